Source: an optimization exercise on an open RTL-to-GDS flow (aim: small area, a short achievable clock period and few clock cycles per item). Production flows keep margins and buffers that such runs may drop.
The RTL was checked by simulation tests, not by an equivalence proof against the original design.
Runs are listed by start time; runs that overlapped did not see each other's results, and the first one shown may already differ from the original design.
The series may have gaps, and a smaller design here may also do less where the tests do not look.

## design/flow/run.sh

```bash
#!/bin/bash
# synth_recipe.tcl (not shown) runs the flow's synth.tcl, then flattens the netlist and writes it again
# the make line also repeats each setting of config.mk as NAME=value (left out here)
make -C /OpenROAD-flow-scripts/flow DESIGN_CONFIG=/design/flow/config.mk WORK_HOME=/design/flow/orfs CLKGATE_MAP_FILE= SYNTH_SCRIPT=/design/flow/synth_recipe.tcl finish
```

## design/flow/config.mk

```make
export PLATFORM = sky130hd
export DESIGN_NAME = lwc
export DESIGN_NICKNAME = lwc
export VERILOG_FILES = /design/flow/design.v
export SDC_FILE = /design/flow/constraint.sdc
export NUM_CORES = 4
export LEC_CHECK = 0
export CAP_MARGIN = 20
export CORE_MARGIN = 2
export CORE_UTILIZATION = 40
export PLACE_DENSITY = 0.6
export SLEW_MARGIN = 20
```

## design/flow/constraint.sdc

```tcl
create_clock -name core_clock -period 6.0 [get_ports {clk}]
set_input_delay 1.2000 -clock core_clock [delete_from_list [all_inputs] [get_ports {clk}]]
set_output_delay 1.2000 -clock core_clock [all_outputs]
set_load 0.01 [all_outputs]
```

## design/flow/design.v

```verilog
module FIFOL1(CLK,
              RST,
              D_IN,
              ENQ,
              FULL_N,
              D_OUT,
              DEQ,
              EMPTY_N,
              CLR);
   parameter             width = 1;
   input                 CLK;
   input                 RST;
   input [width - 1 : 0] D_IN;
   input                 ENQ;
   input                 DEQ;
   input                 CLR ;
   output                FULL_N;
   output                 EMPTY_N;
   output [width - 1 : 0] D_OUT;
   reg                    empty_reg ;
   reg [width - 1 : 0]    D_OUT;
   assign FULL_N = !empty_reg || DEQ;
   assign EMPTY_N = empty_reg ;
   always@(posedge CLK )
     begin
        if (RST == 1'b1)
           begin
             empty_reg <=  1'b0;
           end
        else
           begin
              if (CLR)
                begin
                   empty_reg <=  1'b0;
                end
              else if (ENQ)
                begin
                   empty_reg <=  1'b1;
                end
              else if (DEQ)
                begin
                   empty_reg <=  1'b0;
                end  
           end  
     end  
   always@(posedge CLK )
     begin
          begin
              if (ENQ)
                D_OUT     <=  D_IN;
           end  
     end  
   always@(posedge CLK)
     begin: error_checks
        reg deqerror, enqerror ;
        deqerror =  0;
        enqerror = 0;
        if ( ! empty_reg && DEQ )
          begin
             deqerror = 1 ;
             $display( "Warning: FIFOL1: %m -- Dequeuing from empty fifo" ) ;
          end
        if ( ! FULL_N && ENQ && ! DEQ)
          begin
             enqerror =  1 ;
             $display( "Warning: FIFOL1: %m -- Enqueuing to a full fifo" ) ;
          end
     end
endmodule
module lwc(clk,
	   rst,
	   pdi_data,
	   pdi_valid,
	   pdi_ready,
	   sdi_data,
	   sdi_valid,
	   sdi_ready,
	   do_data,
	   do_last,
	   do_valid,
	   do_ready);
  input  clk;
  input  rst;
  input  [31 : 0] pdi_data;
  input  pdi_valid;
  output pdi_ready;
  input  [31 : 0] sdi_data;
  input  sdi_valid;
  output sdi_ready;
  output [31 : 0] do_data;
  output do_last;
  output do_valid;
  input  do_ready;
  wire [31 : 0] do_data;
  wire do_last, do_valid, pdi_ready, sdi_ready;
  wire [32 : 0] lwc_headersFifo_rv_port1__read,
		lwc_headersFifo_rv_port1__write_1,
		lwc_headersFifo_rv_port2__read,
		lwc_tagFifo_rv_port1__read,
		lwc_tagFifo_rv_port1__write_1,
		lwc_tagFifo_rv_port2__read;
  wire lwc_doSender_fifof_dequeueing_whas,
       lwc_doSender_fifof_enqueueing_whas,
       lwc_doSender_fifof_x_wire_whas,
       lwc_headersFifo_rv_EN_port1__write,
       lwc_pdiReceiver_deq_pw_whas,
       lwc_sdiReceiver_deq_pw_whas;
  reg [319 : 0] ascon_asconState;
  wire [319 : 0] ascon_asconState_D_IN;
  wire ascon_asconState_EN;
  reg [2 : 0] ascon_bdiValidBytes;
  wire [2 : 0] ascon_bdiValidBytes_D_IN;
  wire ascon_bdiValidBytes_EN;
  reg ascon_emitTag;
  wire ascon_emitTag_D_IN, ascon_emitTag_EN;
  reg ascon_finalADStep;
  wire ascon_finalADStep_D_IN, ascon_finalADStep_EN;
  reg ascon_inEmptyType;
  wire ascon_inEmptyType_D_IN, ascon_inEmptyType_EN;
  reg ascon_inLastBlockPadded;
  wire ascon_inLastBlockPadded_D_IN, ascon_inLastBlockPadded_EN;
  reg ascon_inLastOfType;
  wire ascon_inLastOfType_D_IN, ascon_inLastOfType_EN;
  reg [1 : 0] ascon_inPadarg;
  wire [1 : 0] ascon_inPadarg_D_IN;
  wire ascon_inPadarg_EN;
  reg ascon_inPaddedBlockZero;
  wire ascon_inPaddedBlockZero_D_IN, ascon_inPaddedBlockZero_EN;
  reg [3 : 0] ascon_inRecvType;
  wire [3 : 0] ascon_inRecvType_D_IN;
  wire ascon_inRecvType_EN;
  reg [1 : 0] ascon_inState;
  reg [1 : 0] ascon_inState_D_IN;
  wire ascon_inState_EN;
  reg ascon_initStep;
  wire ascon_initStep_D_IN, ascon_initStep_EN;
  reg [127 : 0] ascon_keyR;
  wire [127 : 0] ascon_keyR_D_IN;
  wire ascon_keyR_EN;
  reg ascon_outLastOfType;
  wire ascon_outLastOfType_D_IN, ascon_outLastOfType_EN;
  reg [1 : 0] ascon_outPadarg;
  wire [1 : 0] ascon_outPadarg_D_IN;
  wire ascon_outPadarg_EN;
  reg [2 : 0] ascon_piso_countReg;
  reg [2 : 0] ascon_piso_countReg_D_IN;
  wire ascon_piso_countReg_EN;
  reg [127 : 0] ascon_piso_vec;
  reg [127 : 0] ascon_piso_vec_D_IN;
  wire ascon_piso_vec_EN;
  reg [3 : 0] ascon_roundCounter;
  wire [3 : 0] ascon_roundCounter_D_IN;
  wire ascon_roundCounter_EN;
  reg [2 : 0] ascon_sipo_count_reg;
  wire [2 : 0] ascon_sipo_count_reg_D_IN;
  wire ascon_sipo_count_reg_EN;
  reg [127 : 0] ascon_sipo_vec;
  reg [127 : 0] ascon_sipo_vec_D_IN;
  wire ascon_sipo_vec_EN;
  reg [1 : 0] ascon_xState;
  reg [1 : 0] ascon_xState_D_IN;
  wire ascon_xState_EN;
  reg [1 : 0] lwc_doSender_fifof_cntr_r;
  wire [1 : 0] lwc_doSender_fifof_cntr_r_D_IN;
  wire lwc_doSender_fifof_cntr_r_EN;
  reg [32 : 0] lwc_doSender_fifof_q_0;
  reg [32 : 0] lwc_doSender_fifof_q_0_D_IN;
  wire lwc_doSender_fifof_q_0_EN;
  reg [32 : 0] lwc_doSender_fifof_q_1;
  reg [32 : 0] lwc_doSender_fifof_q_1_D_IN;
  wire lwc_doSender_fifof_q_1_EN;
  reg [1 : 0] lwc_finalRemainBytes;
  wire [1 : 0] lwc_finalRemainBytes_D_IN;
  wire lwc_finalRemainBytes_EN;
  reg [32 : 0] lwc_headersFifo_rv;
  wire [32 : 0] lwc_headersFifo_rv_D_IN;
  wire lwc_headersFifo_rv_EN;
  reg lwc_inSegEoT;
  wire lwc_inSegEoT_D_IN, lwc_inSegEoT_EN;
  reg lwc_inSegLast;
  wire lwc_inSegLast_D_IN, lwc_inSegLast_EN;
  reg [3 : 0] lwc_inSegType;
  wire [3 : 0] lwc_inSegType_D_IN;
  wire lwc_inSegType_EN;
  reg [3 : 0] lwc_inState;
  reg [3 : 0] lwc_inState_D_IN;
  wire lwc_inState_EN;
  reg [13 : 0] lwc_inWordCounter;
  reg [13 : 0] lwc_inWordCounter_D_IN;
  wire lwc_inWordCounter_EN;
  reg [13 : 0] lwc_outCounter;
  reg [13 : 0] lwc_outCounter_D_IN;
  wire lwc_outCounter_EN;
  reg [1 : 0] lwc_outRemainder;
  wire [1 : 0] lwc_outRemainder_D_IN;
  wire lwc_outRemainder_EN;
  reg lwc_outSegLast;
  wire lwc_outSegLast_D_IN, lwc_outSegLast_EN;
  reg [3 : 0] lwc_outSegType;
  wire [3 : 0] lwc_outSegType_D_IN;
  wire lwc_outSegType_EN;
  reg [1 : 0] lwc_outState;
  reg [1 : 0] lwc_outState_D_IN;
  wire lwc_outState_EN;
  reg lwc_statFailure;
  wire lwc_statFailure_D_IN, lwc_statFailure_EN;
  reg [32 : 0] lwc_tagFifo_rv;
  wire [32 : 0] lwc_tagFifo_rv_D_IN;
  wire lwc_tagFifo_rv_EN;
  wire [31 : 0] lwc_pdiReceiver_fifof_D_IN, lwc_pdiReceiver_fifof_D_OUT;
  wire lwc_pdiReceiver_fifof_CLR,
       lwc_pdiReceiver_fifof_DEQ,
       lwc_pdiReceiver_fifof_EMPTY_N,
       lwc_pdiReceiver_fifof_ENQ,
       lwc_pdiReceiver_fifof_FULL_N;
  wire [31 : 0] lwc_sdiReceiver_fifof_D_IN, lwc_sdiReceiver_fifof_D_OUT;
  wire lwc_sdiReceiver_fifof_CLR,
       lwc_sdiReceiver_fifof_DEQ,
       lwc_sdiReceiver_fifof_EMPTY_N,
       lwc_sdiReceiver_fifof_ENQ,
       lwc_sdiReceiver_fifof_FULL_N;
  wire WILL_FIRE_RL_ascon_rl_absorb_squeeze,
       WILL_FIRE_RL_ascon_rl_fill_zero,
       WILL_FIRE_RL_ascon_rl_output_tag,
       WILL_FIRE_RL_lwc_doSender_fifof_both,
       WILL_FIRE_RL_lwc_doSender_fifof_decCtr,
       WILL_FIRE_RL_lwc_doSender_fifof_incCtr,
       WILL_FIRE_RL_lwc_rl_enq_tag,
       WILL_FIRE_RL_lwc_rl_feed_core_pdi,
       WILL_FIRE_RL_lwc_rl_feed_core_sdi,
       WILL_FIRE_RL_lwc_rl_get_pdi_hdr,
       WILL_FIRE_RL_lwc_rl_get_sdi_hdr,
       WILL_FIRE_RL_lwc_rl_get_sdi_inst,
       WILL_FIRE_RL_lwc_rl_get_tag_data,
       WILL_FIRE_RL_lwc_rl_get_tag_hdr,
       WILL_FIRE_RL_lwc_rl_out_header,
       WILL_FIRE_RL_lwc_rl_out_status,
       WILL_FIRE_RL_lwc_rl_pdi_instruction,
       WILL_FIRE_RL_lwc_rl_sendout_data,
       WILL_FIRE_RL_lwc_rl_verify_tag;
  reg [127 : 0] MUX_ascon_piso_vec_write_1__VAL_2;
  reg [32 : 0] MUX_lwc_doSender_fifof_q_0_write_1__VAL_1,
	       MUX_lwc_headersFifo_rv_port1__write_1__VAL_1;
  reg [3 : 0] MUX_ascon_roundCounter_write_1__VAL_1;
  reg [1 : 0] MUX_ascon_inState_write_1__VAL_3;
  wire [319 : 0] MUX_ascon_asconState_write_1__VAL_1,
		 MUX_ascon_asconState_write_1__VAL_2;
  wire [127 : 0] MUX_ascon_piso_vec_write_1__VAL_1,
		 MUX_ascon_sipo_vec_write_1__VAL_1,
		 MUX_ascon_sipo_vec_write_1__VAL_2,
		 MUX_ascon_sipo_vec_write_1__VAL_3;
  wire [32 : 0] MUX_lwc_doSender_fifof_q_0_write_1__VAL_2,
		MUX_lwc_doSender_fifof_q_1_write_1__VAL_2,
		MUX_lwc_doSender_fifof_q_1_write_1__VAL_3,
		MUX_lwc_doSender_fifof_x_wire_wset_1__VAL_1,
		MUX_lwc_doSender_fifof_x_wire_wset_1__VAL_2,
		MUX_lwc_doSender_fifof_x_wire_wset_1__VAL_3;
  wire [13 : 0] MUX_lwc_inWordCounter_write_1__VAL_1,
		MUX_lwc_outCounter_write_1__VAL_1,
		MUX_lwc_outCounter_write_1__VAL_2;
  wire [3 : 0] MUX_lwc_inState_write_1__VAL_2,
	       MUX_lwc_inState_write_1__VAL_3,
	       MUX_lwc_inState_write_1__VAL_5;
  wire [2 : 0] MUX_ascon_piso_countReg_write_1__VAL_2,
	       MUX_ascon_sipo_count_reg_write_1__VAL_1;
  wire [1 : 0] MUX_ascon_inState_write_1__VAL_2,
	       MUX_ascon_inState_write_1__VAL_4,
	       MUX_ascon_inState_write_1__VAL_5,
	       MUX_ascon_xState_write_1__VAL_1,
	       MUX_lwc_doSender_fifof_cntr_r_write_1__VAL_2,
	       MUX_lwc_outState_write_1__VAL_2,
	       MUX_lwc_outState_write_1__VAL_3;
  wire MUX_ascon_emitTag_write_1__SEL_1,
       MUX_ascon_emitTag_write_1__VAL_1,
       MUX_ascon_finalADStep_write_1__SEL_1,
       MUX_ascon_inLastBlockPadded_write_1__SEL_1,
       MUX_ascon_inLastBlockPadded_write_1__VAL_2,
       MUX_ascon_inPaddedBlockZero_write_1__VAL_1,
       MUX_ascon_inState_write_1__PSEL_2,
       MUX_ascon_inState_write_1__SEL_1,
       MUX_ascon_inState_write_1__SEL_2,
       MUX_ascon_initStep_write_1__SEL_1,
       MUX_ascon_outLastOfType_write_1__SEL_1,
       MUX_ascon_piso_countReg_write_1__SEL_2,
       MUX_ascon_roundCounter_write_1__SEL_1,
       MUX_ascon_sipo_count_reg_write_1__SEL_1,
       MUX_ascon_xState_write_1__SEL_1,
       MUX_lwc_doSender_fifof_q_0_write_1__SEL_1,
       MUX_lwc_doSender_fifof_q_0_write_1__SEL_2,
       MUX_lwc_doSender_fifof_q_1_write_1__SEL_1,
       MUX_lwc_doSender_fifof_q_1_write_1__SEL_2,
       MUX_lwc_headersFifo_rv_port1__write_1__SEL_1,
       MUX_lwc_inState_write_1__SEL_1,
       MUX_lwc_inState_write_1__SEL_2,
       MUX_lwc_inState_write_1__SEL_3,
       MUX_lwc_inState_write_1__SEL_4,
       MUX_lwc_inWordCounter_write_1__SEL_1,
       MUX_lwc_inWordCounter_write_1__SEL_3,
       MUX_lwc_outCounter_write_1__SEL_1,
       MUX_lwc_outCounter_write_1__SEL_2,
       MUX_lwc_outState_write_1__SEL_1,
       MUX_lwc_outState_write_1__SEL_2,
       MUX_lwc_outState_write_1__SEL_3,
       MUX_lwc_statFailure_write_1__SEL_1;
  reg [191 : 0] IF_ascon_inRecvType_2_EQ_12_4_THEN_ascon_ascon_ETC___d194;
  reg [63 : 0] CASE_ascon_inRecvType_4_x1_avValue_fst_x2895_5_ETC__q2,
	       CASE_ascon_inRecvType_4_x1_avValue_fst_x3896_5_ETC__q3,
	       IF_IF_ascon_inRecvType_2_EQ_13_3_OR_ascon_inRe_ETC___d126,
	       IF_IF_ascon_inRecvType_2_EQ_13_3_OR_ascon_inRe_ETC___d166,
	       IF_ascon_inRecvType_2_EQ_13_3_THEN_ascon_keyR__ETC___d132,
	       x1_avValue_fst_x0__h2901,
	       x1_avValue_fst_x1__h2902,
	       x__h3347,
	       x__h3901;
  reg [31 : 0] IF_ascon_inPadarg_4_EQ_0_3_THEN_ascon_sipo_vec_ETC___d103,
	       IF_ascon_inPadarg_4_EQ_0_3_THEN_ascon_sipo_vec_ETC___d119,
	       IF_ascon_inPadarg_4_EQ_0_3_THEN_ascon_sipo_vec_ETC___d146,
	       IF_ascon_inPadarg_4_EQ_0_3_THEN_ascon_sipo_vec_ETC___d161,
	       IF_ascon_outPadarg_50_EQ_0_51_THEN_ascon_piso__ETC___d562,
	       IF_lwc_finalRemainBytes_29_EQ_0_37_THEN_lwc_pd_ETC___d479,
	       IF_lwc_finalRemainBytes_29_EQ_0_37_THEN_lwc_sd_ETC___d451;
  reg [7 : 0] CASE_x561_0_0x4B_1_0x5A_2_0x69_3_0x78_4_0x87_5_ETC__q1;
  reg [2 : 0] IF_ascon_inRecvType_2_EQ_13_3_OR_ascon_inRecvT_ETC___d81;
  reg CASE_lwc_pdiReceiver_fifofD_OUT_BITS_31_TO_28_ETC__q5;
  wire [191 : 0] IF_ascon_inRecvType_2_EQ_5_6_OR_ascon_inRecvTy_ETC___d191;
  wire [127 : 0] IF_ascon_finalADStep_04_THEN_ascon_asconState__ETC___d292,
		 IF_ascon_inEmptyType_1_THEN_ascon_asconState_5_ETC___d67,
		 IF_ascon_initStep_05_THEN_ascon_asconState_5_B_ETC___d293,
		 IF_ascon_roundCounter_00_EQ_1_01_AND_NOT_ascon_ETC___d295,
		 IF_ascon_roundCounter_00_EQ_1_01_THEN_IF_ascon_ETC___d294;
  wire [63 : 0] newState___1_x2__h2873,
		newState___1_x3__h2874,
		newState___2_x0__h3403,
		newState___2_x0__h3614,
		newState_x0__h1855,
		newState_x1__h1856,
		newState_x4__h1601,
		state_x0__h9031,
		state_x1__h9042,
		state_x2__h9028,
		state_x2__h9086,
		state_x3__h5417,
		state_x3__h8972,
		state_x4__h5339,
		state_x4__h5413,
		t0__h5389,
		x1_avValue_fst_x2__h2885,
		x1_avValue_fst_x2__h2890,
		x1_avValue_fst_x2__h2895,
		x1_avValue_fst_x3__h2886,
		x1_avValue_fst_x3__h2891,
		x1_avValue_fst_x3__h2896,
		x1_avValue_x0__h1868,
		x1_avValue_x1__h1869,
		x1_avValue_x4__h1872,
		x__h5477,
		x__h5733,
		x__h5735,
		x__h5965,
		x__h6081,
		x__h6190,
		x__h6204,
		x__h8758,
		x__h8948,
		x__h9005,
		x__h9225,
		x__h9311,
		x__h9323,
		x__h9338,
		x__h9341,
		x__h9427,
		x__h9439,
		x__h9457,
		x__h9543,
		x__h9555,
		x__h9572,
		y__h5734,
		y__h5964,
		y__h6080,
		y__h6203,
		y__h6205,
		y__h9006,
		y__h9078,
		y__h9100,
		y__h9226,
		y__h9324,
		y__h9337,
		y__h9342,
		y__h9440,
		y__h9458,
		y__h9556,
		y__h9573;
  wire [31 : 0] b__h15315,
		b__h15322,
		b__h15325,
		b__h16271,
		b__h16278,
		b__h16281,
		b__h18425,
		b__h18432,
		b__h18435,
		lwc_headersFifo_rv_BITS_31_TO_0__q4,
		x__h18399;
  wire [13 : 0] x__h18558;
  wire [7 : 0] spliced_bits__h9104;
  wire [3 : 0] IF_ascon_inEmptyType_1_THEN_12_ELSE_IF_ascon_i_ETC___d37,
	       IF_lwc_inSegType_82_EQ_5_85_AND_lwc_inSegEoT_3_ETC___d489,
	       x__h5561;
  wire [2 : 0] IF_ascon_inEmptyType_1_THEN_0_ELSE_IF_ascon_in_ETC___d79,
	       IF_ascon_inLastBlockPadded_3_THEN_IF_ascon_inP_ETC___d77;
  wire [1 : 0] IF_ascon_inEmptyType_1_THEN_0_ELSE_IF_ascon_in_ETC___d26,
	       lwc_doSender_fifof_cntr_r_41_MINUS_1___d350;
  wire NOT_IF_lwc_tagFifo_rv_port0__read__27_BIT_32_2_ETC___d541,
       NOT_ascon_roundCounter_00_EQ_1_01_98_OR_NOT_as_ETC___d299,
       NOT_lwc_outCounter_36_BITS_13_TO_1_42_EQ_0_43__ETC___d576,
       _dand2ascon_inState_EN_write,
       _dfoo1,
       _dfoo3,
       ascon_inRecvType_2_EQ_1_8_AND_NOT_ascon_inEmpt_ETC___d44,
       ascon_inRecvType_2_EQ_1_8_AND_ascon_inEmptyTyp_ETC___d49,
       ascon_inRecvType_2_EQ_4_7_AND_NOT_ascon_inEmpt_ETC___d43,
       ascon_inRecvType_2_EQ_5_6_AND_NOT_ascon_inEmpt_ETC___d42,
       ascon_roundCounter_00_EQ_1_01_AND_ascon_emitTa_ETC___d304,
       lwc_inWordCounter_27_BITS_13_TO_1_30_EQ_0_31_A_ETC___d440;
  assign pdi_ready =
	     lwc_pdiReceiver_fifof_FULL_N || lwc_pdiReceiver_deq_pw_whas ;
  assign sdi_ready =
	     lwc_sdiReceiver_fifof_FULL_N || lwc_sdiReceiver_deq_pw_whas ;
  assign do_data = lwc_doSender_fifof_q_0[31:0] ;
  assign do_last = lwc_doSender_fifof_q_0[32] ;
  assign do_valid = lwc_doSender_fifof_cntr_r != 2'd0 ;
  FIFOL1 #(.width(32'd32)) lwc_pdiReceiver_fifof(.RST(rst),
						 .CLK(clk),
						 .D_IN(lwc_pdiReceiver_fifof_D_IN),
						 .ENQ(lwc_pdiReceiver_fifof_ENQ),
						 .DEQ(lwc_pdiReceiver_fifof_DEQ),
						 .CLR(lwc_pdiReceiver_fifof_CLR),
						 .D_OUT(lwc_pdiReceiver_fifof_D_OUT),
						 .FULL_N(lwc_pdiReceiver_fifof_FULL_N),
						 .EMPTY_N(lwc_pdiReceiver_fifof_EMPTY_N));
  FIFOL1 #(.width(32'd32)) lwc_sdiReceiver_fifof(.RST(rst),
						 .CLK(clk),
						 .D_IN(lwc_sdiReceiver_fifof_D_IN),
						 .ENQ(lwc_sdiReceiver_fifof_ENQ),
						 .DEQ(lwc_sdiReceiver_fifof_DEQ),
						 .CLR(lwc_sdiReceiver_fifof_CLR),
						 .D_OUT(lwc_sdiReceiver_fifof_D_OUT),
						 .FULL_N(lwc_sdiReceiver_fifof_FULL_N),
						 .EMPTY_N(lwc_sdiReceiver_fifof_EMPTY_N));
  assign WILL_FIRE_RL_ascon_rl_absorb_squeeze =
	     ascon_sipo_count_reg == 3'd4 && ascon_piso_countReg == 3'd0 &&
	     ascon_inState == 2'd3 &&
	     ascon_xState == 2'd0 ;
  assign WILL_FIRE_RL_ascon_rl_output_tag =
	     ascon_piso_countReg == 3'd0 && ascon_xState == 2'd2 ;
  assign WILL_FIRE_RL_ascon_rl_fill_zero =
	     ascon_sipo_count_reg != 3'd4 && ascon_inState == 2'd2 ;
  assign WILL_FIRE_RL_lwc_rl_pdi_instruction =
	     lwc_inState == 4'd0 && lwc_pdiReceiver_fifof_EMPTY_N ;
  assign WILL_FIRE_RL_lwc_rl_get_sdi_inst =
	     lwc_inState == 4'd1 && lwc_sdiReceiver_fifof_EMPTY_N ;
  assign WILL_FIRE_RL_lwc_rl_get_sdi_hdr =
	     ascon_inState == 2'd0 && lwc_inState == 4'd3 &&
	     lwc_sdiReceiver_fifof_EMPTY_N ;
  assign WILL_FIRE_RL_lwc_rl_feed_core_sdi =
	     ascon_sipo_count_reg != 3'd4 && ascon_inState == 2'd1 &&
	     lwc_inState == 4'd8 &&
	     lwc_sdiReceiver_fifof_EMPTY_N ;
  assign WILL_FIRE_RL_lwc_rl_feed_core_pdi =
	     ascon_sipo_count_reg != 3'd4 && ascon_inState == 2'd1 &&
	     lwc_inState == 4'd4 &&
	     lwc_pdiReceiver_fifof_EMPTY_N ;
  assign WILL_FIRE_RL_lwc_rl_get_tag_hdr =
	     lwc_inState == 4'd5 && lwc_pdiReceiver_fifof_EMPTY_N ;
  assign WILL_FIRE_RL_lwc_rl_out_header =
	     lwc_doSender_fifof_cntr_r != 2'd2 && lwc_outState == 2'd0 &&
	     lwc_headersFifo_rv[32] ;
  assign WILL_FIRE_RL_lwc_rl_get_pdi_hdr =
	     ascon_inState == 2'd0 && lwc_inState == 4'd2 &&
	     lwc_pdiReceiver_fifof_EMPTY_N &&
	     CASE_lwc_pdiReceiver_fifofD_OUT_BITS_31_TO_28_ETC__q5 ;
  assign WILL_FIRE_RL_lwc_rl_enq_tag =
	     lwc_inState == 4'd7 && !lwc_headersFifo_rv_port1__read[32] ;
  assign WILL_FIRE_RL_lwc_rl_verify_tag =
	     ascon_piso_countReg != 3'd0 && lwc_outState == 2'd2 &&
	     lwc_tagFifo_rv[32] ;
  assign WILL_FIRE_RL_lwc_rl_get_tag_data =
	     lwc_inState == 4'd6 && !lwc_tagFifo_rv_port1__read[32] &&
	     lwc_pdiReceiver_fifof_EMPTY_N ;
  assign WILL_FIRE_RL_lwc_rl_sendout_data =
	     lwc_doSender_fifof_cntr_r != 2'd2 &&
	     ascon_piso_countReg != 3'd0 &&
	     lwc_outState == 2'd1 ;
  assign WILL_FIRE_RL_lwc_rl_out_status =
	     lwc_doSender_fifof_cntr_r != 2'd2 && lwc_outState == 2'd3 ;
  assign WILL_FIRE_RL_lwc_doSender_fifof_incCtr =
	     lwc_doSender_fifof_enqueueing_whas &&
	     !lwc_doSender_fifof_dequeueing_whas &&
	     lwc_doSender_fifof_x_wire_whas ;
  assign WILL_FIRE_RL_lwc_doSender_fifof_decCtr =
	     !lwc_doSender_fifof_enqueueing_whas &&
	     lwc_doSender_fifof_dequeueing_whas ;
  assign WILL_FIRE_RL_lwc_doSender_fifof_both =
	     lwc_doSender_fifof_enqueueing_whas &&
	     lwc_doSender_fifof_dequeueing_whas &&
	     lwc_doSender_fifof_x_wire_whas ;
  assign MUX_ascon_emitTag_write_1__SEL_1 =
	     WILL_FIRE_RL_ascon_rl_absorb_squeeze &&
	     (ascon_inRecvType == 4'd5 || ascon_inRecvType == 4'd4) ;
  assign MUX_ascon_finalADStep_write_1__SEL_1 =
	     WILL_FIRE_RL_ascon_rl_absorb_squeeze &&
	     ascon_inRecvType_2_EQ_1_8_AND_ascon_inEmptyTyp_ETC___d49 ;
  assign MUX_ascon_inLastBlockPadded_write_1__SEL_1 =
	     WILL_FIRE_RL_ascon_rl_fill_zero &&
	     (ascon_sipo_count_reg == 3'd0 ||
	      !ascon_inLastBlockPadded && ascon_inLastOfType) ;
  assign MUX_ascon_inState_write_1__SEL_1 =
	     WILL_FIRE_RL_ascon_rl_fill_zero && ascon_sipo_count_reg[1] &&
	     ascon_sipo_count_reg[0] ;
  assign MUX_ascon_inState_write_1__PSEL_2 =
	     WILL_FIRE_RL_lwc_rl_feed_core_pdi ||
	     WILL_FIRE_RL_lwc_rl_feed_core_sdi ;
  assign MUX_ascon_inState_write_1__SEL_2 =
	     MUX_ascon_inState_write_1__PSEL_2 &&
	     (ascon_sipo_count_reg[1] && ascon_sipo_count_reg[0] ||
	      lwc_inWordCounter_27_BITS_13_TO_1_30_EQ_0_31_A_ETC___d440) ;
  assign MUX_ascon_initStep_write_1__SEL_1 =
	     WILL_FIRE_RL_ascon_rl_absorb_squeeze &&
	     ascon_inRecvType == 4'd13 ;
  assign MUX_ascon_outLastOfType_write_1__SEL_1 =
	     WILL_FIRE_RL_ascon_rl_absorb_squeeze &&
	     (ascon_inRecvType_2_EQ_5_6_AND_NOT_ascon_inEmpt_ETC___d42 ||
	      ascon_inRecvType_2_EQ_4_7_AND_NOT_ascon_inEmpt_ETC___d43) ;
  assign MUX_ascon_piso_countReg_write_1__SEL_2 =
	     WILL_FIRE_RL_lwc_rl_sendout_data ||
	     WILL_FIRE_RL_lwc_rl_verify_tag ;
  assign MUX_ascon_roundCounter_write_1__SEL_1 =
	     WILL_FIRE_RL_ascon_rl_absorb_squeeze &&
	     (ascon_inRecvType == 4'd13 || ascon_inRecvType == 4'd5 ||
	      ascon_inRecvType == 4'd4 ||
	      ascon_inRecvType == 4'd1 && !ascon_inEmptyType) ;
  assign MUX_ascon_sipo_count_reg_write_1__SEL_1 =
	     WILL_FIRE_RL_lwc_rl_feed_core_pdi ||
	     WILL_FIRE_RL_lwc_rl_feed_core_sdi ||
	     WILL_FIRE_RL_ascon_rl_fill_zero ;
  assign MUX_ascon_xState_write_1__SEL_1 =
	     ascon_xState == 2'd1 && ascon_roundCounter == 4'd1 ;
  assign MUX_lwc_doSender_fifof_q_0_write_1__SEL_1 =
	     WILL_FIRE_RL_lwc_doSender_fifof_incCtr &&
	     lwc_doSender_fifof_cntr_r == 2'd0 ;
  assign MUX_lwc_doSender_fifof_q_0_write_1__SEL_2 =
	     WILL_FIRE_RL_lwc_doSender_fifof_both && _dfoo3 ;
  assign MUX_lwc_doSender_fifof_q_1_write_1__SEL_1 =
	     WILL_FIRE_RL_lwc_doSender_fifof_incCtr &&
	     lwc_doSender_fifof_cntr_r == 2'd1 ;
  assign MUX_lwc_doSender_fifof_q_1_write_1__SEL_2 =
	     WILL_FIRE_RL_lwc_doSender_fifof_both && _dfoo1 ;
  assign MUX_lwc_headersFifo_rv_port1__write_1__SEL_1 =
	     WILL_FIRE_RL_lwc_rl_get_pdi_hdr &&
	     (lwc_pdiReceiver_fifof_D_OUT[31:28] == 4'd5 ||
	      lwc_pdiReceiver_fifof_D_OUT[31:28] == 4'd4 ||
	      lwc_pdiReceiver_fifof_D_OUT[31:28] == 4'd7 &&
	      lwc_pdiReceiver_fifof_D_OUT[24]) ;
  assign MUX_lwc_inState_write_1__SEL_1 =
	     WILL_FIRE_RL_lwc_rl_get_tag_data &&
	     lwc_inWordCounter[13:1] == 13'd0 ;
  assign MUX_lwc_inState_write_1__SEL_2 =
	     WILL_FIRE_RL_lwc_rl_get_pdi_hdr &&
	     (lwc_pdiReceiver_fifof_D_OUT[15:0] != 16'd0 ||
	      lwc_pdiReceiver_fifof_D_OUT[24] ||
	      lwc_pdiReceiver_fifof_D_OUT[31:28] == 4'd5 &&
	      lwc_pdiReceiver_fifof_D_OUT[25]) ;
  assign MUX_lwc_inState_write_1__SEL_3 =
	     WILL_FIRE_RL_lwc_rl_feed_core_pdi &&
	     (lwc_inWordCounter[13:1] == 13'd0 && !lwc_inWordCounter[0] ||
	      lwc_finalRemainBytes == 2'd0 &&
	      lwc_inWordCounter[13:1] == 13'd0) ;
  assign MUX_lwc_inState_write_1__SEL_4 =
	     WILL_FIRE_RL_lwc_rl_feed_core_sdi &&
	     (lwc_inWordCounter[13:1] == 13'd0 && !lwc_inWordCounter[0] ||
	      lwc_finalRemainBytes == 2'd0 &&
	      lwc_inWordCounter[13:1] == 13'd0) ;
  assign MUX_lwc_inWordCounter_write_1__SEL_1 =
	     WILL_FIRE_RL_lwc_rl_get_tag_data ||
	     WILL_FIRE_RL_lwc_rl_feed_core_pdi ||
	     WILL_FIRE_RL_lwc_rl_feed_core_sdi ;
  assign MUX_lwc_inWordCounter_write_1__SEL_3 =
	     WILL_FIRE_RL_lwc_rl_get_tag_hdr ||
	     WILL_FIRE_RL_lwc_rl_get_pdi_hdr ;
  assign MUX_lwc_outCounter_write_1__SEL_1 =
	     WILL_FIRE_RL_lwc_rl_out_header &&
	     (lwc_headersFifo_rv_BITS_31_TO_0__q4[15:0] != 16'd0 ||
	      lwc_headersFifo_rv_BITS_31_TO_0__q4[31:28] == 4'd4) ;
  assign MUX_lwc_outCounter_write_1__SEL_2 =
	     WILL_FIRE_RL_lwc_rl_sendout_data &&
	     NOT_lwc_outCounter_36_BITS_13_TO_1_42_EQ_0_43__ETC___d576 ;
  assign MUX_lwc_outState_write_1__SEL_1 =
	     WILL_FIRE_RL_lwc_rl_verify_tag && lwc_outCounter[13:1] == 13'd0 ;
  assign MUX_lwc_outState_write_1__SEL_2 =
	     WILL_FIRE_RL_lwc_rl_sendout_data &&
	     (lwc_outCounter[13:1] == 13'd0 && !lwc_outCounter[0] ||
	      lwc_outRemainder == 2'd0 && lwc_outCounter[13:1] == 13'd0) ;
  assign MUX_lwc_outState_write_1__SEL_3 =
	     WILL_FIRE_RL_lwc_rl_out_header &&
	     (lwc_headersFifo_rv_BITS_31_TO_0__q4[15:0] != 16'd0 ||
	      lwc_headersFifo_rv_BITS_31_TO_0__q4[24] ||
	      lwc_headersFifo_rv_BITS_31_TO_0__q4[31:28] == 4'd4) ;
  assign MUX_lwc_statFailure_write_1__SEL_1 =
	     WILL_FIRE_RL_lwc_rl_verify_tag &&
	     NOT_IF_lwc_tagFifo_rv_port0__read__27_BIT_32_2_ETC___d541 ;
  assign MUX_ascon_asconState_write_1__VAL_1 =
	     { x__h3347,
	       x__h3901,
	       IF_ascon_inRecvType_2_EQ_12_4_THEN_ascon_ascon_ETC___d194 } ;
  assign MUX_ascon_asconState_write_1__VAL_2 =
	     { x__h8948,
	       x__h9311,
	       x__h9427,
	       IF_ascon_roundCounter_00_EQ_1_01_AND_NOT_ascon_ETC___d295 } ;
  assign MUX_ascon_emitTag_write_1__VAL_1 =
	     ascon_inEmptyType ||
	     ascon_inLastOfType && ascon_inLastBlockPadded ;
  assign MUX_ascon_inLastBlockPadded_write_1__VAL_2 =
	     lwc_finalRemainBytes != 2'd0 &&
	     lwc_inWordCounter[13:1] == 13'd0 &&
	     !lwc_inWordCounter[0] &&
	     lwc_inSegEoT ;
  assign MUX_ascon_inPaddedBlockZero_write_1__VAL_1 =
	     !ascon_inEmptyType && ascon_sipo_count_reg == 3'd0 ;
  assign MUX_ascon_inState_write_1__VAL_2 =
	     (ascon_sipo_count_reg[1] && ascon_sipo_count_reg[0]) ?
	       2'd3 :
	       2'd2 ;
  always @*
	 begin
	   case (ascon_inRecvType)
	     4'd1, 4'd4, 4'd5:
		 MUX_ascon_inState_write_1__VAL_3 =
		     IF_ascon_inEmptyType_1_THEN_0_ELSE_IF_ascon_in_ETC___d26;
	     4'd12, 4'd13: MUX_ascon_inState_write_1__VAL_3 = 2'd0;
	     default: MUX_ascon_inState_write_1__VAL_3 = 2'd0;
	   endcase
	 end
  assign MUX_ascon_inState_write_1__VAL_4 =
	     (lwc_sdiReceiver_fifof_D_OUT[15:0] == 16'd0) ? 2'd2 : 2'd1 ;
  assign MUX_ascon_inState_write_1__VAL_5 =
	     (lwc_pdiReceiver_fifof_D_OUT[15:0] == 16'd0) ? 2'd2 : 2'd1 ;
  assign MUX_ascon_piso_countReg_write_1__VAL_2 = ascon_piso_countReg - 3'd1 ;
  assign MUX_ascon_piso_vec_write_1__VAL_1 =
	     { ascon_piso_vec[95:0], ascon_piso_vec[127:96] } ;
  always @*
	 begin
	   case (ascon_inRecvType)
	     4'd1:
		 MUX_ascon_piso_vec_write_1__VAL_2 =
		     IF_ascon_inEmptyType_1_THEN_ascon_asconState_5_ETC___d67;
	     4'd4, 4'd5:
		 MUX_ascon_piso_vec_write_1__VAL_2 =
		     { newState_x0__h1855, newState_x1__h1856 };
	     4'd12:
		 MUX_ascon_piso_vec_write_1__VAL_2 =
		     ascon_asconState[319:192];
	     4'd13:
		 MUX_ascon_piso_vec_write_1__VAL_2 =
		     { 64'h80800C0800000000, ascon_keyR[127:64] };
	     default: MUX_ascon_piso_vec_write_1__VAL_2 =
			  ascon_asconState[319:192];
	   endcase
	 end
  always @*
	 begin
	   case (ascon_inRecvType)
	     4'd1: MUX_ascon_roundCounter_write_1__VAL_1 = 4'd8;
	     4'd13: MUX_ascon_roundCounter_write_1__VAL_1 = 4'd12;
	     default: MUX_ascon_roundCounter_write_1__VAL_1 =
			  IF_ascon_inEmptyType_1_THEN_12_ELSE_IF_ascon_i_ETC___d37;
	   endcase
	 end
  assign MUX_ascon_sipo_count_reg_write_1__VAL_1 =
	     ascon_sipo_count_reg + 3'd1 ;
  assign MUX_ascon_sipo_vec_write_1__VAL_1 =
	     (ascon_sipo_count_reg == 3'd0 ||
	      !ascon_inLastBlockPadded && ascon_inLastOfType) ?
	       { ascon_sipo_vec[95:0], 32'h80000000 } :
	       { ascon_sipo_vec[95:0], 32'd0 } ;
  assign MUX_ascon_sipo_vec_write_1__VAL_2 =
	     { ascon_sipo_vec[95:0],
	       lwc_inWordCounter_27_BITS_13_TO_1_30_EQ_0_31_A_ETC___d440 ?
		 IF_lwc_finalRemainBytes_29_EQ_0_37_THEN_lwc_sd_ETC___d451 :
		 lwc_sdiReceiver_fifof_D_OUT } ;
  assign MUX_ascon_sipo_vec_write_1__VAL_3 =
	     { ascon_sipo_vec[95:0],
	       lwc_inWordCounter_27_BITS_13_TO_1_30_EQ_0_31_A_ETC___d440 ?
		 IF_lwc_finalRemainBytes_29_EQ_0_37_THEN_lwc_pd_ETC___d479 :
		 lwc_pdiReceiver_fifof_D_OUT } ;
  assign MUX_ascon_xState_write_1__VAL_1 =
	     (!ascon_emitTag || ascon_finalADStep || ascon_initStep) ?
	       2'd0 :
	       2'd2 ;
  assign MUX_lwc_doSender_fifof_cntr_r_write_1__VAL_2 =
	     lwc_doSender_fifof_cntr_r + 2'd1 ;
  always @*
	 begin
	   (* parallel_case *) case (1'b1)
	     WILL_FIRE_RL_lwc_rl_out_header:
		 MUX_lwc_doSender_fifof_q_0_write_1__VAL_1 =
		     MUX_lwc_doSender_fifof_x_wire_wset_1__VAL_1;
	     WILL_FIRE_RL_lwc_rl_sendout_data:
		 MUX_lwc_doSender_fifof_q_0_write_1__VAL_1 =
		     MUX_lwc_doSender_fifof_x_wire_wset_1__VAL_2;
	     WILL_FIRE_RL_lwc_rl_out_status:
		 MUX_lwc_doSender_fifof_q_0_write_1__VAL_1 =
		     MUX_lwc_doSender_fifof_x_wire_wset_1__VAL_3;
	     default: MUX_lwc_doSender_fifof_q_0_write_1__VAL_1 =
			  33'bxxxxxxxxxxxxxxxxxxxxxxxxxxxxxxxxx   ;
	   endcase
	 end
  assign MUX_lwc_doSender_fifof_q_0_write_1__VAL_2 =
	     (lwc_doSender_fifof_cntr_r == 2'd1) ?
	       MUX_lwc_doSender_fifof_q_0_write_1__VAL_1 :
	       lwc_doSender_fifof_q_1 ;
  assign MUX_lwc_doSender_fifof_q_1_write_1__VAL_2 =
	     (lwc_doSender_fifof_cntr_r == 2'd2) ?
	       MUX_lwc_doSender_fifof_q_0_write_1__VAL_1 :
	       { 1'd0,
		 32'bxxxxxxxxxxxxxxxxxxxxxxxxxxxxxxxx    } ;
  assign MUX_lwc_doSender_fifof_q_1_write_1__VAL_3 =
	     { 1'd0,
	       32'bxxxxxxxxxxxxxxxxxxxxxxxxxxxxxxxx    } ;
  assign MUX_lwc_doSender_fifof_x_wire_wset_1__VAL_1 =
	     { 1'd0, lwc_headersFifo_rv[31:0] } ;
  assign MUX_lwc_doSender_fifof_x_wire_wset_1__VAL_2 = { 1'd0, x__h18399 } ;
  assign MUX_lwc_doSender_fifof_x_wire_wset_1__VAL_3 =
	     { 4'd15, lwc_statFailure, 28'b0 } ;
  always @*
	 begin
	   case (lwc_pdiReceiver_fifof_D_OUT[31:28])
	     4'd4:
		 MUX_lwc_headersFifo_rv_port1__write_1__VAL_1 =
		     { 7'd84,
		       lwc_pdiReceiver_fifof_D_OUT[25],
		       9'd0,
		       lwc_pdiReceiver_fifof_D_OUT[15:0] };
	     4'd5:
		 MUX_lwc_headersFifo_rv_port1__write_1__VAL_1 =
		     { 7'd80,
		       lwc_pdiReceiver_fifof_D_OUT[25],
		       9'd256,
		       lwc_pdiReceiver_fifof_D_OUT[15:0] };
	     default: MUX_lwc_headersFifo_rv_port1__write_1__VAL_1 =
			  33'h193000020;
	   endcase
	 end
  assign MUX_lwc_inState_write_1__VAL_2 =
	     (lwc_pdiReceiver_fifof_D_OUT[15:0] == 16'd0) ?
	       ((lwc_pdiReceiver_fifof_D_OUT[31:28] == 4'd5 &&
		 lwc_pdiReceiver_fifof_D_OUT[25]) ?
		  4'd5 :
		  ((lwc_pdiReceiver_fifof_D_OUT[31:28] == 4'd4) ?
		     4'd7 :
		     4'd0)) :
	       4'd4 ;
  assign MUX_lwc_inState_write_1__VAL_3 =
	     (lwc_inSegType == 4'd4 && lwc_inSegEoT) ?
	       4'd7 :
	       IF_lwc_inSegType_82_EQ_5_85_AND_lwc_inSegEoT_3_ETC___d489 ;
  assign MUX_lwc_inState_write_1__VAL_5 =
	     lwc_pdiReceiver_fifof_D_OUT[30] ? 4'd1 : 4'd2 ;
  assign MUX_lwc_inWordCounter_write_1__VAL_1 = lwc_inWordCounter - 14'd1 ;
  assign MUX_lwc_outCounter_write_1__VAL_1 =
	     (lwc_headersFifo_rv_BITS_31_TO_0__q4[15:0] == 16'd0) ?
	       14'd4 :
	       lwc_headersFifo_rv_BITS_31_TO_0__q4[15:2] ;
  assign MUX_lwc_outCounter_write_1__VAL_2 =
	     (lwc_outCounter[13:1] == 13'd0 && !lwc_outCounter[0] ||
	      lwc_outRemainder == 2'd0 && lwc_outCounter[13:1] == 13'd0) ?
	       14'd4 :
	       x__h18558 ;
  assign MUX_lwc_outState_write_1__VAL_2 =
	     lwc_outSegLast ?
	       ((lwc_outSegType == 4'd4) ? 2'd2 : 2'd3) :
	       2'd0 ;
  assign MUX_lwc_outState_write_1__VAL_3 =
	     (lwc_headersFifo_rv_BITS_31_TO_0__q4[15:0] == 16'd0) ?
	       ((lwc_headersFifo_rv_BITS_31_TO_0__q4[31:28] == 4'd4) ?
		  2'd2 :
		  2'd3) :
	       2'd1 ;
  assign lwc_doSender_fifof_x_wire_whas =
	     WILL_FIRE_RL_lwc_rl_out_header ||
	     WILL_FIRE_RL_lwc_rl_sendout_data ||
	     WILL_FIRE_RL_lwc_rl_out_status ;
  assign lwc_pdiReceiver_deq_pw_whas =
	     WILL_FIRE_RL_lwc_rl_get_tag_data ||
	     WILL_FIRE_RL_lwc_rl_get_tag_hdr ||
	     WILL_FIRE_RL_lwc_rl_feed_core_pdi ||
	     WILL_FIRE_RL_lwc_rl_get_pdi_hdr ||
	     WILL_FIRE_RL_lwc_rl_pdi_instruction ;
  assign lwc_sdiReceiver_deq_pw_whas =
	     WILL_FIRE_RL_lwc_rl_feed_core_sdi ||
	     WILL_FIRE_RL_lwc_rl_get_sdi_hdr ||
	     WILL_FIRE_RL_lwc_rl_get_sdi_inst ;
  assign lwc_doSender_fifof_enqueueing_whas =
	     WILL_FIRE_RL_lwc_rl_out_status ||
	     WILL_FIRE_RL_lwc_rl_sendout_data ||
	     WILL_FIRE_RL_lwc_rl_out_header ;
  assign lwc_doSender_fifof_dequeueing_whas =
	     lwc_doSender_fifof_cntr_r != 2'd0 && do_ready ;
  assign lwc_headersFifo_rv_port1__read =
	     WILL_FIRE_RL_lwc_rl_out_header ?
	       MUX_lwc_doSender_fifof_q_1_write_1__VAL_3 :
	       lwc_headersFifo_rv ;
  assign lwc_headersFifo_rv_EN_port1__write =
	     WILL_FIRE_RL_lwc_rl_get_pdi_hdr &&
	     (lwc_pdiReceiver_fifof_D_OUT[31:28] == 4'd5 ||
	      lwc_pdiReceiver_fifof_D_OUT[31:28] == 4'd4 ||
	      lwc_pdiReceiver_fifof_D_OUT[31:28] == 4'd7 &&
	      lwc_pdiReceiver_fifof_D_OUT[24]) ||
	     WILL_FIRE_RL_lwc_rl_enq_tag ;
  assign lwc_headersFifo_rv_port1__write_1 =
	     MUX_lwc_headersFifo_rv_port1__write_1__SEL_1 ?
	       MUX_lwc_headersFifo_rv_port1__write_1__VAL_1 :
	       33'h183000010 ;
  assign lwc_headersFifo_rv_port2__read =
	     lwc_headersFifo_rv_EN_port1__write ?
	       lwc_headersFifo_rv_port1__write_1 :
	       lwc_headersFifo_rv_port1__read ;
  assign lwc_tagFifo_rv_port1__read =
	     WILL_FIRE_RL_lwc_rl_verify_tag ?
	       MUX_lwc_doSender_fifof_q_1_write_1__VAL_3 :
	       lwc_tagFifo_rv ;
  assign lwc_tagFifo_rv_port1__write_1 =
	     { 1'd1, lwc_pdiReceiver_fifof_D_OUT } ;
  assign lwc_tagFifo_rv_port2__read =
	     WILL_FIRE_RL_lwc_rl_get_tag_data ?
	       lwc_tagFifo_rv_port1__write_1 :
	       lwc_tagFifo_rv_port1__read ;
  assign ascon_asconState_D_IN =
	     WILL_FIRE_RL_ascon_rl_absorb_squeeze ?
	       MUX_ascon_asconState_write_1__VAL_1 :
	       MUX_ascon_asconState_write_1__VAL_2 ;
  assign ascon_asconState_EN =
	     WILL_FIRE_RL_ascon_rl_absorb_squeeze || ascon_xState == 2'd1 ;
  assign ascon_bdiValidBytes_D_IN = MUX_ascon_sipo_count_reg_write_1__VAL_1 ;
  assign ascon_bdiValidBytes_EN = MUX_ascon_inState_write_1__PSEL_2 ;
  assign ascon_emitTag_D_IN =
	     MUX_ascon_emitTag_write_1__SEL_1 &&
	     MUX_ascon_emitTag_write_1__VAL_1 ;
  assign ascon_emitTag_EN =
	     WILL_FIRE_RL_ascon_rl_absorb_squeeze &&
	     (ascon_inRecvType == 4'd5 || ascon_inRecvType == 4'd4) ||
	     ascon_xState == 2'd1 &&
	     ascon_roundCounter_00_EQ_1_01_AND_ascon_emitTa_ETC___d304 ;
  assign ascon_finalADStep_D_IN =
	     MUX_ascon_finalADStep_write_1__SEL_1 && !ascon_inEmptyType ;
  assign ascon_finalADStep_EN =
	     WILL_FIRE_RL_ascon_rl_absorb_squeeze &&
	     ascon_inRecvType_2_EQ_1_8_AND_ascon_inEmptyTyp_ETC___d49 ||
	     ascon_xState == 2'd1 && ascon_roundCounter == 4'd1 &&
	     !ascon_initStep &&
	     ascon_finalADStep ;
  assign ascon_inEmptyType_D_IN =
	     WILL_FIRE_RL_lwc_rl_get_sdi_hdr ?
	       lwc_sdiReceiver_fifof_D_OUT[15:0] == 16'd0 :
	       lwc_pdiReceiver_fifof_D_OUT[15:0] == 16'd0 ;
  assign ascon_inEmptyType_EN =
	     WILL_FIRE_RL_lwc_rl_get_sdi_hdr ||
	     WILL_FIRE_RL_lwc_rl_get_pdi_hdr ;
  assign ascon_inLastBlockPadded_D_IN =
	     MUX_ascon_inLastBlockPadded_write_1__SEL_1 ||
	     MUX_ascon_inLastBlockPadded_write_1__VAL_2 ;
  assign ascon_inLastBlockPadded_EN =
	     MUX_ascon_inLastBlockPadded_write_1__SEL_1 ||
	     WILL_FIRE_RL_lwc_rl_feed_core_pdi ||
	     WILL_FIRE_RL_lwc_rl_feed_core_sdi ;
  assign ascon_inLastOfType_D_IN =
	     lwc_inWordCounter[13:1] == 13'd0 &&
	     (!lwc_inWordCounter[0] || lwc_finalRemainBytes == 2'd0) &&
	     lwc_inSegEoT ;
  assign ascon_inLastOfType_EN = MUX_ascon_inState_write_1__PSEL_2 ;
  assign ascon_inPadarg_D_IN = lwc_finalRemainBytes ;
  assign ascon_inPadarg_EN = MUX_ascon_inState_write_1__PSEL_2 ;
  assign ascon_inPaddedBlockZero_D_IN =
	     MUX_ascon_inLastBlockPadded_write_1__SEL_1 &&
	     MUX_ascon_inPaddedBlockZero_write_1__VAL_1 ;
  assign ascon_inPaddedBlockZero_EN =
	     MUX_ascon_inLastBlockPadded_write_1__SEL_1 ||
	     WILL_FIRE_RL_ascon_rl_absorb_squeeze &&
	     (ascon_inRecvType_2_EQ_5_6_AND_NOT_ascon_inEmpt_ETC___d42 ||
	      ascon_inRecvType_2_EQ_4_7_AND_NOT_ascon_inEmpt_ETC___d43 ||
	      ascon_inRecvType_2_EQ_1_8_AND_NOT_ascon_inEmpt_ETC___d44) ;
  assign ascon_inRecvType_D_IN =
	     WILL_FIRE_RL_lwc_rl_get_pdi_hdr ?
	       lwc_pdiReceiver_fifof_D_OUT[31:28] :
	       lwc_sdiReceiver_fifof_D_OUT[31:28] ;
  assign ascon_inRecvType_EN =
	     WILL_FIRE_RL_lwc_rl_get_pdi_hdr ||
	     WILL_FIRE_RL_lwc_rl_get_sdi_hdr ;
  always @*
	 begin
	   (* parallel_case *) case (1'b1)
	     MUX_ascon_inState_write_1__SEL_1: ascon_inState_D_IN = 2'd3;
	     MUX_ascon_inState_write_1__SEL_2:
		 ascon_inState_D_IN = MUX_ascon_inState_write_1__VAL_2;
	     WILL_FIRE_RL_ascon_rl_absorb_squeeze:
		 ascon_inState_D_IN = MUX_ascon_inState_write_1__VAL_3;
	     WILL_FIRE_RL_lwc_rl_get_sdi_hdr:
		 ascon_inState_D_IN = MUX_ascon_inState_write_1__VAL_4;
	     WILL_FIRE_RL_lwc_rl_get_pdi_hdr:
		 ascon_inState_D_IN = MUX_ascon_inState_write_1__VAL_5;
	     default: ascon_inState_D_IN = 2'bxx   ;
	   endcase
	 end
  assign ascon_inState_EN =
	     WILL_FIRE_RL_ascon_rl_fill_zero && ascon_sipo_count_reg[1] &&
	     ascon_sipo_count_reg[0] ||
	     _dand2ascon_inState_EN_write ||
	     WILL_FIRE_RL_ascon_rl_absorb_squeeze ||
	     WILL_FIRE_RL_lwc_rl_get_sdi_hdr ||
	     WILL_FIRE_RL_lwc_rl_get_pdi_hdr ;
  assign ascon_initStep_D_IN = MUX_ascon_initStep_write_1__SEL_1 ;
  assign ascon_initStep_EN =
	     WILL_FIRE_RL_ascon_rl_absorb_squeeze &&
	     ascon_inRecvType == 4'd13 ||
	     ascon_xState == 2'd1 && ascon_roundCounter == 4'd1 &&
	     ascon_initStep ;
  assign ascon_keyR_D_IN = ascon_sipo_vec ;
  assign ascon_keyR_EN =
	     WILL_FIRE_RL_ascon_rl_absorb_squeeze &&
	     ascon_inRecvType == 4'd12 ;
  assign ascon_outLastOfType_D_IN =
	     !MUX_ascon_outLastOfType_write_1__SEL_1 || ascon_inLastOfType ;
  assign ascon_outLastOfType_EN =
	     WILL_FIRE_RL_ascon_rl_absorb_squeeze &&
	     (ascon_inRecvType_2_EQ_5_6_AND_NOT_ascon_inEmpt_ETC___d42 ||
	      ascon_inRecvType_2_EQ_4_7_AND_NOT_ascon_inEmpt_ETC___d43) ||
	     WILL_FIRE_RL_ascon_rl_output_tag ;
  assign ascon_outPadarg_D_IN =
	     MUX_ascon_outLastOfType_write_1__SEL_1 ? ascon_inPadarg : 2'd0 ;
  assign ascon_outPadarg_EN =
	     WILL_FIRE_RL_ascon_rl_absorb_squeeze &&
	     (ascon_inRecvType_2_EQ_5_6_AND_NOT_ascon_inEmpt_ETC___d42 ||
	      ascon_inRecvType_2_EQ_4_7_AND_NOT_ascon_inEmpt_ETC___d43) ||
	     WILL_FIRE_RL_ascon_rl_output_tag ;
  always @*
	 begin
	   (* parallel_case *) case (1'b1)
	     WILL_FIRE_RL_ascon_rl_absorb_squeeze:
		 ascon_piso_countReg_D_IN =
		     IF_ascon_inRecvType_2_EQ_13_3_OR_ascon_inRecvT_ETC___d81;
	     MUX_ascon_piso_countReg_write_1__SEL_2:
		 ascon_piso_countReg_D_IN =
		     MUX_ascon_piso_countReg_write_1__VAL_2;
	     WILL_FIRE_RL_ascon_rl_output_tag:
		 ascon_piso_countReg_D_IN = 3'd4;
	     default: ascon_piso_countReg_D_IN =
			  3'bxxx   ;
	   endcase
	 end
  assign ascon_piso_countReg_EN =
	     WILL_FIRE_RL_ascon_rl_absorb_squeeze ||
	     WILL_FIRE_RL_lwc_rl_sendout_data ||
	     WILL_FIRE_RL_lwc_rl_verify_tag ||
	     WILL_FIRE_RL_ascon_rl_output_tag ;
  always @*
	 begin
	   (* parallel_case *) case (1'b1)
	     MUX_ascon_piso_countReg_write_1__SEL_2:
		 ascon_piso_vec_D_IN = MUX_ascon_piso_vec_write_1__VAL_1;
	     WILL_FIRE_RL_ascon_rl_absorb_squeeze:
		 ascon_piso_vec_D_IN = MUX_ascon_piso_vec_write_1__VAL_2;
	     WILL_FIRE_RL_ascon_rl_output_tag:
		 ascon_piso_vec_D_IN = ascon_asconState[127:0];
	     default: ascon_piso_vec_D_IN =
			  128'bxxxxxxxxxxxxxxxxxxxxxxxxxxxxxxxxxxxxxxxxxxxxxxxxxxxxxxxxxxxxxxxxxxxxxxxxxxxxxxxxxxxxxxxxxxxxxxxxxxxxxxxxxxxxxxxxxxxxxxxxxxxxxxxx   ;
	   endcase
	 end
  assign ascon_piso_vec_EN =
	     WILL_FIRE_RL_lwc_rl_sendout_data ||
	     WILL_FIRE_RL_lwc_rl_verify_tag ||
	     WILL_FIRE_RL_ascon_rl_absorb_squeeze ||
	     WILL_FIRE_RL_ascon_rl_output_tag ;
  assign ascon_roundCounter_D_IN =
	     MUX_ascon_roundCounter_write_1__SEL_1 ?
	       MUX_ascon_roundCounter_write_1__VAL_1 :
	       x__h5561 ;
  assign ascon_roundCounter_EN =
	     WILL_FIRE_RL_ascon_rl_absorb_squeeze &&
	     (ascon_inRecvType == 4'd13 || ascon_inRecvType == 4'd5 ||
	      ascon_inRecvType == 4'd4 ||
	      ascon_inRecvType == 4'd1 && !ascon_inEmptyType) ||
	     ascon_xState == 2'd1 &&
	     NOT_ascon_roundCounter_00_EQ_1_01_98_OR_NOT_as_ETC___d299 ;
  assign ascon_sipo_count_reg_D_IN =
	     MUX_ascon_sipo_count_reg_write_1__SEL_1 ?
	       MUX_ascon_sipo_count_reg_write_1__VAL_1 :
	       3'd0 ;
  assign ascon_sipo_count_reg_EN =
	     WILL_FIRE_RL_lwc_rl_feed_core_pdi ||
	     WILL_FIRE_RL_lwc_rl_feed_core_sdi ||
	     WILL_FIRE_RL_ascon_rl_fill_zero ||
	     WILL_FIRE_RL_ascon_rl_absorb_squeeze ;
  always @*
	 begin
	   (* parallel_case *) case (1'b1)
	     WILL_FIRE_RL_ascon_rl_fill_zero:
		 ascon_sipo_vec_D_IN = MUX_ascon_sipo_vec_write_1__VAL_1;
	     WILL_FIRE_RL_lwc_rl_feed_core_sdi:
		 ascon_sipo_vec_D_IN = MUX_ascon_sipo_vec_write_1__VAL_2;
	     WILL_FIRE_RL_lwc_rl_feed_core_pdi:
		 ascon_sipo_vec_D_IN = MUX_ascon_sipo_vec_write_1__VAL_3;
	     default: ascon_sipo_vec_D_IN =
			  128'bxxxxxxxxxxxxxxxxxxxxxxxxxxxxxxxxxxxxxxxxxxxxxxxxxxxxxxxxxxxxxxxxxxxxxxxxxxxxxxxxxxxxxxxxxxxxxxxxxxxxxxxxxxxxxxxxxxxxxxxxxxxxxxxx   ;
	   endcase
	 end
  assign ascon_sipo_vec_EN =
	     WILL_FIRE_RL_ascon_rl_fill_zero ||
	     WILL_FIRE_RL_lwc_rl_feed_core_sdi ||
	     WILL_FIRE_RL_lwc_rl_feed_core_pdi ;
  always @*
	 begin
	   (* parallel_case *) case (1'b1)
	     MUX_ascon_xState_write_1__SEL_1:
		 ascon_xState_D_IN = MUX_ascon_xState_write_1__VAL_1;
	     MUX_ascon_roundCounter_write_1__SEL_1: ascon_xState_D_IN = 2'd1;
	     WILL_FIRE_RL_ascon_rl_output_tag: ascon_xState_D_IN = 2'd0;
	     default: ascon_xState_D_IN = 2'bxx   ;
	   endcase
	 end
  assign ascon_xState_EN =
	     ascon_xState == 2'd1 && ascon_roundCounter == 4'd1 ||
	     WILL_FIRE_RL_ascon_rl_absorb_squeeze &&
	     (ascon_inRecvType == 4'd13 || ascon_inRecvType == 4'd5 ||
	      ascon_inRecvType == 4'd4 ||
	      ascon_inRecvType == 4'd1 && !ascon_inEmptyType) ||
	     WILL_FIRE_RL_ascon_rl_output_tag ;
  assign lwc_doSender_fifof_cntr_r_D_IN =
	     WILL_FIRE_RL_lwc_doSender_fifof_decCtr ?
	       lwc_doSender_fifof_cntr_r_41_MINUS_1___d350 :
	       MUX_lwc_doSender_fifof_cntr_r_write_1__VAL_2 ;
  assign lwc_doSender_fifof_cntr_r_EN =
	     WILL_FIRE_RL_lwc_doSender_fifof_decCtr ||
	     WILL_FIRE_RL_lwc_doSender_fifof_incCtr ;
  always @*
	 begin
	   (* parallel_case *) case (1'b1)
	     MUX_lwc_doSender_fifof_q_0_write_1__SEL_1:
		 lwc_doSender_fifof_q_0_D_IN =
		     MUX_lwc_doSender_fifof_q_0_write_1__VAL_1;
	     MUX_lwc_doSender_fifof_q_0_write_1__SEL_2:
		 lwc_doSender_fifof_q_0_D_IN =
		     MUX_lwc_doSender_fifof_q_0_write_1__VAL_2;
	     WILL_FIRE_RL_lwc_doSender_fifof_decCtr:
		 lwc_doSender_fifof_q_0_D_IN = lwc_doSender_fifof_q_1;
	     default: lwc_doSender_fifof_q_0_D_IN =
			  33'bxxxxxxxxxxxxxxxxxxxxxxxxxxxxxxxxx   ;
	   endcase
	 end
  assign lwc_doSender_fifof_q_0_EN =
	     WILL_FIRE_RL_lwc_doSender_fifof_incCtr &&
	     lwc_doSender_fifof_cntr_r == 2'd0 ||
	     WILL_FIRE_RL_lwc_doSender_fifof_both && _dfoo3 ||
	     WILL_FIRE_RL_lwc_doSender_fifof_decCtr ;
  always @*
	 begin
	   (* parallel_case *) case (1'b1)
	     MUX_lwc_doSender_fifof_q_1_write_1__SEL_1:
		 lwc_doSender_fifof_q_1_D_IN =
		     MUX_lwc_doSender_fifof_q_0_write_1__VAL_1;
	     MUX_lwc_doSender_fifof_q_1_write_1__SEL_2:
		 lwc_doSender_fifof_q_1_D_IN =
		     MUX_lwc_doSender_fifof_q_1_write_1__VAL_2;
	     WILL_FIRE_RL_lwc_doSender_fifof_decCtr:
		 lwc_doSender_fifof_q_1_D_IN =
		     MUX_lwc_doSender_fifof_q_1_write_1__VAL_3;
	     default: lwc_doSender_fifof_q_1_D_IN =
			  33'bxxxxxxxxxxxxxxxxxxxxxxxxxxxxxxxxx   ;
	   endcase
	 end
  assign lwc_doSender_fifof_q_1_EN =
	     WILL_FIRE_RL_lwc_doSender_fifof_incCtr &&
	     lwc_doSender_fifof_cntr_r == 2'd1 ||
	     WILL_FIRE_RL_lwc_doSender_fifof_both && _dfoo1 ||
	     WILL_FIRE_RL_lwc_doSender_fifof_decCtr ;
  assign lwc_finalRemainBytes_D_IN =
	     WILL_FIRE_RL_lwc_rl_get_sdi_hdr ?
	       lwc_sdiReceiver_fifof_D_OUT[1:0] :
	       lwc_pdiReceiver_fifof_D_OUT[1:0] ;
  assign lwc_finalRemainBytes_EN =
	     WILL_FIRE_RL_lwc_rl_get_sdi_hdr ||
	     WILL_FIRE_RL_lwc_rl_get_pdi_hdr ;
  assign lwc_headersFifo_rv_D_IN = lwc_headersFifo_rv_port2__read ;
  assign lwc_headersFifo_rv_EN = 1'b1 ;
  assign lwc_inSegEoT_D_IN =
	     !WILL_FIRE_RL_lwc_rl_get_pdi_hdr ||
	     lwc_pdiReceiver_fifof_D_OUT[25] ;
  assign lwc_inSegEoT_EN =
	     WILL_FIRE_RL_lwc_rl_get_pdi_hdr ||
	     WILL_FIRE_RL_lwc_rl_get_sdi_hdr ;
  assign lwc_inSegLast_D_IN =
	     !WILL_FIRE_RL_lwc_rl_get_pdi_hdr ||
	     lwc_pdiReceiver_fifof_D_OUT[24] ;
  assign lwc_inSegLast_EN =
	     WILL_FIRE_RL_lwc_rl_get_pdi_hdr ||
	     WILL_FIRE_RL_lwc_rl_get_sdi_hdr ;
  assign lwc_inSegType_D_IN = lwc_pdiReceiver_fifof_D_OUT[31:28] ;
  assign lwc_inSegType_EN = WILL_FIRE_RL_lwc_rl_get_pdi_hdr ;
  always @*
	 begin
	   (* parallel_case *) case (1'b1)
	     MUX_lwc_inState_write_1__SEL_2:
		 lwc_inState_D_IN = MUX_lwc_inState_write_1__VAL_2;
	     MUX_lwc_inState_write_1__SEL_3:
		 lwc_inState_D_IN = MUX_lwc_inState_write_1__VAL_3;
	     WILL_FIRE_RL_lwc_rl_pdi_instruction:
		 lwc_inState_D_IN = MUX_lwc_inState_write_1__VAL_5;
	     MUX_lwc_inState_write_1__SEL_1 ||
	     MUX_lwc_inState_write_1__SEL_4 ||
	     WILL_FIRE_RL_lwc_rl_enq_tag:
		 lwc_inState_D_IN = 4'd0;
	     WILL_FIRE_RL_lwc_rl_get_sdi_inst: lwc_inState_D_IN = 4'd3;
	     WILL_FIRE_RL_lwc_rl_get_tag_hdr: lwc_inState_D_IN = 4'd6;
	     WILL_FIRE_RL_lwc_rl_get_sdi_hdr: lwc_inState_D_IN = 4'd8;
	     default: lwc_inState_D_IN = 4'bxxxx   ;
	   endcase
	 end
  assign lwc_inState_EN =
	     WILL_FIRE_RL_lwc_rl_get_tag_data &&
	     lwc_inWordCounter[13:1] == 13'd0 ||
	     WILL_FIRE_RL_lwc_rl_get_pdi_hdr &&
	     (lwc_pdiReceiver_fifof_D_OUT[15:0] != 16'd0 ||
	      lwc_pdiReceiver_fifof_D_OUT[24] ||
	      lwc_pdiReceiver_fifof_D_OUT[31:28] == 4'd5 &&
	      lwc_pdiReceiver_fifof_D_OUT[25]) ||
	     WILL_FIRE_RL_lwc_rl_feed_core_pdi &&
	     (lwc_inWordCounter[13:1] == 13'd0 && !lwc_inWordCounter[0] ||
	      lwc_finalRemainBytes == 2'd0 &&
	      lwc_inWordCounter[13:1] == 13'd0) ||
	     WILL_FIRE_RL_lwc_rl_feed_core_sdi &&
	     (lwc_inWordCounter[13:1] == 13'd0 && !lwc_inWordCounter[0] ||
	      lwc_finalRemainBytes == 2'd0 &&
	      lwc_inWordCounter[13:1] == 13'd0) ||
	     WILL_FIRE_RL_lwc_rl_pdi_instruction ||
	     WILL_FIRE_RL_lwc_rl_enq_tag ||
	     WILL_FIRE_RL_lwc_rl_get_sdi_inst ||
	     WILL_FIRE_RL_lwc_rl_get_tag_hdr ||
	     WILL_FIRE_RL_lwc_rl_get_sdi_hdr ;
  always @*
	 begin
	   (* parallel_case *) case (1'b1)
	     MUX_lwc_inWordCounter_write_1__SEL_1:
		 lwc_inWordCounter_D_IN =
		     MUX_lwc_inWordCounter_write_1__VAL_1;
	     WILL_FIRE_RL_lwc_rl_get_sdi_hdr:
		 lwc_inWordCounter_D_IN = lwc_sdiReceiver_fifof_D_OUT[15:2];
	     MUX_lwc_inWordCounter_write_1__SEL_3:
		 lwc_inWordCounter_D_IN = lwc_pdiReceiver_fifof_D_OUT[15:2];
	     default: lwc_inWordCounter_D_IN =
			  14'bxxxxxxxxxxxxxx   ;
	   endcase
	 end
  assign lwc_inWordCounter_EN =
	     WILL_FIRE_RL_lwc_rl_get_tag_data ||
	     WILL_FIRE_RL_lwc_rl_feed_core_pdi ||
	     WILL_FIRE_RL_lwc_rl_feed_core_sdi ||
	     WILL_FIRE_RL_lwc_rl_get_sdi_hdr ||
	     WILL_FIRE_RL_lwc_rl_get_tag_hdr ||
	     WILL_FIRE_RL_lwc_rl_get_pdi_hdr ;
  always @*
	 begin
	   (* parallel_case *) case (1'b1)
	     MUX_lwc_outCounter_write_1__SEL_1:
		 lwc_outCounter_D_IN = MUX_lwc_outCounter_write_1__VAL_1;
	     MUX_lwc_outCounter_write_1__SEL_2:
		 lwc_outCounter_D_IN = MUX_lwc_outCounter_write_1__VAL_2;
	     WILL_FIRE_RL_lwc_rl_verify_tag: lwc_outCounter_D_IN = x__h18558;
	     default: lwc_outCounter_D_IN =
			  14'bxxxxxxxxxxxxxx   ;
	   endcase
	 end
  assign lwc_outCounter_EN =
	     WILL_FIRE_RL_lwc_rl_out_header &&
	     (lwc_headersFifo_rv_BITS_31_TO_0__q4[15:0] != 16'd0 ||
	      lwc_headersFifo_rv_BITS_31_TO_0__q4[31:28] == 4'd4) ||
	     WILL_FIRE_RL_lwc_rl_sendout_data &&
	     NOT_lwc_outCounter_36_BITS_13_TO_1_42_EQ_0_43__ETC___d576 ||
	     WILL_FIRE_RL_lwc_rl_verify_tag ;
  assign lwc_outRemainder_D_IN = lwc_headersFifo_rv_BITS_31_TO_0__q4[1:0] ;
  assign lwc_outRemainder_EN = WILL_FIRE_RL_lwc_rl_out_header ;
  assign lwc_outSegLast_D_IN = lwc_headersFifo_rv_BITS_31_TO_0__q4[24] ;
  assign lwc_outSegLast_EN = WILL_FIRE_RL_lwc_rl_out_header ;
  assign lwc_outSegType_D_IN = lwc_headersFifo_rv_BITS_31_TO_0__q4[31:28] ;
  assign lwc_outSegType_EN = WILL_FIRE_RL_lwc_rl_out_header ;
  always @*
	 begin
	   (* parallel_case *) case (1'b1)
	     MUX_lwc_outState_write_1__SEL_1: lwc_outState_D_IN = 2'd3;
	     MUX_lwc_outState_write_1__SEL_2:
		 lwc_outState_D_IN = MUX_lwc_outState_write_1__VAL_2;
	     MUX_lwc_outState_write_1__SEL_3:
		 lwc_outState_D_IN = MUX_lwc_outState_write_1__VAL_3;
	     WILL_FIRE_RL_lwc_rl_out_status: lwc_outState_D_IN = 2'd0;
	     default: lwc_outState_D_IN = 2'bxx   ;
	   endcase
	 end
  assign lwc_outState_EN =
	     WILL_FIRE_RL_lwc_rl_verify_tag &&
	     lwc_outCounter[13:1] == 13'd0 ||
	     WILL_FIRE_RL_lwc_rl_sendout_data &&
	     (lwc_outCounter[13:1] == 13'd0 && !lwc_outCounter[0] ||
	      lwc_outRemainder == 2'd0 && lwc_outCounter[13:1] == 13'd0) ||
	     WILL_FIRE_RL_lwc_rl_out_header &&
	     (lwc_headersFifo_rv_BITS_31_TO_0__q4[15:0] != 16'd0 ||
	      lwc_headersFifo_rv_BITS_31_TO_0__q4[24] ||
	      lwc_headersFifo_rv_BITS_31_TO_0__q4[31:28] == 4'd4) ||
	     WILL_FIRE_RL_lwc_rl_out_status ;
  assign lwc_statFailure_D_IN = MUX_lwc_statFailure_write_1__SEL_1 ;
  assign lwc_statFailure_EN =
	     WILL_FIRE_RL_lwc_rl_verify_tag &&
	     NOT_IF_lwc_tagFifo_rv_port0__read__27_BIT_32_2_ETC___d541 ||
	     WILL_FIRE_RL_lwc_rl_out_status ;
  assign lwc_tagFifo_rv_D_IN = lwc_tagFifo_rv_port2__read ;
  assign lwc_tagFifo_rv_EN = 1'b1 ;
  assign lwc_pdiReceiver_fifof_D_IN = pdi_data ;
  assign lwc_pdiReceiver_fifof_ENQ =
	     lwc_pdiReceiver_fifof_FULL_N && pdi_valid ;
  assign lwc_pdiReceiver_fifof_DEQ = lwc_pdiReceiver_deq_pw_whas ;
  assign lwc_pdiReceiver_fifof_CLR = 1'b0 ;
  assign lwc_sdiReceiver_fifof_D_IN = sdi_data ;
  assign lwc_sdiReceiver_fifof_ENQ =
	     lwc_sdiReceiver_fifof_FULL_N && sdi_valid ;
  assign lwc_sdiReceiver_fifof_DEQ = lwc_sdiReceiver_deq_pw_whas ;
  assign lwc_sdiReceiver_fifof_CLR = 1'b0 ;
  assign IF_ascon_finalADStep_04_THEN_ascon_asconState__ETC___d292 =
	     ascon_finalADStep ?
	       { state_x3__h8972, x__h8758 } :
	       { x__h9543, x__h6190 } ;
  assign IF_ascon_inEmptyType_1_THEN_0_ELSE_IF_ascon_in_ETC___d26 =
	     ascon_inEmptyType ?
	       2'd0 :
	       (ascon_inLastOfType ?
		  (ascon_inLastBlockPadded ? 2'd0 : 2'd2) :
		  2'd1) ;
  assign IF_ascon_inEmptyType_1_THEN_0_ELSE_IF_ascon_in_ETC___d79 =
	     ascon_inEmptyType ?
	       3'd0 :
	       (ascon_inLastOfType ?
		  IF_ascon_inLastBlockPadded_3_THEN_IF_ascon_inP_ETC___d77 :
		  3'd4) ;
  assign IF_ascon_inEmptyType_1_THEN_12_ELSE_IF_ascon_i_ETC___d37 =
	     ascon_inEmptyType ?
	       4'd12 :
	       (ascon_inLastOfType ?
		  (ascon_inLastBlockPadded ? 4'd12 : 4'd8) :
		  4'd8) ;
  assign IF_ascon_inEmptyType_1_THEN_ascon_asconState_5_ETC___d67 =
	     ascon_inEmptyType ?
	       ascon_asconState[319:192] :
	       { newState_x0__h1855, newState_x1__h1856 } ;
  assign IF_ascon_inLastBlockPadded_3_THEN_IF_ascon_inP_ETC___d77 =
	     ascon_inLastBlockPadded ?
	       (ascon_inPaddedBlockZero ? 3'd0 : ascon_bdiValidBytes) :
	       3'd4 ;
  assign IF_ascon_inRecvType_2_EQ_5_6_OR_ascon_inRecvTy_ETC___d191 =
	     { CASE_ascon_inRecvType_4_x1_avValue_fst_x2895_5_ETC__q2,
	       CASE_ascon_inRecvType_4_x1_avValue_fst_x3896_5_ETC__q3,
	       ascon_asconState[63:0] } ;
  assign IF_ascon_initStep_05_THEN_ascon_asconState_5_B_ETC___d293 =
	     ascon_initStep ?
	       { x__h9543, x__h6190 } :
	       IF_ascon_finalADStep_04_THEN_ascon_asconState__ETC___d292 ;
  assign IF_ascon_roundCounter_00_EQ_1_01_AND_NOT_ascon_ETC___d295 =
	     (ascon_roundCounter == 4'd1 && !ascon_emitTag &&
	      !ascon_initStep &&
	      !ascon_finalADStep) ?
	       { state_x3__h8972, state_x4__h5339 } :
	       IF_ascon_roundCounter_00_EQ_1_01_THEN_IF_ascon_ETC___d294 ;
  assign IF_ascon_roundCounter_00_EQ_1_01_THEN_IF_ascon_ETC___d294 =
	     (ascon_roundCounter == 4'd1) ?
	       IF_ascon_initStep_05_THEN_ascon_asconState_5_B_ETC___d293 :
	       { state_x3__h8972, state_x4__h5339 } ;
  assign IF_lwc_inSegType_82_EQ_5_85_AND_lwc_inSegEoT_3_ETC___d489 =
	     (lwc_inSegType == 4'd5 && lwc_inSegEoT) ?
	       4'd5 :
	       (lwc_inSegLast ? 4'd0 : 4'd2) ;
  assign NOT_IF_lwc_tagFifo_rv_port0__read__27_BIT_32_2_ETC___d541 =
	     lwc_tagFifo_rv[31:0] != ascon_piso_vec[127:96] ;
  assign NOT_ascon_roundCounter_00_EQ_1_01_98_OR_NOT_as_ETC___d299 =
	     ascon_roundCounter != 4'd1 ||
	     !ascon_emitTag && !ascon_initStep && !ascon_finalADStep ;
  assign NOT_lwc_outCounter_36_BITS_13_TO_1_42_EQ_0_43__ETC___d576 =
	     lwc_outCounter[13:1] != 13'd0 ||
	     lwc_outRemainder != 2'd0 && lwc_outCounter[0] ||
	     lwc_outSegType == 4'd4 && lwc_outSegLast ;
  assign _dand2ascon_inState_EN_write =
	     (WILL_FIRE_RL_lwc_rl_feed_core_pdi ||
	      WILL_FIRE_RL_lwc_rl_feed_core_sdi) &&
	     (ascon_sipo_count_reg[1] && ascon_sipo_count_reg[0] ||
	      lwc_inWordCounter_27_BITS_13_TO_1_30_EQ_0_31_A_ETC___d440) ;
  assign _dfoo1 =
	     lwc_doSender_fifof_cntr_r != 2'd2 ||
	     lwc_doSender_fifof_cntr_r_41_MINUS_1___d350 == 2'd1 ;
  assign _dfoo3 =
	     lwc_doSender_fifof_cntr_r != 2'd1 ||
	     lwc_doSender_fifof_cntr_r_41_MINUS_1___d350 == 2'd0 ;
  assign ascon_inRecvType_2_EQ_1_8_AND_NOT_ascon_inEmpt_ETC___d44 =
	     ascon_inRecvType == 4'd1 && !ascon_inEmptyType &&
	     ascon_inLastBlockPadded &&
	     ascon_inLastOfType ;
  assign ascon_inRecvType_2_EQ_1_8_AND_ascon_inEmptyTyp_ETC___d49 =
	     ascon_inRecvType == 4'd1 &&
	     (ascon_inEmptyType ||
	      ascon_inLastBlockPadded && ascon_inLastOfType) ;
  assign ascon_inRecvType_2_EQ_4_7_AND_NOT_ascon_inEmpt_ETC___d43 =
	     ascon_inRecvType == 4'd4 && !ascon_inEmptyType &&
	     ascon_inLastBlockPadded &&
	     ascon_inLastOfType ;
  assign ascon_inRecvType_2_EQ_5_6_AND_NOT_ascon_inEmpt_ETC___d42 =
	     ascon_inRecvType == 4'd5 && !ascon_inEmptyType &&
	     ascon_inLastBlockPadded &&
	     ascon_inLastOfType ;
  assign ascon_roundCounter_00_EQ_1_01_AND_ascon_emitTa_ETC___d304 =
	     ascon_roundCounter == 4'd1 && ascon_emitTag && !ascon_initStep &&
	     !ascon_finalADStep ;
  assign b__h15315 = { lwc_sdiReceiver_fifof_D_OUT[31:24], 24'd8388608 } ;
  assign b__h15322 = { lwc_sdiReceiver_fifof_D_OUT[31:16], 16'd32768 } ;
  assign b__h15325 = { lwc_sdiReceiver_fifof_D_OUT[31:8], 8'd128 } ;
  assign b__h16271 = { lwc_pdiReceiver_fifof_D_OUT[31:24], 24'd8388608 } ;
  assign b__h16278 = { lwc_pdiReceiver_fifof_D_OUT[31:16], 16'd32768 } ;
  assign b__h16281 = { lwc_pdiReceiver_fifof_D_OUT[31:8], 8'd128 } ;
  assign b__h18425 = { ascon_piso_vec[127:120], 24'd0 } ;
  assign b__h18432 = { ascon_piso_vec[127:112], 16'd0 } ;
  assign b__h18435 = { ascon_piso_vec[127:104], 8'd0 } ;
  assign lwc_doSender_fifof_cntr_r_41_MINUS_1___d350 =
	     lwc_doSender_fifof_cntr_r - 2'd1 ;
  assign lwc_headersFifo_rv_BITS_31_TO_0__q4 = lwc_headersFifo_rv[31:0] ;
  assign lwc_inWordCounter_27_BITS_13_TO_1_30_EQ_0_31_A_ETC___d440 =
	     lwc_inWordCounter[13:1] == 13'd0 && lwc_inSegEoT &&
	     !lwc_inWordCounter[0] ||
	     lwc_finalRemainBytes == 2'd0 &&
	     lwc_inWordCounter[13:1] == 13'd0 &&
	     lwc_inSegEoT ;
  assign newState___1_x2__h2873 =
	     ascon_asconState[191:128] ^ ascon_keyR[127:64] ;
  assign newState___1_x3__h2874 =
	     ascon_asconState[127:64] ^ ascon_keyR[63:0] ;
  assign newState___2_x0__h3403 =
	     { IF_ascon_inPadarg_4_EQ_0_3_THEN_ascon_sipo_vec_ETC___d103,
	       x1_avValue_fst_x0__h2901[31:0] } ;
  assign newState___2_x0__h3614 =
	     { ascon_sipo_vec[127:96],
	       IF_ascon_inPadarg_4_EQ_0_3_THEN_ascon_sipo_vec_ETC___d119 } ;
  assign newState_x0__h1855 =
	     ascon_asconState[319:256] ^ ascon_sipo_vec[127:64] ;
  assign newState_x1__h1856 =
	     ascon_asconState[255:192] ^ ascon_sipo_vec[63:0] ;
  assign newState_x4__h1601 =
	     { ascon_asconState[63:1], ~ascon_asconState[0] } ;
  assign spliced_bits__h9104 =
	     ascon_asconState[135:128] ^
	     CASE_x561_0_0x4B_1_0x5A_2_0x69_3_0x78_4_0x87_5_ETC__q1 ;
  assign state_x0__h9031 = t0__h5389 ^ y__h9078 ;
  assign state_x1__h9042 = ascon_asconState[255:192] ^ y__h9337 ;
  assign state_x2__h9028 = y__h9100 ^ y__h5964 ;
  assign state_x2__h9086 =
	     { ascon_asconState[191:136], spliced_bits__h9104 } ;
  assign state_x3__h5417 = ascon_asconState[127:64] ^ y__h6080 ;
  assign state_x3__h8972 = x__h9555 ^ y__h9556 ;
  assign state_x4__h5339 = state_x4__h5413 ^ y__h6203 ;
  assign state_x4__h5413 = x__h5733 ^ y__h5734 ;
  assign t0__h5389 = ascon_asconState[319:256] ^ ascon_asconState[63:0] ;
  assign x1_avValue_fst_x2__h2885 =
	     ascon_inLastBlockPadded ?
	       newState___1_x2__h2873 :
	       ascon_asconState[191:128] ;
  assign x1_avValue_fst_x2__h2890 =
	     ascon_inLastOfType ?
	       x1_avValue_fst_x2__h2885 :
	       ascon_asconState[191:128] ;
  assign x1_avValue_fst_x2__h2895 =
	     ascon_inEmptyType ?
	       newState___1_x2__h2873 :
	       x1_avValue_fst_x2__h2890 ;
  assign x1_avValue_fst_x3__h2886 =
	     ascon_inLastBlockPadded ?
	       newState___1_x3__h2874 :
	       ascon_asconState[127:64] ;
  assign x1_avValue_fst_x3__h2891 =
	     ascon_inLastOfType ?
	       x1_avValue_fst_x3__h2886 :
	       ascon_asconState[127:64] ;
  assign x1_avValue_fst_x3__h2896 =
	     ascon_inEmptyType ?
	       newState___1_x3__h2874 :
	       x1_avValue_fst_x3__h2891 ;
  assign x1_avValue_x0__h1868 =
	     ascon_inEmptyType ?
	       ascon_asconState[319:256] :
	       newState_x0__h1855 ;
  assign x1_avValue_x1__h1869 =
	     ascon_inEmptyType ?
	       ascon_asconState[255:192] :
	       newState_x1__h1856 ;
  assign x1_avValue_x4__h1872 =
	     ascon_inEmptyType ? newState_x4__h1601 : ascon_asconState[63:0] ;
  assign x__h18399 =
	     (ascon_piso_countReg == 3'd1 && ascon_outLastOfType) ?
	       IF_ascon_outPadarg_50_EQ_0_51_THEN_ascon_piso__ETC___d562 :
	       ascon_piso_vec[127:96] ;
  assign x__h18558 = lwc_outCounter - 14'd1 ;
  assign x__h5477 = ~ascon_asconState[255:192] ;
  assign x__h5561 = ascon_roundCounter - 4'd1 ;
  assign x__h5733 = ascon_asconState[63:0] ^ ascon_asconState[127:64] ;
  assign x__h5735 = ~t0__h5389 ;
  assign x__h5965 = ~ascon_asconState[127:64] ;
  assign x__h6081 = ~x__h5733 ;
  assign x__h6190 = state_x4__h5339 ^ ascon_keyR[63:0] ;
  assign x__h6204 = { state_x4__h5413[6:0], state_x4__h5413[63:7] } ;
  assign x__h8758 = { state_x4__h5339[63:1], ~state_x4__h5339[0] } ;
  assign x__h8948 = x__h9005 ^ y__h9006 ;
  assign x__h9005 = state_x0__h9031 ^ state_x4__h5413 ;
  assign x__h9225 = { x__h9005[18:0], x__h9005[63:19] } ;
  assign x__h9311 = x__h9323 ^ y__h9324 ;
  assign x__h9323 = state_x1__h9042 ^ state_x0__h9031 ;
  assign x__h9338 = ~y__h9100 ;
  assign x__h9341 = { x__h9323[60:0], x__h9323[63:61] } ;
  assign x__h9427 = x__h9439 ^ y__h9440 ;
  assign x__h9439 = ~state_x2__h9028 ;
  assign x__h9457 = { x__h9439[0], x__h9439[63:1] } ;
  assign x__h9543 = state_x3__h8972 ^ ascon_keyR[127:64] ;
  assign x__h9555 = state_x3__h5417 ^ state_x2__h9028 ;
  assign x__h9572 = { x__h9555[9:0], x__h9555[63:10] } ;
  assign y__h5734 = x__h5735 & ascon_asconState[255:192] ;
  assign y__h5964 = x__h5965 & x__h5733 ;
  assign y__h6080 = x__h6081 & t0__h5389 ;
  assign y__h6203 = x__h6204 ^ y__h6205 ;
  assign y__h6205 = { state_x4__h5413[40:0], state_x4__h5413[63:41] } ;
  assign y__h9006 = x__h9225 ^ y__h9226 ;
  assign y__h9078 = x__h5477 & y__h9100 ;
  assign y__h9100 = state_x2__h9086 ^ ascon_asconState[255:192] ;
  assign y__h9226 = { x__h9005[27:0], x__h9005[63:28] } ;
  assign y__h9324 = x__h9341 ^ y__h9342 ;
  assign y__h9337 = x__h9338 & ascon_asconState[127:64] ;
  assign y__h9342 = { x__h9323[38:0], x__h9323[63:39] } ;
  assign y__h9440 = x__h9457 ^ y__h9458 ;
  assign y__h9458 = { x__h9439[5:0], x__h9439[63:6] } ;
  assign y__h9556 = x__h9572 ^ y__h9573 ;
  assign y__h9573 = { x__h9555[16:0], x__h9555[63:17] } ;
  always @*
	 begin
	   case (ascon_inRecvType)
	     4'd1: x1_avValue_fst_x0__h2901 = x1_avValue_x0__h1868;
	     4'd4, 4'd5: x1_avValue_fst_x0__h2901 = newState_x0__h1855;
	     4'd12: x1_avValue_fst_x0__h2901 = ascon_asconState[319:256];
	     4'd13: x1_avValue_fst_x0__h2901 = 64'h80800C0800000000;
	     default: x1_avValue_fst_x0__h2901 = ascon_asconState[319:256];
	   endcase
	 end
  always @*
	 begin
	   case (ascon_inRecvType)
	     4'd1: x1_avValue_fst_x1__h2902 = x1_avValue_x1__h1869;
	     4'd4, 4'd5: x1_avValue_fst_x1__h2902 = newState_x1__h1856;
	     4'd12: x1_avValue_fst_x1__h2902 = ascon_asconState[255:192];
	     4'd13: x1_avValue_fst_x1__h2902 = ascon_keyR[127:64];
	     default: x1_avValue_fst_x1__h2902 = ascon_asconState[255:192];
	   endcase
	 end
  always @*
	 begin
	   case (x__h5561)
	     4'd0:
		 CASE_x561_0_0x4B_1_0x5A_2_0x69_3_0x78_4_0x87_5_ETC__q1 =
		     8'h4B;
	     4'd1:
		 CASE_x561_0_0x4B_1_0x5A_2_0x69_3_0x78_4_0x87_5_ETC__q1 =
		     8'h5A;
	     4'd2:
		 CASE_x561_0_0x4B_1_0x5A_2_0x69_3_0x78_4_0x87_5_ETC__q1 =
		     8'h69;
	     4'd3:
		 CASE_x561_0_0x4B_1_0x5A_2_0x69_3_0x78_4_0x87_5_ETC__q1 =
		     8'h78;
	     4'd4:
		 CASE_x561_0_0x4B_1_0x5A_2_0x69_3_0x78_4_0x87_5_ETC__q1 =
		     8'h87;
	     4'd5:
		 CASE_x561_0_0x4B_1_0x5A_2_0x69_3_0x78_4_0x87_5_ETC__q1 =
		     8'h96;
	     4'd6:
		 CASE_x561_0_0x4B_1_0x5A_2_0x69_3_0x78_4_0x87_5_ETC__q1 =
		     8'hA5;
	     4'd7:
		 CASE_x561_0_0x4B_1_0x5A_2_0x69_3_0x78_4_0x87_5_ETC__q1 =
		     8'hB4;
	     4'd8:
		 CASE_x561_0_0x4B_1_0x5A_2_0x69_3_0x78_4_0x87_5_ETC__q1 =
		     8'hC3;
	     4'd9:
		 CASE_x561_0_0x4B_1_0x5A_2_0x69_3_0x78_4_0x87_5_ETC__q1 =
		     8'hD2;
	     4'd10:
		 CASE_x561_0_0x4B_1_0x5A_2_0x69_3_0x78_4_0x87_5_ETC__q1 =
		     8'hE1;
	     4'd11:
		 CASE_x561_0_0x4B_1_0x5A_2_0x69_3_0x78_4_0x87_5_ETC__q1 =
		     8'hF0;
	     default: CASE_x561_0_0x4B_1_0x5A_2_0x69_3_0x78_4_0x87_5_ETC__q1 =
			  8'bxxxxxxxx   ;
	   endcase
	 end
  always @*
	 begin
	   case (ascon_inRecvType)
	     4'd1, 4'd12, 4'd13:
		 IF_ascon_inRecvType_2_EQ_13_3_OR_ascon_inRecvT_ETC___d81 =
		     3'd0;
	     4'd4, 4'd5:
		 IF_ascon_inRecvType_2_EQ_13_3_OR_ascon_inRecvT_ETC___d81 =
		     IF_ascon_inEmptyType_1_THEN_0_ELSE_IF_ascon_in_ETC___d79;
	     default: IF_ascon_inRecvType_2_EQ_13_3_OR_ascon_inRecvT_ETC___d81 =
			  3'd0;
	   endcase
	 end
  always @*
	 begin
	   case (ascon_inPadarg)
	     2'd0:
		 IF_ascon_inPadarg_4_EQ_0_3_THEN_ascon_sipo_vec_ETC___d103 =
		     ascon_sipo_vec[127:96];
	     2'd1:
		 IF_ascon_inPadarg_4_EQ_0_3_THEN_ascon_sipo_vec_ETC___d103 =
		     { ascon_sipo_vec[127:120],
		       x1_avValue_fst_x0__h2901[55:32] };
	     2'd2:
		 IF_ascon_inPadarg_4_EQ_0_3_THEN_ascon_sipo_vec_ETC___d103 =
		     { ascon_sipo_vec[127:112],
		       x1_avValue_fst_x0__h2901[47:32] };
	     2'd3:
		 IF_ascon_inPadarg_4_EQ_0_3_THEN_ascon_sipo_vec_ETC___d103 =
		     { ascon_sipo_vec[127:104],
		       x1_avValue_fst_x0__h2901[39:32] };
	   endcase
	 end
  always @*
	 begin
	   case (ascon_inRecvType)
	     4'd1:
		 IF_ascon_inRecvType_2_EQ_13_3_THEN_ascon_keyR__ETC___d132 =
		     x1_avValue_x1__h1869;
	     4'd4, 4'd5:
		 IF_ascon_inRecvType_2_EQ_13_3_THEN_ascon_keyR__ETC___d132 =
		     newState_x1__h1856;
	     4'd13:
		 IF_ascon_inRecvType_2_EQ_13_3_THEN_ascon_keyR__ETC___d132 =
		     ascon_keyR[127:64];
	     default: IF_ascon_inRecvType_2_EQ_13_3_THEN_ascon_keyR__ETC___d132 =
			  ascon_asconState[255:192];
	   endcase
	 end
  always @*
	 begin
	   case (ascon_inPadarg)
	     2'd0:
		 IF_ascon_inPadarg_4_EQ_0_3_THEN_ascon_sipo_vec_ETC___d146 =
		     ascon_sipo_vec[63:32];
	     2'd1:
		 IF_ascon_inPadarg_4_EQ_0_3_THEN_ascon_sipo_vec_ETC___d146 =
		     { ascon_sipo_vec[63:56],
		       x1_avValue_fst_x1__h2902[55:32] };
	     2'd2:
		 IF_ascon_inPadarg_4_EQ_0_3_THEN_ascon_sipo_vec_ETC___d146 =
		     { ascon_sipo_vec[63:48],
		       x1_avValue_fst_x1__h2902[47:32] };
	     2'd3:
		 IF_ascon_inPadarg_4_EQ_0_3_THEN_ascon_sipo_vec_ETC___d146 =
		     { ascon_sipo_vec[63:40],
		       x1_avValue_fst_x1__h2902[39:32] };
	   endcase
	 end
  always @*
	 begin
	   case (ascon_inPadarg)
	     2'd0:
		 IF_ascon_inPadarg_4_EQ_0_3_THEN_ascon_sipo_vec_ETC___d161 =
		     ascon_sipo_vec[31:0];
	     2'd1:
		 IF_ascon_inPadarg_4_EQ_0_3_THEN_ascon_sipo_vec_ETC___d161 =
		     { ascon_sipo_vec[31:24],
		       x1_avValue_fst_x1__h2902[23:0] };
	     2'd2:
		 IF_ascon_inPadarg_4_EQ_0_3_THEN_ascon_sipo_vec_ETC___d161 =
		     { ascon_sipo_vec[31:16],
		       x1_avValue_fst_x1__h2902[15:0] };
	     2'd3:
		 IF_ascon_inPadarg_4_EQ_0_3_THEN_ascon_sipo_vec_ETC___d161 =
		     { ascon_sipo_vec[31:8], x1_avValue_fst_x1__h2902[7:0] };
	   endcase
	 end
  always @*
	 begin
	   case (IF_ascon_inRecvType_2_EQ_13_3_OR_ascon_inRecvT_ETC___d81)
	     3'd1, 3'd2:
		 IF_IF_ascon_inRecvType_2_EQ_13_3_OR_ascon_inRe_ETC___d166 =
		     x1_avValue_fst_x1__h2902;
	     3'd3:
		 IF_IF_ascon_inRecvType_2_EQ_13_3_OR_ascon_inRe_ETC___d166 =
		     { IF_ascon_inPadarg_4_EQ_0_3_THEN_ascon_sipo_vec_ETC___d146,
		       IF_ascon_inRecvType_2_EQ_13_3_THEN_ascon_keyR__ETC___d132[31:0] };
	     3'd4:
		 IF_IF_ascon_inRecvType_2_EQ_13_3_OR_ascon_inRe_ETC___d166 =
		     ascon_inLastBlockPadded ?
		       { ascon_sipo_vec[63:32],
			 IF_ascon_inPadarg_4_EQ_0_3_THEN_ascon_sipo_vec_ETC___d161 } :
		       ascon_sipo_vec[63:0];
	     default: IF_IF_ascon_inRecvType_2_EQ_13_3_OR_ascon_inRe_ETC___d166 =
			  x1_avValue_fst_x1__h2902;
	   endcase
	 end
  always @*
	 begin
	   case (ascon_inRecvType)
	     4'd1: x__h3901 = x1_avValue_x1__h1869;
	     4'd4: x__h3901 = newState_x1__h1856;
	     4'd5:
		 x__h3901 =
		     IF_IF_ascon_inRecvType_2_EQ_13_3_OR_ascon_inRe_ETC___d166;
	     4'd12: x__h3901 = ascon_asconState[255:192];
	     4'd13: x__h3901 = ascon_keyR[127:64];
	     default: x__h3901 = ascon_asconState[255:192];
	   endcase
	 end
  always @*
	 begin
	   case (ascon_inPadarg)
	     2'd0:
		 IF_ascon_inPadarg_4_EQ_0_3_THEN_ascon_sipo_vec_ETC___d119 =
		     ascon_sipo_vec[95:64];
	     2'd1:
		 IF_ascon_inPadarg_4_EQ_0_3_THEN_ascon_sipo_vec_ETC___d119 =
		     { ascon_sipo_vec[95:88],
		       x1_avValue_fst_x0__h2901[23:0] };
	     2'd2:
		 IF_ascon_inPadarg_4_EQ_0_3_THEN_ascon_sipo_vec_ETC___d119 =
		     { ascon_sipo_vec[95:80],
		       x1_avValue_fst_x0__h2901[15:0] };
	     2'd3:
		 IF_ascon_inPadarg_4_EQ_0_3_THEN_ascon_sipo_vec_ETC___d119 =
		     { ascon_sipo_vec[95:72], x1_avValue_fst_x0__h2901[7:0] };
	   endcase
	 end
  always @*
	 begin
	   case (IF_ascon_inRecvType_2_EQ_13_3_OR_ascon_inRecvT_ETC___d81)
	     3'd1:
		 IF_IF_ascon_inRecvType_2_EQ_13_3_OR_ascon_inRe_ETC___d126 =
		     newState___2_x0__h3403;
	     3'd2:
		 IF_IF_ascon_inRecvType_2_EQ_13_3_OR_ascon_inRe_ETC___d126 =
		     newState___2_x0__h3614;
	     3'd3, 3'd4:
		 IF_IF_ascon_inRecvType_2_EQ_13_3_OR_ascon_inRe_ETC___d126 =
		     ascon_sipo_vec[127:64];
	     default: IF_IF_ascon_inRecvType_2_EQ_13_3_OR_ascon_inRe_ETC___d126 =
			  x1_avValue_fst_x0__h2901;
	   endcase
	 end
  always @*
	 begin
	   case (ascon_inRecvType)
	     4'd1: x__h3347 = x1_avValue_x0__h1868;
	     4'd4: x__h3347 = newState_x0__h1855;
	     4'd5:
		 x__h3347 =
		     IF_IF_ascon_inRecvType_2_EQ_13_3_OR_ascon_inRe_ETC___d126;
	     4'd12: x__h3347 = ascon_asconState[319:256];
	     4'd13: x__h3347 = 64'h80800C0800000000;
	     default: x__h3347 = ascon_asconState[319:256];
	   endcase
	 end
  always @*
	 begin
	   case (ascon_outPadarg)
	     2'd0:
		 IF_ascon_outPadarg_50_EQ_0_51_THEN_ascon_piso__ETC___d562 =
		     ascon_piso_vec[127:96];
	     2'd1:
		 IF_ascon_outPadarg_50_EQ_0_51_THEN_ascon_piso__ETC___d562 =
		     b__h18425;
	     2'd2:
		 IF_ascon_outPadarg_50_EQ_0_51_THEN_ascon_piso__ETC___d562 =
		     b__h18432;
	     2'd3:
		 IF_ascon_outPadarg_50_EQ_0_51_THEN_ascon_piso__ETC___d562 =
		     b__h18435;
	   endcase
	 end
  always @*
	 begin
	   case (lwc_finalRemainBytes)
	     2'd0:
		 IF_lwc_finalRemainBytes_29_EQ_0_37_THEN_lwc_pd_ETC___d479 =
		     lwc_pdiReceiver_fifof_D_OUT;
	     2'd1:
		 IF_lwc_finalRemainBytes_29_EQ_0_37_THEN_lwc_pd_ETC___d479 =
		     b__h16271;
	     2'd2:
		 IF_lwc_finalRemainBytes_29_EQ_0_37_THEN_lwc_pd_ETC___d479 =
		     b__h16278;
	     2'd3:
		 IF_lwc_finalRemainBytes_29_EQ_0_37_THEN_lwc_pd_ETC___d479 =
		     b__h16281;
	   endcase
	 end
  always @*
	 begin
	   case (lwc_finalRemainBytes)
	     2'd0:
		 IF_lwc_finalRemainBytes_29_EQ_0_37_THEN_lwc_sd_ETC___d451 =
		     lwc_sdiReceiver_fifof_D_OUT;
	     2'd1:
		 IF_lwc_finalRemainBytes_29_EQ_0_37_THEN_lwc_sd_ETC___d451 =
		     b__h15315;
	     2'd2:
		 IF_lwc_finalRemainBytes_29_EQ_0_37_THEN_lwc_sd_ETC___d451 =
		     b__h15322;
	     2'd3:
		 IF_lwc_finalRemainBytes_29_EQ_0_37_THEN_lwc_sd_ETC___d451 =
		     b__h15325;
	   endcase
	 end
  always @*
	 begin
	   case (ascon_inRecvType)
	     4'd4, 4'd5:
		 CASE_ascon_inRecvType_4_x1_avValue_fst_x2895_5_ETC__q2 =
		     x1_avValue_fst_x2__h2895;
	     default: CASE_ascon_inRecvType_4_x1_avValue_fst_x2895_5_ETC__q2 =
			  ascon_asconState[191:128];
	   endcase
	 end
  always @*
	 begin
	   case (ascon_inRecvType)
	     4'd4, 4'd5:
		 CASE_ascon_inRecvType_4_x1_avValue_fst_x3896_5_ETC__q3 =
		     x1_avValue_fst_x3__h2896;
	     default: CASE_ascon_inRecvType_4_x1_avValue_fst_x3896_5_ETC__q3 =
			  ascon_asconState[127:64];
	   endcase
	 end
  always @*
	 begin
	   case (ascon_inRecvType)
	     4'd1:
		 IF_ascon_inRecvType_2_EQ_12_4_THEN_ascon_ascon_ETC___d194 =
		     { ascon_asconState[191:64], x1_avValue_x4__h1872 };
	     4'd12:
		 IF_ascon_inRecvType_2_EQ_12_4_THEN_ascon_ascon_ETC___d194 =
		     ascon_asconState[191:0];
	     4'd13:
		 IF_ascon_inRecvType_2_EQ_12_4_THEN_ascon_ascon_ETC___d194 =
		     { ascon_keyR[63:0], ascon_sipo_vec };
	     default: IF_ascon_inRecvType_2_EQ_12_4_THEN_ascon_ascon_ETC___d194 =
			  IF_ascon_inRecvType_2_EQ_5_6_OR_ascon_inRecvTy_ETC___d191;
	   endcase
	 end
  always @*
	 begin
	   case (lwc_pdiReceiver_fifof_D_OUT[31:28])
	     4'd4, 4'd5:
		 CASE_lwc_pdiReceiver_fifofD_OUT_BITS_31_TO_28_ETC__q5 =
		     !lwc_headersFifo_rv_port1__read[32];
	     default: CASE_lwc_pdiReceiver_fifofD_OUT_BITS_31_TO_28_ETC__q5 =
			  lwc_pdiReceiver_fifof_D_OUT[31:28] != 4'd7 ||
			  !lwc_pdiReceiver_fifof_D_OUT[24] ||
			  !lwc_headersFifo_rv_port1__read[32];
	   endcase
	 end
  always @(posedge clk)
	 begin
	   if (rst == 1'b1)
	     begin
	       ascon_inState <=  2'd0;
	       ascon_piso_countReg <=  3'd0;
	       ascon_sipo_count_reg <=  3'd0;
	       ascon_xState <=  2'd0;
	       lwc_doSender_fifof_cntr_r <=  2'd0;
	       lwc_doSender_fifof_q_0 <= 
		   { 1'd0,
		     32'bxxxxxxxxxxxxxxxxxxxxxxxxxxxxxxxx    };
	       lwc_doSender_fifof_q_1 <= 
		   { 1'd0,
		     32'bxxxxxxxxxxxxxxxxxxxxxxxxxxxxxxxx    };
	       lwc_headersFifo_rv <= 
		   { 1'd0,
		     32'bxxxxxxxxxxxxxxxxxxxxxxxxxxxxxxxx    };
	       lwc_inState <=  4'd0;
	       lwc_outState <=  2'd0;
	       lwc_statFailure <=  1'd0;
	       lwc_tagFifo_rv <= 
		   { 1'd0,
		     32'bxxxxxxxxxxxxxxxxxxxxxxxxxxxxxxxx    };
	     end
	   else
	     begin
	       if (ascon_inState_EN)
		 ascon_inState <=  ascon_inState_D_IN;
	       if (ascon_piso_countReg_EN)
		 ascon_piso_countReg <= 
		     ascon_piso_countReg_D_IN;
	       if (ascon_sipo_count_reg_EN)
		 ascon_sipo_count_reg <= 
		     ascon_sipo_count_reg_D_IN;
	       if (ascon_xState_EN)
		 ascon_xState <=  ascon_xState_D_IN;
	       if (lwc_doSender_fifof_cntr_r_EN)
		 lwc_doSender_fifof_cntr_r <= 
		     lwc_doSender_fifof_cntr_r_D_IN;
	       if (lwc_doSender_fifof_q_0_EN)
		 lwc_doSender_fifof_q_0 <= 
		     lwc_doSender_fifof_q_0_D_IN;
	       if (lwc_doSender_fifof_q_1_EN)
		 lwc_doSender_fifof_q_1 <= 
		     lwc_doSender_fifof_q_1_D_IN;
	       if (lwc_headersFifo_rv_EN)
		 lwc_headersFifo_rv <= 
		     lwc_headersFifo_rv_D_IN;
	       if (lwc_inState_EN)
		 lwc_inState <=  lwc_inState_D_IN;
	       if (lwc_outState_EN)
		 lwc_outState <=  lwc_outState_D_IN;
	       if (lwc_statFailure_EN)
		 lwc_statFailure <= 
		     lwc_statFailure_D_IN;
	       if (lwc_tagFifo_rv_EN)
		 lwc_tagFifo_rv <=  lwc_tagFifo_rv_D_IN;
	     end
	   if (ascon_asconState_EN)
	     ascon_asconState <=  ascon_asconState_D_IN;
	   if (rst == 1'b1)
	     ascon_bdiValidBytes <=  0;
	   else if (ascon_bdiValidBytes_EN)
	     ascon_bdiValidBytes <= 
		 ascon_bdiValidBytes_D_IN;
	   if (rst == 1'b1)
	     ascon_emitTag <=  1'd0;
	   else if (ascon_emitTag_EN)
	     ascon_emitTag <=  ascon_emitTag_D_IN;
	   if (rst == 1'b1)
	     ascon_finalADStep <=  1'd0;
	   else if (ascon_finalADStep_EN)
	     ascon_finalADStep <= 
		 ascon_finalADStep_D_IN;
	   if (rst == 1'b1)
	     ascon_inEmptyType <=  0;
	   else if (ascon_inEmptyType_EN)
	     ascon_inEmptyType <= 
		 ascon_inEmptyType_D_IN;
	   if (rst == 1'b1)
	     ascon_inLastBlockPadded <=  0;
	   else if (ascon_inLastBlockPadded_EN)
	     ascon_inLastBlockPadded <= 
		 ascon_inLastBlockPadded_D_IN;
	   if (rst == 1'b1)
	     ascon_inLastOfType <=  0;
	   else if (ascon_inLastOfType_EN)
	     ascon_inLastOfType <= 
		 ascon_inLastOfType_D_IN;
	   if (rst == 1'b1)
	     ascon_inPadarg <=  0;
	   else if (ascon_inPadarg_EN)
	     ascon_inPadarg <=  ascon_inPadarg_D_IN;
	   if (rst == 1'b1)
	     ascon_inPaddedBlockZero <=  1'd0;
	   else if (ascon_inPaddedBlockZero_EN)
	     ascon_inPaddedBlockZero <= 
		 ascon_inPaddedBlockZero_D_IN;
	   if (rst == 1'b1)
	     ascon_inRecvType <=  0;
	   else if (ascon_inRecvType_EN)
	     ascon_inRecvType <=  ascon_inRecvType_D_IN;
	   if (rst == 1'b1)
	     ascon_initStep <=  1'd0;
	   else if (ascon_initStep_EN)
	     ascon_initStep <=  ascon_initStep_D_IN;
	   if (ascon_keyR_EN)
	     ascon_keyR <=  ascon_keyR_D_IN;
	   if (rst == 1'b1)
	     ascon_outLastOfType <=  0;
	   else if (ascon_outLastOfType_EN)
	     ascon_outLastOfType <= 
		 ascon_outLastOfType_D_IN;
	   if (rst == 1'b1)
	     ascon_outPadarg <=  0;
	   else if (ascon_outPadarg_EN)
	     ascon_outPadarg <=  ascon_outPadarg_D_IN;
	   if (ascon_piso_vec_EN)
	     ascon_piso_vec <=  ascon_piso_vec_D_IN;
	   if (rst == 1'b1)
	     ascon_roundCounter <=  0;
	   else if (ascon_roundCounter_EN)
	     ascon_roundCounter <= 
		 ascon_roundCounter_D_IN;
	   if (ascon_sipo_vec_EN)
	     ascon_sipo_vec <=  ascon_sipo_vec_D_IN;
	   if (rst == 1'b1)
	     lwc_finalRemainBytes <=  0;
	   else if (lwc_finalRemainBytes_EN)
	     lwc_finalRemainBytes <= 
		 lwc_finalRemainBytes_D_IN;
	   if (rst == 1'b1)
	     lwc_inSegEoT <=  0;
	   else if (lwc_inSegEoT_EN)
	     lwc_inSegEoT <=  lwc_inSegEoT_D_IN;
	   if (rst == 1'b1)
	     lwc_inSegLast <=  0;
	   else if (lwc_inSegLast_EN)
	     lwc_inSegLast <=  lwc_inSegLast_D_IN;
	   if (rst == 1'b1)
	     lwc_inSegType <=  0;
	   else if (lwc_inSegType_EN)
	     lwc_inSegType <=  lwc_inSegType_D_IN;
	   if (rst == 1'b1)
	     lwc_inWordCounter <=  0;
	   else if (lwc_inWordCounter_EN)
	     lwc_inWordCounter <= 
		 lwc_inWordCounter_D_IN;
	   if (rst == 1'b1)
	     lwc_outCounter <=  0;
	   else if (lwc_outCounter_EN)
	     lwc_outCounter <=  lwc_outCounter_D_IN;
	   if (rst == 1'b1)
	     lwc_outRemainder <=  0;
	   else if (lwc_outRemainder_EN)
	     lwc_outRemainder <=  lwc_outRemainder_D_IN;
	   if (rst == 1'b1)
	     lwc_outSegLast <=  0;
	   else if (lwc_outSegLast_EN)
	     lwc_outSegLast <=  lwc_outSegLast_D_IN;
	   if (rst == 1'b1)
	     lwc_outSegType <=  0;
	   else if (lwc_outSegType_EN)
	     lwc_outSegType <=  lwc_outSegType_D_IN;
	 end
endmodule   
```

==> results_dict.tcl, run 1 <==
set metrics [dict create \
    synth_ff_type "edfxtp_1" \
    hold_end "lwc_outSegType[0]$_SDFFE_PP0P_" \
    cts_tree "yes" \
    final_nets 6475 \
    ff2ff_path_depth 8 \
    multiInputGateArea_sq_um 32000 \
    cts_sinks 975 \
    fin_tns_setup_ns 0 \
    crit_type "flip-flop to output pin" \
    gp_congestion 1.07 \
    crit_required_ns 4.80 \
    critPathMostFrequentCell "buf_4" \
    slowest_delay_ns 0.60 \
    seq_area_sq_um 28400 \
    worstMarginPinSlew_ns 1.34 \
    worst_setup_path_start_kind "flip-flop" \
    syn_area_sq_um 62000 \
    r2r_start "ascon_inEmptyType$_SDFFE_PP0N_" \
    dp_hpwl_microns 209000 \
    worst_path_max_delay_cell "or4_1" \
    drv_slew 0 \
    antenna_found_initial 10 \
    r2r_end "ascon_piso_vec[40]$_DFFE_PP_" \
    ioPinCount 105 \
    fin_skew_ns 0.0685 \
    die-width_microns 398 \
    cts_root_buf "clkbuf_16" \
    final_common_cell "edfxtp_1" \
    drt-pass1-iter-count 8 \
    min_path_cells 2 \
    area_growth_pct 13.3 \
    status "finished clean" \
    cts_setup_buffers 0 \
    cts_hold_buf 0 \
    synth-compound-area-share 0.171 \
    track_usage 0.353 \
    finalHoldViolCount 0 \
    overflow 0 \
    via_per_inst 6.22 \
    drt-initial-drc-count 8303 \
    yosys_warnings 2 \
    synth_fp_nets 6391 \
    wirelength_microns 287000 \
    largest_reg_flops 320 \
    rows 144 \
    synth.top_cell.area_share 0.429 \
    yosys-top-cells-area "edfxtp_1 43%, xnor2_1 13%, xor2_1 8.0%, o21ai_0 4.4%, a21oi_1 4.3%" \
    grt_pass1_wl_microns 392000 \
    ys_seq_area_frac 0.458 \
    period_needed_ns 4.69 \
    synth-adder-area-share 0.0318 \
    post-place-ws_ns 1.91 \
    critPathLaunch "lwc_doSender_fifof_cntr_r[0]$_SDFFE_PP0P_" \
    synth_cells 6182 \
    grt_max_degree 165 \
    cts_resized 0 \
    start_util 0.403 \
    h-tree-depth 3 \
    synth-xor-area-share 0.211 \
    maxCapViolations 0 \
    post-route-period-util 0.782 \
    reg2reg_slack_ns 1.62 \
    drc 0 \
    worst_slack_ns 1.31 \
    critPathMaxFanout 16 \
    nFillCells 14561 \
    finalSetupViolCount 0 \
    wl_per_cell_microns 34.1 \
    critPathCaptureType "output pin" \
    die_h_microns 398 \
    clk_pin_slew_worst_paths_ns 0.06 \
    synth_edf_count 885 \
    clk_latency_ns 0.81 \
    port_buffers 104 \
    regMostFlops "ascon_asconState" \
    worst_hold_startpoint "lwc_outSegType[0]$_SDFFE_PP0P_" \
    most-common-layout-cells "885 x edfxtp_1, 876 x xnor2_1, 556 x xor2_1, 540 x nand2_1, 534 x o21ai_0" \
    syn_avg_cell_area_sq_um 10.0 \
    path_cells "inv_1 > ha_1 > o31ai_2 > buf_4 > a211oi_1 > o21ai_1 > buf_4 > or4_1 > clkdlybuf4s50_1" \
    cp.arrival_ns 3.49 \
    vias 52318 \
    die_area_sq_um 158000 \
    ant_nets 0 \
    fmax_mhz 213 \
    grt_setup_unrepaired "no" \
    grt_pass1_vias 48011 \
    min_path_type "flip-flop to flip-flop" \
    numCtsBuffers 113 \
    drive_gt1_frac 0.0760 \
    synth_top_family_by_area "XOR/XNOR gates" \
    synth.largest_area_cell "edfxtp_1" \
    async_flop_share 0 \
    synthMuxAreaShare 0.00458 \
    max_slew_margin 0.105 \
    synth_simple_gate_area_frac 0.0909 \
    clockBufferDepth 3 \
    core-area_sq_um 154000 \
    ys_seq_elements 975 \
    yosysUniqueCellTypes 95 \
]
-- routing by layer --
metal,share of wire,wire length [microns],vias up,track usage
met3,0.13,36500,744,0.0983
met1,0.37,107000,25538,0.461
met4,0.089,25400,4,0.254
met2,0.41,117000,3731,0.501
met5,0.00011,32,-,0
li1,-,-,22301,-
-- cells by family after synthesis --
kind of cell,after synthesis
compound gates,1740
simple gates,1263
xor+xnor,1476
flops,975
fa+ha+maj,162
buf+inv,538
mux,28
-- layout make-up --
cell class	instances	share of cell area
Multi-Input combinational cell	4669	0.455
Sequential cell	975	0.404
Clock buffer	149	0.0424
Timing Repair Buffer	321	0.0414
Tap cell	2044	0.0364
Clock inverter	66	0.0102
Inverter	186	0.0100
Antenna cell	6	0.000214
-- through the flow --
stage | utilization | instance area (sq um) | std cells | hold WS [ns]
after floorplan | - | 62000 | 6182 | 0.432
after global placement | 0.431 | 66300 | 8188 | 0.445
after detailed placement | 0.431 | 66400 | 8191 | 0.449
after CTS | 0.455 | 70100 | 8406 | 0.457
after global routing | 0.456 | 70300 | 8413 | 0.469
final | 0.456 | 70300 | 8416 | 0.453
-- synth_stat cells, drive strengths merged (13+ instances only) --
master  number
a21boi      13
a22oi      276
a22o        29
clkbuf     275
o22ai       50
or3         17
nand2b      13
mux2i       25
xnor2      903
a211oi      58
nand2      546
a21oi      537
edfxtp     885
a31oi       41
nor4        26
inv        186
a221oi      27
nor3        85
ha         140
and2        46
a32o        47
nor2b       34
xor2       564
buf         77
maj3        22
nand3b      13
nor2       356
nor3b       15
and3        43
o21ai      553
dfxtp       90
nand3       31
-- worst max path at each step --
stage,endpoint,slack (ns),cells past startpoint
floorplan,ascon_asconState[100]$_DFFE_PP_,0.16,9
global placement,ascon_asconState[115]$_DFFE_PP_,1.90,9
detailed placement,ascon_asconState[179]$_DFFE_PP_,1.91,9
CTS,pdi_ready,1.30,9
global route,pdi_ready,1.16,9
finish,pdi_ready,1.31,9
-- worst max-delay path: cells and delay by family (launching register included) --
kind,cells,cell delay [ns]
adder cells (fa/ha/maj),1,0.26
AO/OA/AOI/OAI,3,0.47
buffers and inverters,4,1.04
AND/OR/NAND/NOR,1,0.60
flip-flops,1,0.32
Testbench counts, summed over its fixed seeds: cycles 22,988, bytes 20,910.
Power of run 1 is not shown: the default activity estimate is doubtful for this run.
==> inputs of run 2 (changes only) <==
==> design/flow/design.v (replaced) <==
module lwc (
  input  wire        clk,
  input  wire        rst,
  input  wire [31:0] pdi_data,
  input  wire        pdi_valid,
  output wire        pdi_ready,
  input  wire [31:0] sdi_data,
  input  wire        sdi_valid,
  output wire        sdi_ready,
  output wire [31:0] do_data,
  output wire        do_last,
  output wire        do_valid,
  input  wire        do_ready
);
  reg [319:0] st;           
  reg [127:0] key;
  reg [127:0] blk;          
  localparam BT_NONCE = 2'd0, BT_AD = 2'd1, BT_MSG = 2'd2, BT_TAG = 2'd3;
  localparam P_INSTR = 4'd0, P_KEY = 4'd1, P_NHDR = 4'd2, P_NONCE = 4'd3,
             P_AHDR = 4'd4, P_AD = 4'd5, P_APAD = 4'd6, P_MHDR = 4'd7,
             P_MSG = 4'd8, P_MPAD = 4'd9, P_THDR = 4'd10, P_TAG = 4'd11;
  localparam C_IDLE = 2'd0, C_PERM = 2'd1, C_TAG = 2'd2;
  localparam O_IDLE = 3'd0, O_DATA = 3'd1, O_THDR = 3'd2, O_TAG = 3'd3, O_STAT = 3'd4;
  reg        b_rdy;
  reg [1:0]  b_type;
  reg [4:0]  b_n;           
  reg        b_last;        
  reg [1:0]  wc;            
  reg [3:0]  ps;
  reg        p_dec;
  reg [15:0] rem;           
  reg [2:0]  kcnt;
  reg [1:0]  cs;
  reg [3:0]  rnd;
  reg        c_init;        
  reg        c_final;       
  reg        dpend;         
  reg [2:0]  os;
  reg        o_dec;
  reg        hdr_pend;
  reg        o_final;
  reg        tag_rdy;
  reg        fail;
  reg [1:0]  o_idx;
  reg [3:0]  obusy;         
  reg [31:0] od;
  reg        ol, ov;
  reg        pr, sr;
  assign do_data   = od;
  assign do_last   = ol;
  assign do_valid  = ov;
  assign pdi_ready = pr;
  assign sdi_ready = sr;
  wire [63:0] x0 = st[319:256], x1 = st[255:192], x2 = st[191:128],
              x3 = st[127:64],  x4 = st[63:0];
  wire [7:0]  rc = {~rnd, rnd};
  wire [63:0] a0 = x0 ^ x4;
  wire [63:0] a2 = x2 ^ x1 ^ {56'd0, rc};
  wire [63:0] a4 = x4 ^ x3;
  wire [63:0] b0 = a0 ^ (~x1 & a2);
  wire [63:0] b1 = x1 ^ (~a2 & x3);
  wire [63:0] b2 = a2 ^ (~x3 & a4);
  wire [63:0] b3 = x3 ^ (~a4 & a0);
  wire [63:0] b4 = a4 ^ (~a0 & x1);
  wire [63:0] c0 = b0 ^ b4;
  wire [63:0] c1 = b1 ^ b0;
  wire [63:0] c2 = ~b2;
  wire [63:0] c3 = b3 ^ b2;
  wire [63:0] c4 = b4;
  wire [63:0] r0 = c0 ^ {c0[18:0], c0[63:19]} ^ {c0[27:0], c0[63:28]};
  wire [63:0] r1 = c1 ^ {c1[60:0], c1[63:61]} ^ {c1[38:0], c1[63:39]};
  wire [63:0] r2 = c2 ^ {c2[0],    c2[63:1]}  ^ {c2[5:0],  c2[63:6]};
  wire [63:0] r3 = c3 ^ {c3[9:0],  c3[63:10]} ^ {c3[16:0], c3[63:17]};
  wire [63:0] r4 = c4 ^ {c4[6:0],  c4[63:7]}  ^ {c4[40:0], c4[63:41]};
  wire last_rnd = (rnd == 4'd11);
  wire is_msg   = (b_type == BT_MSG);
  wire fin_blk  = is_msg && b_last;
  wire blk_ok   = b_rdy && (b_type == BT_AD || (is_msg && obusy == 4'd0));
  wire perm     = (cs == C_PERM);
  wire absorb   = perm && last_rnd && !c_final && blk_ok;
  wire st_step  = perm && (!last_rnd || c_final || blk_ok);
  wire etag     = (cs == C_TAG) && !o_dec && (os == O_THDR || os == O_TAG) &&
                  (b_rdy ? b_type == BT_NONCE : wc == 2'd0);
  wire dtag     = (cs == C_TAG) && o_dec && b_rdy && b_type == BT_TAG;
  wire init     = b_rdy && b_type == BT_NONCE && (cs == C_IDLE || etag);
  reg [15:0] bm, bp;        
  integer j;
  always @* begin
    for (j = 0; j < 16; j = j + 1) begin
      bm[15-j] = absorb && (j < b_n);
      bp[15-j] = absorb && b_last && (j == b_n);
    end
  end
  wire        rdec   = is_msg && o_dec;
  wire        k34    = last_rnd && (c_init || c_final);
  wire        k23    = absorb && fin_blk;
  wire        dsep   = absorb && dpend && is_msg;
  wire [127:0] rrate = {r0, r1};
  reg  [127:0] rate_n, obk;
  always @* begin
    for (j = 0; j < 16; j = j + 1) begin
      obk[8*j +: 8] = rrate[8*j +: 8] ^ blk[8*j +: 8];
      if (bm[j])
        rate_n[8*j +: 8] = rdec ? blk[8*j +: 8] : obk[8*j +: 8];
      else
        rate_n[8*j +: 8] = rrate[8*j +: 8] ^ {bp[j], 7'd0};
    end
  end
  wire [63:0] x2_n = r2 ^ (k23 ? key[127:64] : 64'd0);
  wire [63:0] x3_n = r3 ^ (k23 ? key[63:0] : 64'd0) ^ (k34 ? key[127:64] : 64'd0);
  wire [63:0] x4_n = r4 ^ (k34 ? key[63:0] : 64'd0) ^ {63'd0, dsep};
  reg [127:0] obm;
  always @* begin
    for (j = 0; j < 16; j = j + 1)
      obm[8*j +: 8] = bm[j] ? obk[8*j +: 8] : 8'd0;
  end
  wire p_fire = pdi_valid && pr;
  wire s_fire = sdi_valid && sr;
  wire o_free = !ov || do_ready;
  wire        seg_end = (rem <= 16'd4);
  wire [4:0]  nbytes  = {wc, 2'b00} + (seg_end ? rem[2:0] : 3'd4);
  wire        blk_end = (wc == 2'd3) || seg_end;
  wire [3:0]  wmask   = (b_n == 5'd0) ? 4'b0000 : (b_n <= 5'd4) ? 4'b1000 :
                        (b_n <= 5'd8) ? 4'b1100 : (b_n <= 5'd12) ? 4'b1110 : 4'b1111;
  reg [3:0]  ps_n;  reg p_dec_n; reg [15:0] rem_n; reg [2:0] kcnt_n;
  reg        b_rdy_n; reg [1:0] b_type_n; reg [4:0] b_n_n; reg b_last_n; reg [1:0] wc_n;
  reg [1:0]  cs_n;  reg [3:0] rnd_n; reg c_init_n, c_final_n, dpend_n;
  reg [2:0]  os_n;  reg o_dec_n, hdr_pend_n, o_final_n, tag_rdy_n, fail_n;
  reg [1:0]  o_idx_n; reg [3:0] obusy_n;
  reg [31:0] od_n;  reg ol_n, ov_n;
  reg        pr_n, sr_n;
  reg        emit;
  always @* begin
    ps_n = ps; p_dec_n = p_dec; rem_n = rem; kcnt_n = kcnt;
    b_rdy_n = b_rdy; b_type_n = b_type; b_n_n = b_n; b_last_n = b_last; wc_n = wc;
    cs_n = cs; rnd_n = rnd; c_init_n = c_init; c_final_n = c_final; dpend_n = dpend;
    os_n = os; o_dec_n = o_dec; hdr_pend_n = hdr_pend; o_final_n = o_final;
    tag_rdy_n = tag_rdy; fail_n = fail; o_idx_n = o_idx; obusy_n = obusy;
    od_n = od; ol_n = ol; ov_n = ov;
    case (ps)
      P_INSTR: if (p_fire) begin
        if (pdi_data[31:28] == 4'h7) begin
          ps_n = P_KEY; kcnt_n = 3'd0;
        end else begin
          ps_n = P_NHDR; p_dec_n = pdi_data[28];
        end
      end
      P_KEY: if (s_fire) begin
        kcnt_n = kcnt + 3'd1;
        if (kcnt == 3'd5) ps_n = P_INSTR;
      end
      P_NHDR: if (p_fire) ps_n = P_NONCE;
      P_NONCE, P_TAG: if (p_fire) begin
        wc_n = wc + 2'd1;
        if (wc == 2'd3) begin
          b_rdy_n = 1'b1;
          b_type_n = (ps == P_NONCE) ? BT_NONCE : BT_TAG;
          ps_n = (ps == P_NONCE) ? P_AHDR : P_INSTR;
        end
      end
      P_AHDR: if (p_fire) begin
        rem_n = pdi_data[15:0];
        ps_n = (pdi_data[15:0] == 16'd0) ? P_MHDR : P_AD;
      end
      P_AD, P_MSG: if (p_fire) begin
        wc_n = wc + 2'd1;
        rem_n = seg_end ? 16'd0 : rem - 16'd4;
        if (blk_end) begin
          wc_n = 2'd0;
          b_rdy_n = 1'b1;
          b_type_n = (ps == P_AD) ? BT_AD : BT_MSG;
          b_n_n = nbytes;
          b_last_n = seg_end && nbytes != 5'd16;
          if (seg_end)
            ps_n = (nbytes == 5'd16) ? ((ps == P_AD) ? P_APAD : P_MPAD)
                 : (ps == P_AD) ? P_MHDR : (p_dec ? P_THDR : P_INSTR);
        end
      end
      P_APAD, P_MPAD: if (!b_rdy) begin
        b_rdy_n = 1'b1;
        b_type_n = (ps == P_APAD) ? BT_AD : BT_MSG;
        b_n_n = 5'd0;
        b_last_n = 1'b1;
        ps_n = (ps == P_APAD) ? P_MHDR : (p_dec ? P_THDR : P_INSTR);
      end
      P_MHDR: if (p_fire) begin
        rem_n = pdi_data[15:0];
        hdr_pend_n = 1'b1;
        o_dec_n = p_dec;
        ps_n = (pdi_data[15:0] == 16'd0) ? P_MPAD : P_MSG;
      end
      P_THDR: if (p_fire) ps_n = P_TAG;
      default: ps_n = P_INSTR;
    endcase
    if (perm) begin
      if (!last_rnd) rnd_n = rnd + 4'd1;
      else if (c_final) cs_n = C_TAG;
      else if (blk_ok) begin
        rnd_n = fin_blk ? 4'd0 : 4'd4;
        c_init_n = 1'b0;
        c_final_n = fin_blk;
        if (is_msg) begin
          dpend_n = 1'b0;
          obusy_n = wmask;
          o_idx_n = 2'd0;
          if (b_last) o_final_n = 1'b1;
        end
        b_rdy_n = 1'b0;
      end
    end
    if (dtag) begin
      cs_n = C_IDLE; b_rdy_n = 1'b0; tag_rdy_n = 1'b1;
      fail_n = (blk != st[127:0]);
    end
    if (etag) begin
      cs_n = C_IDLE; tag_rdy_n = 1'b1; fail_n = 1'b0;
      obusy_n = 4'b1111; o_idx_n = 2'd0;
    end
    if (init) begin
      cs_n = C_PERM; rnd_n = 4'd0; c_init_n = 1'b1; c_final_n = 1'b0; dpend_n = 1'b1;
      b_rdy_n = 1'b0;
    end
    emit = 1'b0;
    if (o_free) begin
      case (os)
        O_IDLE: if (hdr_pend) begin
          emit = 1'b1; hdr_pend_n = 1'b0; os_n = O_DATA;
          od_n = {o_dec ? 8'h43 : 8'h52, 8'h00, rem}; ol_n = 1'b0;
        end
        O_DATA, O_TAG: if (obusy[~o_idx] && (os == O_DATA || tag_rdy)) begin
          emit = 1'b1;
          obusy_n[~o_idx] = 1'b0;
          o_idx_n = o_idx + 2'd1;
          case (o_idx)
            2'd0: od_n = blk[127:96];
            2'd1: od_n = blk[95:64];
            2'd2: od_n = blk[63:32];
            default: od_n = blk[31:0];
          endcase
          ol_n = 1'b0;
          if (os == O_TAG && o_idx == 2'd3) os_n = O_STAT;
        end
        O_THDR: begin
          emit = 1'b1; os_n = O_TAG;
          od_n = 32'h83000010; ol_n = 1'b0;
        end
        default: if (tag_rdy) begin
          emit = 1'b1; os_n = O_IDLE; tag_rdy_n = 1'b0;
          od_n = {fail ? 4'hF : 4'hE, 28'd0}; ol_n = 1'b1;
        end
      endcase
    end
    if (os == O_DATA && o_final && obusy == 4'd0) begin
      o_final_n = 1'b0;
      os_n = o_dec ? O_STAT : O_THDR;
    end
    ov_n = emit || (ov && !do_ready);
    case (ps_n)
      P_INSTR, P_NHDR, P_THDR: pr_n = 1'b1;
      P_AHDR:                  pr_n = !hdr_pend_n;
      P_NONCE, P_AD, P_TAG:    pr_n = !b_rdy_n && !obusy_n[~wc_n] &&
                                      !(cs_n == C_TAG && !o_dec_n && wc_n == 2'd0);
      P_MSG:                   pr_n = !b_rdy_n && !obusy_n[~wc_n] && !hdr_pend_n;
      P_MHDR:                  pr_n = (os_n == O_IDLE) && !hdr_pend_n;
      default:                 pr_n = 1'b0;
    endcase
    sr_n = (ps_n == P_KEY) && (cs_n != C_PERM);
  end
  always @(posedge clk) begin
    if (rst) begin
      ps <= P_INSTR; p_dec <= 1'b0; rem <= 16'd0; kcnt <= 3'd0;
      b_rdy <= 1'b0; b_type <= BT_NONCE; b_n <= 5'd0; b_last <= 1'b0; wc <= 2'd0;
      cs <= C_IDLE; rnd <= 4'd0; c_init <= 1'b0; c_final <= 1'b0; dpend <= 1'b0;
      os <= O_IDLE; o_dec <= 1'b0; hdr_pend <= 1'b0; o_final <= 1'b0;
      tag_rdy <= 1'b0; fail <= 1'b0; o_idx <= 2'd0; obusy <= 4'd0;
      ol <= 1'b0; ov <= 1'b0; pr <= 1'b1; sr <= 1'b0;
    end else begin
      ps <= ps_n; p_dec <= p_dec_n; rem <= rem_n; kcnt <= kcnt_n;
      b_rdy <= b_rdy_n; b_type <= b_type_n; b_n <= b_n_n; b_last <= b_last_n; wc <= wc_n;
      cs <= cs_n; rnd <= rnd_n; c_init <= c_init_n; c_final <= c_final_n; dpend <= dpend_n;
      os <= os_n; o_dec <= o_dec_n; hdr_pend <= hdr_pend_n; o_final <= o_final_n;
      tag_rdy <= tag_rdy_n; fail <= fail_n; o_idx <= o_idx_n; obusy <= obusy_n;
      ol <= ol_n; ov <= ov_n; pr <= pr_n; sr <= sr_n;
    end
  end
  always @(posedge clk) begin
    if (emit) od <= od_n;
    if (s_fire && kcnt >= 3'd2) key <= {key[95:0], sdi_data};
    if (init)
      st <= {64'h80800c0800000000, key, blk};
    else if (st_step)
      st <= {rate_n, x2_n, x3_n, x4_n};
    if (etag)
      blk <= st[127:0];
    else if (absorb && is_msg)
      blk <= obm;
    else if (p_fire && (ps == P_NONCE || ps == P_AD || ps == P_MSG || ps == P_TAG))
      case (wc)
        2'd0: blk[127:96] <= pdi_data;
        2'd1: blk[95:64]  <= pdi_data;
        2'd2: blk[63:32]  <= pdi_data;
        default: blk[31:0] <= pdi_data;
      endcase
  end
endmodule
==> run 2 against run 1 <==
  * Clock skew down 0.023 ns
  * Critical path type is now flip-flop to flip-flop
  * Final cell count shrank 12%
  * Non-clock buffer count is 53 lower
  * Final area down 17%
  * Synthesized cell count down 10%
  * Utilization rose by 0.090 points
  * Die area down 17%
  * Via count down 12%
  * Fmax rose by 14%
  * Critical path depth decreased by 1
  * Wire length decreased by 7.0%
  * Register-to-register slack improved by 0.25 ns
  * Still clean on timing, DRC and antenna
==> results_dict.tcl, run 2 <==
set metrics [dict create \
    overflow 0 \
    port_buffers 104 \
    synth_edf_count 544 \
    ant_nets 0 \
    cts_sinks 670 \
    antenna_found_initial 14 \
    dp_hpwl_microns 203000 \
    drt-pass1-iter-count 11 \
    die-width_microns 363 \
    syn_area_sq_um 51400 \
    gp_congestion 1.15 \
    finalHoldViolCount 0 \
    synth.top_cell.area_share 0.318 \
    critPathMaxFanout 30 \
    finalSetupViolCount 0 \
    regMostFlops "st" \
    top_regs "st x320, blk x128, key x128" \
    max_slew_margin 0.0790 \
    most-common-layout-cells "1052 x xnor2_1, 697 x nand2_1, 544 x edfxtp_1, 474 x a21oi_1, 443 x xor2_1" \
    worstMarginPinSlew_ns 1.37 \
    vias 45807 \
    min_path_type "flip-flop to flip-flop" \
    grt_setup_unrepaired "no" \
    h-tree-depth 3 \
    yosysUniqueCellTypes 88 \
    cp.arrival_ns 4.56 \
    drc 0 \
    start_util 0.403 \
    postLayoutCoreUtil 0.457 \
    die_h_microns 363 \
    final_nets 5846 \
    drv_slew 0 \
    clockBufferDepth 3 \
    cts_root_buf "clkbuf_16" \
    core-area_sq_um 128000 \
    ys_seq_area_frac 0.367 \
    die_area_sq_um 131000 \
    yosysMostFrequentCell "xnor2_1" \
    cts_setup_buffers 0 \
    wl_per_cell_microns 36.1 \
    rows 131 \
    syn_avg_cell_area_sq_um 9.29 \
    wirelength_microns 267000 \
    fin_skew_ns 0.0453 \
    crit_required_ns 6.43 \
    via_per_inst 6.21 \
    cts_resized 0 \
    nFillCells 12308 \
    critPathCaptureType "flip-flop" \
    yosys-top-cells-count "1092 x xnor2_1, 698 x nand2_1, 544 x edfxtp_1" \
    synth.largest_area_cell "edfxtp_1" \
    fmax_mhz 242 \
    clk_latency_ns 0.75 \
    post-route-period-util 0.688 \
    async_flop_share 0 \
    maxCapViolations 0 \
    yosys-top-cells-area "edfxtp_1 32%, xnor2_1 19%, xor2_1 7.7%, nand2_1 5.1%, dfxtp_1 4.9%" \
    grt_pass1_vias 41985 \
    cts_tree "yes" \
    fin_tns_setup_ns 0 \
    ioPinCount 105 \
    yosys_warnings 1 \
    numCtsBuffers 88 \
    cts_hold_buf 0 \
    ys_seq_elements 670 \
    final_common_cell "xnor2_1" \
    drt-initial-drc-count 8568 \
    period_needed_ns 4.13 \
    drive_gt1_frac 0.0931 \
    grt_max_degree 193 \
    status "finished clean" \
    synth_cells 5533 \
    track_usage 0.398 \
    clk_pin_slew_worst_paths_ns 0.06 \
    largest_reg_flops 320 \
    synth_fp_nets 5741 \
    grt_pass1_wl_microns 358000 \
    area_growth_pct 13.3 \
    crit_type "flip-flop to flip-flop" \
    synth_ff_type "edfxtp_1" \
    worst_setup_path_start_kind "flip-flop" \
]
[run 2: per-stage QoR]
step	instances	instance area (sq um)	worst slack [ns]	hold WS, ns
2_1_floorplan	5533	51400	0.207	0.457
5_1_grt	7378	58300	1.86	0.521
6_report	7382	58300	1.87	0.495
3_5_place_dp	7208	55200	2.10	0.486
4_1_cts	7374	58100	2.02	0.493
3_3_place_gp	7206	55200	2.00	0.472
[run 2: area by class of cell]
class                   count  area [sq um]  area share
clock buffers             127          2520      0.0433
clock inverters            39           343     0.00588
multi-input cells        4399         31300       0.537
diodes                      6          15.0    0.000258
repair buffers            268          2380      0.0408
flip-flops and latches    670         18900       0.324
inverters                 211           796      0.0137
well taps                1662          2080      0.0357
[run 2: per-layer routing]
| metal | routed length (microns) | part of all wire | track usage | vias up |
|---|---|---|---|---|
| met5 | 150 | 0.00056 | 0.00296 | - |
| li1 | - | - | - | 19187 |
| met1 | 96800 | 0.36 | 0.495 | 22247 |
| met4 | 27200 | 0.10 | 0.335 | 14 |
| met2 | 104000 | 0.39 | 0.543 | 3478 |
| met3 | 38300 | 0.14 | 0.147 | 881 |
[run 2: logic make-up (layout without fill, tap and decap cells)]
| group | Yosys count | in the layout | synth area share |
|---|---|---|---|
| buffers and inverters | 464 | 645 | 0.0356 |
| adders and majority gates | 139 | 139 | 0.0338 |
| other | 0 | 6 | 0 |
| DFF | 670 | 670 | 0.367 |
| AOI/OAI and AO/OA | 1155 | 1155 | 0.136 |
| muxes | 38 | 38 | 0.00776 |
| and+or+nand+nor | 1406 | 1406 | 0.119 |
| xor gates and xnor gates | 1661 | 1661 | 0.302 |
[run 2: worst max-delay path: stages, from the launching register on]
cell	delay, ns
dfxtp_1	0.49
nor2b_1	0.78
and4_1	0.83
and2_4	0.70
buf_4	0.43
nand2_1	0.12
xnor2_1	0.19
xnor2_1	0.14
o21ai_1	0.08
[run 2: worst paths after layout]
check / start / end / slack, ns / depth (start not counted)
max: cs[0]$_SDFF_PP0_ / st[118]$_DFFE_PP_ / 1.87 / 8
min: st[265]$_SDFFE_PP0P_ / st[265]$_SDFFE_PP0P_ / 0.50 / 2
max reg2reg: cs[0]$_SDFF_PP0_ / st[118]$_DFFE_PP_ / 1.87 / 8
min reg2reg: st[265]$_SDFFE_PP0P_ / st[265]$_SDFFE_PP0P_ / 0.50 / 2
Testbench counts for the RTL of run 2, summed over its fixed seeds: cycles 19,789, bytes 20,910.
Power of run 2 is not shown: the default activity estimate is doubtful for this run.
==> inputs of run 3 (changes only) <==
--- a/design/flow/design.v
+++ b/design/flow/design.v
@@ -30,7 +30,10 @@
   reg        p_dec;
   reg [15:0] rem;           
+  reg        rle4, req4;    
   reg [2:0]  kcnt;
+  reg [1:0]  kq;            
   reg [1:0]  cs;
   reg [3:0]  rnd;
+  reg        lrnd;          
   reg        c_init;        
   reg        c_final;       
@@ -73,5 +76,5 @@
   wire [63:0] r3 = c3 ^ {c3[9:0],  c3[63:10]} ^ {c3[16:0], c3[63:17]};
   wire [63:0] r4 = c4 ^ {c4[6:0],  c4[63:7]}  ^ {c4[40:0], c4[63:41]};
-  wire last_rnd = (rnd == 4'd11);
+  wire last_rnd = lrnd;
   wire is_msg   = (b_type == BT_MSG);
   wire fin_blk  = is_msg && b_last;
@@ -81,7 +84,7 @@
   wire st_step  = perm && (!last_rnd || c_final || blk_ok);
   wire etag     = (cs == C_TAG) && !o_dec && (os == O_THDR || os == O_TAG) &&
-                  (b_rdy ? b_type == BT_NONCE : wc == 2'd0);
+                  (b_rdy ? (b_type == BT_NONCE && kq == 2'd0) : wc == 2'd0);
   wire dtag     = (cs == C_TAG) && o_dec && b_rdy && b_type == BT_TAG;
-  wire init     = b_rdy && b_type == BT_NONCE && (cs == C_IDLE || etag);
+  wire init     = b_rdy && b_type == BT_NONCE && kq == 2'd0 && (cs == C_IDLE || etag);
   reg [15:0] bm, bp;        
   integer j;
@@ -118,10 +121,11 @@
   wire s_fire = sdi_valid && sr;
   wire o_free = !ov || do_ready;
-  wire        seg_end = (rem <= 16'd4);
+  wire        seg_end = rle4;
   wire [4:0]  nbytes  = {wc, 2'b00} + (seg_end ? rem[2:0] : 3'd4);
   wire        blk_end = (wc == 2'd3) || seg_end;
+  wire        full16  = (wc == 2'd3) && req4;
   wire [3:0]  wmask   = (b_n == 5'd0) ? 4'b0000 : (b_n <= 5'd4) ? 4'b1000 :
                         (b_n <= 5'd8) ? 4'b1100 : (b_n <= 5'd12) ? 4'b1110 : 4'b1111;
-  reg [3:0]  ps_n;  reg p_dec_n; reg [15:0] rem_n; reg [2:0] kcnt_n;
+  reg [3:0]  ps_n;  reg p_dec_n; reg [15:0] rem_n; reg [2:0] kcnt_n; reg [1:0] kq_n;
   reg        b_rdy_n; reg [1:0] b_type_n; reg [4:0] b_n_n; reg b_last_n; reg [1:0] wc_n;
   reg [1:0]  cs_n;  reg [3:0] rnd_n; reg c_init_n, c_final_n, dpend_n;
@@ -132,5 +136,5 @@
   reg        emit;
   always @* begin
-    ps_n = ps; p_dec_n = p_dec; rem_n = rem; kcnt_n = kcnt;
+    ps_n = ps; p_dec_n = p_dec; rem_n = rem; kcnt_n = kcnt; kq_n = kq;
     b_rdy_n = b_rdy; b_type_n = b_type; b_n_n = b_n; b_last_n = b_last; wc_n = wc;
     cs_n = cs; rnd_n = rnd; c_init_n = c_init; c_final_n = c_final; dpend_n = dpend;
@@ -141,13 +145,9 @@
       P_INSTR: if (p_fire) begin
         if (pdi_data[31:28] == 4'h7) begin
-          ps_n = P_KEY; kcnt_n = 3'd0;
+          kq_n = kq + 2'd1;
         end else begin
           ps_n = P_NHDR; p_dec_n = pdi_data[28];
         end
       end
-      P_KEY: if (s_fire) begin
-        kcnt_n = kcnt + 3'd1;
-        if (kcnt == 3'd5) ps_n = P_INSTR;
-      end
       P_NHDR: if (p_fire) ps_n = P_NONCE;
       P_NONCE, P_TAG: if (p_fire) begin
@@ -171,7 +171,7 @@
           b_type_n = (ps == P_AD) ? BT_AD : BT_MSG;
           b_n_n = nbytes;
-          b_last_n = seg_end && nbytes != 5'd16;
+          b_last_n = seg_end && !full16;
           if (seg_end)
-            ps_n = (nbytes == 5'd16) ? ((ps == P_AD) ? P_APAD : P_MPAD)
+            ps_n = full16 ? ((ps == P_AD) ? P_APAD : P_MPAD)
                  : (ps == P_AD) ? P_MHDR : (p_dec ? P_THDR : P_INSTR);
         end
@@ -193,4 +193,11 @@
       default: ps_n = P_INSTR;
     endcase
+    if (s_fire) begin
+      kcnt_n = kcnt + 3'd1;
+      if (kcnt == 3'd5) begin
+        kcnt_n = 3'd0;
+        kq_n = kq_n - 2'd1;
+      end
+    end
     if (perm) begin
       if (!last_rnd) rnd_n = rnd + 4'd1;
@@ -257,5 +264,6 @@
     ov_n = emit || (ov && !do_ready);
     case (ps_n)
-      P_INSTR, P_NHDR, P_THDR: pr_n = 1'b1;
+      P_INSTR:                 pr_n = (kq_n != 2'd3);
+      P_NHDR, P_THDR:          pr_n = 1'b1;
       P_AHDR:                  pr_n = !hdr_pend_n;
       P_NONCE, P_AD, P_TAG:    pr_n = !b_rdy_n && !obusy_n[~wc_n] &&
@@ -265,9 +273,10 @@
       default:                 pr_n = 1'b0;
     endcase
-    sr_n = (ps_n == P_KEY) && (cs_n != C_PERM);
+    sr_n = (kq_n != 2'd0) && (cs_n != C_PERM);
   end
   always @(posedge clk) begin
     if (rst) begin
-      ps <= P_INSTR; p_dec <= 1'b0; rem <= 16'd0; kcnt <= 3'd0;
+      ps <= P_INSTR; p_dec <= 1'b0; rem <= 16'd0; kcnt <= 3'd0; kq <= 2'd0;
+      rle4 <= 1'b1; req4 <= 1'b0; lrnd <= 1'b0;
       b_rdy <= 1'b0; b_type <= BT_NONCE; b_n <= 5'd0; b_last <= 1'b0; wc <= 2'd0;
       cs <= C_IDLE; rnd <= 4'd0; c_init <= 1'b0; c_final <= 1'b0; dpend <= 1'b0;
@@ -276,5 +285,6 @@
       ol <= 1'b0; ov <= 1'b0; pr <= 1'b1; sr <= 1'b0;
     end else begin
-      ps <= ps_n; p_dec <= p_dec_n; rem <= rem_n; kcnt <= kcnt_n;
+      ps <= ps_n; p_dec <= p_dec_n; rem <= rem_n; kcnt <= kcnt_n; kq <= kq_n;
+      rle4 <= (rem_n <= 16'd4); req4 <= (rem_n == 16'd4); lrnd <= (rnd_n == 4'd11);
       b_rdy <= b_rdy_n; b_type <= b_type_n; b_n <= b_n_n; b_last <= b_last_n; wc <= wc_n;
       cs <= cs_n; rnd <= rnd_n; c_init <= c_init_n; c_final <= c_final_n; dpend <= dpend_n;
--- a/design/flow/config.mk
+++ b/design/flow/config.mk
@@ -10,3 +10,4 @@
 export CORE_UTILIZATION = 40
 export PLACE_DENSITY = 0.6
+export SETUP_SLACK_MARGIN = 3.0
 export SLEW_MARGIN = 20
==> run 3 against run 2 <==
  * Via count up 4.4%
  * Global-route usage up 4.2 points
  * Final cell count up 2.0%
  * Final area up 8.3%
  * Setup slack better by 0.89 ns
  * Fmax up 28%
  * Non-clock buffer count up 141
==> results_dict.tcl, run 3 <==
set metrics [dict create \
    status "finished clean" \
    ioPinCount 105 \
    h-tree-depth 3 \
    rows 131 \
    dp_hpwl_microns 219000 \
    cts_hold_buf 0 \
    fin_skew_ns 0.0491 \
    track_usage 0.440 \
    clk_latency_ns 0.74 \
    drt-initial-drc-count 8164 \
    synth_ff_type "edfxtp_1" \
    critPathMaxFanout 51 \
    numCtsBuffers 88 \
    synth_cells 5543 \
    vias 47817 \
    synth_edf_count 544 \
    synth.largest_area_cell "edfxtp_1" \
    min_path_type "flip-flop to flip-flop" \
    syn_avg_cell_area_sq_um 9.30 \
    worst_hold_startpoint "c_init$_SDFFE_PP0P_" \
    nFillCells 11888 \
    wirelength_microns 297000 \
    drv_slew 0 \
    largest_reg_flops 320 \
    ys_seq_elements 675 \
    area_growth_pct 22.5 \
    synth.top_cell.area_share 0.317 \
    core-area_sq_um 128000 \
    max_slew_margin 0.0851 \
    maxCapViolations 0 \
    cts_sinks 675 \
    final_common_cell "xnor2_1" \
    yosys-top-cells-count "967 x xnor2_1, 744 x nand2_1, 544 x edfxtp_1" \
    die_h_microns 363 \
    die-width_microns 363 \
    most-common-layout-cells "829 x xnor2_1, 736 x nand2_1, 544 x edfxtp_1, 450 x xor2_1, 418 x a21oi_1" \
    final_nets 5989 \
    ant_nets 0 \
    antenna_found_initial 12 \
    top_regs "st x320, blk x128, key x128" \
    crit_required_ns 6.42 \
    async_flop_share 0 \
    finalHoldViolCount 0 \
    port_buffers 104 \
    start_util 0.404 \
    critPathCaptureType "flip-flop" \
    grt_setup_unrepaired "yes" \
    syn_area_sq_um 51500 \
    clockBufferDepth 3 \
    grt_pass1_wl_microns 389000 \
    fin_tns_setup_ns 0 \
    worst_setup_path_start_kind "flip-flop" \
    grt_max_degree 148 \
    gp_congestion 1.07 \
    synth_fp_nets 5749 \
    r2r_start "c_final$_SDFFE_PP0P_" \
    drive_gt1_frac 0.152 \
    critPathLaunch "c_final$_SDFFE_PP0P_" \
    yosys-top-cells-area "edfxtp_1 32%, xnor2_1 16%, xor2_1 9.0%, nand2_1 5.4%, dfxtp_1 5.1%" \
    yosysUniqueCellTypes 98 \
    cts_root_buf "clkbuf_16" \
    overflow 0 \
    yosys_warnings 1 \
    regMostFlops "st" \
    post-route-period-util 0.539 \
    period_needed_ns 3.23 \
    cts_tree "yes" \
    cp.arrival_ns 3.66 \
    worstMarginPinSlew_ns 1.36 \
    ys_seq_area_frac 0.368 \
    yosysMostFrequentCell "xnor2_1" \
    wl_per_cell_microns 39.4 \
    crit_type "flip-flop to flip-flop" \
    via_per_inst 6.35 \
    fmax_mhz 309 \
    drt-pass1-iter-count 7 \
    drc 0 \
    grt_pass1_vias 43335 \
    finalSetupViolCount 0 \
    die_area_sq_um 132000 \
    clk_pin_slew_worst_paths_ns 0.06 \
]
[run 3: cell types whose count changed in the layout (fill, tap and decap cells not counted), sizes merged, moves of 28 or more]
cell	delta
nand2	+49
nor2	-40
o21ai	+32
xnor2	-217
o21a	-40
xor3	+31
a21oi	-28
xor2	+76
buf	+135
xnor3	+40
and3	-29
[run 3: worst paths after layout]
kind                    endpoint  slack [ns]  depth (start not counted)
max reg2reg     st[15]$_DFFE_PP_        2.77                          6
min          c_init$_SDFFE_PP0P_        0.49                          2
max             st[15]$_DFFE_PP_        2.77                          6
min reg2reg  c_init$_SDFFE_PP0P_        0.49                          2
[run 3: cell type report]
type                            count  area, sq um  share of cell area
Timing Repair Buffer              409         4110              0.0651
Multi-Input combinational cell   4394        34100               0.541
Sequential cell                   675        19000               0.301
Clock buffer                      118         2500              0.0397
Inverter                          215          830              0.0131
Antenna cell                        6         15.0            0.000238
Tap cell                         1662         2080              0.0330
Clock inverter                     47          449             0.00712
[run 3: worst max-delay path, stage by stage (launching register included)]
cell,delay (ns)
dfxtp_1,0.50
o21a_4,0.55
buf_16,0.43
nand2_1,0.46
xor2_2,0.33
xnor2_2,0.43
a21oi_1,0.13
[run 3: what timing repair did]
item / CTS / global route
gates resized for setup: 280 / 160
setup buffers: 58 / 56
endpoints found under the setup margin: 786 / 242
gates cloned: 13 / 1
pin swaps: 30 / 47
[run 3: metrics by stage]
stage | utilization | instance area, sq um | hold WS [ns] | setup slack, ns | instances
after detailed placement | 0.436 | 55700 | 0.478 | 1.80 | 7227
final | 0.494 | 63100 | 0.486 | 2.77 | 7526
after CTS | 0.482 | 61600 | 0.485 | 2.88 | 7463
after global routing | 0.494 | 63100 | 0.514 | 2.85 | 7520
after floorplan | - | 51600 | 0.437 | 0.375 | 5543
after global placement | 0.436 | 55600 | 0.470 | 1.83 | 7224
[run 3: logic make-up (layout without fill, tap and decap cells)]
group           count (synthesis)  count (layout)  share of synthesized area
compound gates               1183            1189                      0.138
xor+xnor                     1591            1591                      0.294
fa+ha+maj                     138             138                     0.0335
buf+inv                       482             789                     0.0363
flops                         675             675                      0.368
mux                            40              40                    0.00811
other cells                     0               6                          0
simple gates                 1434            1436                      0.122
[run 3: layer usage]
layer | up-vias | part of all wire | track usage
met5 | - | 0.00024 | 0
met3 | 918 | 0.14 | 0.144
met4 | 10 | 0.11 | 0.371
met2 | 3745 | 0.39 | 0.603
li1 | 19587 | - | -
met1 | 23557 | 0.36 | 0.557
Testbench counts for the RTL of run 3, summed over its fixed seeds: cycles 19,597, bytes 20,910.
Power of run 3 is not shown: the default activity estimate is doubtful for this run.
==> inputs of run 4 (changes only) <==
--- a/design/flow/design.v
+++ b/design/flow/design.v
@@ -50,4 +50,5 @@
   reg        ol, ov;
   reg        pr, sr;
+  reg [3:0]  wsel;          
   assign do_data   = od;
   assign do_last   = ol;
@@ -87,16 +88,9 @@
   wire dtag     = (cs == C_TAG) && o_dec && b_rdy && b_type == BT_TAG;
   wire init     = b_rdy && b_type == BT_NONCE && kq == 2'd0 && (cs == C_IDLE || etag);
+  wire dinit_ok = (cs == C_IDLE) && (kq == 2'd0);
+  wire init_d   = pdi_valid && pr && ps == P_NONCE && wc == 2'd3 && dinit_ok;
   reg [15:0] bm, bp;        
+  reg        rdec, k34, k23, dsep;
   integer j;
-  always @* begin
-    for (j = 0; j < 16; j = j + 1) begin
-      bm[15-j] = absorb && (j < b_n);
-      bp[15-j] = absorb && b_last && (j == b_n);
-    end
-  end
-  wire        rdec   = is_msg && o_dec;
-  wire        k34    = last_rnd && (c_init || c_final);
-  wire        k23    = absorb && fin_blk;
-  wire        dsep   = absorb && dpend && is_msg;
   wire [127:0] rrate = {r0, r1};
   reg  [127:0] rate_n, obk;
@@ -121,81 +115,24 @@
   wire s_fire = sdi_valid && sr;
   wire o_free = !ov || do_ready;
-  wire        seg_end = rle4;
-  wire [4:0]  nbytes  = {wc, 2'b00} + (seg_end ? rem[2:0] : 3'd4);
-  wire        blk_end = (wc == 2'd3) || seg_end;
-  wire        full16  = (wc == 2'd3) && req4;
-  wire [3:0]  wmask   = (b_n == 5'd0) ? 4'b0000 : (b_n <= 5'd4) ? 4'b1000 :
-                        (b_n <= 5'd8) ? 4'b1100 : (b_n <= 5'd12) ? 4'b1110 : 4'b1111;
-  reg [3:0]  ps_n;  reg p_dec_n; reg [15:0] rem_n; reg [2:0] kcnt_n; reg [1:0] kq_n;
-  reg        b_rdy_n; reg [1:0] b_type_n; reg [4:0] b_n_n; reg b_last_n; reg [1:0] wc_n;
+  wire [3:0] wmask = (b_n == 5'd0) ? 4'b0000 : (b_n <= 5'd4) ? 4'b1000 :
+                     (b_n <= 5'd8) ? 4'b1100 : (b_n <= 5'd12) ? 4'b1110 : 4'b1111;
+  reg [2:0]  kcnt_n; reg [1:0] kq_dec;
   reg [1:0]  cs_n;  reg [3:0] rnd_n; reg c_init_n, c_final_n, dpend_n;
-  reg [2:0]  os_n;  reg o_dec_n, hdr_pend_n, o_final_n, tag_rdy_n, fail_n;
+  reg [2:0]  os_n;  reg o_final_n, tag_rdy_n, fail_n;
   reg [1:0]  o_idx_n; reg [3:0] obusy_n;
   reg [31:0] od_n;  reg ol_n, ov_n;
-  reg        pr_n, sr_n;
-  reg        emit;
+  reg        emit, hdr_clr, b_clr;
   always @* begin
-    ps_n = ps; p_dec_n = p_dec; rem_n = rem; kcnt_n = kcnt; kq_n = kq;
-    b_rdy_n = b_rdy; b_type_n = b_type; b_n_n = b_n; b_last_n = b_last; wc_n = wc;
+    kcnt_n = kcnt; kq_dec = 2'd0;
     cs_n = cs; rnd_n = rnd; c_init_n = c_init; c_final_n = c_final; dpend_n = dpend;
-    os_n = os; o_dec_n = o_dec; hdr_pend_n = hdr_pend; o_final_n = o_final;
+    os_n = os; o_final_n = o_final;
     tag_rdy_n = tag_rdy; fail_n = fail; o_idx_n = o_idx; obusy_n = obusy;
     od_n = od; ol_n = ol; ov_n = ov;
-    case (ps)
-      P_INSTR: if (p_fire) begin
-        if (pdi_data[31:28] == 4'h7) begin
-          kq_n = kq + 2'd1;
-        end else begin
-          ps_n = P_NHDR; p_dec_n = pdi_data[28];
-        end
-      end
-      P_NHDR: if (p_fire) ps_n = P_NONCE;
-      P_NONCE, P_TAG: if (p_fire) begin
-        wc_n = wc + 2'd1;
-        if (wc == 2'd3) begin
-          b_rdy_n = 1'b1;
-          b_type_n = (ps == P_NONCE) ? BT_NONCE : BT_TAG;
-          ps_n = (ps == P_NONCE) ? P_AHDR : P_INSTR;
-        end
-      end
-      P_AHDR: if (p_fire) begin
-        rem_n = pdi_data[15:0];
-        ps_n = (pdi_data[15:0] == 16'd0) ? P_MHDR : P_AD;
-      end
-      P_AD, P_MSG: if (p_fire) begin
-        wc_n = wc + 2'd1;
-        rem_n = seg_end ? 16'd0 : rem - 16'd4;
-        if (blk_end) begin
-          wc_n = 2'd0;
-          b_rdy_n = 1'b1;
-          b_type_n = (ps == P_AD) ? BT_AD : BT_MSG;
-          b_n_n = nbytes;
-          b_last_n = seg_end && !full16;
-          if (seg_end)
-            ps_n = full16 ? ((ps == P_AD) ? P_APAD : P_MPAD)
-                 : (ps == P_AD) ? P_MHDR : (p_dec ? P_THDR : P_INSTR);
-        end
-      end
-      P_APAD, P_MPAD: if (!b_rdy) begin
-        b_rdy_n = 1'b1;
-        b_type_n = (ps == P_APAD) ? BT_AD : BT_MSG;
-        b_n_n = 5'd0;
-        b_last_n = 1'b1;
-        ps_n = (ps == P_APAD) ? P_MHDR : (p_dec ? P_THDR : P_INSTR);
-      end
-      P_MHDR: if (p_fire) begin
-        rem_n = pdi_data[15:0];
-        hdr_pend_n = 1'b1;
-        o_dec_n = p_dec;
-        ps_n = (pdi_data[15:0] == 16'd0) ? P_MPAD : P_MSG;
-      end
-      P_THDR: if (p_fire) ps_n = P_TAG;
-      default: ps_n = P_INSTR;
-    endcase
+    b_clr = 1'b0; hdr_clr = 1'b0;
     if (s_fire) begin
       kcnt_n = kcnt + 3'd1;
       if (kcnt == 3'd5) begin
         kcnt_n = 3'd0;
-        kq_n = kq_n - 2'd1;
+        kq_dec = 2'd1;
       end
     end
@@ -213,9 +150,9 @@
           if (b_last) o_final_n = 1'b1;
         end
-        b_rdy_n = 1'b0;
+        b_clr = 1'b1;
       end
     end
     if (dtag) begin
-      cs_n = C_IDLE; b_rdy_n = 1'b0; tag_rdy_n = 1'b1;
+      cs_n = C_IDLE; b_clr = 1'b1; tag_rdy_n = 1'b1;
       fail_n = (blk != st[127:0]);
     end
@@ -226,5 +163,5 @@
     if (init) begin
       cs_n = C_PERM; rnd_n = 4'd0; c_init_n = 1'b1; c_final_n = 1'b0; dpend_n = 1'b1;
-      b_rdy_n = 1'b0;
+      b_clr = 1'b1;
     end
     emit = 1'b0;
@@ -232,5 +169,5 @@
       case (os)
         O_IDLE: if (hdr_pend) begin
-          emit = 1'b1; hdr_pend_n = 1'b0; os_n = O_DATA;
+          emit = 1'b1; hdr_clr = 1'b1; os_n = O_DATA;
           od_n = {o_dec ? 8'h43 : 8'h52, 8'h00, rem}; ol_n = 1'b0;
         end
@@ -263,15 +200,52 @@
     end
     ov_n = emit || (ov && !do_ready);
-    case (ps_n)
-      P_INSTR:                 pr_n = (kq_n != 2'd3);
-      P_NHDR, P_THDR:          pr_n = 1'b1;
-      P_AHDR:                  pr_n = !hdr_pend_n;
-      P_NONCE, P_AD, P_TAG:    pr_n = !b_rdy_n && !obusy_n[~wc_n] &&
-                                      !(cs_n == C_TAG && !o_dec_n && wc_n == 2'd0);
-      P_MSG:                   pr_n = !b_rdy_n && !obusy_n[~wc_n] && !hdr_pend_n;
-      P_MHDR:                  pr_n = (os_n == O_IDLE) && !hdr_pend_n;
-      default:                 pr_n = 1'b0;
-    endcase
-    sr_n = (kq_n != 2'd0) && (cs_n != C_PERM);
+  end
+  wire [3:0]  ps_a[0:1];  wire p_dec_a[0:1]; wire [15:0] rem_a[0:1];
+  wire        rle4_a[0:1], req4_a[0:1]; wire [1:0] kq_a[0:1];
+  wire        b_rdy_a[0:1]; wire [1:0] b_type_a[0:1]; wire [4:0] b_n_a[0:1];
+  wire        b_last_a[0:1]; wire [1:0] wc_a[0:1]; wire hdr_pend_a[0:1];
+  wire        o_dec_a[0:1], pr_a[0:1];
+  wire [3:0]  wsel_a[0:1];
+  wire        tag_blk = (cs_n == C_TAG) && !o_dec;
+  wire        dtag_ok = (cs_n == C_TAG) && o_dec;
+  genvar g;
+  generate
+    for (g = 0; g < 2; g = g + 1) begin : prs
+      lwc_prs u (
+        .pf(g == 1), .pdi_data(pdi_data),
+        .ps(ps), .p_dec(p_dec), .rem(rem), .rle4(rle4), .req4(req4), .kq(kq),
+        .b_rdy(b_rdy), .b_type(b_type), .b_n(b_n), .b_last(b_last), .wc(wc),
+        .hdr_pend(hdr_pend), .o_dec(o_dec),
+        .b_clr(b_clr), .hdr_clr(hdr_clr), .kq_dec(kq_dec),
+        .obusy_n(obusy_n), .tag_blk(tag_blk), .os_idle_n(os_n == O_IDLE),
+        .dtag_ok(dtag_ok), .dinit_ok(dinit_ok),
+        .ps_n(ps_a[g]), .p_dec_n(p_dec_a[g]), .rem_n(rem_a[g]), .rle4_n(rle4_a[g]),
+        .req4_n(req4_a[g]), .kq_n(kq_a[g]), .b_rdy_n(b_rdy_a[g]), .b_type_n(b_type_a[g]),
+        .b_n_n(b_n_a[g]), .b_last_n(b_last_a[g]), .wc_n(wc_a[g]),
+        .hdr_pend_n(hdr_pend_a[g]), .o_dec_n(o_dec_a[g]), .pr_n(pr_a[g]),
+        .wsel_n(wsel_a[g]));
+    end
+  endgenerate
+  wire pfi = p_fire;
+  wire [1:0] kq_n = pfi ? kq_a[1] : kq_a[0];
+  wire sr_n = (kq_n != 2'd0) && (cs_n != C_PERM) && !init_d;
+  wire [3:0] rnd_x     = init_d ? 4'd0 : rnd_n;
+  wire       c_init_x  = init_d ? 1'b1 : c_init_n;
+  wire       c_final_x = init_d ? 1'b0 : c_final_n;
+  wire       dpend_x   = init_d ? 1'b1 : dpend_n;
+  wire [1:0] b_type_x  = pfi ? b_type_a[1] : b_type_a[0];
+  wire       b_last_x  = pfi ? b_last_a[1] : b_last_a[0];
+  wire [4:0] b_n_x     = pfi ? b_n_a[1] : b_n_a[0];
+  wire       o_dec_x   = pfi ? o_dec_a[1] : o_dec_a[0];
+  wire       lab_x     = (rnd_x == 4'd11) && !c_final_x;
+  always @(posedge clk) begin
+    rdec <= (b_type_x == BT_MSG) && o_dec_x;
+    k34  <= (rnd_x == 4'd11) && (c_init_x || c_final_x);
+    k23  <= lab_x && (b_type_x == BT_MSG) && b_last_x;
+    dsep <= lab_x && dpend_x && (b_type_x == BT_MSG);
+    for (j = 0; j < 16; j = j + 1) begin
+      bm[15-j] <= lab_x && (j < b_n_x);
+      bp[15-j] <= lab_x && b_last_x && (j == b_n_x);
+    end
   end
   always @(posedge clk) begin
@@ -283,13 +257,30 @@
       os <= O_IDLE; o_dec <= 1'b0; hdr_pend <= 1'b0; o_final <= 1'b0;
       tag_rdy <= 1'b0; fail <= 1'b0; o_idx <= 2'd0; obusy <= 4'd0;
-      ol <= 1'b0; ov <= 1'b0; pr <= 1'b1; sr <= 1'b0;
+      ol <= 1'b0; ov <= 1'b0; pr <= 1'b1; sr <= 1'b0; wsel <= 4'd0;
     end else begin
-      ps <= ps_n; p_dec <= p_dec_n; rem <= rem_n; kcnt <= kcnt_n; kq <= kq_n;
-      rle4 <= (rem_n <= 16'd4); req4 <= (rem_n == 16'd4); lrnd <= (rnd_n == 4'd11);
-      b_rdy <= b_rdy_n; b_type <= b_type_n; b_n <= b_n_n; b_last <= b_last_n; wc <= wc_n;
-      cs <= cs_n; rnd <= rnd_n; c_init <= c_init_n; c_final <= c_final_n; dpend <= dpend_n;
-      os <= os_n; o_dec <= o_dec_n; hdr_pend <= hdr_pend_n; o_final <= o_final_n;
+      ps <= pfi ? ps_a[1] : ps_a[0];
+      p_dec <= pfi ? p_dec_a[1] : p_dec_a[0];
+      rem <= pfi ? rem_a[1] : rem_a[0];
+      rle4 <= pfi ? rle4_a[1] : rle4_a[0];
+      req4 <= pfi ? req4_a[1] : req4_a[0];
+      kq <= kq_n;
+      b_rdy <= pfi ? b_rdy_a[1] : b_rdy_a[0];
+      b_type <= pfi ? b_type_a[1] : b_type_a[0];
+      b_n <= pfi ? b_n_a[1] : b_n_a[0];
+      b_last <= pfi ? b_last_a[1] : b_last_a[0];
+      wc <= pfi ? wc_a[1] : wc_a[0];
+      hdr_pend <= pfi ? hdr_pend_a[1] : hdr_pend_a[0];
+      o_dec <= pfi ? o_dec_a[1] : o_dec_a[0];
+      pr <= pfi ? pr_a[1] : pr_a[0];
+      wsel <= pfi ? wsel_a[1] : wsel_a[0];
+      kcnt <= kcnt_n; lrnd <= !init_d && (rnd_n == 4'd11);
+      if (init_d) begin
+        cs <= C_PERM; rnd <= 4'd0; c_init <= 1'b1; c_final <= 1'b0; dpend <= 1'b1;
+      end else begin
+        cs <= cs_n; rnd <= rnd_n; c_init <= c_init_n; c_final <= c_final_n; dpend <= dpend_n;
+      end
+      os <= os_n; o_final <= o_final_n;
       tag_rdy <= tag_rdy_n; fail <= fail_n; o_idx <= o_idx_n; obusy <= obusy_n;
-      ol <= ol_n; ov <= ov_n; pr <= pr_n; sr <= sr_n;
+      ol <= ol_n; ov <= ov_n; sr <= sr_n;
     end
   end
@@ -299,4 +290,6 @@
     if (init)
       st <= {64'h80800c0800000000, key, blk};
+    else if (init_d)
+      st <= {64'h80800c0800000000, key, blk[127:32], pdi_data};
     else if (st_step)
       st <= {rate_n, x2_n, x3_n, x4_n};
@@ -305,11 +298,135 @@
     else if (absorb && is_msg)
       blk <= obm;
-    else if (p_fire && (ps == P_NONCE || ps == P_AD || ps == P_MSG || ps == P_TAG))
-      case (wc)
-        2'd0: blk[127:96] <= pdi_data;
-        2'd1: blk[95:64]  <= pdi_data;
-        2'd2: blk[63:32]  <= pdi_data;
-        default: blk[31:0] <= pdi_data;
-      endcase
+    else begin
+      if (p_fire && wsel[3]) blk[127:96] <= pdi_data;
+      if (p_fire && wsel[2]) blk[95:64]  <= pdi_data;
+      if (p_fire && wsel[1]) blk[63:32]  <= pdi_data;
+      if (p_fire && wsel[0]) blk[31:0]   <= pdi_data;
+    end
+  end
+endmodule
+module lwc_prs (
+  input  wire        pf,
+  input  wire [31:0] pdi_data,
+  input  wire [3:0]  ps,
+  input  wire        p_dec,
+  input  wire [15:0] rem,
+  input  wire        rle4, req4,
+  input  wire [1:0]  kq,
+  input  wire        b_rdy,
+  input  wire [1:0]  b_type,
+  input  wire [4:0]  b_n,
+  input  wire        b_last,
+  input  wire [1:0]  wc,
+  input  wire        hdr_pend, o_dec,
+  input  wire        b_clr, hdr_clr,
+  input  wire [1:0]  kq_dec,
+  input  wire [3:0]  obusy_n,
+  input  wire        tag_blk, os_idle_n,
+  input  wire        dtag_ok, dinit_ok,
+  output reg  [3:0]  ps_n,
+  output reg         p_dec_n,
+  output reg  [15:0] rem_n,
+  output wire        rle4_n, req4_n,
+  output reg  [1:0]  kq_n,
+  output reg         b_rdy_n,
+  output reg  [1:0]  b_type_n,
+  output reg  [4:0]  b_n_n,
+  output reg         b_last_n,
+  output reg  [1:0]  wc_n,
+  output reg         hdr_pend_n, o_dec_n,
+  output reg         pr_n,
+  output reg  [3:0]  wsel_n
+);
+  localparam BT_NONCE = 2'd0, BT_AD = 2'd1, BT_MSG = 2'd2, BT_TAG = 2'd3;
+  localparam P_INSTR = 4'd0, P_NHDR = 4'd2, P_NONCE = 4'd3,
+             P_AHDR = 4'd4, P_AD = 4'd5, P_APAD = 4'd6, P_MHDR = 4'd7,
+             P_MSG = 4'd8, P_MPAD = 4'd9, P_THDR = 4'd10, P_TAG = 4'd11;
+  wire        seg_end = rle4;
+  wire [4:0]  nbytes  = {wc, 2'b00} + (seg_end ? rem[2:0] : 3'd4);
+  wire        blk_end = (wc == 2'd3) || seg_end;
+  wire        full16  = (wc == 2'd3) && req4;
+  wire        lz      = (pdi_data[15:0] == 16'd0);
+  wire        hdr_in  = pf && (ps == P_AHDR || ps == P_MHDR);
+  wire        dat_in  = pf && (ps == P_AD || ps == P_MSG);
+  reg         tfree;
+  assign rle4_n = hdr_in ? (pdi_data[15:0] <= 16'd4) : dat_in ? (seg_end || rem <= 16'd8) : rle4;
+  assign req4_n = hdr_in ? (pdi_data[15:0] == 16'd4) : dat_in ? (rem == 16'd8) : req4;
+  always @* begin
+    ps_n = ps; p_dec_n = p_dec; rem_n = rem; kq_n = kq - kq_dec;
+    b_rdy_n = b_rdy && !b_clr; b_type_n = b_type; b_n_n = b_n; b_last_n = b_last; wc_n = wc;
+    hdr_pend_n = hdr_pend && !hdr_clr; o_dec_n = o_dec;
+    case (ps)
+      P_INSTR: if (pf) begin
+        if (pdi_data[31:28] == 4'h7) begin
+          kq_n = kq - kq_dec + 2'd1;
+        end else begin
+          ps_n = P_NHDR; p_dec_n = pdi_data[28];
+        end
+      end
+      P_NHDR: if (pf) ps_n = P_NONCE;
+      P_NONCE, P_TAG: if (pf) begin
+        wc_n = wc + 2'd1;
+        if (wc == 2'd3) begin
+          b_rdy_n = !(ps == P_NONCE && dinit_ok);
+          b_type_n = (ps == P_NONCE) ? BT_NONCE : BT_TAG;
+          ps_n = (ps == P_NONCE) ? P_AHDR : P_INSTR;
+        end
+      end
+      P_AHDR: if (pf) begin
+        rem_n = pdi_data[15:0];
+        ps_n = lz ? P_MHDR : P_AD;
+      end
+      P_AD, P_MSG: if (pf) begin
+        wc_n = wc + 2'd1;
+        rem_n = seg_end ? 16'd0 : rem - 16'd4;
+        if (blk_end) begin
+          wc_n = 2'd0;
+          b_rdy_n = 1'b1;
+          b_type_n = (ps == P_AD) ? BT_AD : BT_MSG;
+          b_n_n = nbytes;
+          b_last_n = seg_end && !full16;
+          if (seg_end)
+            ps_n = full16 ? ((ps == P_AD) ? P_APAD : P_MPAD)
+                 : (ps == P_AD) ? P_MHDR : (p_dec ? P_THDR : P_INSTR);
+        end
+      end
+      P_APAD, P_MPAD: if (!b_rdy) begin
+        b_rdy_n = 1'b1;
+        b_type_n = (ps == P_APAD) ? BT_AD : BT_MSG;
+        b_n_n = 5'd0;
+        b_last_n = 1'b1;
+        ps_n = (ps == P_APAD) ? P_MHDR : (p_dec ? P_THDR : P_INSTR);
+      end
+      P_MHDR: if (pf) begin
+        rem_n = pdi_data[15:0];
+        hdr_pend_n = 1'b1;
+        o_dec_n = p_dec;
+        ps_n = lz ? P_MPAD : P_MSG;
+      end
+      P_THDR: if (pf) ps_n = P_TAG;
+      default: ps_n = P_INSTR;
+    endcase
+    tfree = b_rdy_n && b_type_n == BT_TAG && dtag_ok;
+    case (ps_n)
+      P_INSTR:                 pr_n = !kq[1];
+      P_NHDR, P_THDR:          pr_n = 1'b1;
+      P_AHDR:                  pr_n = !hdr_pend_n;
+      P_NONCE:                 pr_n = (!b_rdy_n || tfree) && !obusy_n[~wc_n] &&
+                                      !(tag_blk && wc_n == 2'd0);
+      P_TAG:                   pr_n = !b_rdy_n && !obusy_n[~wc_n] &&
+                                      !(tag_blk && wc_n == 2'd0);
+      P_AD:                    pr_n = !b_rdy_n && !obusy_n[~wc_n] &&
+                                      !(tag_blk && wc_n == 2'd0);
+      P_MSG:                   pr_n = !b_rdy_n && !obusy_n[~wc_n] && !hdr_pend_n;
+      P_MHDR:                  pr_n = os_idle_n && !hdr_pend_n;
+      default:                 pr_n = 1'b0;
+    endcase
+    if (pf && ps == P_AHDR)
+      pr_n = !b_rdy_n && !obusy_n[~wc] && !(tag_blk && wc == 2'd0) &&
+             os_idle_n && !hdr_pend_n;
+    wsel_n = 4'd0;
+    if (ps_n == P_NONCE || ps_n == P_AD || ps_n == P_MSG || ps_n == P_TAG)
+      wsel_n[~wc_n] = 1'b1;
   end
 endmodule
--- a/design/flow/config.mk
+++ b/design/flow/config.mk
@@ -8,6 +8,6 @@
 export CAP_MARGIN = 20
 export CORE_MARGIN = 2
-export CORE_UTILIZATION = 40
-export PLACE_DENSITY = 0.6
+export CORE_UTILIZATION = 50
+export PLACE_DENSITY = 0.7
 export SETUP_SLACK_MARGIN = 3.0
 export SLEW_MARGIN = 20
==> run 4 against run 3 <==
  * Die area is 17% lower
  * Clock skew shrank 0.013 ns
  * Synthesized cell count increased by 4.9%
  * Final cell count shrank 1.7%
  * Non-clock buffer count down 71
  * Final area down 0.43%
  * Global-route usage is 6.6 points higher
  * Wire length shrank 4.9%
==> results_dict.tcl, run 4 <==
set metrics [dict create \
    status "finished clean" \
    port_buffers 104 \
    grt_pass1_wl_microns 376000 \
    synth_fp_nets 6021 \
    track_usage 0.506 \
    worst_path_max_delay_cell "or4_4" \
    most-common-layout-cells "943 x xnor2_1, 812 x nand2_1, 544 x edfxtp_1, 533 x o21ai_0, 389 x xor2_1" \
    cp.arrival_ns 3.59 \
    numCtsBuffers 87 \
    rows 119 \
    seq_area_sq_um 19800 \
    synth_edf_count 544 \
    grtUsageMet2 0.689 \
    overflow 0 \
    max_slew_margin 0.0250 \
    largest_reg_flops 320 \
    synth_cells 5813 \
    async_flop_share 0 \
    critPathMostFrequentCell "or4_4" \
    ioPinCount 105 \
    clk_latency_ns 0.72 \
    ys_seq_area_frac 0.370 \
    drv_slew 0 \
    path_cells "or4_4 > or4_4 > buf_4 > a21oi_2 > o21a_1 > a21oi_1" \
    multiInputGateArea_sq_um 34200 \
    worstMarginPinSlew_ns 1.46 \
    antenna_found_initial 23 \
    ys_seq_elements 715 \
    yosysMostFrequentCell "xnor2_1" \
    top_regs "st x320, blk x128, key x128" \
    fin_skew_ns 0.0363 \
    gp_congestion 1.13 \
    syn_avg_cell_area_sq_um 9.18 \
    clk_pin_slew_worst_paths_ns 0.06 \
    drt-initial-drc-count 9092 \
    use_met3 0.178 \
    slowest_delay_ns 0.79 \
    synth_ff_type "edfxtp_1" \
    syn_area_sq_um 53300 \
    whs_ns 0.487 \
    yosys-top-cells-count "1084 x xnor2_1, 823 x nand2_1, 544 x edfxtp_1" \
    grt_pass1_vias 44406 \
    cts_hold_buf 0 \
    vias 49510 \
    yosys_warnings 2 \
    min_path_type "flip-flop to flip-flop" \
    placed_cell_area_sq_um 56700 \
    die_area_sq_um 109000 \
    yosys-top-cells-area "edfxtp_1 31%, xnor2_1 18%, xor2_1 7.3%, dfxtp_1 6.4%, nand2_1 5.8%" \
    worst_setup_path_start_kind "flip-flop" \
    drive_gt1_frac 0.124 \
    period_needed_ns 3.16 \
    die-width_microns 331 \
    regMostFlops "st" \
    crit_required_ns 6.43 \
    post-route-period-util 0.527 \
    via_per_inst 6.69 \
    synth.top_cell.area_share 0.306 \
    core-area_sq_um 106000 \
    final_common_cell "xnor2_1" \
    final_nets 6139 \
    cts_root_buf "clkbuf_16" \
    yosysUniqueCellTypes 86 \
    wirelength_microns 282000 \
    area_growth_pct 17.8 \
    die_h_microns 331 \
    start_util 0.505 \
    wl_per_cell_microns 38.1 \
    grt_setup_unrepaired "yes" \
    drt-pass1-iter-count 9 \
    grtUsageMet1 0.647 \
    crit_type "flip-flop to flip-flop" \
    dp_hpwl_microns 208000 \
    reg2reg_slack_ns 2.84 \
    ant_nets 0 \
    h-tree-depth 3 \
    maxCapViolations 0 \
    drc 0 \
    nFillCells 9227 \
    grt_max_degree 163 \
    clockBufferDepth 3 \
    design_area_sq_um 62800 \
    busiest_layer "met2" \
    synth.largest_area_cell "edfxtp_1" \
    cts_tree "yes" \
    finalHoldViolCount 0 \
    fmax_mhz 317 \
    cts_sinks 715 \
    finalSetupViolCount 0 \
    critPathCaptureType "flip-flop" \
    critPathMaxFanout 22 \
]
[run 4: changes by cell type after synthesis, moves of 50 or more]
cell / before / now
xnor2_1: 967 / 1084
nand2_1: 744 / 823
nand2b_1: 21 / 71
o21ai_0: 338 / 539
xor2_1: 528 / 446
nand3_1: 86 / 35
clkbuf_1: 201 / 267
nor2_1: 337 / 260
a21oi_1: 451 / 335
[run 4: layout make-up]
cell class | instances | area share
Clock buffer | 119 | 0.0389
Antenna cell | 7 | 0.000279
Sequential cell | 715 | 0.315
Multi-Input combinational cell | 4571 | 0.545
Clock inverter | 42 | 0.00773
Tap cell | 1391 | 0.0277
Inverter | 218 | 0.0131
Timing Repair Buffer | 338 | 0.0527
[run 4: per-layer routing]
| layer | part of all wire | vias to the layer above | wire (microns) |
|---|---|---|---|
| li1 | - | 20251 | - |
| met1 | 0.35 | 24079 | 100000 |
| met2 | 0.39 | 4154 | 110000 |
| met3 | 0.15 | 1004 | 42700 |
| met4 | 0.10 | 22 | 29000 |
| met5 | 0.00081 | - | 228 |
[run 4: through the flow]
stage	setup slack, ns	util	instances	setup TNS (ns)
CTS	2.88	0.582	7353	0
finish	2.84	0.595	7401	0
global route	2.86	0.595	7395	0
floorplan	-0.190	-	5813	-48.64
detailed placement	1.53	0.537	7163	0
global placement	1.55	0.536	7162	0
[run 4: cell families after synthesis]
logic type,count (synthesis),share of synthesized area
mux,34,0.00711
xor+xnor,1598,0.280
compound gates,1338,0.152
flops,715,0.370
buf+inv,535,0.0386
fa+ha+maj,139,0.0326
simple gates,1454,0.120
[run 4: worst max-delay path, delay by kind of cell (launching register included)]
kind	cells	cell delay, ns
buffers and inverters	1	0.40
and+or+nand+nor	2	1.40
DFF	1	0.32
AOI/OAI and AO/OA	3	0.67
[run 4: repair_timing]
action | in CTS | in global routing
endpoints found under the setup margin | 842 | 619
gates cloned | 12 | 3
resized for setup | 237 | 159
buffers inserted | 17 | 37
pin swaps | 19 | 29
[run 4: path summary, 6_finish.rpt]
path                       start  cells after the start                 to
max reg2reg  obusy[0]$_SDFF_PP0_                      6  blk[53]$_DFFE_PP_
min reg2reg    c_init$_SDFF_PP0_                      2  c_init$_SDFF_PP0_
max          obusy[0]$_SDFF_PP0_                      6  blk[53]$_DFFE_PP_
min            c_init$_SDFF_PP0_                      2  c_init$_SDFF_PP0_
Testbench counts for the RTL of run 4, summed over its fixed seeds: cycles 19,275, bytes 20,910.
Power of run 4 is left out: the tool's default activity adds up to more than one toggle a clock period on the data nets, which glitch-free logic cannot reach.
==> inputs of run 5 (changes only) <==
--- a/design/flow/config.mk
+++ b/design/flow/config.mk
@@ -9,4 +9,5 @@
 export CORE_MARGIN = 2
 export CORE_UTILIZATION = 50
+export CTS_BUF_LIST = sky130_fd_sc_hd__clkbuf_4 sky130_fd_sc_hd__clkbuf_8
 export PLACE_DENSITY = 0.7
 export SETUP_SLACK_MARGIN = 3.0
==> run 5 against run 4 <==
  * Still clean on timing, DRC and antenna
  * Synthesized cell count unchanged
  * Utilization shrank 0.19 points
  * Wire length rose by 0.29%
  * Sequential share of layout area up 0.10 points
  * Fmax decreased by 2.4%
  * Count of clock-buffer cells in the layout increased by 86
  * Flip-flop and latch count unchanged
  * First-iteration DRC count up 1.5%
  * Die area unchanged
  * Clock skew grew 0.017 ns
  * Non-clock buffer count rose by 10
==> results_dict.tcl, run 5 <==
set metrics [dict create \
    grt_pass1_wl_microns 378000 \
    yosys-top-cells-count "1084 x xnor2_1, 823 x nand2_1, 544 x edfxtp_1" \
    wl_per_cell_microns 37.7 \
    numCtsBuffers 140 \
    fin_skew_ns 0.0529 \
    yosysMostFrequentCell "xnor2_1" \
    path_cells "xnor2_1 > nand4_1 > nor4_1 > nand4_1 > nor4_4 > a2111oi_0" \
    r2r_start "blk[103]$_DFFE_PP_" \
    overflow 0 \
    dp_hpwl_microns 208000 \
    drv_slew 0 \
    slowest_delay_ns 0.64 \
    cts_hold_buf 0 \
    ys_seq_area_frac 0.370 \
    grt_setup_unrepaired "yes" \
    multiInputGateArea_sq_um 34200 \
    most-common-layout-cells "946 x xnor2_1, 810 x nand2_1, 544 x edfxtp_1, 533 x o21ai_0, 388 x xor2_1" \
    maxCapViolations 0 \
    worst_hold_startpoint "c_init$_SDFF_PP0_" \
    vias 50014 \
    yosysUniqueCellTypes 86 \
    core-area_sq_um 106000 \
    antenna_found_initial 25 \
    synth_edf_count 544 \
    worst_setup_path_start_kind "flip-flop" \
    grt_pass1_vias 44935 \
    whs_ns 0.490 \
    die_area_sq_um 109000 \
    post-route-period-util 0.540 \
    critPathLaunch "blk[103]$_DFFE_PP_" \
    syn_avg_cell_area_sq_um 9.18 \
    largest_reg_flops 320 \
    cts_tree "yes" \
    clk_pin_slew_worst_paths_ns 0.06 \
    die_h_microns 331 \
    finalSetupViolCount 0 \
    max_slew_margin 0.131 \
    nFillCells 9371 \
    die-width_microns 331 \
    track_usage 0.510 \
    async_flop_share 0 \
    critPathMostFrequentCell "nand4_1" \
    critPathCaptureType "flip-flop" \
    synth_cells 5813 \
    status "finished clean" \
    yosys-top-cells-area "edfxtp_1 31%, xnor2_1 18%, xor2_1 7.3%, dfxtp_1 6.4%, nand2_1 5.8%" \
    gp_congestion 1.13 \
    synth.top_cell.area_share 0.306 \
    worstMarginPinSlew_ns 1.29 \
    finalHoldViolCount 0 \
    synth.largest_area_cell "edfxtp_1" \
    critPathMaxFanout 5 \
    start_util 0.505 \
    cts_root_buf "clkbuf_8" \
    drt-initial-drc-count 9230 \
    ioPinCount 105 \
    clk_latency_ns 0.90 \
    yosys_warnings 2 \
    synth_fp_nets 6021 \
    crit_type "flip-flop to flip-flop" \
    rows 119 \
    final_nets 6202 \
    drt-pass1-iter-count 9 \
    crit_required_ns 6.71 \
    period_needed_ns 3.24 \
    area_growth_pct 17.4 \
    wirelength_microns 283000 \
    ys_seq_elements 715 \
    regMostFlops "st" \
    synth_ff_type "edfxtp_1" \
    grt_max_degree 163 \
    h-tree-depth 4 \
    drc 0 \
    ant_nets 0 \
    port_buffers 104 \
    seq_area_sq_um 19800 \
    top_regs "st x320, blk x128, key x128" \
    cts_sinks 715 \
    worst_path_max_delay_cell "nor4_4" \
    final_common_cell "xnor2_1" \
    clockBufferDepth 3 \
    syn_area_sq_um 53300 \
    drive_gt1_frac 0.140 \
    via_per_inst 6.66 \
    min_path_type "flip-flop to flip-flop" \
    cp.arrival_ns 3.95 \
    fmax_mhz 309 \
]
==> run 5: kinds of logic (layout without fill, tap and decap cells) <==
kind of cell,count (synthesis),after routing,share of synthesized area
xor+xnor,1598,1598,0.280
simple gates,1454,1461,0.120
compound gates,1338,1339,0.152
flops,715,715,0.370
buf+inv,535,822,0.0386
fa+ha+maj,139,139,0.0326
mux,34,34,0.00711
other cells,0,14,0
==> run 5: timing repair <==
item | 4_1_cts | 5_1_grt
resized for setup | 227 | 144
pin swaps | 14 | 22
setup buffers | 19 | 47
setup endpoints to repair | 841 | 582
gates cloned | 13 | 0
==> run 5: metrics by stage <==
step | setup TNS [ns] | utilization | cells | setup slack (ns) | area, sq um
after floorplan | -48.64 | - | 5813 | -0.190 | 53400
after global placement | 0 | 0.536 | 7162 | 1.55 | 56600
after detailed placement | 0 | 0.537 | 7163 | 1.53 | 56700
after CTS | 0 | 0.580 | 7451 | 2.87 | 61300
after global routing | 0 | 0.593 | 7503 | 2.89 | 62600
final | 0 | 0.593 | 7513 | 2.76 | 62600
==> run 5: path summary, 6_finish.rpt <==
path / end / slack [ns] / depth (start not counted)
setup / recovery: fail$_SDFFE_PP0P_ / 2.76 / 6
hold / removal: c_init$_SDFF_PP0_ / 0.49 / 2
setup reg to reg: fail$_SDFFE_PP0P_ / 2.76 / 6
hold reg to reg: c_init$_SDFF_PP0_ / 0.49 / 2
==> run 5: cell type report <==
type | instances | area share
diodes | 14 | 0.000559
clock buffers | 205 | 0.0404
clock inverters | 51 | 0.00479
inverters | 218 | 0.0131
multi-input cells | 4571 | 0.545
flip-flops and latches | 715 | 0.316
well taps | 1391 | 0.0278
repair buffers | 348 | 0.0519
==> run 5: layer usage <==
metal / routed length, microns / GRT usage / vias to the layer above
met5: 154 / 0 / -
met4: 28900 / 0.423 / 20
met3: 43700 / 0.193 / 1058
met2: 110000 / 0.687 / 4195
met1: 100000 / 0.643 / 24337
li1: - / - / 20404
==> run 5: worst max-delay path, delay by kind of cell, from the launching register on <==
| kind | cells | cell delay (ns) |
|---|---|---|
| simple gates | 4 | 1.80 |
| flops | 1 | 0.58 |
| compound gates | 1 | 0.15 |
| xor+xnor | 1 | 0.54 |
Power of run 5 is left out for the same reason.
==> inputs of run 6 (changes only) <==
--- a/design/flow/design.v
+++ b/design/flow/design.v
@@ -44,5 +44,6 @@
   reg        o_final;
   reg        tag_rdy;
-  reg        fail;
+  reg [3:0]  fpart;         
+  wire       fail = |fpart;
   reg [1:0]  o_idx;
   reg [3:0]  obusy;         
@@ -80,12 +81,10 @@
   wire is_msg   = (b_type == BT_MSG);
   wire fin_blk  = is_msg && b_last;
-  wire blk_ok   = b_rdy && (b_type == BT_AD || (is_msg && obusy == 4'd0));
   wire perm     = (cs == C_PERM);
-  wire absorb   = perm && last_rnd && !c_final && blk_ok;
-  wire st_step  = perm && (!last_rnd || c_final || blk_ok);
-  wire etag     = (cs == C_TAG) && !o_dec && (os == O_THDR || os == O_TAG) &&
-                  (b_rdy ? (b_type == BT_NONCE && kq == 2'd0) : wc == 2'd0);
-  wire dtag     = (cs == C_TAG) && o_dec && b_rdy && b_type == BT_TAG;
-  wire init     = b_rdy && b_type == BT_NONCE && kq == 2'd0 && (cs == C_IDLE || etag);
+  reg  absorb;    
+  reg  st_step;   
+  reg  etag;      
+  reg  dtag;      
+  reg  init;      
   wire dinit_ok = (cs == C_IDLE) && (kq == 2'd0);
   wire init_d   = pdi_valid && pr && ps == P_NONCE && wc == 2'd3 && dinit_ok;
@@ -119,5 +118,5 @@
   reg [2:0]  kcnt_n; reg [1:0] kq_dec;
   reg [1:0]  cs_n;  reg [3:0] rnd_n; reg c_init_n, c_final_n, dpend_n;
-  reg [2:0]  os_n;  reg o_final_n, tag_rdy_n, fail_n;
+  reg [2:0]  os_n;  reg o_final_n, tag_rdy_n; reg [3:0] fpart_n;
   reg [1:0]  o_idx_n; reg [3:0] obusy_n;
   reg [31:0] od_n;  reg ol_n, ov_n;
@@ -127,5 +126,5 @@
     cs_n = cs; rnd_n = rnd; c_init_n = c_init; c_final_n = c_final; dpend_n = dpend;
     os_n = os; o_final_n = o_final;
-    tag_rdy_n = tag_rdy; fail_n = fail; o_idx_n = o_idx; obusy_n = obusy;
+    tag_rdy_n = tag_rdy; fpart_n = fpart; o_idx_n = o_idx; obusy_n = obusy;
     od_n = od; ol_n = ol; ov_n = ov;
     b_clr = 1'b0; hdr_clr = 1'b0;
@@ -140,5 +139,5 @@
       if (!last_rnd) rnd_n = rnd + 4'd1;
       else if (c_final) cs_n = C_TAG;
-      else if (blk_ok) begin
+      else if (absorb) begin
         rnd_n = fin_blk ? 4'd0 : 4'd4;
         c_init_n = 1'b0;
@@ -155,8 +154,9 @@
     if (dtag) begin
       cs_n = C_IDLE; b_clr = 1'b1; tag_rdy_n = 1'b1;
-      fail_n = (blk != st[127:0]);
+      fpart_n = {blk[127:96] != st[127:96], blk[95:64] != st[95:64],
+                 blk[63:32] != st[63:32], blk[31:0] != st[31:0]};
     end
     if (etag) begin
-      cs_n = C_IDLE; tag_rdy_n = 1'b1; fail_n = 1'b0;
+      cs_n = C_IDLE; tag_rdy_n = 1'b1; fpart_n = 4'd0;
       obusy_n = 4'b1111; o_idx_n = 2'd0;
     end
@@ -239,4 +239,24 @@
   wire       o_dec_x   = pfi ? o_dec_a[1] : o_dec_a[0];
   wire       lab_x     = (rnd_x == 4'd11) && !c_final_x;
+  wire [1:0] cs_x      = init_d ? C_PERM : cs_n;
+  wire       b_rdy_x   = pfi ? b_rdy_a[1] : b_rdy_a[0];
+  wire [1:0] wc_x      = pfi ? wc_a[1] : wc_a[0];
+  wire       perm_x    = (cs_x == C_PERM);
+  wire       lrnd_x    = (rnd_x == 4'd11);
+  wire       blk_ok_x  = b_rdy_x && (b_type_x == BT_AD || (b_type_x == BT_MSG && obusy_n == 4'd0));
+  wire       etag_x    = (cs_x == C_TAG) && !o_dec_x && (os_n == O_THDR || os_n == O_TAG) &&
+                         (b_rdy_x ? (b_type_x == BT_NONCE && kq_n == 2'd0) : wc_x == 2'd0);
+  always @(posedge clk) begin
+    if (rst) begin
+      absorb <= 1'b0; st_step <= 1'b0; etag <= 1'b0; dtag <= 1'b0; init <= 1'b0;
+    end else begin
+      absorb  <= perm_x && lrnd_x && !c_final_x && blk_ok_x;
+      st_step <= perm_x && (!lrnd_x || c_final_x || blk_ok_x);
+      etag    <= etag_x;
+      dtag    <= (cs_x == C_TAG) && o_dec_x && b_rdy_x && b_type_x == BT_TAG;
+      init    <= b_rdy_x && b_type_x == BT_NONCE && kq_n == 2'd0 &&
+                 (cs_x == C_IDLE || etag_x);
+    end
+  end
   always @(posedge clk) begin
     rdec <= (b_type_x == BT_MSG) && o_dec_x;
@@ -256,5 +276,5 @@
       cs <= C_IDLE; rnd <= 4'd0; c_init <= 1'b0; c_final <= 1'b0; dpend <= 1'b0;
       os <= O_IDLE; o_dec <= 1'b0; hdr_pend <= 1'b0; o_final <= 1'b0;
-      tag_rdy <= 1'b0; fail <= 1'b0; o_idx <= 2'd0; obusy <= 4'd0;
+      tag_rdy <= 1'b0; fpart <= 4'd0; o_idx <= 2'd0; obusy <= 4'd0;
       ol <= 1'b0; ov <= 1'b0; pr <= 1'b1; sr <= 1'b0; wsel <= 4'd0;
     end else begin
@@ -281,5 +301,5 @@
       end
       os <= os_n; o_final <= o_final_n;
-      tag_rdy <= tag_rdy_n; fail <= fail_n; o_idx <= o_idx_n; obusy <= obusy_n;
+      tag_rdy <= tag_rdy_n; fpart <= fpart_n; o_idx <= o_idx_n; obusy <= obusy_n;
       ol <= ol_n; ov <= ov_n; sr <= sr_n;
     end
--- a/design/flow/config.mk
+++ b/design/flow/config.mk
@@ -9,5 +9,4 @@
 export CORE_MARGIN = 2
 export CORE_UTILIZATION = 50
-export CTS_BUF_LIST = sky130_fd_sc_hd__clkbuf_4 sky130_fd_sc_hd__clkbuf_8
 export PLACE_DENSITY = 0.7
 export SETUP_SLACK_MARGIN = 3.0
==> run 6 against run 5 <==
  * Still clean
  * Utilization fell by 0.68 points
  * Final area is 0.10% higher
  * Critical path depth up 2
  * Via count shrank 1.7%
  * Non-clock buffer count down 4
  * Fmax shrank 1.4%
  * Critical endpoint is now st[14]$_DFFE_PP_
==> results_dict.tcl, run 6 <==
set metrics [dict create \
    grt_setup_unrepaired "yes" \
    die-width_microns 332 \
    top_regs "st x320, blk x128, key x128" \
    crit_required_ns 6.43 \
    wirelength_microns 279000 \
    dp_hpwl_microns 209000 \
    synth.top_cell.area_share 0.304 \
    hold_end "dpend$_SDFF_PP0_" \
    r2r_start "st[55]$_DFFE_PP_" \
    min_path_type "flip-flop to flip-flop" \
    cts_root_buf "clkbuf_16" \
    drive_gt1_frac 0.113 \
    synth_cells 5999 \
    grt_pass1_vias 44248 \
    cts_sinks 723 \
    die_h_microns 332 \
    yosysUniqueCellTypes 87 \
    final_nets 6268 \
    area_growth_pct 16.6 \
    syn_avg_cell_area_sq_um 8.96 \
    track_usage 0.491 \
    synth.largest_area_cell "edfxtp_1" \
    worst_hold_startpoint "dpend$_SDFF_PP0_" \
    status "finished clean" \
    path_depth 8 \
    crit_family "XOR/XNOR gates" \
    synth_ff_type "edfxtp_1" \
    critPathCaptureType "flip-flop" \
    grt_max_degree 84 \
    reg2reg_slack_ns 2.72 \
    start_util 0.503 \
    vias 49143 \
    worst_path_max_delay_cell "o21ai_1" \
    synth_edf_count 544 \
    finalSetupViolCount 0 \
    path_cells "xor2_1 > nor2_1 > xnor2_4 > xnor2_1 > xnor2_2 > nand2_1 > o21ai_1 > o21ai_0" \
    yosysMostFrequentCell "xnor2_1" \
    yosys-top-cells-area "edfxtp_1 30%, xnor2_1 19%, xor2_1 7.9%, nand2_1 6.9%, dfxtp_1 6.7%" \
    wl_per_cell_microns 37.0 \
    maxCapViolations 0 \
    drt-initial-drc-count 8858 \
    post-place-ws_ns 1.72 \
    fin_skew_ns 0.0310 \
    clk_latency_ns 0.72 \
    worstMarginPinSlew_ns 1.39 \
    die_area_sq_um 110000 \
    cp.arrival_ns 3.71 \
    grt_pass1_wl_microns 371000 \
    port_buffers 104 \
    min_path_cells 2 \
    clk_pin_slew_worst_paths_ns 0.07 \
    finalHoldViolCount 0 \
    yosys-top-cells-count "1180 x xnor2_1, 985 x nand2_1, 544 x edfxtp_1" \
    ioPinCount 105 \
    whs_ns 0.483 \
    yosys_warnings 2 \
    ant_nets 0 \
    antenna_found_initial 21 \
    fmax_mhz 305 \
    gp_congestion 1.10 \
    cts_tree "yes" \
    r2r_end "st[14]$_DFFE_PP_" \
    overflow 0 \
    slowest_delay_ns 0.51 \
    drv_slew 0 \
    regMostFlops "st" \
    core-area_sq_um 107000 \
    drt-pass1-iter-count 7 \
    numCtsBuffers 88 \
    max_slew_margin 0.0713 \
    post-route-period-util 0.547 \
    largest_reg_flops 320 \
    async_flop_share 0 \
    h-tree-depth 3 \
    worst_setup_path_start_kind "flip-flop" \
    drc 0 \
    period_needed_ns 3.28 \
    most-common-layout-cells "1036 x xnor2_1, 980 x nand2_1, 544 x edfxtp_1, 522 x o21ai_0, 432 x xor2_1" \
    via_per_inst 6.51 \
    rows 120 \
    ff2ff_path_depth 8 \
    clockBufferDepth 3 \
    ys_seq_area_frac 0.371 \
    synth_fp_nets 6207 \
    final_common_cell "xnor2_1" \
    crit_type "flip-flop to flip-flop" \
    critPathMaxFanout 5 \
    critPathBufInv 0 \
    syn_area_sq_um 53700 \
    worst_slack_ns 2.72 \
    cts_hold_buf 0 \
    ys_seq_elements 723 \
]
## run 6: changes by cell type after synthesis, sizes merged, moves of 26 or more
cell,change
xnor3,-48
o41ai,-27
xnor2,+97
a22oi,+41
o221ai,+27
clkbuf,+73
o21a,-30
nand2b,-26
a21oi,-77
xor2,+39
nand2,+162
nand3,+28
## run 6: cell families after synthesis
kind of cell    synth area share
compound gates             0.137
xor+xnor                   0.280
fa+ha+maj                 0.0324
buf+inv                   0.0416
flops                      0.371
mux                      0.00933
simple gates               0.129
## run 6: what timing repair did
item / in CTS / in global routing
setup buffers: 16 / 30
resized for setup: 185 / 118
hold endpoints to repair: 0 / 0
gates cloned: 6 / 1
endpoints found under the setup margin: 803 / 497
pin swaps: 18 / 33
## run 6: cell type report
type / count / area, sq um
sequential: 723 / 20000
inverter: 211 / 796
antenna: 9 / 22.5
multi-input combinational: 4692 / 33900
timing repair buffer: 344 / 3280
tap: 1403 / 1760
fill: 9358 / 44200
clock buffer: 108 / 2360
clock inverter: 57 / 602
## run 6: worst reg2reg max path: stages (launching register included)
cell and delay [ns]:
edfxtp_1 0.49, xor2_1 0.31, nor2_1 0.16, xnor2_4 0.41, xnor2_1 0.26, xnor2_2 0.43, nand2_1 0.27, o21ai_1 0.51
o21ai_0 0.15
## run 6: worst max-delay path by stage
stage	start	end	slack [ns]
final	st[55]$_DFFE_PP_	st[14]$_DFFE_PP_	2.72
after global routing	st[55]$_DFFE_PP_	st[14]$_DFFE_PP_	2.83
after CTS	st[55]$_DFFE_PP_	st[14]$_DFFE_PP_	2.84
after detailed placement	pdi_data[13]	pr$_SDFF_PP1_	1.72
after global placement	pdi_data[13]	pr$_SDFF_PP1_	1.72
after floorplan	pdi_valid	st[0]$_DFFE_PP_	-0.37
## run 6: metal layers
metal / vias to the layer above / routed length, microns / global-route usage
met5: - / 102 / 0.00217
met4: 16 / 27000 / 0.382
met3: 990 / 42100 / 0.171
met2: 4047 / 111000 / 0.687
met1: 23591 / 99000 / 0.616
li1: 20499 / - / -
## run 6: metrics by stage
stage | util | instance area [sq um] | setup TNS [ns] | std cells
2_1_floorplan | - | 53800 | -95.70 | 5999
3_3_place_gp | 0.533 | 57000 | 0 | 7320
3_5_place_dp | 0.534 | 57100 | 0 | 7320
4_1_cts | 0.576 | 61600 | 0 | 7507
5_1_grt | 0.586 | 62700 | 0 | 7538
6_report | 0.586 | 62700 | 0 | 7547
Testbench counts for the RTL of run 6, summed over its fixed seeds: cycles 19,275, bytes 20,910.
Power of run 6 is left out for the same reason.
==> inputs of run 7 (changes only) <==
--- a/design/flow/design.v
+++ b/design/flow/design.v
@@ -48,4 +48,5 @@
   reg [1:0]  o_idx;
   reg [3:0]  obusy;         
+  reg [1:0]  o_li, o_pb;    
   reg [31:0] od;
   reg        ol, ov;
@@ -88,5 +89,6 @@
   reg  init;      
   wire dinit_ok = (cs == C_IDLE) && (kq == 2'd0);
-  wire init_d   = pdi_valid && pr && ps == P_NONCE && wc == 2'd3 && dinit_ok;
+  reg  init_dc;
+  wire init_d   = pdi_valid && init_dc;
   reg [15:0] bm, bp;        
   reg        rdec, k34, k23, dsep;
@@ -106,9 +108,4 @@
   wire [63:0] x3_n = r3 ^ (k23 ? key[63:0] : 64'd0) ^ (k34 ? key[127:64] : 64'd0);
   wire [63:0] x4_n = r4 ^ (k34 ? key[63:0] : 64'd0) ^ {63'd0, dsep};
-  reg [127:0] obm;
-  always @* begin
-    for (j = 0; j < 16; j = j + 1)
-      obm[8*j +: 8] = bm[j] ? obk[8*j +: 8] : 8'd0;
-  end
   wire p_fire = pdi_valid && pr;
   wire s_fire = sdi_valid && sr;
@@ -119,5 +116,6 @@
   reg [1:0]  cs_n;  reg [3:0] rnd_n; reg c_init_n, c_final_n, dpend_n;
   reg [2:0]  os_n;  reg o_final_n, tag_rdy_n; reg [3:0] fpart_n;
-  reg [1:0]  o_idx_n; reg [3:0] obusy_n;
+  reg [1:0]  o_idx_n; reg [3:0] obusy_n; reg [1:0] o_li_n, o_pb_n;
+  wire [4:0] b_n_m1 = b_n - 5'd1;
   reg [31:0] od_n;  reg ol_n, ov_n;
   reg        emit, hdr_clr, b_clr;
@@ -126,5 +124,5 @@
     cs_n = cs; rnd_n = rnd; c_init_n = c_init; c_final_n = c_final; dpend_n = dpend;
     os_n = os; o_final_n = o_final;
-    tag_rdy_n = tag_rdy; fpart_n = fpart; o_idx_n = o_idx; obusy_n = obusy;
+    tag_rdy_n = tag_rdy; fpart_n = fpart; o_idx_n = o_idx; obusy_n = obusy; o_li_n = o_li; o_pb_n = o_pb;
     od_n = od; ol_n = ol; ov_n = ov;
     b_clr = 1'b0; hdr_clr = 1'b0;
@@ -147,4 +145,6 @@
           obusy_n = wmask;
           o_idx_n = 2'd0;
+          o_li_n = b_n_m1[3:2];
+          o_pb_n = b_n[1:0];
           if (b_last) o_final_n = 1'b1;
         end
@@ -159,5 +159,5 @@
     if (etag) begin
       cs_n = C_IDLE; tag_rdy_n = 1'b1; fpart_n = 4'd0;
-      obusy_n = 4'b1111; o_idx_n = 2'd0;
+      obusy_n = 4'b1111; o_idx_n = 2'd0; o_pb_n = 2'd0;
     end
     if (init) begin
@@ -182,4 +182,11 @@
             default: od_n = blk[31:0];
           endcase
+          if (o_idx == o_li)
+            case (o_pb)
+              2'd1: od_n[23:0] = 24'd0;
+              2'd2: od_n[15:0] = 16'd0;
+              2'd3: od_n[7:0]  = 8'd0;
+              default: ;
+            endcase
           ol_n = 1'b0;
           if (os == O_TAG && o_idx == 2'd3) os_n = O_STAT;
@@ -242,4 +249,5 @@
   wire       b_rdy_x   = pfi ? b_rdy_a[1] : b_rdy_a[0];
   wire [1:0] wc_x      = pfi ? wc_a[1] : wc_a[0];
+  wire [3:0] ps_x      = pfi ? ps_a[1] : ps_a[0];
   wire       perm_x    = (cs_x == C_PERM);
   wire       lrnd_x    = (rnd_x == 4'd11);
@@ -250,4 +258,5 @@
     if (rst) begin
       absorb <= 1'b0; st_step <= 1'b0; etag <= 1'b0; dtag <= 1'b0; init <= 1'b0;
+      init_dc <= 1'b0;
     end else begin
       absorb  <= perm_x && lrnd_x && !c_final_x && blk_ok_x;
@@ -257,4 +266,6 @@
       init    <= b_rdy_x && b_type_x == BT_NONCE && kq_n == 2'd0 &&
                  (cs_x == C_IDLE || etag_x);
+      init_dc <= (pfi ? pr_a[1] : pr_a[0]) && ps_x == P_NONCE && wc_x == 2'd3 &&
+                 cs_x == C_IDLE && kq_n == 2'd0;
     end
   end
@@ -276,5 +287,5 @@
       cs <= C_IDLE; rnd <= 4'd0; c_init <= 1'b0; c_final <= 1'b0; dpend <= 1'b0;
       os <= O_IDLE; o_dec <= 1'b0; hdr_pend <= 1'b0; o_final <= 1'b0;
-      tag_rdy <= 1'b0; fpart <= 4'd0; o_idx <= 2'd0; obusy <= 4'd0;
+      tag_rdy <= 1'b0; fpart <= 4'd0; o_idx <= 2'd0; obusy <= 4'd0; o_li <= 2'd0; o_pb <= 2'd0;
       ol <= 1'b0; ov <= 1'b0; pr <= 1'b1; sr <= 1'b0; wsel <= 4'd0;
     end else begin
@@ -301,5 +312,5 @@
       end
       os <= os_n; o_final <= o_final_n;
-      tag_rdy <= tag_rdy_n; fpart <= fpart_n; o_idx <= o_idx_n; obusy <= obusy_n;
+      tag_rdy <= tag_rdy_n; fpart <= fpart_n; o_idx <= o_idx_n; obusy <= obusy_n; o_li <= o_li_n; o_pb <= o_pb_n;
       ol <= ol_n; ov <= ov_n; sr <= sr_n;
     end
@@ -310,5 +321,5 @@
     if (init)
       st <= {64'h80800c0800000000, key, blk};
-    else if (init_d)
+    else if (init_dc)
       st <= {64'h80800c0800000000, key, blk[127:32], pdi_data};
     else if (st_step)
@@ -317,5 +328,5 @@
       blk <= st[127:0];
     else if (absorb && is_msg)
-      blk <= obm;
+      blk <= obk;
     else begin
       if (p_fire && wsel[3]) blk[127:96] <= pdi_data;
==> run 7 against run 6 <==
  * Still clean
  * Worst hold slack better by 0.0097 ns
  * Register-to-register slack better by 0.08 ns
  * Flip-flop and latch count is 5 higher
  * Global-route usage is 1.5 points higher
  * Sequential share of layout area is 0.33 points lower
  * Critical path depth is 3 lower
  * Via count is 1.6% higher
  * Clock skew is 0.0080 ns higher
  * Final cell count is 0.95% lower
  * Die area hardly changed
  * Setup slack better by 0.082 ns
  * Synthesized cell count is 3.1% lower
  * Critical path type unchanged
  * Highest routed layer unchanged
==> results_dict.tcl, run 7 <==
set metrics [dict create \
    status "finished clean" \
    wirelength_microns 287000 \
    post-route-period-util 0.533 \
    via_per_inst 6.68 \
    drv_slew 0 \
    synth.largest_area_cell "edfxtp_1" \
    start_util 0.503 \
    most-common-layout-cells "928 x xnor2_1, 873 x nand2_1, 547 x o21ai_0, 544 x edfxtp_1, 361 x xor2_1" \
    cp.arrival_ns 3.60 \
    ys_seq_area_frac 0.372 \
    cts_root_buf "clkbuf_16" \
    regMostFlops "st" \
    async_flop_share 0 \
    synth_fp_nets 6023 \
    drt-pass1-iter-count 10 \
    top_regs "st x320, blk x128, key x128" \
    final_common_cell "xnor2_1" \
    worst_path_max_delay_cell "dfxtp_4" \
    port_buffers 104 \
    drive_gt1_frac 0.137 \
    overflow 0 \
    grt_max_degree 197 \
    die_h_microns 332 \
    yosys-top-cells-area "edfxtp_1 30%, xnor2_1 17%, xor2_1 7.5%, dfxtp_1 6.8%, nand2_1 6.1%" \
    ant_nets 0 \
    fmax_mhz 313 \
    numCtsBuffers 90 \
    critPathCaptureType "flip-flop" \
    synth_ff_type "edfxtp_1" \
    clk_latency_ns 0.72 \
    gp_congestion 1.14 \
    min_path_type "flip-flop to flip-flop" \
    critPathBufInv 1 \
    yosysUniqueCellTypes 84 \
    syn_avg_cell_area_sq_um 9.25 \
    h-tree-depth 3 \
    die_area_sq_um 110000 \
    yosys-top-cells-count "1070 x xnor2_1, 878 x nand2_1, 551 x o21ai_0" \
    grt_pass1_wl_microns 380000 \
    cts_sinks 728 \
    wl_per_cell_microns 38.4 \
    track_usage 0.506 \
    drc 0 \
    grt_pass1_vias 44174 \
    worstMarginPinSlew_ns 1.35 \
    drt-initial-drc-count 9229 \
    core-area_sq_um 107000 \
    yosys_warnings 2 \
    rows 120 \
    finalSetupViolCount 0 \
    cts_tree "yes" \
    die-width_microns 332 \
    grt_setup_unrepaired "yes" \
    crit_type "flip-flop to flip-flop" \
    syn_area_sq_um 53800 \
    synth_edf_count 544 \
    final_nets 6188 \
    path_cells "buf_4 > nand2_1 > nor2_1 > a311o_1 > o21ai_0" \
    area_growth_pct 18.4 \
    synth.top_cell.area_share 0.304 \
    cts_hold_buf 0 \
    yosysMostFrequentCell "xnor2_1" \
    fin_skew_ns 0.0390 \
    ioPinCount 105 \
    period_needed_ns 3.20 \
    worst_setup_path_start_kind "flip-flop" \
    clockBufferDepth 3 \
    crit_required_ns 6.40 \
    synth_cells 5813 \
    ys_seq_elements 728 \
    max_slew_margin 0.0903 \
    fin_tns_setup_ns 0 \
    finalHoldViolCount 0 \
    largest_reg_flops 320 \
    vias 49929 \
    maxCapViolations 0 \
    crit_family "flip-flops" \
    slowest_delay_ns 0.87 \
    critPathMaxFanout 49 \
    antenna_found_initial 28 \
    dp_hpwl_microns 220000 \
    clk_pin_slew_worst_paths_ns 0.07 \
]
## run 7: cell count changes after synthesis, moves of 20 or more
| cell | delta |
|---|---|
| nand2_1 | -107 |
| xor2_1 | -20 |
| a32oi_1 | +44 |
| nor2_1 | +41 |
| mux2i_1 | +36 |
| o21ai_0 | +27 |
| o21a_1 | -54 |
| o41ai_1 | +40 |
| clkbuf_1 | -81 |
| a22oi_1 | -68 |
| a21oi_1 | -57 |
| xnor2_1 | -110 |
| xnor3_1 | +35 |
## run 7: final cells by class
| class | count | area (sq um) |
|---|---|---|
| fill | 9365 | 43200 |
| clock buffer | 126 | 2600 |
| sequential | 728 | 20100 |
| multi-input combinational | 4572 | 34700 |
| antenna | 17 | 42.5 |
| timing repair buffer | 368 | 3230 |
| clock inverter | 43 | 452 |
| tap | 1403 | 1760 |
| inverter | 218 | 845 |
## run 7: per-stage QoR
| step | setup slack [ns] | hold slack (ns) | area [sq um] | utilization | cells |
|---|---|---|---|---|---|
| after CTS | 2.73 | 0.491 | 62000 | 0.580 | 7403 |
| final | 2.80 | 0.493 | 63700 | 0.596 | 7475 |
| after global routing | 2.83 | 0.513 | 63600 | 0.595 | 7458 |
| after global placement | 1.43 | 0.459 | 57300 | 0.536 | 7214 |
| after floorplan | 2.44 | 0.446 | 53900 | - | 5813 |
| after detailed placement | 1.45 | 0.477 | 57400 | 0.537 | 7216 |
## run 7: final timing paths
path,slack (ns),to,cells after the start,from
worst max-delay path,2.80,st[211]$_DFFE_PP_,5,rdec$_DFF_P_
worst min-delay path,0.49,st[297]$_SDFFE_PP0P_,2,st[297]$_SDFFE_PP0P_
worst max register to register,2.80,st[211]$_DFFE_PP_,5,rdec$_DFF_P_
worst min register to register,0.49,st[297]$_SDFFE_PP0P_,2,st[297]$_SDFFE_PP0P_
## run 7: logic make-up (layout without fill, tap and decap cells)
group                      after synthesis  count (layout)  synth area share
AOI/OAI and AO/OA                     1157            1157             0.133
xor gates and xnor gates              1600            1600             0.278
adders and majority gates              148             148            0.0341
buffers and inverters                  513             755            0.0360
DFF                                    728             728             0.372
muxes                                  100             100            0.0196
other                                    0              17                 0
and+or+nand+nor                       1567            1567             0.127
## run 7: tightest hold or removal path: stages (launching register included)
cell and delay [ns]:
dfxtp_1 0.32, nand2_1 0.05, o21ai_0 0.06
## run 7: repair_timing
action	CTS	global route
buffers inserted	18	55
endpoints found under the hold margin	0	0
resized for setup	221	195
pin swaps	16	39
endpoints found under the setup margin	325	351
## run 7: per-layer routing
metal / track usage / part of all wire
met4: 0.405 / 0.099
met1: 0.645 / 0.36
met3: 0.190 / 0.16
met2: 0.682 / 0.39
met5: 0 / 0.00043
Testbench counts for the RTL of run 7, summed over its fixed seeds: cycles 19,275, bytes 20,910.
Power of run 7 is left out for the same reason.
==> inputs of run 8 (changes only) <==
--- a/design/flow/config.mk
+++ b/design/flow/config.mk
@@ -10,4 +10,4 @@
 export CORE_UTILIZATION = 50
 export PLACE_DENSITY = 0.7
-export SETUP_SLACK_MARGIN = 3.0
+export SETUP_SLACK_MARGIN = 3.3
 export SLEW_MARGIN = 20
==> run 8 against run 7 <==
  * Flip-flop and latch count is the same
  * Utilization grew 6.0 points
  * Worst hold slack lost 0.0075 ns
  * Highest routed layer unchanged
  * Critical endpoint is now fpart[0]$_SDFFE_PP0P_
  * Register-to-register slack gained 0.13 ns
  * First-iteration DRC count is the same
  * Fmax grew 4.2%
  * Still clean on timing, DRC and antenna
  * Clock skew grew 0.0052 ns
  * Critical path type unchanged
==> results_dict.tcl, run 8 <==
set metrics [dict create \
    fin_tns_setup_ns 0 \
    syn_avg_cell_area_sq_um 9.25 \
    grt_setup_unrepaired "yes" \
    critPathMaxFanout 4 \
    drt-pass1-iter-count 10 \
    largest_reg_flops 320 \
    die-width_microns 332 \
    drive_gt1_frac 0.233 \
    ys_seq_elements 728 \
    wirelength_microns 298000 \
    ant_nets 0 \
    synth_simple_gate_area_frac 0.127 \
    fmax_mhz 326 \
    path_depth 8 \
    yosys_warnings 2 \
    final_nets 6485 \
    worst_setup_path_start_kind "flip-flop" \
    status "finished clean" \
    synth_fp_nets 6023 \
    ff2ff_path_depth 8 \
    clockBufferDepth 3 \
    start_util 0.503 \
    final_common_cell "nand2_1" \
    die_area_sq_um 110000 \
    crit_required_ns 6.60 \
    critPathCaptureType "flip-flop" \
    dp_hpwl_microns 219000 \
    core-area_sq_um 107000 \
    syn_area_sq_um 53800 \
    critPathBufInv 2 \
    min_path_cells 2 \
    most-common-layout-cells "864 x nand2_1, 762 x xnor2_1, 544 x edfxtp_1, 525 x o21ai_0, 441 x buf_4" \
    area_growth_pct 30.3 \
    cp.arrival_ns 3.67 \
    period_needed_ns 3.07 \
    grt_pass1_vias 45785 \
    drc 0 \
    fin_skew_ns 0.0443 \
    gp_congestion 1.14 \
    crit_family "simple AND/OR/NAND/NOR gates" \
    top_regs "st x320, blk x128, key x128" \
    port_buffers 104 \
    yosys-top-cells-area "edfxtp_1 30%, xnor2_1 17%, xor2_1 7.5%, dfxtp_1 6.8%, nand2_1 6.1%" \
    maxCapViolations 0 \
    yosys-top-cells-count "1070 x xnor2_1, 878 x nand2_1, 551 x o21ai_0" \
    postLayoutCoreUtil 0.656 \
    synth-compound-area-share 0.133 \
    synth_top_family_by_area "XOR/XNOR gates" \
    overflow 0 \
    ioPinCount 105 \
    synth-xor-area-share 0.278 \
    regMostFlops "st" \
    via_per_inst 6.69 \
    synth-adder-area-share 0.0341 \
    synth.top_cell.area_share 0.304 \
    antenna_found_initial 24 \
    drt-initial-drc-count 9229 \
    finalSetupViolCount 0 \
    clk_latency_ns 0.72 \
    worst_slack_ns 2.93 \
    wl_per_cell_microns 38.3 \
    ys_seq_area_frac 0.372 \
    worst_path_max_delay_cell "nor4_1" \
    crit_type "flip-flop to flip-flop" \
    min_path_type "flip-flop to flip-flop" \
    die_h_microns 332 \
    finalHoldViolCount 0 \
    cts_tree "yes" \
    synth_cells 5813 \
    cts_root_buf "clkbuf_16" \
    numCtsBuffers 89 \
    slowest_delay_ns 0.62 \
    synth.largest_area_cell "edfxtp_1" \
    yosysMostFrequentCell "xnor2_1" \
    vias 51990 \
    max_slew_margin 0.143 \
    drv_slew 0 \
    rows 120 \
    post-place-ws_ns 1.51 \
    reg2reg_slack_ns 2.93 \
    path_cells "buf_4 > xnor2_2 > nand4_1 > nor4_1 > nand4_1 > nor4_1 > buf_4 > nor2_1" \
    grt_max_degree 174 \
    synth_ff_type "edfxtp_1" \
    synth_edf_count 544 \
    h-tree-depth 3 \
    clk_pin_slew_worst_paths_ns 0.06 \
    layout.cells.non_filler 7769 \
    async_flop_share 0 \
    post-route-period-util 0.512 \
    yosysUniqueCellTypes 84 \
    dp.cells 7215 \
    grt_pass1_wl_microns 391000 \
    worstMarginPinSlew_ns 1.28 \
    cts_hold_buf 0 \
    cts_sinks 728 \
    synthMuxAreaShare 0.0196 \
    track_usage 0.520 \
]
-- run 8: changes by cell type in the layout (fill, tap and decap cells not counted), moves of 44 or more --
cell,before,now
buf_6,9,53
xor2_1,361,301
xnor2_4,19,76
buf_4,239,441
buf_12,15,63
xnor2_2,123,232
xnor2_1,928,762
-- run 8: worst paths after layout --
path | endpoint | startpoint
setup / recovery | fpart[0]$_SDFFE_PP0P_ | st[18]$_DFFE_PP_
hold / removal | c_init$_SDFF_PP0_ | c_init$_SDFF_PP0_
setup reg to reg | fpart[0]$_SDFFE_PP0P_ | st[18]$_DFFE_PP_
hold reg to reg | c_init$_SDFF_PP0_ | c_init$_SDFF_PP0_
-- run 8: what timing repair did --
action,in CTS,in global routing
buffers inserted,149,215
pin swaps,113,202
setup endpoints to repair,918,426
cloned,2,1
gates resized for setup,586,452
-- run 8: final cells by class --
| type | instances | area, sq um |
|---|---|---|
| Inverter | 218 | 845 |
| Antenna cell | 14 | 35.0 |
| Fill cell | 8634 | 36800 |
| Sequential cell | 728 | 20100 |
| Timing Repair Buffer | 665 | 6220 |
| Clock buffer | 119 | 2430 |
| Clock inverter | 49 | 568 |
| Tap cell | 1403 | 1760 |
| Multi-Input combinational cell | 4573 | 38100 |
-- run 8: metal layers --
layer / wire (microns) / GRT usage / part of all wire
met5: 381 / 0 / 0.0013
met4: 32200 / 0.432 / 0.11
met3: 48700 / 0.222 / 0.16
met2: 115000 / 0.693 / 0.38
met1: 102000 / 0.646 / 0.34
-- run 8: worst register-to-register path, stage by stage (launching register included) --
cell	delay, ns
edfxtp_1	0.50
buf_4	0.20
xnor2_2	0.29
nand4_1	0.38
nor4_1	0.45
nand4_1	0.22
nor4_1	0.62
buf_4	0.27
nor2_1	0.05
-- run 8: cell families after synthesis --
logic type / count (synthesis)
and+or+nand+nor: 1567
AOI/OAI and AO/OA: 1157
muxes: 100
xor gates and xnor gates: 1600
DFF: 728
adders and majority gates: 148
buffers and inverters: 513
-- run 8: stage by stage --
stage	cell area [sq um]	hold WS [ns]
2_1_floorplan	54100	0.446
3_3_place_gp	57400	0.459
4_1_cts	65500	0.489
5_1_grt	70000	0.515
3_5_place_dp	57500	0.475
6_report	70100	0.486
Power of run 8 is left out for the same reason.
==> inputs of run 9 (changes only) <==
--- a/design/flow/config.mk
+++ b/design/flow/config.mk
@@ -10,4 +10,4 @@
 export CORE_UTILIZATION = 50
 export PLACE_DENSITY = 0.7
-export SETUP_SLACK_MARGIN = 3.3
-export SLEW_MARGIN = 20
+export SETUP_SLACK_MARGIN = 3.0
+export SLEW_MARGIN = 60
==> run 9 against run 8 <==
  * Clock skew down 0.021 ns
  * Count of clock-buffer cells in the layout down 1
  * Global-route usage down 1.2 points
  * Critical path type unchanged
  * Largest cell class unchanged
==> results_dict.tcl, run 9 <==
set metrics [dict create \
    status "finished clean" \
    track_usage 0.508 \
    grt_pass1_wl_microns 382000 \
    finalHoldViolCount 0 \
    antenna_found_initial 24 \
    fin_tns_setup_ns 0 \
    synth_edf_count 544 \
    synth.top_cell.area_share 0.304 \
    ant_nets 0 \
    yosysMostFrequentCell "xnor2_1" \
    fin_skew_ns 0.0236 \
    critPathCaptureType "flip-flop" \
    finalSetupViolCount 0 \
    yosysUniqueCellTypes 84 \
    cp.arrival_ns 3.61 \
    numCtsBuffers 88 \
    max_slew_margin 0.509 \
    core-area_sq_um 107000 \
    vias 50188 \
    syn_avg_cell_area_sq_um 9.25 \
    drt-pass1-iter-count 8 \
    clockBufferDepth 3 \
    critPathMaxFanout 17 \
    synth_ff_type "edfxtp_1" \
    via_per_inst 6.67 \
    design_area_sq_um 65500 \
    final_nets 6250 \
    overflow 0 \
    placed_cell_area_sq_um 61000 \
    die_area_sq_um 110000 \
    syn_area_sq_um 53800 \
    drt-initial-drc-count 8555 \
    nFillCells 9124 \
    largest_reg_flops 320 \
    clk_pin_slew_worst_paths_ns 0.06 \
    post-route-period-util 0.523 \
    worst_setup_path_start_kind "flip-flop" \
    drive_gt1_frac 0.163 \
    yosys_warnings 2 \
    top_regs "st x320, blk x128, key x128" \
    cts_hold_buf 0 \
    cts_tree "yes" \
    cts_sinks 728 \
    ys_seq_area_frac 0.372 \
    synth.largest_area_cell "edfxtp_1" \
    area_growth_pct 21.7 \
    ys_seq_elements 728 \
    die-width_microns 332 \
    port_buffers 104 \
    drv_slew 0 \
    wirelength_microns 287000 \
    gp_congestion 1.14 \
    synth_fp_nets 6023 \
    fmax_mhz 319 \
    grt_setup_unrepaired "yes" \
    cts_root_buf "clkbuf_16" \
    worstMarginPinSlew_ns 0.731 \
    grt_max_degree 96 \
    start_util 0.503 \
    async_flop_share 0 \
    wl_per_cell_microns 38.2 \
    dp_hpwl_microns 224000 \
    period_needed_ns 3.14 \
    grt_pass1_vias 44745 \
    regMostFlops "st" \
    ioPinCount 105 \
    yosys-top-cells-area "edfxtp_1 30%, xnor2_1 17%, xor2_1 7.5%, dfxtp_1 6.8%, nand2_1 6.1%" \
    rows 120 \
    clk_latency_ns 0.71 \
    most-common-layout-cells "873 x nand2_1, 866 x xnor2_1, 544 x edfxtp_1, 532 x o21ai_0, 337 x xor2_1" \
    crit_type "flip-flop to flip-flop" \
    final_common_cell "nand2_1" \
    min_path_type "flip-flop to flip-flop" \
    synth_cells 5813 \
    drc 0 \
    crit_required_ns 6.47 \
    maxCapViolations 0 \
    h-tree-depth 3 \
    die_h_microns 332 \
    yosys-top-cells-count "1070 x xnor2_1, 878 x nand2_1, 551 x o21ai_0" \
]
## run 9: cell counts after synthesis
No cell type changed its count.
## run 9: metrics by stage
step,instances,setup WS [ns],utilization,hold slack (ns)
final,7520,2.86,0.612,0.493
after detailed placement,7288,1.60,0.570,0.483
after CTS,7462,2.92,0.600,0.492
after floorplan,5813,2.44,-,0.446
after global placement,7214,1.43,0.536,0.459
after global routing,7511,2.86,0.612,0.526
## run 9: per-layer routing
| metal | GRT usage | vias to the layer above | routed length, microns |
|---|---|---|---|
| met1 | 0.648 | 24297 | 102000 |
| met2 | 0.681 | 4254 | 111000 |
| li1 | - | 20534 | - |
| met3 | 0.189 | 1081 | 44700 |
| met5 | 0.0122 | - | 306 |
| met4 | 0.412 | 22 | 29700 |
## run 9: area by class of cell
type / count / area [sq um] / area share
Antenna cell: 9 / 22.5 / 0.000344
Clock buffer: 118 / 2450 / 0.0374
Clock inverter: 40 / 349 / 0.00533
Inverter: 218 / 837 / 0.0128
Multi-Input combinational cell: 4572 / 36000 / 0.549
Sequential cell: 728 / 20100 / 0.306
Tap cell: 1403 / 1760 / 0.0268
Timing Repair Buffer: 432 / 4040 / 0.0618
## run 9: path summary, 6_finish.rpt
path	from	to	slack (ns)	cells after the start
worst max-delay path	o_idx[0]$_SDFF_PP0_	od[28]$_DFFE_PP_	2.86	9
worst min-delay path	st[275]$_SDFFE_PP0P_	st[275]$_SDFFE_PP0P_	0.49	2
worst max register to register	o_idx[0]$_SDFF_PP0_	od[28]$_DFFE_PP_	2.86	9
worst min register to register	st[275]$_SDFFE_PP0P_	st[275]$_SDFFE_PP0P_	0.49	2
## run 9: cell families (layout without fill, tap and decap cells)
logic type,after synthesis,count (layout),synth area share
fa+ha+maj,148,148,0.0341
simple gates,1567,1567,0.127
flops,728,728,0.372
other cells,0,9,0
xor+xnor,1600,1600,0.278
compound gates,1157,1157,0.133
buf+inv,513,808,0.0360
mux,100,100,0.0196
## run 9: what timing repair did
| item | CTS | global route |
|---|---|---|
| hold endpoints to repair | 0 | 0 |
| resized for setup | 75 | 104 |
| pin swaps | 10 | 27 |
| endpoints found under the setup margin | 87 | 123 |
| setup buffers | 16 | 40 |
## run 9: critical path: stages (launching register included)
cell and delay (ns):
dfxtp_4 0.36, buf_4 0.16, inv_1 0.19, ha_2 0.59, buf_4 0.48, a222oi_1 0.16, buf_1 0.18, o21ai_1 0.35
a21oi_1 0.12, a21oi_1 0.30
Power of run 9 is left out for the same reason.
==> inputs of run 10 (changes only) <==
==> design/flow/design.v: back to that of run 4 <==
==> run 10 against run 9 <==
  * Flip-flop and latch count fell by 13
  * Worst hold slack got worse by 0.0043 ns
  * Via count fell by 0.15%
  * Synthesized cell count did not move
  * Highest routed layer unchanged
  * Sequential share of layout area fell by 0.22 points
  * Final cell count fell by 0.20%
  * Clock skew rose by 0.00056 ns
  * Largest cell class unchanged
  * Global-route usage fell by 0.24 points
  * Fmax rose by 0.45%
==> results_dict.tcl, run 10 <==
set metrics [dict create \
    seq_area_sq_um 19800 \
    vias 50114 \
    min_path_type "flip-flop to flip-flop" \
    syn_avg_cell_area_sq_um 9.18 \
    dp_hpwl_microns 213000 \
    fin_tns_setup_ns 0 \
    critPathMaxFanout 6 \
    wl_per_cell_microns 37.7 \
    finalSetupViolCount 0 \
    finalHoldViolCount 0 \
    critPathBufInv 1 \
    clk_latency_ns 0.72 \
    cts_root_buf "clkbuf_16" \
    placed_cell_area_sq_um 60100 \
    layout.cells.non_filler 7505 \
    cts_tree "yes" \
    h-tree-depth 3 \
    whs_ns 0.488 \
    cts_hold_buf 0 \
    numCtsBuffers 88 \
    ys_seq_elements 715 \
    syn_area_sq_um 53300 \
    post-route-period-util 0.521 \
    synth_cells 5813 \
    drive_gt1_frac 0.157 \
    grt_pass1_vias 44815 \
    final_nets 6240 \
    nFillCells 9042 \
    top_regs "st x320, blk x128, key x128" \
    drc 0 \
    ant_nets 0 \
    area_growth_pct 22.1 \
    multiInputGateArea_sq_um 35200 \
    cp.arrival_ns 3.71 \
    design_area_sq_um 65100 \
    antenna_found_initial 12 \
    die_area_sq_um 109000 \
    status "finished clean" \
    core-area_sq_um 106000 \
    worst_path_max_delay_cell "nor4_1" \
    overflow 0 \
    worstMarginPinSlew_ns 0.712 \
    worst_setup_path_start_kind "flip-flop" \
    drt-pass1-iter-count 10 \
    ioPinCount 105 \
    maxCapViolations 0 \
    synth_fp_nets 6021 \
    max_slew_margin 0.522 \
    most-common-layout-cells "888 x xnor2_1, 809 x nand2_1, 544 x edfxtp_1, 522 x o21ai_0, 365 x xor2_1" \
    yosys_warnings 2 \
    cts_sinks 715 \
    yosysUniqueCellTypes 86 \
    path_cells "xnor2_1 > nand4_1 > nor4_1 > nand4_1 > nor4_4 > buf_4 > a2111oi_0" \
    crit_family "simple AND/OR/NAND/NOR gates" \
    async_flop_share 0 \
    fmax_mhz 320 \
    grt_pass1_wl_microns 375000 \
    period_needed_ns 3.12 \
    critPathMostFrequentCell "nand4_1" \
    die-width_microns 331 \
    fin_skew_ns 0.0242 \
    clockBufferDepth 3 \
    slowest_delay_ns 0.56 \
    crit_required_ns 6.59 \
    start_util 0.505 \
    final_common_cell "xnor2_1" \
    gp_congestion 1.13 \
    track_usage 0.505 \
    grt_max_degree 86 \
    drt-initial-drc-count 9081 \
    yosys-top-cells-count "1084 x xnor2_1, 823 x nand2_1, 544 x edfxtp_1" \
    critPathCaptureType "flip-flop" \
    synth.largest_area_cell "edfxtp_1" \
    via_per_inst 6.68 \
    synth_edf_count 544 \
    regMostFlops "st" \
    dp.cells 7249 \
    largest_reg_flops 320 \
    die_h_microns 331 \
    yosys-top-cells-area "edfxtp_1 31%, xnor2_1 18%, xor2_1 7.3%, dfxtp_1 6.4%, nand2_1 5.8%" \
    yosysMostFrequentCell "xnor2_1" \
    ys_seq_area_frac 0.370 \
    crit_type "flip-flop to flip-flop" \
    clk_pin_slew_worst_paths_ns 0.06 \
    grt_setup_unrepaired "yes" \
    rows 119 \
    synth_ff_type "edfxtp_1" \
    synth.top_cell.area_share 0.306 \
    drv_slew 0 \
    port_buffers 104 \
    wirelength_microns 283000 \
]
[run 10: cell types whose count changed after synthesis, moves of 23 or more]
cell,change
o21a_1,+84
buf_2,+24
a32oi_1,-39
a21oi_1,+136
o2111ai_1,-29
nand2_1,-55
a22oi_1,+27
mux2i_1,-46
nand2b_1,+40
nor2_1,-48
a21boi_0,+23
[run 10: path summary, 6_finish.rpt]
check                    start                end  slack [ns]  cells past startpoint
min          c_init$_SDFF_PP0_  c_init$_SDFF_PP0_        0.49                      2
max reg2reg  blk[77]$_DFFE_PP_  fail$_SDFFE_PP0P_        2.88                      7
min reg2reg  c_init$_SDFF_PP0_  c_init$_SDFF_PP0_        0.49                      2
max          blk[77]$_DFFE_PP_  fail$_SDFFE_PP0P_        2.88                      7
[run 10: worst register-to-register path, cell delays in order, from the launching register on]
cell       delay [ns]
edfxtp_1         0.53
xnor2_1          0.49
nand4_1          0.39
nor4_1           0.56
nand4_1          0.35
nor4_4           0.37
buf_4            0.23
a2111oi_0        0.08
[run 10: layout make-up]
cell class	instances	share of cell area
Multi-Input combinational cell	4568	0.540
Sequential cell	715	0.304
Timing Repair Buffer	441	0.0694
Clock buffer	123	0.0400
Tap cell	1391	0.0267
Inverter	218	0.0127
Clock inverter	42	0.00671
Antenna cell	7	0.000269
[run 10: per-stage QoR]
stage / setup WS, ns / util
2_1_floorplan: -0.190 / -
3_3_place_gp: 1.55 / 0.536
3_5_place_dp: 1.33 / 0.569
4_1_cts: 2.90 / 0.605
5_1_grt: 2.91 / 0.617
6_report: 2.88 / 0.617
[run 10: cells by family (layout without fill, tap and decap cells)]
kind of cell,Yosys count,in the layout,share of synthesized area
AO/OA/AOI/OAI,1338,1338,0.152
flip-flops,715,715,0.370
XOR/XNOR,1598,1598,0.280
other,0,7,0
AND/OR/NAND/NOR,1454,1459,0.120
adder cells (fa/ha/maj),139,139,0.0326
buffers and inverters,535,824,0.0386
multiplexers,34,34,0.00711
[run 10: layer usage]
layer / vias to the layer above / share of wire / global-route usage
met5: - / 0.00025 / 0.000435
li1: 20436 / - / -
met1: 24373 / 0.35 / 0.646
met4: 10 / 0.10 / 0.387
met3: 992 / 0.15 / 0.176
met2: 4303 / 0.39 / 0.697
[run 10: what timing repair did]
item,in CTS,in global routing
resized for setup,64,86
cloned,13,5
endpoints found under the setup margin,584,221
pin swaps,12,14
setup buffers,18,38
Testbench counts for the RTL of run 10, summed over its fixed seeds: cycles 19,275, bytes 20,910.
Power of run 10 is left out for the same reason.
==> inputs of run 11 (changes only) <==
--- a/design/flow/config.mk
+++ b/design/flow/config.mk
@@ -9,4 +9,6 @@
 export CORE_MARGIN = 2
 export CORE_UTILIZATION = 50
+export CTS_CLUSTER_DIAMETER = 90
+export CTS_CLUSTER_SIZE = 20
 export PLACE_DENSITY = 0.7
 export SETUP_SLACK_MARGIN = 3.0
==> run 11 against run 10 <==
  * Worst hold slack improved by 0.0071 ns
  * First-iteration DRC count fell by 0.35%
  * Area after synthesis did not move
  * Fmax barely moved
  * Utilization fell by 1.3 points
  * Register-to-register slack barely moved
==> results_dict.tcl, run 11 <==
set metrics [dict create \
    die_area_sq_um 109000 \
    drt-initial-drc-count 9049 \
    ys_seq_area_frac 0.370 \
    r2r_start "st[12]$_DFFE_PP_" \
    grt_max_degree 86 \
    path_cells "xnor2_1 > nand2_1 > xor2_4 > xnor2_2 > buf_2 > xnor3_1 > xnor2_1 > nand2_1 > a22oi_1" \
    gp_congestion 1.13 \
    nFillCells 9178 \
    design_area_sq_um 63800 \
    cts_hold_buf 0 \
    drv_slew 0 \
    multiInputGateArea_sq_um 35200 \
    hold_end "c_init$_SDFF_PP0_" \
    wirelength_microns 281000 \
    synth.top_cell.area_share 0.306 \
    drt-pass1-iter-count 9 \
    synth_ff_type "edfxtp_1" \
    syn_area_sq_um 53300 \
    cp.arrival_ns 3.66 \
    ys_seq_elements 715 \
    syn_avg_cell_area_sq_um 9.18 \
    seq_area_sq_um 19800 \
    crit_type "flip-flop to flip-flop" \
    dp_hpwl_microns 213000 \
    r2r_end "blk[121]$_DFFE_PP_" \
    worstMarginPinSlew_ns 0.678 \
    yosysUniqueCellTypes 86 \
    largest_reg_flops 320 \
    finalSetupViolCount 0 \
    post-route-period-util 0.521 \
    yosys-top-cells-area "edfxtp_1 31%, xnor2_1 18%, xor2_1 7.3%, dfxtp_1 6.4%, nand2_1 5.8%" \
    cts_sinks 715 \
    ff2ff_path_depth 9 \
    grt_setup_unrepaired "yes" \
    status "finished clean" \
    synth_fp_nets 6021 \
    track_usage 0.501 \
    h-tree-depth 2 \
    clk_pin_slew_worst_paths_ns 0.09 \
    maxCapViolations 0 \
    fin_skew_ns 0.0434 \
    most-common-layout-cells "886 x xnor2_1, 811 x nand2_1, 544 x edfxtp_1, 521 x o21ai_0, 364 x xor2_1" \
    yosysMostFrequentCell "xnor2_1" \
    area_growth_pct 19.5 \
    min_path_cells 2 \
    min_path_type "flip-flop to flip-flop" \
    antenna_found_initial 19 \
    die_h_microns 331 \
    clk_latency_ns 0.72 \
    cts_root_buf "clkbuf_16" \
    finalHoldViolCount 0 \
    slowest_delay_ns 0.51 \
    final_nets 6209 \
    synth.largest_area_cell "edfxtp_1" \
    worst_hold_startpoint "c_init$_SDFF_PP0_" \
    final_common_cell "xnor2_1" \
    fin_tns_setup_ns 0 \
    period_needed_ns 3.12 \
    critPathCaptureType "flip-flop" \
    regMostFlops "st" \
    ant_nets 0 \
    placed_cell_area_sq_um 60100 \
    core-area_sq_um 106000 \
    worst_path_max_delay_cell "xnor2_1" \
    critPathMaxFanout 5 \
    drc 0 \
    ioPinCount 105 \
    whs_ns 0.495 \
    drive_gt1_frac 0.150 \
    synth_cells 5813 \
    yosys-top-cells-count "1084 x xnor2_1, 823 x nand2_1, 544 x edfxtp_1" \
    max_slew_margin 0.545 \
    start_util 0.505 \
    yosys_warnings 2 \
    vias 49583 \
    async_flop_share 0 \
    synth_edf_count 544 \
    wl_per_cell_microns 37.7 \
    fmax_mhz 320 \
    via_per_inst 6.67 \
    die-width_microns 331 \
    clockBufferDepth 3 \
    reg2reg_slack_ns 2.88 \
    overflow 0 \
    rows 119 \
    grt_pass1_wl_microns 373000 \
    crit_required_ns 6.53 \
    worst_setup_path_start_kind "flip-flop" \
    numCtsBuffers 48 \
    port_buffers 104 \
    grt_pass1_vias 44243 \
    cts_tree "yes" \
    top_regs "st x320, blk x128, key x128" \
]
-- run 11: cell counts after synthesis --
No cell type changed its count.
-- run 11: cell families after synthesis --
group	Yosys count	synth area share
mux	34	0.00711
fa+ha+maj	139	0.0326
compound gates	1338	0.152
xor+xnor	1598	0.280
buf+inv	535	0.0386
flops	715	0.370
simple gates	1454	0.120
-- run 11: per-layer routing --
layer / share of wire / GRT usage / wire (microns) / up-vias
met5: 0.00036 / 0 / 100 / -
met4: 0.10 / 0.396 / 28700 / 16
met3: 0.15 / 0.176 / 42500 / 994
met2: 0.39 / 0.687 / 110000 / 4115
met1: 0.36 / 0.639 / 99600 / 24113
li1: - / - / - / 20345
-- run 11: worst max-delay path, delay by kind of cell, from the launching register on --
family	cells	cell delay, ns
buffers and inverters	1	0.28
AOI/OAI and AO/OA	1	0.21
and+or+nand+nor	2	0.31
DFF	1	0.49
xor gates and xnor gates	5	1.65
-- run 11: stage by stage --
step / std cells / util / setup slack (ns)
2_1_floorplan: 5813 / - / -0.190
3_3_place_gp: 7162 / 0.536 / 1.55
3_5_place_dp: 7249 / 0.569 / 1.33
4_1_cts: 7370 / 0.591 / 2.92
5_1_grt: 7431 / 0.604 / 2.94
6_report: 7439 / 0.604 / 2.88
-- run 11: final cells by class --
| cell class | instances | share of cell area |
|---|---|---|
| diodes | 8 | 0.000314 |
| repair buffers | 450 | 0.0713 |
| clock inverters | 18 | 0.00373 |
| well taps | 1391 | 0.0273 |
| clock buffers | 71 | 0.0217 |
| inverters | 218 | 0.0130 |
| flip-flops and latches | 715 | 0.311 |
| multi-input cells | 4568 | 0.552 |
-- run 11: repair_timing --
item | 4_1_cts | 5_1_grt
pin swaps | 12 | 18
cloned | 13 | 5
setup endpoints to repair | 582 | 225
buffers inserted | 19 | 48
gates resized for setup | 68 | 94
-- run 11: worst max path at each step --
stage                         startpoint                  to  slack, ns  depth (start not counted)
CTS                 b_type[0]$_SDFF_PP0_       bp[6]$_DFF_P_       2.92                          9
floorplan                      pdi_valid     st[0]$_DFFE_PP_      -0.19                          7
detailed placement             pdi_valid    st[53]$_DFFE_PP_       1.33                          9
global placement               pdi_valid   st[149]$_DFFE_PP_       1.55                          6
finish                  st[12]$_DFFE_PP_  blk[121]$_DFFE_PP_       2.88                          9
global route            st[28]$_DFFE_PP_   blk[73]$_DFFE_PP_       2.94                          8
Power of run 11 is left out for the same reason.
==> inputs of run 12 (changes only) <==
--- a/design/flow/config.mk
+++ b/design/flow/config.mk
@@ -13,3 +13,3 @@
 export PLACE_DENSITY = 0.7
 export SETUP_SLACK_MARGIN = 3.0
-export SLEW_MARGIN = 60
+export SLEW_MARGIN = 20
==> run 12 against run 11 <==
  * Still clean on timing, DRC and antenna
  * Non-clock buffer count decreased by 98
  * Setup slack got worse by 0.056 ns
  * First-iteration DRC count decreased by 1.2%
  * Worst hold slack improved by 0.0045 ns
  * Fmax decreased by 1.8%
  * Wire length increased by 0.14%
  * Final cell count decreased by 1.3%
  * Highest routed layer unchanged
==> results_dict.tcl, run 12 <==
set metrics [dict create \
    status "finished clean" \
    nFillCells 9335 \
    whs_ns 0.500 \
    yosys-top-cells-area "edfxtp_1 31%, xnor2_1 18%, xor2_1 7.3%, dfxtp_1 6.4%, nand2_1 5.8%" \
    syn_area_sq_um 53300 \
    worst_path_max_delay_cell "nor4_4" \
    cp.arrival_ns 3.71 \
    port_buffers 104 \
    dp_hpwl_microns 208000 \
    drv_slew 0 \
    slowest_delay_ns 0.64 \
    top_regs "st x320, blk x128, key x128" \
    cts_tree "yes" \
    synth.top_cell.area_share 0.306 \
    drt-initial-drc-count 8941 \
    crit_type "flip-flop to flip-flop" \
    clockBufferDepth 3 \
    h-tree-depth 2 \
    ys_seq_area_frac 0.370 \
    grt_pass1_vias 43932 \
    final_nets 6115 \
    wl_per_cell_microns 38.3 \
    finalSetupViolCount 0 \
    grt_setup_unrepaired "yes" \
    die-width_microns 331 \
    post-route-period-util 0.530 \
    area_growth_pct 15.4 \
    synth.largest_area_cell "edfxtp_1" \
    vias 49146 \
    fmax_mhz 315 \
    die_area_sq_um 109000 \
    drive_gt1_frac 0.119 \
    antenna_found_initial 14 \
    ant_nets 0 \
    regMostFlops "st" \
    cts_hold_buf 0 \
    critPathBufInv 1 \
    worstMarginPinSlew_ns 1.40 \
    worst_setup_path_start_kind "flip-flop" \
    seq_area_sq_um 19800 \
    design_area_sq_um 61600 \
    ys_seq_elements 715 \
    rows 119 \
    yosysUniqueCellTypes 86 \
    postLayoutCoreUtil 0.583 \
    grt_max_degree 163 \
    finalHoldViolCount 0 \
    ioPinCount 105 \
    via_per_inst 6.69 \
    post-place-ws_ns 1.53 \
    yosysMostFrequentCell "xnor2_1" \
    placed_cell_area_sq_um 56700 \
    synth_ff_type "edfxtp_1" \
    yosys-top-cells-count "1084 x xnor2_1, 823 x nand2_1, 544 x edfxtp_1" \
    numCtsBuffers 48 \
    critPathCaptureType "flip-flop" \
    grt_pass1_wl_microns 373000 \
    start_util 0.505 \
    core-area_sq_um 106000 \
    multiInputGateArea_sq_um 34200 \
    async_flop_share 0 \
    worst_slack_ns 2.82 \
    most-common-layout-cells "940 x xnor2_1, 813 x nand2_1, 544 x edfxtp_1, 533 x o21ai_0, 389 x xor2_1" \
    crit_family "simple AND/OR/NAND/NOR gates" \
    synth_cells 5813 \
    final_common_cell "xnor2_1" \
    path_cells "buf_4 > xnor2_2 > nand4_1 > nor4_1 > nand4_1 > nor4_4 > a2111oi_0" \
    critPathMaxFanout 4 \
    largest_reg_flops 320 \
    yosys_warnings 2 \
    cts_root_buf "clkbuf_16" \
    drt-pass1-iter-count 7 \
    gp_congestion 1.13 \
    track_usage 0.502 \
    period_needed_ns 3.18 \
    synth_fp_nets 6021 \
    cts_sinks 715 \
    die_h_microns 331 \
    clk_pin_slew_worst_paths_ns 0.10 \
    synth_edf_count 544 \
    maxCapViolations 0 \
    crit_required_ns 6.53 \
    drc 0 \
    min_path_type "flip-flop to flip-flop" \
    fin_skew_ns 0.0526 \
    clk_latency_ns 0.72 \
    critPathMostFrequentCell "nand4_1" \
    max_slew_margin 0.0673 \
    wirelength_microns 281000 \
    overflow 0 \
    syn_avg_cell_area_sq_um 9.18 \
]
## run 12: kinds of logic (layout without fill, tap and decap cells)
family | after synthesis | in the layout | synth area share
buf+inv | 535 | 659 | 0.0386
other cells | 0 | 4 | 0
xor+xnor | 1598 | 1598 | 0.280
fa+ha+maj | 139 | 139 | 0.0326
flops | 715 | 715 | 0.370
mux | 34 | 34 | 0.00711
compound gates | 1338 | 1339 | 0.152
simple gates | 1454 | 1462 | 0.120
## run 12: through the flow
stage          setup TNS [ns]  cells
6_report                    0   7341
3_3_place_gp                0   7162
2_1_floorplan          -48.64   5813
4_1_cts                     0   7284
5_1_grt                     0   7337
3_5_place_dp                0   7163
## run 12: path summary, 6_finish.rpt
path	startpoint	endpoint	slack, ns	cells past startpoint
hold / removal	st[267]$_SDFFE_PP0P_	st[267]$_SDFFE_PP0P_	0.50	2
setup reg to reg	st[28]$_DFFE_PP_	fail$_SDFFE_PP0P_	2.82	7
hold reg to reg	st[267]$_SDFFE_PP0P_	st[267]$_SDFFE_PP0P_	0.50	2
setup / recovery	st[28]$_DFFE_PP_	fail$_SDFFE_PP0P_	2.82	7
## run 12: repair_timing
action,in CTS,in global routing
setup endpoints to repair,841,635
pin swaps,18,33
gates cloned,11,3
resized for setup,224,168
setup buffers,21,50
## run 12: area by class of cell
type                            count  share of cell area
Sequential cell                   715               0.321
Tap cell                         1391              0.0283
Inverter                          218              0.0133
Clock inverter                     19             0.00382
Clock buffer                       70              0.0227
Multi-Input combinational cell   4572               0.556
Timing Repair Buffer              352              0.0544
Antenna cell                        4            0.000163
## run 12: worst reg2reg max path: stages, from the launching register on
cell and delay, ns:
edfxtp_1 0.53, buf_4 0.20, xnor2_2 0.39, nand4_1 0.37, nor4_1 0.48, nand4_1 0.23, nor4_4 0.64, a2111oi_0 0.15
## run 12: layer usage
metal / global-route usage / part of all wire / vias up
met5: 0 / 0.00030 / -
met4: 0.419 / 0.10 / 12
met3: 0.164 / 0.15 / 977
met2: 0.684 / 0.39 / 4180
met1: 0.643 / 0.35 / 23831
li1: - / - / 20146
Power of run 12 is left out for the same reason.
==> inputs of run 13 (changes only) <==
--- a/design/flow/design.v
+++ b/design/flow/design.v
@@ -47,4 +47,5 @@
   reg [1:0]  o_idx;
   reg [3:0]  obusy;         
+  reg [1:0]  o_li, o_pb;    
   reg [31:0] od;
   reg        ol, ov;
@@ -89,5 +90,6 @@
   wire init     = b_rdy && b_type == BT_NONCE && kq == 2'd0 && (cs == C_IDLE || etag);
   wire dinit_ok = (cs == C_IDLE) && (kq == 2'd0);
-  wire init_d   = pdi_valid && pr && ps == P_NONCE && wc == 2'd3 && dinit_ok;
+  reg  init_dc;
+  wire init_d   = pdi_valid && init_dc;
   reg [15:0] bm, bp;        
   reg        rdec, k34, k23, dsep;
@@ -107,9 +109,4 @@
   wire [63:0] x3_n = r3 ^ (k23 ? key[63:0] : 64'd0) ^ (k34 ? key[127:64] : 64'd0);
   wire [63:0] x4_n = r4 ^ (k34 ? key[63:0] : 64'd0) ^ {63'd0, dsep};
-  reg [127:0] obm;
-  always @* begin
-    for (j = 0; j < 16; j = j + 1)
-      obm[8*j +: 8] = bm[j] ? obk[8*j +: 8] : 8'd0;
-  end
   wire p_fire = pdi_valid && pr;
   wire s_fire = sdi_valid && sr;
@@ -120,5 +117,6 @@
   reg [1:0]  cs_n;  reg [3:0] rnd_n; reg c_init_n, c_final_n, dpend_n;
   reg [2:0]  os_n;  reg o_final_n, tag_rdy_n, fail_n;
-  reg [1:0]  o_idx_n; reg [3:0] obusy_n;
+  reg [1:0]  o_idx_n; reg [3:0] obusy_n; reg [1:0] o_li_n, o_pb_n;
+  wire [4:0] b_n_m1 = b_n - 5'd1;
   reg [31:0] od_n;  reg ol_n, ov_n;
   reg        emit, hdr_clr, b_clr;
@@ -127,5 +125,5 @@
     cs_n = cs; rnd_n = rnd; c_init_n = c_init; c_final_n = c_final; dpend_n = dpend;
     os_n = os; o_final_n = o_final;
-    tag_rdy_n = tag_rdy; fail_n = fail; o_idx_n = o_idx; obusy_n = obusy;
+    tag_rdy_n = tag_rdy; fail_n = fail; o_idx_n = o_idx; obusy_n = obusy; o_li_n = o_li; o_pb_n = o_pb;
     od_n = od; ol_n = ol; ov_n = ov;
     b_clr = 1'b0; hdr_clr = 1'b0;
@@ -148,4 +146,6 @@
           obusy_n = wmask;
           o_idx_n = 2'd0;
+          o_li_n = b_n_m1[3:2];
+          o_pb_n = b_n[1:0];
           if (b_last) o_final_n = 1'b1;
         end
@@ -159,5 +159,5 @@
     if (etag) begin
       cs_n = C_IDLE; tag_rdy_n = 1'b1; fail_n = 1'b0;
-      obusy_n = 4'b1111; o_idx_n = 2'd0;
+      obusy_n = 4'b1111; o_idx_n = 2'd0; o_pb_n = 2'd0;
     end
     if (init) begin
@@ -182,4 +182,11 @@
             default: od_n = blk[31:0];
           endcase
+          if (o_idx == o_li)
+            case (o_pb)
+              2'd1: od_n[23:0] = 24'd0;
+              2'd2: od_n[15:0] = 16'd0;
+              2'd3: od_n[7:0]  = 8'd0;
+              default: ;
+            endcase
           ol_n = 1'b0;
           if (os == O_TAG && o_idx == 2'd3) os_n = O_STAT;
@@ -239,4 +246,10 @@
   wire       o_dec_x   = pfi ? o_dec_a[1] : o_dec_a[0];
   wire       lab_x     = (rnd_x == 4'd11) && !c_final_x;
+  wire [1:0] cs_x      = init_d ? C_PERM : cs_n;
+  always @(posedge clk) begin
+    if (rst) init_dc <= 1'b0;
+    else     init_dc <= (pfi ? pr_a[1] : pr_a[0]) && (pfi ? ps_a[1] : ps_a[0]) == P_NONCE &&
+                        (pfi ? wc_a[1] : wc_a[0]) == 2'd3 && cs_x == C_IDLE && kq_n == 2'd0;
+  end
   always @(posedge clk) begin
     rdec <= (b_type_x == BT_MSG) && o_dec_x;
@@ -256,5 +269,5 @@
       cs <= C_IDLE; rnd <= 4'd0; c_init <= 1'b0; c_final <= 1'b0; dpend <= 1'b0;
       os <= O_IDLE; o_dec <= 1'b0; hdr_pend <= 1'b0; o_final <= 1'b0;
-      tag_rdy <= 1'b0; fail <= 1'b0; o_idx <= 2'd0; obusy <= 4'd0;
+      tag_rdy <= 1'b0; fail <= 1'b0; o_idx <= 2'd0; obusy <= 4'd0; o_li <= 2'd0; o_pb <= 2'd0;
       ol <= 1'b0; ov <= 1'b0; pr <= 1'b1; sr <= 1'b0; wsel <= 4'd0;
     end else begin
@@ -281,5 +294,5 @@
       end
       os <= os_n; o_final <= o_final_n;
-      tag_rdy <= tag_rdy_n; fail <= fail_n; o_idx <= o_idx_n; obusy <= obusy_n;
+      tag_rdy <= tag_rdy_n; fail <= fail_n; o_idx <= o_idx_n; obusy <= obusy_n; o_li <= o_li_n; o_pb <= o_pb_n;
       ol <= ol_n; ov <= ov_n; sr <= sr_n;
     end
@@ -290,5 +303,5 @@
     if (init)
       st <= {64'h80800c0800000000, key, blk};
-    else if (init_d)
+    else if (init_dc)
       st <= {64'h80800c0800000000, key, blk[127:32], pdi_data};
     else if (st_step)
@@ -297,5 +310,5 @@
       blk <= st[127:0];
     else if (absorb && is_msg)
-      blk <= obm;
+      blk <= obk;
     else begin
       if (p_fire && wsel[3]) blk[127:96] <= pdi_data;
==> run 13 against run 12 <==
  * Wire length is 1.5% higher
  * Sequential share of layout area shrank 0.43 points
  * Flip-flop and latch count grew 5
  * Still clean
  * Setup slack improved by 0.097 ns
  * Worst hold slack lost 0.024 ns
  * Critical endpoint is now st[6]$_DFFE_PP_
  * Critical path depth is 1 lower
  * Final area increased by 1.9%
  * Utilization is 0.38 points higher
  * Clock skew fell by 0.0077 ns
  * Non-clock buffer count shrank 17
  * Highest routed layer unchanged
  * Fmax up 3.1%
  * Register-to-register slack improved by 0.097 ns
==> results_dict.tcl, run 13 <==
set metrics [dict create \
    worst_setup_path_start_kind "flip-flop" \
    grt_pass1_vias 43389 \
    die_h_microns 332 \
    area_growth_pct 16.8 \
    track_usage 0.501 \
    reg2reg_slack_ns 2.92 \
    crit_type "flip-flop to flip-flop" \
    min_path_type "flip-flop to flip-flop" \
    ant_nets 0 \
    drv_slew 0 \
    synth_edf_count 544 \
    top_regs "st x320, blk x128, key x128" \
    nFillCells 9280 \
    r2r_end "st[6]$_DFFE_PP_" \
    critPathCaptureType "flip-flop" \
    ys_seq_area_frac 0.369 \
    r2r_start "st[6]$_DFFE_PP_" \
    synth_cells 5718 \
    final_common_cell "xnor2_1" \
    async_flop_share 0 \
    fmax_mhz 324 \
    status "finished clean" \
    fin_tns_setup_ns 0 \
    critPathMaxFanout 5 \
    design_area_sq_um 62800 \
    die-width_microns 332 \
    crit_required_ns 6.56 \
    fin_skew_ns 0.0448 \
    wirelength_microns 285000 \
    die_area_sq_um 110000 \
    grt_setup_unrepaired "yes" \
    clk_pin_slew_worst_paths_ns 0.09 \
    synth.largest_area_cell "edfxtp_1" \
    placed_cell_area_sq_um 57400 \
    grt_max_degree 119 \
    drc 0 \
    clockBufferDepth 3 \
    gp_congestion 1.14 \
    worstMarginPinSlew_ns 1.35 \
    rows 120 \
    post-place-ws_ns 1.80 \
    numCtsBuffers 48 \
    largest_reg_flops 320 \
    ff2ff_path_depth 6 \
    hold_end "ol$_SDFFE_PP0P_" \
    maxCapViolations 0 \
    grt_pass1_wl_microns 376000 \
    most-common-layout-cells "850 x xnor2_1, 737 x nand2_1, 544 x edfxtp_1, 503 x o21ai_0, 386 x xor2_1" \
    ioPinCount 105 \
    multiInputGateArea_sq_um 35400 \
    synth.top_cell.area_share 0.304 \
    post-route-period-util 0.514 \
    via_per_inst 6.73 \
    finalSetupViolCount 0 \
    synth_fp_nets 5928 \
    yosysMostFrequentCell "xnor2_1" \
    syn_avg_cell_area_sq_um 9.40 \
    overflow 0 \
    drt-pass1-iter-count 9 \
    finalHoldViolCount 0 \
    seq_area_sq_um 19900 \
    worst_hold_startpoint "ol$_SDFFE_PP0P_" \
    antenna_found_initial 24 \
    cts_root_buf "clkbuf_16" \
    yosys_warnings 2 \
    drive_gt1_frac 0.127 \
    h-tree-depth 2 \
    vias 49014 \
    core-area_sq_um 107000 \
    wl_per_cell_microns 39.1 \
    cts_hold_buf 0 \
    synth_ff_type "edfxtp_1" \
    yosysUniqueCellTypes 96 \
    drt-initial-drc-count 9226 \
    start_util 0.503 \
    final_nets 6043 \
    yosys-top-cells-area "edfxtp_1 30%, xnor2_1 17%, xor2_1 7.4%, dfxtp_1 6.6%, nand2_1 5.2%" \
    syn_area_sq_um 53800 \
    yosys-top-cells-count "1028 x xnor2_1, 743 x nand2_1, 544 x edfxtp_1" \
    worst_slack_ns 2.92 \
    cts_tree "yes" \
    period_needed_ns 3.08 \
    dp_hpwl_microns 215000 \
    regMostFlops "st" \
    cp.arrival_ns 3.64 \
    max_slew_margin 0.0916 \
    port_buffers 104 \
    clk_latency_ns 0.74 \
    min_path_cells 2 \
    ys_seq_elements 720 \
    cts_sinks 720 \
]
## run 13: changes by cell type in the layout (fill, tap and decap cells not counted), moves of 32 or more
cell | previous run | this run
a21oi_1 | 299 | 352
nand2b_1 | 70 | 20
and3_1 | 28 | 67
o21a_1 | 93 | 22
xnor2_1 | 940 | 850
nand2_1 | 813 | 737
and2_1 | 28 | 65
a211oi_1 | 13 | 77
buf_4 | 216 | 184
mux2i_1 | 30 | 66
## run 13: critical path, stage by stage (launching register included)
cell      delay, ns
edfxtp_1       0.53
ha_1           0.51
xor2_2         0.84
xnor2_1        0.20
xnor2_1        0.51
mux2i_1        0.17
o21ai_0        0.17
## run 13: layout make-up
| type | instances | share of cell area |
|---|---|---|
| Antenna cell | 11 | 0.000439 |
| Clock buffer | 64 | 0.0206 |
| Clock inverter | 24 | 0.00393 |
| Inverter | 216 | 0.0130 |
| Multi-Input combinational cell | 4512 | 0.565 |
| Sequential cell | 720 | 0.317 |
| Tap cell | 1403 | 0.0280 |
| Timing Repair Buffer | 335 | 0.0523 |
## run 13: worst max path at each step
stage / start / end / slack, ns
floorplan: sdi_valid / key[0]$_DFFE_PP_ / 2.44
global placement: pdi_data[10] / wsel[2]$_SDFF_PP0_ / 1.73
finish: st[6]$_DFFE_PP_ / st[6]$_DFFE_PP_ / 2.92
global route: st[46]$_DFFE_PP_ / blk[82]$_DFFE_PP_ / 2.86
detailed placement: pdi_data[15] / wsel[3]$_SDFF_PP0_ / 1.80
CTS: st[29]$_DFFE_PP_ / blk[93]$_DFFE_PP_ / 2.93
## run 13: logic make-up after synthesis
group	Yosys count	synth area share
and+or+nand+nor	1420	0.118
DFF	720	0.369
adders and majority gates	146	0.0337
muxes	77	0.0149
buffers and inverters	490	0.0347
AOI/OAI and AO/OA	1268	0.141
xor gates and xnor gates	1597	0.288
## run 13: per-stage QoR
stage	hold slack [ns]	util	cells
global route	0.514	0.587	7274
CTS	0.479	0.571	7230
detailed placement	0.465	0.537	7110
finish	0.476	0.587	7285
floorplan	0.449	-	5718
global placement	0.461	0.536	7109
## run 13: routing by layer
| layer | up-vias | wire length [microns] | global-route usage |
|---|---|---|---|
| li1 | 19993 | - | - |
| met1 | 23756 | 98700 | 0.623 |
| met2 | 4188 | 111000 | 0.679 |
| met3 | 1055 | 44800 | 0.194 |
| met4 | 22 | 30400 | 0.420 |
| met5 | - | 266 | 0 |
## run 13: repair_timing
action | 4_1_cts | 5_1_grt
setup endpoints to repair | 675 | 350
pin swaps | 22 | 37
gates resized for setup | 262 | 177
gates cloned | 3 | 2
setup buffers | 29 | 42
Testbench counts for the RTL of run 13, summed over its fixed seeds: cycles 19,275, bytes 20,910.
Power of run 13 is left out for the same reason.
==> inputs of run 14 (changes only) <==
--- a/design/flow/config.mk
+++ b/design/flow/config.mk
@@ -12,4 +12,4 @@
 export CTS_CLUSTER_SIZE = 20
 export PLACE_DENSITY = 0.7
-export SETUP_SLACK_MARGIN = 3.0
+export SETUP_SLACK_MARGIN = 2.8
 export SLEW_MARGIN = 20
==> run 14 against run 13 <==
  * Still clean on timing, DRC and antenna
  * First-iteration DRC count increased by 1.8%
  * Wire length down 4.7%
  * Fmax shrank 11%
  * Critical path depth did not move
  * Critical path type unchanged
  * Critical endpoint is now fail$_SDFFE_PP0P_
  * Highest routed layer unchanged
==> results_dict.tcl, run 14 <==
set metrics [dict create \
    ioPinCount 105 \
    yosys_warnings 2 \
    antenna_found_initial 23 \
    async_flop_share 0 \
    drc 0 \
    grt_pass1_wl_microns 362000 \
    grt_pass1_vias 43373 \
    yosys-top-cells-area "edfxtp_1 30%, xnor2_1 17%, xor2_1 7.4%, dfxtp_1 6.6%, nand2_1 5.2%" \
    final_common_cell "xnor2_1" \
    yosysUniqueCellTypes 96 \
    synth_ff_type "edfxtp_1" \
    min_path_cells 2 \
    track_usage 0.479 \
    grt_max_degree 129 \
    start_util 0.503 \
    clockBufferDepth 3 \
    nFillCells 9527 \
    cts_sinks 720 \
    overflow 0 \
    ff2ff_path_depth 6 \
    post-route-period-util 0.577 \
    die-width_microns 332 \
    yosys-top-cells-count "1028 x xnor2_1, 743 x nand2_1, 544 x edfxtp_1" \
    port_buffers 104 \
    period_needed_ns 3.46 \
    maxCapViolations 0 \
    largest_reg_flops 320 \
    h-tree-depth 2 \
    finalHoldViolCount 0 \
    most-common-layout-cells "933 x xnor2_1, 737 x nand2_1, 544 x edfxtp_1, 504 x o21ai_0, 411 x xor2_1" \
    yosysMostFrequentCell "xnor2_1" \
    grt_setup_unrepaired "yes" \
    whs_ns 0.490 \
    synth_cells 5718 \
    critPathCaptureType "flip-flop" \
    crit_type "flip-flop to flip-flop" \
    numCtsBuffers 47 \
    synth.top_cell.area_share 0.304 \
    ys_seq_elements 720 \
    status "finished clean" \
    syn_area_sq_um 53800 \
    regMostFlops "st" \
    ant_nets 0 \
    drt-initial-drc-count 9396 \
    die_h_microns 332 \
    crit_required_ns 6.57 \
    dp_hpwl_microns 201000 \
    clk_latency_ns 0.75 \
    syn_avg_cell_area_sq_um 9.40 \
    finalSetupViolCount 0 \
    synth.largest_area_cell "edfxtp_1" \
    max_slew_margin 0.0829 \
    gp_congestion 1.19 \
    ys_seq_area_frac 0.369 \
    drive_gt1_frac 0.0892 \
    vias 48947 \
    wl_per_cell_microns 37.6 \
    die_area_sq_um 110000 \
    critPathMaxFanout 6 \
    clk_pin_slew_worst_paths_ns 0.09 \
    via_per_inst 6.77 \
    drv_slew 0 \
    final_nets 5989 \
    rows 120 \
    min_path_type "flip-flop to flip-flop" \
    worst_setup_path_start_kind "flip-flop" \
    fmax_mhz 289 \
    worstMarginPinSlew_ns 1.38 \
    synth_fp_nets 5928 \
    cts_root_buf "clkbuf_16" \
    fin_tns_setup_ns 0 \
    cts_hold_buf 0 \
    fin_skew_ns 0.0505 \
    synth_edf_count 544 \
    core-area_sq_um 107000 \
    cp.arrival_ns 4.03 \
    cts_tree "yes" \
    area_growth_pct 12.4 \
    drt-pass1-iter-count 10 \
    wirelength_microns 272000 \
    top_regs "st x320, blk x128, key x128" \
]
run 14: cell counts after synthesis:
No cell type changed its count.
run 14: routing by layer:
layer  wire, microns  up-vias  global-route usage
li1                -    19893                   -
met1           93800    23593               0.594
met2          103000     4322               0.628
met3           44900     1125               0.213
met4           29800       14               0.406
met5             243        -            0.000868
run 14: area by class of cell:
cell class	count	area, sq um	area share
multi-input combinational	4510	33800	0.559
sequential	720	19900	0.329
timing repair buffer	284	2630	0.0434
tap	1403	1760	0.0290
clock buffer	68	1350	0.0223
inverter	216	813	0.0135
clock inverter	19	173	0.00286
antenna	11	27.5	0.000456
run 14: stage by stage:
step / setup WS [ns] / cells / area (sq um) / util
finish: 2.54 / 7231 / 60400 / 0.565
global route: 2.68 / 7221 / 60400 / 0.565
CTS: 2.53 / 7203 / 59300 / 0.555
detailed placement: 1.99 / 7107 / 57200 / 0.535
global placement: 1.94 / 7106 / 57100 / 0.534
floorplan: 2.44 / 5718 / 53800 / -
run 14: critical path: stages (launching register included):
cell	delay, ns
edfxtp_1	0.57
xnor2_1	0.84
nand4_1	0.52
nor4_1	0.47
nand4_1	0.15
nor4_2	0.60
a2111oi_0	0.14
run 14: final timing paths:
path | start | endpoint | slack, ns
max reg2reg | blk[43]$_DFFE_PP_ | fail$_SDFFE_PP0P_ | 2.54
min | dpend$_SDFF_PP0_ | dpend$_SDFF_PP0_ | 0.49
max | blk[43]$_DFFE_PP_ | fail$_SDFFE_PP0P_ | 2.54
min reg2reg | dpend$_SDFF_PP0_ | dpend$_SDFF_PP0_ | 0.49
run 14: cells by family after synthesis:
logic type / count (synthesis) / synth area share
adders and majority gates: 146 / 0.0337
xor gates and xnor gates: 1597 / 0.288
buffers and inverters: 490 / 0.0347
DFF: 720 / 0.369
AOI/OAI and AO/OA: 1268 / 0.141
muxes: 77 / 0.0149
and+or+nand+nor: 1420 / 0.118
run 14: what timing repair did:
| item | in CTS | in global routing |
|---|---|---|
| endpoints found under the setup margin | 512 | 426 |
| resized for setup | 79 | 124 |
| setup buffers | 6 | 6 |
| gates cloned | 3 | 1 |
| pin swaps | 6 | 12 |
Power of run 14 is left out for the same reason.
==> inputs of run 15 (changes only) <==
--- a/design/flow/config.mk
+++ b/design/flow/config.mk
@@ -8,8 +8,8 @@
 export CAP_MARGIN = 20
 export CORE_MARGIN = 2
-export CORE_UTILIZATION = 50
+export CORE_UTILIZATION = 40
 export CTS_CLUSTER_DIAMETER = 90
 export CTS_CLUSTER_SIZE = 20
-export PLACE_DENSITY = 0.7
-export SETUP_SLACK_MARGIN = 2.8
+export PLACE_DENSITY = 0.6
+export SETUP_SLACK_MARGIN = 3.0
 export SLEW_MARGIN = 20
==> run 15 against run 14 <==
  * Final cell count grew 6.7%
  * Sequential share of layout area shrank 1.5 points
  * Count of clock-buffer cells in the layout shrank 2
  * Setup slack gained 0.26 ns
  * Area after synthesis is the same
  * Non-clock buffer count grew 113
  * Fmax grew 8.2%
==> results_dict.tcl, run 15 <==
set metrics [dict create \
    reg2reg_slack_ns 2.80 \
    yosys-top-cells-count "1028 x xnor2_1, 743 x nand2_1, 544 x edfxtp_1" \
    vias 48480 \
    grt_pass1_wl_microns 391000 \
    fmax_mhz 312 \
    drv_slew 0 \
    grt_pass1_vias 43363 \
    post-place-ws_ns 1.68 \
    worst_setup_path_start_kind "flip-flop" \
    cts_sinks 720 \
    period_needed_ns 3.20 \
    cts_hold_buf 0 \
    start_util 0.403 \
    rows 134 \
    synth_ff_type "edfxtp_1" \
    drc 0 \
    yosysUniqueCellTypes 96 \
    most-common-layout-cells "855 x xnor2_1, 736 x nand2_1, 544 x edfxtp_1, 494 x o21ai_0, 404 x xor2_1" \
    ys_seq_area_frac 0.369 \
    h-tree-depth 2 \
    die-width_microns 371 \
    synth.top_cell.area_share 0.304 \
    wirelength_microns 299000 \
    yosys_warnings 2 \
    max_slew_margin 0.142 \
    clk_latency_ns 0.73 \
    via_per_inst 6.28 \
    synth.largest_area_cell "edfxtp_1" \
    clk_pin_slew_worst_paths_ns 0.09 \
    regMostFlops "st" \
    numCtsBuffers 50 \
    syn_area_sq_um 53800 \
    final_nets 6109 \
    fin_tns_setup_ns 0 \
    fin_skew_ns 0.0577 \
    grt_max_degree 185 \
    critPathMaxFanout 6 \
    status "finished clean" \
    top_regs "st x320, blk x128, key x128" \
    whs_ns 0.481 \
    finalSetupViolCount 0 \
    wl_per_cell_microns 38.7 \
    crit_required_ns 6.57 \
    cp.arrival_ns 3.78 \
    worst_slack_ns 2.80 \
    final_common_cell "xnor2_1" \
    cts_root_buf "clkbuf_16" \
    synth_cells 5718 \
    finalHoldViolCount 0 \
    grt_setup_unrepaired "yes" \
    overflow 0 \
    clockBufferDepth 3 \
    worstMarginPinSlew_ns 1.27 \
    yosys-top-cells-area "edfxtp_1 30%, xnor2_1 17%, xor2_1 7.4%, dfxtp_1 6.6%, nand2_1 5.2%" \
    die_h_microns 371 \
    ioPinCount 105 \
    largest_reg_flops 320 \
    core-area_sq_um 133000 \
    maxCapViolations 0 \
    async_flop_share 0 \
    critPathCaptureType "flip-flop" \
    die_area_sq_um 137000 \
    drive_gt1_frac 0.136 \
    antenna_found_initial 12 \
    area_growth_pct 18.0 \
    gp_congestion 1.09 \
    dp_hpwl_microns 224000 \
    synth_edf_count 544 \
    syn_avg_cell_area_sq_um 9.40 \
    ant_nets 0 \
    synth_fp_nets 5928 \
    min_path_type "flip-flop to flip-flop" \
    yosysMostFrequentCell "xnor2_1" \
    cts_tree "yes" \
    post-route-period-util 0.534 \
    port_buffers 104 \
    crit_type "flip-flop to flip-flop" \
    ys_seq_elements 720 \
    drt-initial-drc-count 8529 \
    drt-pass1-iter-count 11 \
    track_usage 0.422 \
]
[run 15: final timing paths]
check / startpoint / endpoint / cells past startpoint
worst min-delay path: ol$_SDFFE_PP0P_ / ol$_SDFFE_PP0P_ / 2
worst max register to register: blk[35]$_DFFE_PP_ / fail$_SDFFE_PP0P_ / 5
worst max-delay path: blk[35]$_DFFE_PP_ / fail$_SDFFE_PP0P_ / 5
worst min register to register: ol$_SDFFE_PP0P_ / ol$_SDFFE_PP0P_ / 2
[run 15: critical path: stages, from the launching register on]
cell       delay, ns
edfxtp_1        0.60
xor2_1          0.36
nor4_1          1.15
nand4_1         0.35
nor4_2          0.47
a2111oi_0       0.15
[run 15: cell type report]
class / count / area, sq um
fillers: 12848 / 70000
inverters: 216 / 813
clock inverters: 26 / 262
well taps: 1768 / 2210
clock buffers: 66 / 1360
flip-flops and latches: 720 / 19900
diodes: 8 / 20.0
repair buffers: 397 / 3710
multi-input cells: 4514 / 35100
[run 15: logic make-up (layout without fill, tap and decap cells)]
group	count (synthesis)	after routing	synth area share
xor gates and xnor gates	1597	1597	0.288
buffers and inverters	490	705	0.0347
other	0	8	0
and+or+nand+nor	1420	1425	0.118
muxes	77	77	0.0149
adders and majority gates	146	146	0.0337
AOI/OAI and AO/OA	1268	1269	0.141
DFF	720	720	0.369
[run 15: layer usage]
layer,vias up,part of all wire,wire [microns],track usage
met3,831,0.13,39200,0.125
met2,3447,0.40,119000,0.590
met1,24036,0.38,112000,0.549
li1,20148,-,-,-
met5,-,0.00047,141,0
met4,18,0.094,28000,0.313
[run 15: through the flow]
step | instance area (sq um) | std cells | utilization
2_1_floorplan | 53900 | 5718 | -
3_3_place_gp | 57900 | 7498 | 0.434
3_5_place_dp | 58100 | 7502 | 0.435
4_1_cts | 61700 | 7638 | 0.463
5_1_grt | 63400 | 7708 | 0.475
6_report | 63400 | 7715 | 0.475
[run 15: repair_timing]
| action | in CTS | in global routing |
|---|---|---|
| cloned | 6 | 3 |
| pin swaps | 24 | 44 |
| buffers inserted | 38 | 65 |
| gates resized for setup | 256 | 186 |
| setup endpoints to repair | 794 | 332 |
Power of run 15 is left out for the same reason.
==> inputs of run 16 (changes only) <==
--- a/design/flow/config.mk
+++ b/design/flow/config.mk
@@ -8,8 +8,8 @@
 export CAP_MARGIN = 20
 export CORE_MARGIN = 2
-export CORE_UTILIZATION = 40
+export CORE_UTILIZATION = 50
 export CTS_CLUSTER_DIAMETER = 90
 export CTS_CLUSTER_SIZE = 20
-export PLACE_DENSITY = 0.6
-export SETUP_SLACK_MARGIN = 3.0
+export PLACE_DENSITY = 0.7
+export SETUP_SLACK_MARGIN = 3.1
 export SLEW_MARGIN = 20
==> run 16 against run 15 <==
  * Non-clock buffer count increased by 22
  * Synthesized cell count did not move
  * Wire length decreased by 5.0%
  * Fmax grew 2.7%
  * Die area is 20% lower
  * Utilization grew 12 points
  * Final area is 1.2% higher
  * Sequential share of layout area is 0.35 points lower
  * Count of clock-buffer cells in the layout is 3 higher
  * Setup slack gained 0.086 ns
  * Flip-flop and latch count unchanged
  * Global-route usage rose by 6.9 points
==> results_dict.tcl, run 16 <==
set metrics [dict create \
    post-route-period-util 0.519 \
    r2r_end "st[82]$_DFFE_PP_" \
    slowest_delay_ns 1.00 \
    max_slew_margin 0.110 \
    critPathBufInv 1 \
    finalHoldViolCount 0 \
    cts_sinks 720 \
    drive_gt1_frac 0.152 \
    ys_seq_elements 720 \
    regMostFlops "st" \
    path_depth 7 \
    vias 50351 \
    antenna_found_initial 29 \
    path_cells "inv_1 > ha_1 > xor2_2 > xnor2_1 > xnor2_1 > xnor2_1 > o21ai_0" \
    top_regs "st x320, blk x128, key x128" \
    period_needed_ns 3.12 \
    via_per_inst 6.82 \
    final_common_cell "xnor2_1" \
    critPathCaptureType "flip-flop" \
    synth.largest_area_cell "edfxtp_1" \
    critPathMaxFanout 5 \
    yosysMostFrequentCell "xnor2_1" \
    yosys-top-cells-count "1028 x xnor2_1, 743 x nand2_1, 544 x edfxtp_1" \
    area_growth_pct 19.3 \
    start_util 0.503 \
    synth_fp_nets 5928 \
    syn_area_sq_um 53800 \
    critical_path.endpoint "st[82]$_DFFE_PP_" \
    drt-initial-drc-count 10240 \
    fin_tns_setup_ns 0 \
    ff2ff_path_depth 7 \
    synth_ff_type "edfxtp_1" \
    numCtsBuffers 47 \
    reg2reg_slack_ns 2.88 \
    yosys_warnings 2 \
    wirelength_microns 284000 \
    rows 120 \
    gp_congestion 1.19 \
    drv_slew 0 \
    ys_seq_area_frac 0.369 \
    crit_type "flip-flop to flip-flop" \
    port_buffers 104 \
    min_path_type "flip-flop to flip-flop" \
    worst_setup_path_start_kind "flip-flop" \
    fmax_mhz 321 \
    synth_edf_count 544 \
    cts_tree "yes" \
    wl_per_cell_microns 38.5 \
    clk_pin_slew_worst_paths_ns 0.10 \
    yosys-top-cells-area "edfxtp_1 30%, xnor2_1 17%, xor2_1 7.4%, dfxtp_1 6.6%, nand2_1 5.2%" \
    yosysUniqueCellTypes 96 \
    clockBufferDepth 3 \
    grt_pass1_vias 43861 \
    die_h_microns 332 \
    h-tree-depth 2 \
    r2r_start "st[92]$_DFFE_PP_" \
    drc 0 \
    clk_latency_ns 0.73 \
    synth.top_cell.area_share 0.304 \
    synth_cells 5718 \
    die-width_microns 332 \
    cp.arrival_ns 3.56 \
    worstMarginPinSlew_ns 1.33 \
    critPathMostFrequentCell "xnor2_1" \
    core-area_sq_um 107000 \
    die_area_sq_um 110000 \
    critPathLaunch "st[92]$_DFFE_PP_" \
    post-place-ws_ns 1.94 \
    maxCapViolations 0 \
    grt_pass1_wl_microns 371000 \
    worst_path_max_delay_cell "xnor2_1" \
    overflow 0 \
    grt_max_degree 137 \
    drt-pass1-iter-count 10 \
    crit_required_ns 6.44 \
    cts_hold_buf 0 \
    finalSetupViolCount 0 \
    largest_reg_flops 320 \
    dp_hpwl_microns 203000 \
    syn_avg_cell_area_sq_um 9.40 \
    final_nets 6127 \
    track_usage 0.491 \
    ant_nets 0 \
    async_flop_share 0 \
    fin_skew_ns 0.0466 \
    worst_slack_ns 2.88 \
    grt_setup_unrepaired "yes" \
    ioPinCount 105 \
    cts_root_buf "clkbuf_16" \
    crit_family "XOR/XNOR gates" \
    most-common-layout-cells "797 x xnor2_1, 733 x nand2_1, 544 x edfxtp_1, 499 x o21ai_0, 372 x xor2_1" \
    status "finished clean" \
]
-- run 16: through the flow --
step / cell area, sq um / instances / hold WS (ns) / util
floorplan: 53900 / 5718 / 0.449 / -
global placement: 57100 / 7095 / 0.462 / 0.534
detailed placement: 57100 / 7096 / 0.465 / 0.534
CTS: 61200 / 7223 / 0.483 / 0.573
global route: 64100 / 7359 / 0.531 / 0.600
finish: 64200 / 7380 / 0.484 / 0.600
-- run 16: kinds of logic (layout without fill, tap and decap cells) --
| group | count (synthesis) | count (layout) | share of synthesized area |
|---|---|---|---|
| flip-flops | 720 | 720 | 0.369 |
| adder cells (fa/ha/maj) | 146 | 146 | 0.0337 |
| XOR/XNOR | 1597 | 1597 | 0.288 |
| AND/OR/NAND/NOR | 1420 | 1425 | 0.118 |
| multiplexers | 77 | 77 | 0.0149 |
| buffers and inverters | 490 | 723 | 0.0347 |
| other | 0 | 21 | 0 |
| AO/OA/AOI/OAI | 1268 | 1268 | 0.141 |
-- run 16: routing by layer --
layer | GRT usage | up-vias | part of all wire
li1 | - | 20161 | -
met1 | 0.593 | 24104 | 0.34
met2 | 0.654 | 4787 | 0.38
met3 | 0.242 | 1277 | 0.17
met4 | 0.398 | 22 | 0.11
met5 | 0.00825 | - | 0.00064
-- run 16: worst register-to-register path: stages, from the launching register on --
cell      delay [ns]
edfxtp_1        0.49
inv_1           0.23
ha_1            0.25
xor2_2          0.21
xnor2_1         1.00
xnor2_1         0.36
xnor2_1         0.22
o21ai_0         0.09
-- run 16: worst min-delay path by stage --
stage                     slack (ns)                  from  depth (start not counted)                    to
after floorplan                 0.45      dpend$_SDFF_PP0_                          2      dpend$_SDFF_PP0_
final                           0.48       ol$_SDFFE_PP0P_                          2       ol$_SDFFE_PP0P_
after CTS                       0.48       ol$_SDFFE_PP0P_                          2       ol$_SDFFE_PP0P_
after detailed placement        0.47       ol$_SDFFE_PP0P_                          2       ol$_SDFFE_PP0P_
after global placement          0.46      dpend$_SDFF_PP0_                          2      dpend$_SDFF_PP0_
after global routing            0.53  rem[12]$_SDFFE_PP0P_                          2  rem[12]$_SDFFE_PP0P_
-- run 16: area by class of cell --
| cell class | instances | area (sq um) |
|---|---|---|
| antenna | 21 | 52.6 |
| clock buffer | 69 | 1340 |
| clock inverter | 19 | 164 |
| fill | 9028 | 42700 |
| inverter | 216 | 817 |
| multi-input combinational | 4513 | 36100 |
| sequential | 720 | 19900 |
| tap | 1403 | 1760 |
| timing repair buffer | 419 | 3990 |
-- run 16: repair_timing --
item	4_1_cts	5_1_grt
gates cloned	6	4
buffers inserted	33	130
pin swaps	30	85
gates resized for setup	335	258
endpoints found under the setup margin	752	328
Power of run 16 is left out for the same reason.
==> inputs of run 17 (changes only) <==
--- a/design/flow/config.mk
+++ b/design/flow/config.mk
@@ -8,8 +8,8 @@
 export CAP_MARGIN = 20
 export CORE_MARGIN = 2
-export CORE_UTILIZATION = 50
+export CORE_UTILIZATION = 45
 export CTS_CLUSTER_DIAMETER = 90
 export CTS_CLUSTER_SIZE = 20
-export PLACE_DENSITY = 0.7
-export SETUP_SLACK_MARGIN = 3.1
+export PLACE_DENSITY = 0.65
+export SETUP_SLACK_MARGIN = 3.0
 export SLEW_MARGIN = 20
==> run 17 against run 16 <==
  * Still clean
  * Final cell count grew 0.88%
  * Sequential share of layout area grew 0.76 points
  * Non-clock buffer count shrank 55
  * Fmax shrank 2.3%
  * Worst hold slack lost 0.0032 ns
  * Via count shrank 3.6%
  * Wire length grew 0.25%
  * Count of clock-buffer cells in the layout shrank 2
  * Flip-flop and latch count is the same
  * Synthesized cell count is the same
  * Utilization shrank 7.1 points
  * Critical path depth grew 1
  * Highest routed layer unchanged
==> results_dict.tcl, run 17 <==
set metrics [dict create \
    max_slew_margin 0.136 \
    ys_seq_elements 720 \
    port_buffers 104 \
    yosys_warnings 2 \
    whs_ns 0.481 \
    wl_met1_microns 103000 \
    path_cells "xnor2_1 > and2_1 > xnor2_4 > xnor2_1 > xnor3_1 > xnor2_1 > o21ai_0 > a21boi_0" \
    synth.top_cell.area_share 0.304 \
    async_flop_share 0 \
    core-area_sq_um 118000 \
    die_h_microns 350 \
    reg2reg_slack_ns 2.81 \
    drt-pass1-iter-count 8 \
    wirelength_microns 285000 \
    ant_nets 0 \
    yosys-top-cells-area "edfxtp_1 30%, xnor2_1 17%, xor2_1 7.4%, dfxtp_1 6.6%, nand2_1 5.2%" \
    die_area_sq_um 122000 \
    hold_end "ol$_SDFFE_PP0P_" \
    crit_family "XOR/XNOR gates" \
    ioPinCount 105 \
    synth_ff_type "edfxtp_1" \
    min_path_type "flip-flop to flip-flop" \
    worst_setup_path_start_kind "flip-flop" \
    post-route-period-util 0.531 \
    yosysMostFrequentCell "xnor2_1" \
    fmax_mhz 314 \
    grt_max_degree 116 \
    die-width_microns 350 \
    final_nets 6072 \
    rows 126 \
    cts_sinks 720 \
    syn_area_sq_um 53800 \
    fin_skew_ns 0.0353 \
    synth_cells 5718 \
    slowest_delay_ns 0.69 \
    r2r_start "st[23]$_DFFE_PP_" \
    wl_per_cell_microns 38.2 \
    area_growth_pct 16.4 \
    r2r_end "blk[68]$_DFFE_PP_" \
    finalSetupViolCount 0 \
    drive_gt1_frac 0.124 \
    dr_wl_met3_microns 39600 \
    min_path_cells 2 \
    overflow 0 \
    regMostFlops "st" \
    most-common-layout-cells "861 x xnor2_1, 737 x nand2_1, 544 x edfxtp_1, 493 x o21ai_0, 401 x xor2_1" \
    synth.largest_area_cell "edfxtp_1" \
    crit_required_ns 6.45 \
    grt_setup_unrepaired "yes" \
    antenna_found_initial 16 \
    period_needed_ns 3.19 \
    via_per_inst 6.52 \
    syn_avg_cell_area_sq_um 9.40 \
    synth_fp_nets 5928 \
    largest_reg_flops 320 \
    top_layer "met5" \
    cts_root_buf "clkbuf_16" \
    gp_congestion 1.10 \
    dr_wl_met2_microns 113000 \
    crit_type "flip-flop to flip-flop" \
    final_common_cell "xnor2_1" \
    track_usage 0.456 \
    status "finished clean" \
    worst_hold_startpoint "ol$_SDFFE_PP0P_" \
    start_util 0.455 \
    drv_slew 0 \
    worst_path_max_delay_cell "xnor3_1" \
    clockBufferDepth 3 \
    cp.arrival_ns 3.63 \
    fin_tns_setup_ns 0 \
    critPathMaxFanout 5 \
    top_regs "st x320, blk x128, key x128" \
    ff2ff_path_depth 8 \
    critPathBufInv 0 \
    critPathCaptureType "flip-flop" \
    numCtsBuffers 47 \
    finalHoldViolCount 0 \
    cts_tree "yes" \
    yosysUniqueCellTypes 96 \
    dp_hpwl_microns 213000 \
    grt_pass1_wl_microns 379000 \
    ys_seq_area_frac 0.369 \
    drc 0 \
    drt-initial-drc-count 8358 \
    grt_pass1_vias 43687 \
    critPathMostFrequentCell "xnor2_1" \
    maxCapViolations 0 \
    synth_edf_count 544 \
    vias 48546 \
    worstMarginPinSlew_ns 1.29 \
    clk_pin_slew_worst_paths_ns 0.10 \
    clk_latency_ns 0.71 \
    h-tree-depth 2 \
    yosys-top-cells-count "1028 x xnor2_1, 743 x nand2_1, 544 x edfxtp_1" \
]
==> run 17: cell families after synthesis <==
group | synth area share
compound gates | 0.141
xor+xnor | 0.288
fa+ha+maj | 0.0337
buf+inv | 0.0347
flops | 0.369
mux | 0.0149
simple gates | 0.118
==> run 17: what timing repair did <==
item | 4_1_cts | 5_1_grt
setup buffers | 20 | 55
gates cloned | 5 | 0
pin swaps | 17 | 44
endpoints found under the setup margin | 796 | 422
gates resized for setup | 258 | 154
hold buffers | 0 | 0
==> run 17: final cells by class <==
type	instances	area [sq um]
Fill cell	10844	55600
Tap cell	1536	1920
Multi-Input combinational cell	4513	35100
Timing Repair Buffer	364	3320
Clock buffer	67	1310
Antenna cell	9	22.5
Sequential cell	720	19900
Clock inverter	20	194
Inverter	216	813
==> run 17: how the worst max path moves through the flow <==
stage                     start            endpoint  slack, ns  depth (start not counted)
6_report       st[23]$_DFFE_PP_   blk[68]$_DFFE_PP_       2.81                          8
5_1_grt        st[23]$_DFFE_PP_   blk[68]$_DFFE_PP_       2.77                          8
4_1_cts        st[54]$_DFFE_PP_   st[207]$_DFFE_PP_       2.94                          8
3_5_place_dp       pdi_data[14]  wsel[2]$_SDFF_PP0_       1.74                          9
3_3_place_gp       pdi_data[14]  wsel[3]$_SDFF_PP0_       1.73                          9
2_1_floorplan         sdi_valid    key[0]$_DFFE_PP_       2.44                          2
==> run 17: worst min-delay path, stage by stage, from the launching register on <==
cell      delay, ns
dfxtp_1        0.32
nand2b_1       0.06
a21oi_1        0.06
==> run 17: stage by stage <==
stage / area (sq um) / util / cells / setup WS, ns
floorplan: 53900 / - / 5718 / 2.44
global placement: 57500 / 0.487 / 7269 / 1.73
detailed placement: 57600 / 0.487 / 7269 / 1.74
CTS: 61000 / 0.516 / 7381 / 2.94
global route: 62600 / 0.529 / 7436 / 2.77
finish: 62600 / 0.529 / 7445 / 2.81
==> run 17: metal layers <==
layer | up-vias | GRT usage
li1 | 20051 | -
met1 | 23787 | 0.583
met2 | 3739 | 0.631
met3 | 959 | 0.150
met4 | 10 | 0.357
met5 | - | 0
Power of run 17 is left out for the same reason.

## what the ideal ports hide
The flow's constraints put no driver on any port. The routed layouts listed below were extracted and timed again, unchanged, in two steps. Step 1 sets driving cells, clkbuf_16 on the clock port and buf_2 on the other inputs (assumed; they add their load-dependent delay and slew). Step 2 also shifts input and output timing later by t, the mid clock arrival at the registers, as if the neighbouring blocks saw the same clock. Slacks: no drivers / after step 1 / after step 2; pairs: no drivers / after step 1.
run | t, ns | setup slack, ns | worst slew at a driven data input, ns
run 1 | 0.857 | 1.307 / 1.221 / 1.619 | 0.04
run 2 | 0.808 | 1.872 / 1.872 / 1.872 | 0.07
run 3 | 0.794 | 2.766 / 2.766 / 2.345 | 0.11
run 4 | 0.772 | 2.841 / 2.841 / 2.248 | 0.11
run 5 | 0.959 | 2.763 / 2.763 / 2.132 | 0.10
run 6 | 0.788 | 2.718 / 2.718 / 2.320 | 0.10
run 7 | 0.790 | 2.800 / 2.800 / 2.115 | 0.14
run 8 | 0.786 | 2.930 / 2.930 / 2.436 | 0.11
run 9 | 0.786 | 2.863 / 2.863 / 2.277 | 0.13
run 10 | 0.796 | 2.877 / 2.877 / 2.204 | 0.11
run 11 | 0.766 | 2.876 / 2.876 / 2.295 | 0.12
run 12 | 0.765 | 2.820 / 2.820 / 2.222 | 0.11
run 13 | 0.802 | 2.917 / 2.917 / 2.182 | 0.07
run 14 | 0.810 | 2.535 / 2.535 / 2.175 | 0.06
run 15 | 0.793 | 2.798 / 2.798 / 2.316 | 0.07
run 16 | 0.799 | 2.884 / 2.884 / 2.460 | 0.10
run 17 | 0.780 | 2.812 / 2.812 / 2.351 | 0.07
After both steps setup and hold are still met in every run listed. For run 13, which loses most, drivers alone change the setup slack by 0.000 ns; drivers and shift together by -0.735 ns.
